This design comes from an exercise in tuning for small area on the open sky130 flow, not from production work. At most, simulation tests tie the RTL to the original design; equivalence was not proved. Runs are listed by start time; runs that overlapped did not see each other's results, and the first one shown may already differ from the original design. The series may have gaps, and a smaller design here may also do less where the tests do not look. Only the layout flow was run in runs 4, 5 and 8 to 10; the RTL was not checked for function there. Power figures rest on the tool's default switching activity, not on a simulated workload.

## design/flow/config.mk

```make
export PLATFORM = sky130hd
export DESIGN_NAME = nasdaq_moldudp_itch
export DESIGN_NICKNAME = nasdaq_moldudp_itch
export VERILOG_FILES = /design/flow/design.v
export SDC_FILE = /design/flow/constraint.sdc
export NUM_CORES = 4
export LEC_CHECK = 0
export CAP_MARGIN = 20
export CORE_MARGIN = 2
export CORE_UTILIZATION = 40
export SLEW_MARGIN = 20
```

## design/flow/constraint.sdc

```tcl
create_clock -name core_clock -period 5.0 [get_ports {clk}]
set_input_delay 1.0000 -clock core_clock [delete_from_list [all_inputs] [get_ports {clk}]]
set_output_delay 1.0000 -clock core_clock [all_outputs]
set_load 0.01 [all_outputs]
```

## design/flow/design.v

```verilog
module moldudp64_handler (
    input  wire        clk,
    input  wire        rst,
    input  wire        udp_payload_valid,
    input  wire [7:0]  udp_payload_data,
    input  wire        udp_payload_start,
    input  wire        udp_payload_end,
    output wire        itch_msg_valid,
    output wire [7:0]  itch_msg_data,
    output wire        itch_msg_start,
    output wire        itch_msg_end,
    output wire [79:0] session_id,
    output wire [63:0] sequence_number,
    output wire [15:0] message_count,
    output wire        session_valid,
    output wire        sequence_gap,
    output wire [31:0] gap_count,
    output wire [31:0] packet_count,
    output wire [31:0] msg_extracted
);
    localparam [2:0] IDLE               = 3'd0,
                     PARSE_SESSION_ID   = 3'd1,
                     PARSE_SEQUENCE_NUM = 3'd2,
                     PARSE_MSG_COUNT    = 3'd3,
                     PARSE_MSG_LEN      = 3'd4,
                     FORWARD_MSG_DATA   = 3'd5,
                     PACKET_END         = 3'd6,
                     ERROR_STATE        = 3'd7;
    reg [2:0]  state;
    reg [79:0] session_id_reg;
    reg [63:0] sequence_num_reg;
    reg [15:0] msg_count_reg;
    reg [63:0] expected_seq;
    reg        seq_initialized;
    reg [15:0] current_msg_len;
    reg [15:0] msg_byte_cnt;
    reg [15:0] msgs_remaining;
    reg [7:0]  header_byte_cnt;
    reg [31:0] pkt_count;
    reg [31:0] msg_count_stat;
    reg [31:0] gap_cnt;
    reg        out_valid;
    reg [7:0]  out_data;
    reg        out_start;
    reg        out_end;
    reg        gap_detected;
    reg        msg_first_byte;
    wire [15:0] new_msg_count = {msg_count_reg[15:8], udp_payload_data};
    always @(posedge clk) begin
        if (rst) begin
            state           <= IDLE;
            header_byte_cnt <= 8'd0;
            msg_byte_cnt    <= 16'd0;
            current_msg_len <= 16'd0;
            msgs_remaining  <= 16'd0;
            pkt_count       <= 32'd0;
            msg_count_stat  <= 32'd0;
            gap_cnt         <= 32'd0;
            seq_initialized <= 1'b0;
            out_valid       <= 1'b0;
            out_start       <= 1'b0;
            out_end         <= 1'b0;
            gap_detected    <= 1'b0;
            msg_first_byte  <= 1'b0;
        end else begin
            out_start    <= 1'b0;
            out_end      <= 1'b0;
            out_valid    <= 1'b0;
            gap_detected <= 1'b0;
            case (state)
                IDLE: begin
                    if (udp_payload_start && udp_payload_valid) begin
                        state <= PARSE_SESSION_ID;
                        session_id_reg[79:72] <= udp_payload_data;
                        header_byte_cnt <= 8'd1;
                    end
                end
                PARSE_SESSION_ID: begin
                    if (udp_payload_valid) begin
                        case (header_byte_cnt)
                            8'd1: session_id_reg[71:64] <= udp_payload_data;
                            8'd2: session_id_reg[63:56] <= udp_payload_data;
                            8'd3: session_id_reg[55:48] <= udp_payload_data;
                            8'd4: session_id_reg[47:40] <= udp_payload_data;
                            8'd5: session_id_reg[39:32] <= udp_payload_data;
                            8'd6: session_id_reg[31:24] <= udp_payload_data;
                            8'd7: session_id_reg[23:16] <= udp_payload_data;
                            8'd8: session_id_reg[15:8]  <= udp_payload_data;
                            8'd9: begin
                                session_id_reg[7:0] <= udp_payload_data;
                                state <= PARSE_SEQUENCE_NUM;
                                header_byte_cnt <= 8'd0;
                            end
                            default: ;
                        endcase
                        if (header_byte_cnt < 8'd9)
                            header_byte_cnt <= header_byte_cnt + 8'd1;
                    end
                    if (udp_payload_end)
                        state <= ERROR_STATE;
                end
                PARSE_SEQUENCE_NUM: begin
                    if (udp_payload_valid) begin
                        case (header_byte_cnt)
                            8'd0: sequence_num_reg[63:56] <= udp_payload_data;
                            8'd1: sequence_num_reg[55:48] <= udp_payload_data;
                            8'd2: sequence_num_reg[47:40] <= udp_payload_data;
                            8'd3: sequence_num_reg[39:32] <= udp_payload_data;
                            8'd4: sequence_num_reg[31:24] <= udp_payload_data;
                            8'd5: sequence_num_reg[23:16] <= udp_payload_data;
                            8'd6: sequence_num_reg[15:8]  <= udp_payload_data;
                            8'd7: begin
                                sequence_num_reg[7:0] <= udp_payload_data;
                                state <= PARSE_MSG_COUNT;
                                header_byte_cnt <= 8'd0;
                            end
                            default: ;
                        endcase
                        if (header_byte_cnt < 8'd7)
                            header_byte_cnt <= header_byte_cnt + 8'd1;
                    end
                    if (udp_payload_end)
                        state <= ERROR_STATE;
                end
                PARSE_MSG_COUNT: begin
                    if (udp_payload_valid) begin
                        case (header_byte_cnt)
                            8'd0: msg_count_reg[15:8] <= udp_payload_data;
                            8'd1: begin
                                msg_count_reg[7:0] <= udp_payload_data;
                                if (seq_initialized) begin
                                    if (sequence_num_reg != expected_seq) begin
                                        gap_detected <= 1'b1;
                                        gap_cnt <= gap_cnt + 32'd1;
                                    end
                                end
                                seq_initialized <= 1'b1;
                                expected_seq <= sequence_num_reg + {48'd0, new_msg_count};
                                msgs_remaining <= new_msg_count;
                                if (new_msg_count == 16'd0) begin
                                    state <= PACKET_END;
                                end else begin
                                    state <= PARSE_MSG_LEN;
                                    header_byte_cnt <= 8'd0;
                                end
                                pkt_count <= pkt_count + 32'd1;
                            end
                            default: ;
                        endcase
                        if (header_byte_cnt < 8'd1)
                            header_byte_cnt <= header_byte_cnt + 8'd1;
                    end
                    if (udp_payload_end)
                        state <= ERROR_STATE;
                end
                PARSE_MSG_LEN: begin
                    if (udp_payload_valid) begin
                        case (header_byte_cnt)
                            8'd0: current_msg_len[15:8] <= udp_payload_data;
                            8'd1: begin
                                current_msg_len[7:0] <= udp_payload_data;
                                if (current_msg_len[15:8] == 8'h00 && udp_payload_data == 8'h00) begin
                                    msgs_remaining <= msgs_remaining - 16'd1;
                                    if (msgs_remaining <= 16'd1)
                                        state <= PACKET_END;
                                    else
                                        header_byte_cnt <= 8'd0;
                                end else begin
                                    state <= FORWARD_MSG_DATA;
                                    msg_byte_cnt <= 16'd0;
                                    msg_first_byte <= 1'b1;
                                end
                            end
                            default: ;
                        endcase
                        if (header_byte_cnt < 8'd1)
                            header_byte_cnt <= header_byte_cnt + 8'd1;
                    end
                    if (udp_payload_end)
                        state <= ERROR_STATE;
                end
                FORWARD_MSG_DATA: begin
                    if (udp_payload_valid) begin
                        out_valid <= 1'b1;
                        out_data <= udp_payload_data;
                        msg_byte_cnt <= msg_byte_cnt + 16'd1;
                        if (msg_first_byte) begin
                            out_start <= 1'b1;
                            msg_first_byte <= 1'b0;
                        end
                        if (msg_byte_cnt >= current_msg_len - 16'd1) begin
                            out_end <= 1'b1;
                            msgs_remaining <= msgs_remaining - 16'd1;
                            msg_count_stat <= msg_count_stat + 32'd1;
                            if (msgs_remaining <= 16'd1) begin
                                state <= PACKET_END;
                            end else begin
                                state <= PARSE_MSG_LEN;
                                header_byte_cnt <= 8'd0;
                            end
                        end
                    end
                    if (udp_payload_end) begin
                        if (msg_byte_cnt < current_msg_len - 16'd1)
                            state <= ERROR_STATE;    
                        else
                            state <= IDLE;
                    end
                end
                PACKET_END: begin
                    if (udp_payload_end || !udp_payload_valid)
                        state <= IDLE;
                end
                ERROR_STATE: begin
                    state <= IDLE;
                end
                default: state <= IDLE;
            endcase
        end
    end
    assign itch_msg_valid  = out_valid;
    assign itch_msg_data   = out_data;
    assign itch_msg_start  = out_start;
    assign itch_msg_end    = out_end;
    assign session_id      = session_id_reg;
    assign sequence_number = sequence_num_reg;
    assign message_count   = msg_count_reg;
    assign session_valid   = seq_initialized;
    assign sequence_gap    = gap_detected;
    assign gap_count       = gap_cnt;
    assign packet_count    = pkt_count;
    assign msg_extracted   = msg_count_stat;
endmodule
module nasdaq_itch_parser (
    input  wire        clk,
    input  wire        rst,
    input  wire        itch_msg_valid,
    input  wire [7:0]  itch_msg_data,
    input  wire        itch_msg_start,
    input  wire        itch_msg_end,
    output reg         msg_valid,
    output wire [7:0]  msg_type,
    output reg         msg_error,
    output reg         add_order_valid,
    output wire [15:0] stock_locate,
    output wire [15:0] tracking_number,
    output wire [47:0] timestamp,
    output wire [63:0] order_ref,
    output wire        buy_sell,
    output wire [31:0] shares,
    output wire [63:0] stock_symbol,
    output wire [31:0] price,
    output reg         order_executed_valid,
    output wire [31:0] exec_shares,
    output wire [63:0] match_number,
    output reg         order_cancel_valid,
    output wire [31:0] cancel_shares,
    output reg         order_delete_valid,
    output reg         order_replace_valid,
    output wire [63:0] original_order_ref,
    output wire [63:0] new_order_ref,
    output wire [31:0] new_shares,
    output wire [31:0] new_price,
    output wire [31:0] total_messages,
    output wire [31:0] filtered_messages
);
    localparam [2:0] IDLE        = 3'd0,
                     READ_TYPE   = 3'd1,
                     COUNT_BYTES = 3'd2,
                     COMPLETE    = 3'd3,
                     ERROR       = 3'd4;
    localparam [7:0] MSG_ADD_ORDER      = 8'h41;   
    localparam [7:0] MSG_ORDER_EXECUTED = 8'h45;   
    localparam [7:0] MSG_ORDER_DELETE   = 8'h44;   
    localparam [7:0] MSG_ORDER_CANCEL   = 8'h58;   
    localparam [7:0] MSG_ORDER_REPLACE  = 8'h55;   
    localparam [7:0] MSG_SYSTEM_EVENT   = 8'h53;   
    localparam [7:0] MSG_STOCK_DIR      = 8'h52;   
    localparam [7:0] MSG_TRADE          = 8'h50;   
    localparam [7:0] MSG_CROSS_TRADE    = 8'h51;   
    localparam ENABLE_SYMBOL_FILTER = 0;
    reg [2:0]  state;
    reg [7:0]  current_msg_type;
    reg [7:0]  expected_length;
    reg [7:0]  byte_counter;
    reg [15:0] stock_locate_reg;
    reg [15:0] tracking_number_reg;
    reg [47:0] timestamp_reg;
    reg [63:0] order_ref_reg;
    reg        buy_sell_reg;
    reg [31:0] shares_reg;
    reg [63:0] stock_symbol_reg;
    reg [31:0] price_reg;
    reg [31:0] exec_shares_reg;
    reg [63:0] match_number_reg;
    reg [31:0] cancel_shares_reg;
    reg [63:0] original_order_ref_reg;
    reg [63:0] new_order_ref_reg;
    reg [31:0] new_shares_reg;
    reg [31:0] new_price_reg;
    reg [31:0] total_msg_counter;
    reg [31:0] filtered_msg_counter;
    function [7:0] get_msg_length;
        input [7:0] t;
        begin
            case (t)
                MSG_SYSTEM_EVENT:   get_msg_length = 8'd12;
                MSG_STOCK_DIR:      get_msg_length = 8'd39;
                MSG_ADD_ORDER:      get_msg_length = 8'd36;
                MSG_ORDER_EXECUTED: get_msg_length = 8'd31;
                MSG_ORDER_CANCEL:   get_msg_length = 8'd23;
                MSG_ORDER_DELETE:   get_msg_length = 8'd19;
                MSG_ORDER_REPLACE:  get_msg_length = 8'd35;
                MSG_TRADE:          get_msg_length = 8'd44;
                MSG_CROSS_TRADE:    get_msg_length = 8'd40;
                default:            get_msg_length = 8'd0;
            endcase
        end
    endfunction
    function is_symbol_filtered;
        input [63:0] sym;
        begin
            if (!ENABLE_SYMBOL_FILTER)
                is_symbol_filtered = 1'b1;
            else
                is_symbol_filtered =
                    sym == 64'h4141504C20202020 || sym == 64'h54534C4120202020 ||
                    sym == 64'h5350592020202020 || sym == 64'h5151512020202020 ||
                    sym == 64'h474F4F474C202020 || sym == 64'h4D53465420202020 ||
                    sym == 64'h414D5A4E20202020 || sym == 64'h4E56444120202020 ||
                    sym == 64'h4248502020202020 || sym == 64'h4342412020202020 ||
                    sym == 64'h43534C2020202020 || sym == 64'h5742432020202020 ||
                    sym == 64'h4E41422020202020 || sym == 64'h414E5A2020202020 ||
                    sym == 64'h5745532020202020 || sym == 64'h574F572020202020;
        end
    endfunction
    wire [8:0] byte_counter_p1 = {1'b0, byte_counter} + 9'd1;
    wire       last_byte       = byte_counter_p1 >= {1'b0, expected_length};
    always @(posedge clk) begin
        if (rst) begin
            state                <= IDLE;
            current_msg_type     <= 8'd0;
            expected_length      <= 8'd0;
            byte_counter         <= 8'd0;
            msg_valid            <= 1'b0;
            msg_error            <= 1'b0;
            add_order_valid      <= 1'b0;
            order_executed_valid <= 1'b0;
            order_cancel_valid   <= 1'b0;
            order_delete_valid   <= 1'b0;
            order_replace_valid  <= 1'b0;
            total_msg_counter    <= 32'd0;
            filtered_msg_counter <= 32'd0;
        end else begin
            msg_valid            <= 1'b0;
            msg_error            <= 1'b0;
            add_order_valid      <= 1'b0;
            order_executed_valid <= 1'b0;
            order_cancel_valid   <= 1'b0;
            order_delete_valid   <= 1'b0;
            order_replace_valid  <= 1'b0;
            case (state)
                IDLE: begin
                    if (itch_msg_start && itch_msg_valid) begin
                        current_msg_type <= itch_msg_data;
                        expected_length  <= get_msg_length(itch_msg_data);
                        byte_counter     <= 8'd1;
                        if (get_msg_length(itch_msg_data) == 8'd0)
                            state <= ERROR;
                        else
                            state <= COUNT_BYTES;
                    end
                end
                READ_TYPE: begin
                    state <= IDLE;
                end
                COUNT_BYTES: begin
                    if (itch_msg_valid) begin
                        if (current_msg_type == MSG_ADD_ORDER) begin
                            case (byte_counter)
                            8'd1: stock_locate_reg[15:8] <= itch_msg_data;
                            8'd2: stock_locate_reg[7:0] <= itch_msg_data;
                            8'd3: tracking_number_reg[15:8] <= itch_msg_data;
                            8'd4: tracking_number_reg[7:0] <= itch_msg_data;
                            8'd5: timestamp_reg[47:40] <= itch_msg_data;
                            8'd6: timestamp_reg[39:32] <= itch_msg_data;
                            8'd7: timestamp_reg[31:24] <= itch_msg_data;
                            8'd8: timestamp_reg[23:16] <= itch_msg_data;
                            8'd9: timestamp_reg[15:8] <= itch_msg_data;
                            8'd10: timestamp_reg[7:0] <= itch_msg_data;
                            8'd11: order_ref_reg[63:56] <= itch_msg_data;
                            8'd12: order_ref_reg[55:48] <= itch_msg_data;
                            8'd13: order_ref_reg[47:40] <= itch_msg_data;
                            8'd14: order_ref_reg[39:32] <= itch_msg_data;
                            8'd15: order_ref_reg[31:24] <= itch_msg_data;
                            8'd16: order_ref_reg[23:16] <= itch_msg_data;
                            8'd17: order_ref_reg[15:8] <= itch_msg_data;
                            8'd18: order_ref_reg[7:0] <= itch_msg_data;
                            8'd19: buy_sell_reg <= (itch_msg_data == 8'h42);
                            8'd20: shares_reg[31:24] <= itch_msg_data;
                            8'd21: shares_reg[23:16] <= itch_msg_data;
                            8'd22: shares_reg[15:8] <= itch_msg_data;
                            8'd23: shares_reg[7:0] <= itch_msg_data;
                            8'd24: stock_symbol_reg[63:56] <= itch_msg_data;
                            8'd25: stock_symbol_reg[55:48] <= itch_msg_data;
                            8'd26: stock_symbol_reg[47:40] <= itch_msg_data;
                            8'd27: stock_symbol_reg[39:32] <= itch_msg_data;
                            8'd28: stock_symbol_reg[31:24] <= itch_msg_data;
                            8'd29: stock_symbol_reg[23:16] <= itch_msg_data;
                            8'd30: stock_symbol_reg[15:8] <= itch_msg_data;
                            8'd31: stock_symbol_reg[7:0] <= itch_msg_data;
                            8'd32: price_reg[31:24] <= itch_msg_data;
                            8'd33: price_reg[23:16] <= itch_msg_data;
                            8'd34: price_reg[15:8] <= itch_msg_data;
                            8'd35: price_reg[7:0] <= itch_msg_data;
                            default: ;
                            endcase
                        end else if (current_msg_type == MSG_ORDER_EXECUTED) begin
                            case (byte_counter)
                            8'd11: order_ref_reg[63:56] <= itch_msg_data;
                            8'd12: order_ref_reg[55:48] <= itch_msg_data;
                            8'd13: order_ref_reg[47:40] <= itch_msg_data;
                            8'd14: order_ref_reg[39:32] <= itch_msg_data;
                            8'd15: order_ref_reg[31:24] <= itch_msg_data;
                            8'd16: order_ref_reg[23:16] <= itch_msg_data;
                            8'd17: order_ref_reg[15:8] <= itch_msg_data;
                            8'd18: order_ref_reg[7:0] <= itch_msg_data;
                            8'd19: exec_shares_reg[31:24] <= itch_msg_data;
                            8'd20: exec_shares_reg[23:16] <= itch_msg_data;
                            8'd21: exec_shares_reg[15:8] <= itch_msg_data;
                            8'd22: exec_shares_reg[7:0] <= itch_msg_data;
                            8'd23: match_number_reg[63:56] <= itch_msg_data;
                            8'd24: match_number_reg[55:48] <= itch_msg_data;
                            8'd25: match_number_reg[47:40] <= itch_msg_data;
                            8'd26: match_number_reg[39:32] <= itch_msg_data;
                            8'd27: match_number_reg[31:24] <= itch_msg_data;
                            8'd28: match_number_reg[23:16] <= itch_msg_data;
                            8'd29: match_number_reg[15:8] <= itch_msg_data;
                            8'd30: match_number_reg[7:0] <= itch_msg_data;
                            default: ;
                            endcase
                        end else if (current_msg_type == MSG_ORDER_CANCEL) begin
                            case (byte_counter)
                            8'd11: order_ref_reg[63:56] <= itch_msg_data;
                            8'd12: order_ref_reg[55:48] <= itch_msg_data;
                            8'd13: order_ref_reg[47:40] <= itch_msg_data;
                            8'd14: order_ref_reg[39:32] <= itch_msg_data;
                            8'd15: order_ref_reg[31:24] <= itch_msg_data;
                            8'd16: order_ref_reg[23:16] <= itch_msg_data;
                            8'd17: order_ref_reg[15:8] <= itch_msg_data;
                            8'd18: order_ref_reg[7:0] <= itch_msg_data;
                            8'd19: cancel_shares_reg[31:24] <= itch_msg_data;
                            8'd20: cancel_shares_reg[23:16] <= itch_msg_data;
                            8'd21: cancel_shares_reg[15:8] <= itch_msg_data;
                            8'd22: cancel_shares_reg[7:0] <= itch_msg_data;
                            default: ;
                            endcase
                        end else if (current_msg_type == MSG_ORDER_DELETE) begin
                            case (byte_counter)
                            8'd11: order_ref_reg[63:56] <= itch_msg_data;
                            8'd12: order_ref_reg[55:48] <= itch_msg_data;
                            8'd13: order_ref_reg[47:40] <= itch_msg_data;
                            8'd14: order_ref_reg[39:32] <= itch_msg_data;
                            8'd15: order_ref_reg[31:24] <= itch_msg_data;
                            8'd16: order_ref_reg[23:16] <= itch_msg_data;
                            8'd17: order_ref_reg[15:8] <= itch_msg_data;
                            8'd18: order_ref_reg[7:0] <= itch_msg_data;
                            default: ;
                            endcase
                        end else if (current_msg_type == MSG_ORDER_REPLACE) begin
                            case (byte_counter)
                            8'd11: original_order_ref_reg[63:56] <= itch_msg_data;
                            8'd12: original_order_ref_reg[55:48] <= itch_msg_data;
                            8'd13: original_order_ref_reg[47:40] <= itch_msg_data;
                            8'd14: original_order_ref_reg[39:32] <= itch_msg_data;
                            8'd15: original_order_ref_reg[31:24] <= itch_msg_data;
                            8'd16: original_order_ref_reg[23:16] <= itch_msg_data;
                            8'd17: original_order_ref_reg[15:8] <= itch_msg_data;
                            8'd18: original_order_ref_reg[7:0] <= itch_msg_data;
                            8'd19: new_order_ref_reg[63:56] <= itch_msg_data;
                            8'd20: new_order_ref_reg[55:48] <= itch_msg_data;
                            8'd21: new_order_ref_reg[47:40] <= itch_msg_data;
                            8'd22: new_order_ref_reg[39:32] <= itch_msg_data;
                            8'd23: new_order_ref_reg[31:24] <= itch_msg_data;
                            8'd24: new_order_ref_reg[23:16] <= itch_msg_data;
                            8'd25: new_order_ref_reg[15:8] <= itch_msg_data;
                            8'd26: new_order_ref_reg[7:0] <= itch_msg_data;
                            8'd27: new_shares_reg[31:24] <= itch_msg_data;
                            8'd28: new_shares_reg[23:16] <= itch_msg_data;
                            8'd29: new_shares_reg[15:8] <= itch_msg_data;
                            8'd30: new_shares_reg[7:0] <= itch_msg_data;
                            8'd31: new_price_reg[31:24] <= itch_msg_data;
                            8'd32: new_price_reg[23:16] <= itch_msg_data;
                            8'd33: new_price_reg[15:8] <= itch_msg_data;
                            8'd34: new_price_reg[7:0] <= itch_msg_data;
                            default: ;
                            endcase
                        end
                        byte_counter <= byte_counter + 8'd1;
                        if (last_byte)
                            state <= COMPLETE;
                    end
                    if (itch_msg_end && !last_byte)
                        state <= ERROR;
                end
                COMPLETE: begin
                    total_msg_counter <= total_msg_counter + 32'd1;
                    if (current_msg_type == MSG_ADD_ORDER) begin
                        if (is_symbol_filtered(stock_symbol_reg)) begin
                            msg_valid <= 1'b1;
                            add_order_valid <= 1'b1;
                            filtered_msg_counter <= filtered_msg_counter + 32'd1;
                        end
                    end else if (current_msg_type == MSG_ORDER_EXECUTED) begin
                        msg_valid <= 1'b1;
                        order_executed_valid <= 1'b1;
                        filtered_msg_counter <= filtered_msg_counter + 32'd1;
                    end else if (current_msg_type == MSG_ORDER_CANCEL) begin
                        msg_valid <= 1'b1;
                        order_cancel_valid <= 1'b1;
                        filtered_msg_counter <= filtered_msg_counter + 32'd1;
                    end else if (current_msg_type == MSG_ORDER_DELETE) begin
                        msg_valid <= 1'b1;
                        order_delete_valid <= 1'b1;
                        filtered_msg_counter <= filtered_msg_counter + 32'd1;
                    end else if (current_msg_type == MSG_ORDER_REPLACE) begin
                        msg_valid <= 1'b1;
                        order_replace_valid <= 1'b1;
                        filtered_msg_counter <= filtered_msg_counter + 32'd1;
                    end
                    state <= IDLE;
                end
                ERROR: begin
                    msg_error <= 1'b1;
                    state <= IDLE;
                end
                default: state <= IDLE;
            endcase
            if (itch_msg_end) begin
                if (state != COMPLETE && state != IDLE && state != ERROR) begin
                    if (!(state == COUNT_BYTES && last_byte)) begin
                        msg_error <= 1'b1;
                        state <= IDLE;
                    end
                end
            end
        end
    end
    assign msg_type           = current_msg_type;
    assign stock_locate       = stock_locate_reg;
    assign tracking_number    = tracking_number_reg;
    assign timestamp          = timestamp_reg;
    assign order_ref          = order_ref_reg;
    assign buy_sell           = buy_sell_reg;
    assign shares             = shares_reg;
    assign stock_symbol       = stock_symbol_reg;
    assign price              = price_reg;
    assign exec_shares        = exec_shares_reg;
    assign match_number       = match_number_reg;
    assign cancel_shares      = cancel_shares_reg;
    assign original_order_ref = original_order_ref_reg;
    assign new_order_ref      = new_order_ref_reg;
    assign new_shares         = new_shares_reg;
    assign new_price          = new_price_reg;
    assign total_messages     = total_msg_counter;
    assign filtered_messages  = filtered_msg_counter;
endmodule
module nasdaq_moldudp_itch (
    input  wire        clk,
    input  wire        rst,
    input  wire        udp_payload_valid,
    input  wire [7:0]  udp_payload_data,
    input  wire        udp_payload_start,
    input  wire        udp_payload_end,
    output wire [79:0] session_id,
    output wire [63:0] sequence_number,
    output wire [15:0] message_count,
    output wire        session_valid,
    output wire        sequence_gap,
    output wire [31:0] gap_count,
    output wire [31:0] packet_count,
    output wire [31:0] msg_extracted,
    output wire        msg_valid,
    output wire [7:0]  msg_type,
    output wire        msg_error,
    output wire        add_order_valid,
    output wire [15:0] stock_locate,
    output wire [15:0] tracking_number,
    output wire [47:0] timestamp,
    output wire [63:0] order_ref,
    output wire        buy_sell,
    output wire [31:0] shares,
    output wire [63:0] stock_symbol,
    output wire [31:0] price,
    output wire        order_executed_valid,
    output wire [31:0] exec_shares,
    output wire [63:0] match_number,
    output wire        order_cancel_valid,
    output wire [31:0] cancel_shares,
    output wire        order_delete_valid,
    output wire        order_replace_valid,
    output wire [63:0] original_order_ref,
    output wire [63:0] new_order_ref,
    output wire [31:0] new_shares,
    output wire [31:0] new_price,
    output wire [31:0] total_messages,
    output wire [31:0] filtered_messages
);
    wire       mold_itch_valid;
    wire [7:0] mold_itch_data;
    wire       mold_itch_start;
    wire       mold_itch_end;
    moldudp64_handler moldudp64_inst (
        .clk               (clk),
        .rst               (rst),
        .udp_payload_valid (udp_payload_valid),
        .udp_payload_data  (udp_payload_data),
        .udp_payload_start (udp_payload_start),
        .udp_payload_end   (udp_payload_end),
        .itch_msg_valid    (mold_itch_valid),
        .itch_msg_data     (mold_itch_data),
        .itch_msg_start    (mold_itch_start),
        .itch_msg_end      (mold_itch_end),
        .session_id        (session_id),
        .sequence_number   (sequence_number),
        .message_count     (message_count),
        .session_valid     (session_valid),
        .sequence_gap      (sequence_gap),
        .gap_count         (gap_count),
        .packet_count      (packet_count),
        .msg_extracted     (msg_extracted)
    );
    nasdaq_itch_parser nasdaq_itch_inst (
        .clk                  (clk),
        .rst                  (rst),
        .itch_msg_valid       (mold_itch_valid),
        .itch_msg_data        (mold_itch_data),
        .itch_msg_start       (mold_itch_start),
        .itch_msg_end         (mold_itch_end),
        .msg_valid            (msg_valid),
        .msg_type             (msg_type),
        .msg_error            (msg_error),
        .add_order_valid      (add_order_valid),
        .stock_locate         (stock_locate),
        .tracking_number      (tracking_number),
        .timestamp            (timestamp),
        .order_ref            (order_ref),
        .buy_sell             (buy_sell),
        .shares               (shares),
        .stock_symbol         (stock_symbol),
        .price                (price),
        .order_executed_valid (order_executed_valid),
        .exec_shares          (exec_shares),
        .match_number         (match_number),
        .order_cancel_valid   (order_cancel_valid),
        .cancel_shares        (cancel_shares),
        .order_delete_valid   (order_delete_valid),
        .order_replace_valid  (order_replace_valid),
        .original_order_ref   (original_order_ref),
        .new_order_ref        (new_order_ref),
        .new_shares           (new_shares),
        .new_price            (new_price),
        .total_messages       (total_messages),
        .filtered_messages    (filtered_messages)
    );
endmodule
```

## design/flow/run.sh

```bash
#!/bin/bash
# synth_recipe.tcl (not shown) runs the flow's synth.tcl, then flattens the netlist and writes it again
# the make line also repeats each setting of config.mk as NAME=value (left out here)
make -C /OpenROAD-flow-scripts/flow DESIGN_CONFIG=/design/flow/config.mk WORK_HOME=/design/flow/orfs CLKGATE_MAP_FILE= SYNTH_SCRIPT=/design/flow/synth_recipe.tcl finish
```

==> flow_summary.toml, run 1 <==
[power]
switchingPower_mw = 4.20
swShare = 0.224
comb_power_share = 0.048
power_density_nw_per_um2 = 337
power_frac_seq = 0.519
power.internal_mw = 14.6
power.leakage_nw = 18.5
ir_drop_mv = 0.293
pwr-share-clk = 0.432

[sta]
worst_slew_pin_slew_ns = 1.09
final.setup.worst_slack_ns = 0.886
slew_violations = 0
setup_viol = 0
fmax_mhz = 243
rsz0062_at_grt = "no"
finalHoldViolCount = 0
timing.slew.headroom = 0.270
finClkSkew_ns = 0.0230
fin_setup_tns_ns = 0
final.min_clock_period_ns = 4.11
period_share = 0.823

[placement]
dp_hpwl_um = 101000
place_inst = 5201
place_ws_ns = 0.619
place.gp.congestion = 0.888
port_buffers = 942

[run_status]
status = "complete, no violations"

[global_route]
gr-total-overflow = 0
grt_antenna_before_repair = 5
grt_max_degree = 168
grt_pass1_wl_um = 195000
first_global_vias = 26600
grt_usage = 0.257

[clocking]
clk_latency_ns = 0.71
clockBufferDepth = 3
hold_buffers = 0
cts_tree = "done"
clk_pin_slew_ns = 0.06
cts-resized-gates = 0
post_cts_buffers = 0
htreeDepth = 3
numClockSinks = 1081
cts_root_buf = "clkbuf_16"
cts_buffers = 110

[layout]
drive_gt1_frac = 0.0659
largest_register_ffs = 80
fin_nets = 4015
instances_no_fill = 5409
syn2layout_area_growth_pct = 36.4

[yosys]
synth_edf_count = 825
ys.flop_type = "edfxtp_1"
syn-cell-area_um2 = 40900
synth_top_cell_area_share = 0.606
ys_seq_elements = 1081
yosysTopAreaCell = "edfxtp_1"
ys_seq_area_frac = 0.732
synthTopCellsByArea = "edfxtp_1 (61%), dfxtp_1 (13%), xnor2_1 (3.8%)"
synth_common_cells = "edfxtp_1 (825), nor2_1 (309), dfxtp_1 (256), nand2_1 (184), xnor2_1 (176)"
ys_async_sr_fraction = 0
synthCells = 2922
ys_types = 72
syn_area_per_cell_um2 = 14.0
ys_warn_count = 2
yosysMostFrequentCell = "edfxtp_1"

[worst_hold_path]
min_path_type = "reg2reg"

[routing]
drc = 0
via_per_inst = 5.22
drt_iter0_drc = 2269
routedWlPerCell_um = 25.8
dr.pass1.iters = 6
routed_wl_um = 140000
final_antenna_net_count = 0
num_vias = 28200

[critical_path]
crit_fanout = 17
worstSetupPathType = "reg2reg"
critical_path.top_delay_family = "simple AND/OR/NAND/NOR gates"
crit_required_ns = 5.60
path_buf_inv = 2
cp.arrival_ns = 4.71
critPathMaxStageDelay_ns = 0.48
start_kind = "flop"
end_kind = "flop"
crit_chain = "nor3_1 > nand2b_1 > nor4_1 > nand2b_1 > nor4_1 > xnor2_1 > ha_1 > a21oi_1 > o21a_1 > a2bb2oi_1 > nand2_1 > nor3_1 > buf_4 > nor3_1 > buf_4 > a311oi_1"
critPathSlowestCell = "a2bb2oi_1"
cp_common_cell = "nor3_1"

[floorplanning]
ios = 943
core_area_um2 = 102000
die_h_um = 324
die_w_um = 324
start_util = 0.402
placementRows = 117
die_area_um2 = 105000

[job]
maxCapViolations = 0
path summary, 6_finish.rpt:
| check | start | endpoint | slack, ns | cells past startpoint |
|---|---|---|---|---|
| worst max-delay path | moldudp64_inst.current_msg_len[2] | moldudp64_inst.header_byte_cnt[0] | 0.89 | 16 |
| worst min-delay path | nasdaq_itch_inst.expected_length[5] | nasdaq_itch_inst.expected_length[5] | 0.46 | 2 |
| worst min register to register | nasdaq_itch_inst.expected_length[5] | nasdaq_itch_inst.expected_length[5] | 0.46 | 2 |
| worst max register to register | moldudp64_inst.current_msg_len[2] | moldudp64_inst.header_byte_cnt[0] | 0.89 | 16 |
kinds of logic after synthesis:
group                    Yosys count  synth area share
AND/OR/NAND/NOR                 1007             0.124
multiplexers                      21           0.00527
adder cells (fa/ha/maj)           59            0.0181
XOR/XNOR                         246            0.0527
buffers and inverters            156            0.0149
AO/OA/AOI/OAI                    352            0.0531
flip-flops                      1081             0.732
placed cells by master, fill, tap and decap left out, types with 19 or more instances in the layout:
cell type and count:
nor2_1 306, nand3_1 91, xor2_1 70, and2_1 19
and3_1 51, clkdlybuf4s50_1 941, nor2b_1 23, inv_1 60
o31ai_1 27, edfxtp_1 825, xnor2_1 176, dfxtp_1 256
buf_4 61, or3_1 39, a21oi_1 130, clkbuf_16 112
nor3_1 62, o21ai_0 79, ha_1 56, and4_1 27
clkbuf_1 21, nand2_1 184, clkinv_2 19, nor4_1 43
clkinv_1 25, nand4_1 89
stage by stage:
stage	hold WS (ns)	power (mW)	cell area [um2]	utilization
floorplan	0.431	10.5	40900	-
global placement	0.442	10.8	52100	0.513
detailed placement	0.447	10.8	52200	0.513
CTS	0.455	18.9	55700	0.548
global route	0.497	19.3	55700	0.548
finish	0.456	18.8	55700	0.548
cell type report:
type	count	area, um2
clock inverter	65	559
sequential	1081	29900
antenna	2	5.00
clock buffer	141	2990
multi-input combinational	1685	10400
timing repair buffer	1006	9950
fill	8474	45900
inverter	61	229
tap	1368	1710
metal layers:
metal | vias to the layer above | GRT usage | routed length (um)
met5 | - | 0 | 0
li1 | 12900 | - | -
met3 | 197 | 0.0727 | 11800
met4 | 0 | 0.0877 | 4460
met1 | 14000 | 0.309 | 53600
met2 | 1111 | 0.442 | 69800
power groups by stage:
stage          Clock [mW]  Sequential (mW)  Combinational (mW)
3_3_place_gp            0             9.93               0.890
6_report             8.11             9.74               0.908
2_1_floorplan           0             9.89               0.627
5_1_grt              8.60             9.74               0.997
3_5_place_dp            0             9.93               0.893
4_1_cts              8.25             9.73               0.898
tightest hold or removal path, cell delays in order, from the launching register on:
cell	delay, ns
dfxtp_1	0.31
nand2_1	0.05
a21oi_1	0.05
==> run 2: changes to the inputs <==
==> design/flow/design.v (replaced) <==
module moldudp64_handler (
    input  wire        clk,
    input  wire        rst,
    input  wire        udp_payload_valid,
    input  wire [7:0]  udp_payload_data,
    input  wire        udp_payload_start,
    input  wire        udp_payload_end,
    output wire        itch_msg_valid,
    output wire [7:0]  itch_msg_data,
    output wire        itch_msg_start,
    output wire        itch_msg_end,
    output wire [79:0] session_id,
    output wire [63:0] sequence_number,
    output wire [15:0] message_count,
    output wire        session_valid,
    output wire        sequence_gap,
    output wire [31:0] gap_count,
    output wire [31:0] packet_count,
    output wire [31:0] msg_extracted
);
    localparam [2:0] IDLE               = 3'd0,
                     PARSE_SESSION_ID   = 3'd1,
                     PARSE_SEQUENCE_NUM = 3'd2,
                     PARSE_MSG_COUNT    = 3'd3,
                     PARSE_MSG_LEN      = 3'd4,
                     FORWARD_MSG_DATA   = 3'd5,
                     PACKET_END         = 3'd6,
                     ERROR_STATE        = 3'd7;
    reg [2:0]  state;
    reg [79:0] session_id_reg;
    reg [63:0] sequence_num_reg;
    reg [15:0] msg_count_reg;
    reg [63:0] expected_seq;
    reg        seq_initialized;
    reg [15:0] msg_rem;
    reg [15:0] msgs_remaining;
    reg [3:0]  header_byte_cnt;
    reg [31:0] pkt_count;
    reg [31:0] msg_count_stat;
    reg [31:0] gap_cnt;
    reg        out_valid;
    reg [7:0]  out_data;
    reg        out_start;
    reg        out_end;
    reg        gap_detected;
    reg        msg_first_byte;
    wire [15:0] new_msg_count = {msg_count_reg[15:8], udp_payload_data};
    wire [15:0] new_msg_len   = {msg_rem[15:8], udp_payload_data};
    wire        msg_last      = (msg_rem == 16'd0);
    wire        one_left      = (msgs_remaining[15:1] == 15'd0);
    always @(posedge clk) begin
        if (rst) begin
            state           <= IDLE;
            pkt_count       <= 32'd0;
            msg_count_stat  <= 32'd0;
            gap_cnt         <= 32'd0;
            seq_initialized <= 1'b0;
            out_valid       <= 1'b0;
            out_start       <= 1'b0;
            out_end         <= 1'b0;
            gap_detected    <= 1'b0;
        end else begin
            out_start    <= 1'b0;
            out_end      <= 1'b0;
            out_valid    <= 1'b0;
            gap_detected <= 1'b0;
            case (state)
                IDLE: begin
                    if (udp_payload_start && udp_payload_valid) begin
                        state <= PARSE_SESSION_ID;
                        session_id_reg[79:72] <= udp_payload_data;
                        header_byte_cnt <= 4'd1;
                    end
                end
                PARSE_SESSION_ID: begin
                    if (udp_payload_valid) begin
                        case (header_byte_cnt)
                            4'd1: session_id_reg[71:64] <= udp_payload_data;
                            4'd2: session_id_reg[63:56] <= udp_payload_data;
                            4'd3: session_id_reg[55:48] <= udp_payload_data;
                            4'd4: session_id_reg[47:40] <= udp_payload_data;
                            4'd5: session_id_reg[39:32] <= udp_payload_data;
                            4'd6: session_id_reg[31:24] <= udp_payload_data;
                            4'd7: session_id_reg[23:16] <= udp_payload_data;
                            4'd8: session_id_reg[15:8]  <= udp_payload_data;
                            default: session_id_reg[7:0] <= udp_payload_data;
                        endcase
                        if (header_byte_cnt == 4'd9) begin
                            state <= PARSE_SEQUENCE_NUM;
                            header_byte_cnt <= 4'd0;
                        end else begin
                            header_byte_cnt <= header_byte_cnt + 4'd1;
                        end
                    end
                    if (udp_payload_end)
                        state <= ERROR_STATE;
                end
                PARSE_SEQUENCE_NUM: begin
                    if (udp_payload_valid) begin
                        case (header_byte_cnt[2:0])
                            3'd0: sequence_num_reg[63:56] <= udp_payload_data;
                            3'd1: sequence_num_reg[55:48] <= udp_payload_data;
                            3'd2: sequence_num_reg[47:40] <= udp_payload_data;
                            3'd3: sequence_num_reg[39:32] <= udp_payload_data;
                            3'd4: sequence_num_reg[31:24] <= udp_payload_data;
                            3'd5: sequence_num_reg[23:16] <= udp_payload_data;
                            3'd6: sequence_num_reg[15:8]  <= udp_payload_data;
                            3'd7: sequence_num_reg[7:0]   <= udp_payload_data;
                        endcase
                        if (header_byte_cnt[2:0] == 3'd7) begin
                            state <= PARSE_MSG_COUNT;
                            header_byte_cnt <= 4'd0;
                        end else begin
                            header_byte_cnt <= header_byte_cnt + 4'd1;
                        end
                    end
                    if (udp_payload_end)
                        state <= ERROR_STATE;
                end
                PARSE_MSG_COUNT: begin
                    if (udp_payload_valid) begin
                        if (!header_byte_cnt[0]) begin
                            msg_count_reg[15:8] <= udp_payload_data;
                            header_byte_cnt <= 4'd1;
                        end else begin
                            msg_count_reg[7:0] <= udp_payload_data;
                            if (seq_initialized && sequence_num_reg != expected_seq) begin
                                gap_detected <= 1'b1;
                                gap_cnt <= gap_cnt + 32'd1;
                            end
                            seq_initialized <= 1'b1;
                            expected_seq <= sequence_num_reg + {48'd0, new_msg_count};
                            msgs_remaining <= new_msg_count;
                            if (new_msg_count == 16'd0) begin
                                state <= PACKET_END;
                            end else begin
                                state <= PARSE_MSG_LEN;
                                header_byte_cnt <= 4'd0;
                            end
                            pkt_count <= pkt_count + 32'd1;
                        end
                    end
                    if (udp_payload_end)
                        state <= ERROR_STATE;
                end
                PARSE_MSG_LEN: begin
                    if (udp_payload_valid) begin
                        if (!header_byte_cnt[0]) begin
                            msg_rem[15:8] <= udp_payload_data;
                            header_byte_cnt <= 4'd1;
                        end else begin
                            msg_rem <= new_msg_len - 16'd1;
                            if (new_msg_len == 16'd0) begin
                                msgs_remaining <= msgs_remaining - 16'd1;
                                if (one_left)
                                    state <= PACKET_END;
                                else
                                    header_byte_cnt <= 4'd0;
                            end else begin
                                state <= FORWARD_MSG_DATA;
                                msg_first_byte <= 1'b1;
                            end
                        end
                    end
                    if (udp_payload_end)
                        state <= ERROR_STATE;
                end
                FORWARD_MSG_DATA: begin
                    if (udp_payload_valid) begin
                        out_valid <= 1'b1;
                        out_data <= udp_payload_data;
                        msg_rem <= msg_rem - 16'd1;
                        if (msg_first_byte) begin
                            out_start <= 1'b1;
                            msg_first_byte <= 1'b0;
                        end
                        if (msg_last) begin
                            out_end <= 1'b1;
                            msgs_remaining <= msgs_remaining - 16'd1;
                            msg_count_stat <= msg_count_stat + 32'd1;
                            if (one_left) begin
                                state <= PACKET_END;
                            end else begin
                                state <= PARSE_MSG_LEN;
                                header_byte_cnt <= 4'd0;
                            end
                        end
                    end
                    if (udp_payload_end) begin
                        if (!msg_last)
                            state <= ERROR_STATE;
                        else
                            state <= IDLE;
                    end
                end
                PACKET_END: begin
                    if (udp_payload_end || !udp_payload_valid)
                        state <= IDLE;
                end
                default: begin
                    state <= IDLE;
                end
            endcase
        end
    end
    assign itch_msg_valid  = out_valid;
    assign itch_msg_data   = out_data;
    assign itch_msg_start  = out_start;
    assign itch_msg_end    = out_end;
    assign session_id      = session_id_reg;
    assign sequence_number = sequence_num_reg;
    assign message_count   = msg_count_reg;
    assign session_valid   = seq_initialized;
    assign sequence_gap    = gap_detected;
    assign gap_count       = gap_cnt;
    assign packet_count    = pkt_count;
    assign msg_extracted   = msg_count_stat;
endmodule
module nasdaq_itch_parser (
    input  wire        clk,
    input  wire        rst,
    input  wire        itch_msg_valid,
    input  wire [7:0]  itch_msg_data,
    input  wire        itch_msg_start,
    input  wire        itch_msg_end,
    output wire        msg_valid,
    output wire [7:0]  msg_type,
    output reg         msg_error,
    output wire        add_order_valid,
    output wire [15:0] stock_locate,
    output wire [15:0] tracking_number,
    output wire [47:0] timestamp,
    output wire [63:0] order_ref,
    output wire        buy_sell,
    output wire [31:0] shares,
    output wire [63:0] stock_symbol,
    output wire [31:0] price,
    output wire        order_executed_valid,
    output wire [31:0] exec_shares,
    output wire [63:0] match_number,
    output wire        order_cancel_valid,
    output wire [31:0] cancel_shares,
    output wire        order_delete_valid,
    output wire        order_replace_valid,
    output wire [63:0] original_order_ref,
    output wire [63:0] new_order_ref,
    output wire [31:0] new_shares,
    output wire [31:0] new_price,
    output wire [31:0] total_messages,
    output wire [31:0] filtered_messages
);
    localparam [1:0] IDLE        = 2'd0,
                     COUNT_BYTES = 2'd1,
                     COMPLETE    = 2'd2,
                     ERROR       = 2'd3;
    localparam [7:0] MSG_ADD_ORDER      = 8'h41;   
    localparam [7:0] MSG_ORDER_EXECUTED = 8'h45;   
    localparam [7:0] MSG_ORDER_DELETE   = 8'h44;   
    localparam [7:0] MSG_ORDER_CANCEL   = 8'h58;   
    localparam [7:0] MSG_ORDER_REPLACE  = 8'h55;   
    localparam [7:0] MSG_SYSTEM_EVENT   = 8'h53;   
    localparam [7:0] MSG_STOCK_DIR      = 8'h52;   
    localparam [7:0] MSG_TRADE          = 8'h50;   
    localparam [7:0] MSG_CROSS_TRADE    = 8'h51;   
    reg [1:0]   state;
    reg [7:0]   current_msg_type;
    reg [5:0]   byte_counter;       
    reg [279:0] msg_buf;            
    reg         report;             
    reg [31:0]  total_msg_counter;
    reg [31:0]  filtered_msg_counter;
    function [5:0] last_pos;
        input [7:0] t;
        begin
            case (t)
                MSG_SYSTEM_EVENT:   last_pos = 6'd11;
                MSG_STOCK_DIR:      last_pos = 6'd38;
                MSG_ADD_ORDER:      last_pos = 6'd35;
                MSG_ORDER_EXECUTED: last_pos = 6'd30;
                MSG_ORDER_CANCEL:   last_pos = 6'd22;
                MSG_ORDER_DELETE:   last_pos = 6'd18;
                MSG_ORDER_REPLACE:  last_pos = 6'd34;
                MSG_TRADE:          last_pos = 6'd43;
                MSG_CROSS_TRADE:    last_pos = 6'd39;
                default:            last_pos = 6'd0;
            endcase
        end
    endfunction
    wire is_a = current_msg_type == MSG_ADD_ORDER;
    wire is_e = current_msg_type == MSG_ORDER_EXECUTED;
    wire is_x = current_msg_type == MSG_ORDER_CANCEL;
    wire is_d = current_msg_type == MSG_ORDER_DELETE;
    wire is_u = current_msg_type == MSG_ORDER_REPLACE;
    wire reported_type = is_a | is_e | is_x | is_d | is_u;
    wire last_byte = byte_counter == last_pos(current_msg_type);
    integer k;
    always @(posedge clk) begin
        if (rst) begin
            state                <= IDLE;
            msg_error            <= 1'b0;
            report               <= 1'b0;
            total_msg_counter    <= 32'd0;
            filtered_msg_counter <= 32'd0;
        end else begin
            msg_error <= 1'b0;
            report    <= 1'b0;
            case (state)
                IDLE: begin
                    if (itch_msg_start && itch_msg_valid) begin
                        current_msg_type <= itch_msg_data;
                        byte_counter     <= 6'd1;
                        if (last_pos(itch_msg_data) == 6'd0)
                            state <= ERROR;
                        else
                            state <= COUNT_BYTES;
                    end
                end
                COUNT_BYTES: begin
                    if (itch_msg_valid) begin
                        byte_counter <= byte_counter + 6'd1;
                        if (last_byte)
                            state <= COMPLETE;
                    end
                    if (itch_msg_end && !last_byte) begin
                        msg_error <= 1'b1;
                        state <= IDLE;
                    end
                end
                COMPLETE: begin
                    total_msg_counter <= total_msg_counter + 32'd1;
                    if (reported_type) begin
                        report <= 1'b1;
                        filtered_msg_counter <= filtered_msg_counter + 32'd1;
                    end
                    state <= IDLE;
                end
                default: begin
                    msg_error <= 1'b1;
                    state <= IDLE;
                end
            endcase
        end
    end
    always @(posedge clk) begin
        if (state == COUNT_BYTES && itch_msg_valid) begin
            for (k = 1; k <= 35; k = k + 1)
                if (byte_counter == k)
                    msg_buf[8*k-1 -: 8] <= itch_msg_data;
        end
    end
    assign msg_valid            = report;
    assign add_order_valid      = report & is_a;
    assign order_executed_valid = report & is_e;
    assign order_cancel_valid   = report & is_x;
    assign order_delete_valid   = report & is_d;
    assign order_replace_valid  = report & is_u;
    assign msg_type           = current_msg_type;
    assign stock_locate       = {msg_buf[7:0], msg_buf[15:8]};
    assign tracking_number    = {msg_buf[23:16], msg_buf[31:24]};
    assign timestamp          = {msg_buf[39:32], msg_buf[47:40], msg_buf[55:48], msg_buf[63:56], msg_buf[71:64], msg_buf[79:72]};
    assign order_ref          = {msg_buf[87:80], msg_buf[95:88], msg_buf[103:96], msg_buf[111:104], msg_buf[119:112], msg_buf[127:120], msg_buf[135:128], msg_buf[143:136]};
    assign buy_sell           = msg_buf[151:144] == 8'h42;
    assign shares             = {msg_buf[159:152], msg_buf[167:160], msg_buf[175:168], msg_buf[183:176]};
    assign stock_symbol       = {msg_buf[191:184], msg_buf[199:192], msg_buf[207:200], msg_buf[215:208], msg_buf[223:216], msg_buf[231:224], msg_buf[239:232], msg_buf[247:240]};
    assign price              = {msg_buf[255:248], msg_buf[263:256], msg_buf[271:264], msg_buf[279:272]};
    assign exec_shares        = {msg_buf[151:144], msg_buf[159:152], msg_buf[167:160], msg_buf[175:168]};
    assign match_number       = {msg_buf[183:176], msg_buf[191:184], msg_buf[199:192], msg_buf[207:200], msg_buf[215:208], msg_buf[223:216], msg_buf[231:224], msg_buf[239:232]};
    assign cancel_shares      = {msg_buf[151:144], msg_buf[159:152], msg_buf[167:160], msg_buf[175:168]};
    assign original_order_ref = {msg_buf[87:80], msg_buf[95:88], msg_buf[103:96], msg_buf[111:104], msg_buf[119:112], msg_buf[127:120], msg_buf[135:128], msg_buf[143:136]};
    assign new_order_ref      = {msg_buf[151:144], msg_buf[159:152], msg_buf[167:160], msg_buf[175:168], msg_buf[183:176], msg_buf[191:184], msg_buf[199:192], msg_buf[207:200]};
    assign new_shares         = {msg_buf[215:208], msg_buf[223:216], msg_buf[231:224], msg_buf[239:232]};
    assign new_price          = {msg_buf[247:240], msg_buf[255:248], msg_buf[263:256], msg_buf[271:264]};
    assign total_messages     = total_msg_counter;
    assign filtered_messages  = filtered_msg_counter;
endmodule
module nasdaq_moldudp_itch (
    input  wire        clk,
    input  wire        rst,
    input  wire        udp_payload_valid,
    input  wire [7:0]  udp_payload_data,
    input  wire        udp_payload_start,
    input  wire        udp_payload_end,
    output wire [79:0] session_id,
    output wire [63:0] sequence_number,
    output wire [15:0] message_count,
    output wire        session_valid,
    output wire        sequence_gap,
    output wire [31:0] gap_count,
    output wire [31:0] packet_count,
    output wire [31:0] msg_extracted,
    output wire        msg_valid,
    output wire [7:0]  msg_type,
    output wire        msg_error,
    output wire        add_order_valid,
    output wire [15:0] stock_locate,
    output wire [15:0] tracking_number,
    output wire [47:0] timestamp,
    output wire [63:0] order_ref,
    output wire        buy_sell,
    output wire [31:0] shares,
    output wire [63:0] stock_symbol,
    output wire [31:0] price,
    output wire        order_executed_valid,
    output wire [31:0] exec_shares,
    output wire [63:0] match_number,
    output wire        order_cancel_valid,
    output wire [31:0] cancel_shares,
    output wire        order_delete_valid,
    output wire        order_replace_valid,
    output wire [63:0] original_order_ref,
    output wire [63:0] new_order_ref,
    output wire [31:0] new_shares,
    output wire [31:0] new_price,
    output wire [31:0] total_messages,
    output wire [31:0] filtered_messages
);
    wire       mold_itch_valid;
    wire [7:0] mold_itch_data;
    wire       mold_itch_start;
    wire       mold_itch_end;
    moldudp64_handler moldudp64_inst (
        .clk               (clk),
        .rst               (rst),
        .udp_payload_valid (udp_payload_valid),
        .udp_payload_data  (udp_payload_data),
        .udp_payload_start (udp_payload_start),
        .udp_payload_end   (udp_payload_end),
        .itch_msg_valid    (mold_itch_valid),
        .itch_msg_data     (mold_itch_data),
        .itch_msg_start    (mold_itch_start),
        .itch_msg_end      (mold_itch_end),
        .session_id        (session_id),
        .sequence_number   (sequence_number),
        .message_count     (message_count),
        .session_valid     (session_valid),
        .sequence_gap      (sequence_gap),
        .gap_count         (gap_count),
        .packet_count      (packet_count),
        .msg_extracted     (msg_extracted)
    );
    nasdaq_itch_parser nasdaq_itch_inst (
        .clk                  (clk),
        .rst                  (rst),
        .itch_msg_valid       (mold_itch_valid),
        .itch_msg_data        (mold_itch_data),
        .itch_msg_start       (mold_itch_start),
        .itch_msg_end         (mold_itch_end),
        .msg_valid            (msg_valid),
        .msg_type             (msg_type),
        .msg_error            (msg_error),
        .add_order_valid      (add_order_valid),
        .stock_locate         (stock_locate),
        .tracking_number      (tracking_number),
        .timestamp            (timestamp),
        .order_ref            (order_ref),
        .buy_sell             (buy_sell),
        .shares               (shares),
        .stock_symbol         (stock_symbol),
        .price                (price),
        .order_executed_valid (order_executed_valid),
        .exec_shares          (exec_shares),
        .match_number         (match_number),
        .order_cancel_valid   (order_cancel_valid),
        .cancel_shares        (cancel_shares),
        .order_delete_valid   (order_delete_valid),
        .order_replace_valid  (order_replace_valid),
        .original_order_ref   (original_order_ref),
        .new_order_ref        (new_order_ref),
        .new_shares           (new_shares),
        .new_price            (new_price),
        .total_messages       (total_messages),
        .filtered_messages    (filtered_messages)
    );
endmodule
==> flow_summary.toml, run 2 <==
[layout]
largest_register_ffs = 280
instances_no_fill = 4385
n_fill_cell = 6590
syn2layout_area_growth_pct = 35.0
layout_common_cells = "clkdlybuf4s50_1 (941), edfxtp_1 (563), nor2_1 (247), dfxtp_1 (172), nand2_1 (167)"
layout_commonest_cell = "clkdlybuf4s50_1"
drive_gt1_frac = 0.0609
fin_nets = 3317

[worst_hold_path]
hold_start = "moldudp64_inst.msg_count_stat[5]"
holdPathStages = 2
min_path_type = "reg2reg"
hold_end = "moldudp64_inst.msg_count_stat[5]"

[clocking]
cts_tree = "done"
clk_pin_slew_ns = 0.05
hold_buffers = 0
clockBufferDepth = 3
post_cts_buffers = 0
numClockSinks = 735
cts_root_buf = "clkbuf_16"
clk_latency_ns = 0.64
cts_buffers = 81
htreeDepth = 3
cts-resized-gates = 0

[routing]
dr.pass1.iters = 5
num_vias = 23500
routedWlPerCell_um = 30.1
drc = 0
routed_wl_um = 132000
final_antenna_net_count = 0
drt_iter0_drc = 1985
via_per_inst = 5.35

[sta]
setup_viol = 0
timing.slew.headroom = 0.261
fin_setup_tns_ns = 0
worst_slew_pin_slew_ns = 1.10
rsz0062_at_grt = "no"
slew_violations = 0
finClkSkew_ns = 0.0297
fmax_mhz = 264
final.min_clock_period_ns = 3.79
period_share = 0.758
finalHoldViolCount = 0

[yosys]
ys_seq_area_frac = 0.637
synth_mux_area_frac = 0.00611
syn_area_per_cell_um2 = 12.3
ys_seq_elements = 735
synthXorXnorAreaFrac = 0.0765
yosysTopAreaCell = "edfxtp_1"
synth_compound_area_frac = 0.0428
synth_edf_count = 563
synthCells = 2590
synthSimpleGateAreaFrac = 0.134
syn-cell-area_um2 = 31900
synthTopCellsByArea = "edfxtp_1 (53%), dfxtp_1 (11%), buf_4 (7.3%)"
ys.flop_type = "edfxtp_1"
synth_top_cell_area_share = 0.529
synthAdderAreaFrac = 0.0139
ys_warn_count = 2
ys_types = 69
synth_common_cells = "edfxtp_1 (563), buf_4 (312), nor2_1 (247), dfxtp_1 (172), nand2_1 (167)"
ys_async_sr_fraction = 0
synth_top_family_by_area = "simple AND/OR/NAND/NOR gates"
yosysMostFrequentCell = "edfxtp_1"

[critical_path]
end_kind = "output pin"
crit_required_ns = 4.00
r2r-start = "moldudp64_inst.sequence_num_reg[2]"
crit_fanout = 15
worstSetupPathType = "reg2out"
cp.arrival_ns = 2.79
start_kind = "flop"
reg2reg_depth = 7
r2r_setup_slack_ns = 1.34
reg2reg_to = "moldudp64_inst.gap_cnt[31]"

[job]
maxCapViolations = 0

[placement]
place.gp.congestion = 0.998
place_inst = 4236
dp_hpwl_um = 102000
port_buffers = 942

[power]
ir_drop_mv = 0.228
pwr-share-clk = 0.455
power_density_nw_per_um2 = 314
switchingPower_mw = 3.07
power.leakage_nw = 14.5
power.internal_mw = 10.5
comb_power_share = 0.046
swShare = 0.226
power_frac_seq = 0.499

[global_route]
grt_pass1_wl_um = 179000
first_global_vias = 22700
grt_usage = 0.311
gr-total-overflow = 0
grt_antenna_before_repair = 7
grt_max_degree = 77

[floorplanning]
die_area_um2 = 82100
ios = 943
start_util = 0.404
die_w_um = 287
placementRows = 103
die_h_um = 287
core_area_um2 = 79000

[run_status]
status = "complete, no violations"
## run 2: cell types whose count changed in the layout (fill, tap and decap cells not counted), moves of 18 or more
cell	before	now
nand4_1	89	69
xor2_1	70	125
edfxtp_1	825	563
a21oi_1	130	72
dfxtp_1	256	172
nor2_1	306	247
clkbuf_16	112	81
ha_1	56	34
o31ai_1	27	9
xnor2_1	176	154
buf_4	61	35
nand3_1	91	67
## run 2: power by group through the flow
| stage | registers, mW | logic (mW) | clock network [mW] |
|---|---|---|---|
| after global placement | 6.88 | 0.601 | 0 |
| after floorplan | 6.83 | 0.424 | 0 |
| after CTS | 6.76 | 0.619 | 6.28 |
| after global routing | 6.77 | 0.681 | 6.50 |
| after detailed placement | 6.89 | 0.617 | 0 |
| final | 6.76 | 0.620 | 6.17 |
## run 2: stage by stage
| step | utilization | hold slack (ns) | total power [mW] | setup WS (ns) | area [um2] |
|---|---|---|---|---|---|
| after global routing | 0.546 | 0.522 | 13.9 | 1.13 | 43100 |
| after global placement | 0.511 | 0.486 | 7.49 | 0.779 | 40300 |
| after detailed placement | 0.511 | 0.494 | 7.51 | 0.685 | 40300 |
| after floorplan | - | 0.420 | 7.25 | 1.04 | 31900 |
| after CTS | 0.545 | 0.501 | 13.7 | 1.18 | 43100 |
| final | 0.546 | 0.502 | 13.5 | 1.21 | 43100 |
## run 2: critical path, cell delays in order, from the launching register on
cell,delay [ns]
edfxtp_1,0.62
or3b_2,0.61
nor4_1,0.25
clkdlybuf4s50_1,0.70
## run 2: area by class of cell
type / instances / area, um2 / share of cell area
flip-flops and latches: 735 / 20300 / 0.472
repair buffers: 977 / 9690 / 0.225
multi-input cells: 1411 / 8760 / 0.203
clock buffers: 100 / 2160 / 0.0501
well taps: 1050 / 1310 / 0.0305
clock inverters: 48 / 583 / 0.0135
inverters: 63 / 236 / 0.00549
diodes: 1 / 2.50 / 0.0000581
## run 2: kinds of logic (layout without fill, tap and decap cells)
| kind of cell | Yosys count | after routing |
|---|---|---|
| compound gates | 227 | 227 |
| xor+xnor | 279 | 279 |
| fa+ha+maj | 35 | 35 |
| buf+inv | 444 | 1188 |
| flops | 735 | 735 |
| mux | 18 | 18 |
| other cells | 0 | 1 |
| simple gates | 852 | 852 |
## run 2: worst max-delay path by stage
stage,cells past startpoint,end,from,slack [ns]
after floorplan,8,moldudp64_inst.msgs_remaining[0],udp_payload_data[1],1.04
after global placement,11,moldudp64_inst.expected_seq[54],udp_payload_data[1],0.78
after detailed placement,11,moldudp64_inst.expected_seq[48],udp_payload_data[1],0.68
after CTS,3,order_delete_valid,nasdaq_itch_inst.current_msg_type[3],1.18
after global routing,3,order_delete_valid,nasdaq_itch_inst.current_msg_type[3],1.13
final,3,order_delete_valid,nasdaq_itch_inst.current_msg_type[3],1.21
## run 2: routing by layer
metal | vias up | GRT usage | part of all wire
met5 | - | 0.0180 | 0.0017
met4 | 4 | 0.118 | 0.040
met3 | 198 | 0.119 | 0.11
met2 | 1175 | 0.502 | 0.47
met1 | 11800 | 0.376 | 0.38
li1 | 10300 | - | -
==> run 3: changes to the inputs <==
==> design/flow/flow/run.sh (new file) <==
#!/bin/bash
# Standard ORFS layout (standard.sh), with two layout-only changes:
#  - port buffers use the smallest buffer cell instead of clkdlybuf4s50_1;
#  - buffers that Yosys inserted (e.g. to split nets that feed several output
#    ports) are removed at floorplan, since every port gets its own buffer anyway.
# Synthesis is the standard synthesis, unchanged.
set -euo pipefail
export BUFFER_PORTS_ARGS="-buffer_cell sky130_fd_sc_hd__buf_1"
export REMOVE_ABC_BUFFERS=1
bash standard.sh > standard_flow.log 2>&1
==> design/flow/standard.sh (new file) <==
#!/bin/bash
# synth_recipe.tcl (not shown) runs the flow's synth.tcl, then flattens the netlist and writes it again
# the make line also repeats each setting of config.mk as NAME=value (left out here)
make -C /OpenROAD-flow-scripts/flow DESIGN_CONFIG=/design/flow/config.mk WORK_HOME=/design/flow/orfs CLKGATE_MAP_FILE= SYNTH_SCRIPT=/design/flow/synth_recipe.tcl "${@:-finish}"
--- a/design/flow/config.mk
+++ b/design/flow/config.mk
@@ -8,4 +8,5 @@
 export CAP_MARGIN = 20
 export CORE_MARGIN = 2
 export CORE_UTILIZATION = 40
+export CTS_BUF_LIST = sky130_fd_sc_hd__clkbuf_4
 export SLEW_MARGIN = 20
removed: design/flow/run.sh
==> flow_summary.toml, run 3 <==
[layout]
layout_commonest_cell = "buf_1"
fin_nets = 3430
drive_gt1_frac = 0.106
syn2layout_area_growth_pct = 15.6
layout_common_cells = "buf_1 (941), edfxtp_1 (563), clkbuf_4 (276), nor2_1 (247), dfxtp_1 (172)"
largest_register_ffs = 280
fin_util = 0.467

[placement]
place.gp.congestion = 1.02
dp_hpwl_um = 96600
port_buffers = 942

[clocking]
cts_tree = "done"
cts_root_buf = "clkbuf_4"
cts-resized-gates = 0
clk_pin_slew_ns = 0.07
htreeDepth = 4
clockBufferDepth = 3
numClockSinks = 735
post_cts_buffers = 0
cts_buffers = 190
clk_latency_ns = 1.06
hold_buffers = 0

[global_route]
use_met1 = 0.382
grt_max_degree = 93
grt_antenna_before_repair = 6
first_global_vias = 22500
busiest_layer = "met2"
met3_usage = 0.128
grt_usage = 0.301
gr-total-overflow = 0
grt_pass1_wl_um = 172000
grt_use_met2 = 0.462

[critical_path]
cp.arrival_ns = 2.61
r2r-start = "moldudp64_inst.sequence_num_reg[0]"
path_buf_inv = 1
crit_fanout = 15
end_kind = "output pin"
reg2reg_to = "moldudp64_inst.expected_seq[58]"
start_kind = "flop"
r2r_setup_slack_ns = 1.43
critPathMaxStageDelay_ns = 0.59
critical_path.top_delay_family = "simple AND/OR/NAND/NOR gates"
reg2reg_depth = 11
crit_required_ns = 4.00
critPathSlowestCell = "edfxtp_1"
crit_chain = "or3b_2 > nor4_1 > buf_1"
worstSetupPathType = "reg2out"

[power]
ir_drop_mv = 0.275
p_total_mw = 12.6
power.leakage_nw = 12.1
power_density_nw_per_um2 = 342

[sta]
setup_viol = 0
timing.slew.headroom = 0.280
rsz0062_at_grt = "no"
worst_slew_pin_slew_ns = 1.07
finalHoldViolCount = 0
fin_setup_tns_ns = 0
final.min_clock_period_ns = 3.61
period_share = 0.721
finClkSkew_ns = 0.105
slew_violations = 0
fmax_mhz = 277

[run_status]
status = "complete, no violations"

[yosys]
synth_common_cells = "edfxtp_1 (563), buf_4 (312), nor2_1 (247), dfxtp_1 (172), nand2_1 (167)"
synthCells = 2590
syn_area_per_cell_um2 = 12.3
yosysMostFrequentCell = "edfxtp_1"
synth_top_cell_area_share = 0.529
synth_edf_count = 563
ys_seq_area_frac = 0.637
ys_types = 69
ys_seq_elements = 735
ys_async_sr_fraction = 0
yosysTopAreaCell = "edfxtp_1"
synthTopCellsByArea = "edfxtp_1 (53%), dfxtp_1 (11%), buf_4 (7.3%)"
ys.flop_type = "edfxtp_1"
syn-cell-area_um2 = 31900
ys_warn_count = 2

[worst_hold_path]
hold_start = "udp_payload_data[0]"
min_path_type = "in2reg"
holdPathStages = 2
hold_end = "moldudp64_inst.expected_seq[0]"

[routing]
final_antenna_net_count = 0
drt_iter0_drc = 2150
dr.pass1.iters = 5
drc = 0
num_vias = 24000
routedWlPerCell_um = 27.9
routed_wl_um = 128000
via_per_inst = 5.24

[floorplanning]
core_area_um2 = 79000
ios = 943
die_w_um = 287
start_util = 0.404
die_area_um2 = 82100
die_h_um = 287
placementRows = 103

[job]
maxCapViolations = 0
-- run 3: cell counts after synthesis --
Identical to the previous run, type by type.
-- run 3: how the worst max path moves through the flow --
stage,cells past startpoint,start,slack (ns),end
floorplan,8,udp_payload_data[1],1.00,moldudp64_inst.msgs_remaining[0]
global placement,9,udp_payload_data[7],0.97,moldudp64_inst.expected_seq[63]
detailed placement,9,udp_payload_data[7],0.92,moldudp64_inst.expected_seq[63]
CTS,3,nasdaq_itch_inst.current_msg_type[3],1.27,order_delete_valid
global route,4,nasdaq_itch_inst.current_msg_type[0],1.17,add_order_valid
finish,3,nasdaq_itch_inst.current_msg_type[3],1.39,order_delete_valid
-- run 3: stage by stage --
| step | instances | hold slack (ns) | setup WS [ns] | area (um2) |
|---|---|---|---|---|
| floorplan | 2209 | 0.420 | 1.00 | 29300 |
| global placement | 4240 | 0.479 | 0.969 | 34500 |
| detailed placement | 4240 | 0.481 | 0.922 | 34500 |
| CTS | 4581 | 0.225 | 1.27 | 36900 |
| global route | 4586 | 0.284 | 1.17 | 36900 |
| finish | 4586 | 0.360 | 1.39 | 36900 |
-- run 3: routing by layer --
metal / vias up / wire length [um] / share of wire
met1: 12000 / 51200 / 0.40
met3: 189 / 14500 / 0.11
li1: 10700 / - / -
met2: 1211 / 58300 / 0.46
met5: - / 0 / 0
met4: 0 / 3600 / 0.028
-- run 3: worst reg2reg max path, delay by kind of cell, from the launching register on --
| family | cells | cell delay, ns |
|---|---|---|
| AO/OA/AOI/OAI | 5 | 1.68 |
| buffers and inverters | 2 | 0.42 |
| XOR/XNOR | 1 | 0.17 |
| adder cells (fa/ha/maj) | 2 | 0.47 |
| flip-flops | 1 | 0.46 |
| AND/OR/NAND/NOR | 1 | 0.07 |
-- run 3: logic make-up (layout without fill, tap and decap cells) --
family | Yosys count | in the layout | synth area share
fa+ha+maj | 35 | 35 | 0.0139
simple gates | 852 | 852 | 0.134
flops | 735 | 735 | 0.637
compound gates | 227 | 227 | 0.0428
xor+xnor | 279 | 279 | 0.0765
other cells | 0 | 5 | 0
mux | 18 | 18 | 0.00611
buf+inv | 444 | 1385 | 0.0890
-- run 3: layout make-up --
type                       count  area (um2)
inverter                      63         236
multi-input combinational   1411        8750
antenna                        5        12.5
fill                        7393       42100
clock buffer                 275        2060
tap                         1050        1310
timing repair buffer         981        3830
sequential                   735       20300
clock inverter                66         364
-- run 3: where the power goes --
group / internal (mW) / total [mW] / switching, mW
clock: 2.57 / 5.26 / 2.69
sequential: 6.64 / 6.75 / 0.109
combinational: 0.193 / 0.612 / 0.419
total: 9.41 / 12.6 / 3.22
==> run 4: changes to the inputs <==
--- a/design/flow/design.v
+++ b/design/flow/design.v
@@ -48,6 +48,19 @@
     wire [15:0] new_msg_len   = {msg_rem[15:8], udp_payload_data};
     wire        msg_last      = (msg_rem == 16'd0);
     wire        one_left      = (msgs_remaining[15:1] == 15'd0);
+    wire        count_done    = state == PARSE_MSG_COUNT && udp_payload_valid && header_byte_cnt[0];
+    wire        gap_found     = count_done && seq_initialized && sequence_num_reg != expected_seq;
+    wire        msg_done      = state == FORWARD_MSG_DATA && udp_payload_valid && msg_last;
+    function [31:0] incr;
+        input [31:0] c;
+        input        inc;
+        integer      i;
+        begin
+            incr[0] = c[0] ^ inc;
+            for (i = 1; i < 32; i = i + 1)
+                incr[i] = c[i] ^ (inc & (&(c | ~((32'd1 << i) - 32'd1))));
+        end
+    endfunction
     always @(posedge clk) begin
         if (rst) begin
             state           <= IDLE;
@@ -63,7 +76,10 @@
             out_start    <= 1'b0;
             out_end      <= 1'b0;
             out_valid    <= 1'b0;
-            gap_detected <= 1'b0;
+            gap_detected <= gap_found;
+            pkt_count      <= incr(pkt_count, count_done);
+            gap_cnt        <= incr(gap_cnt, gap_found);
+            msg_count_stat <= incr(msg_count_stat, msg_done);
             case (state)
                 IDLE: begin
                     if (udp_payload_start && udp_payload_valid) begin
@@ -124,10 +140,6 @@
                             header_byte_cnt <= 4'd1;
                         end else begin
                             msg_count_reg[7:0] <= udp_payload_data;
-                            if (seq_initialized && sequence_num_reg != expected_seq) begin
-                                gap_detected <= 1'b1;
-                                gap_cnt <= gap_cnt + 32'd1;
-                            end
                             seq_initialized <= 1'b1;
                             expected_seq <= sequence_num_reg + {48'd0, new_msg_count};
                             msgs_remaining <= new_msg_count;
@@ -137,7 +149,6 @@
                                 state <= PARSE_MSG_LEN;
                                 header_byte_cnt <= 4'd0;
                             end
-                            pkt_count <= pkt_count + 32'd1;
                         end
                     end
                     if (udp_payload_end)
@@ -177,7 +188,6 @@
                         if (msg_last) begin
                             out_end <= 1'b1;
                             msgs_remaining <= msgs_remaining - 16'd1;
-                            msg_count_stat <= msg_count_stat + 32'd1;
                             if (one_left) begin
                                 state <= PACKET_END;
                             end else begin
@@ -294,6 +304,16 @@
     wire reported_type = is_a | is_e | is_x | is_d | is_u;
     wire last_byte = byte_counter == last_pos(current_msg_type);
     integer k;
+    function [31:0] incr;
+        input [31:0] c;
+        input        inc;
+        integer      i;
+        begin
+            incr[0] = c[0] ^ inc;
+            for (i = 1; i < 32; i = i + 1)
+                incr[i] = c[i] ^ (inc & (&(c | ~((32'd1 << i) - 32'd1))));
+        end
+    endfunction
     always @(posedge clk) begin
         if (rst) begin
             state                <= IDLE;
@@ -304,6 +324,8 @@
         end else begin
             msg_error <= 1'b0;
             report    <= 1'b0;
+            total_msg_counter    <= incr(total_msg_counter, state == COMPLETE);
+            filtered_msg_counter <= incr(filtered_msg_counter, state == COMPLETE && reported_type);
             case (state)
                 IDLE: begin
                     if (itch_msg_start && itch_msg_valid) begin
@@ -327,11 +349,7 @@
                     end
                 end
                 COMPLETE: begin
-                    total_msg_counter <= total_msg_counter + 32'd1;
-                    if (reported_type) begin
-                        report <= 1'b1;
-                        filtered_msg_counter <= filtered_msg_counter + 32'd1;
-                    end
+                    report <= reported_type;
                     state <= IDLE;
                 end
                 default: begin
==> flow_summary.toml, run 4 <==
[critical_path]
r2r-start = "moldudp64_inst.msg_rem[0]"
end_kind = "output pin"
crit_fanout = 11
worstSetupPathType = "reg2out"
cp.arrival_ns = 2.95
reg2reg_to = "moldudp64_inst.state[1]"
r2r_setup_slack_ns = 1.53
crit_required_ns = 4.00
start_kind = "flop"
reg2reg_depth = 9

[sta]
fin_setup_tns_ns = 0
period_share = 0.790
finClkSkew_ns = 0.0879
rsz0062_at_grt = "no"
timing.slew.headroom = 0.245
worst_slew_pin_slew_ns = 1.13
finalHoldViolCount = 0
fmax_mhz = 253
setup_viol = 0
final.min_clock_period_ns = 3.95
slew_violations = 0

[yosys]
synthTopCellsByArea = "edfxtp_1 (53%), dfxtp_1 (11%), buf_4 (7.4%)"
ys_types = 74
synth_common_cells = "edfxtp_1 (563), buf_4 (312), nor2_1 (270), dfxtp_1 (172), xor2_1 (144)"
synth_edf_count = 563
yosysTopAreaCell = "edfxtp_1"
ys_seq_elements = 735
ys_async_sr_fraction = 0
syn_area_per_cell_um2 = 12.6
ys.flop_type = "edfxtp_1"
synthCells = 2523
yosysMostFrequentCell = "edfxtp_1"
synth_top_cell_area_share = 0.533
syn-cell-area_um2 = 31700
ys_seq_area_frac = 0.641
ys_warn_count = 2

[clocking]
clk_pin_slew_ns = 0.06
post_cts_buffers = 0
cts_buffers = 193
hold_buffers = 0
cts_root_buf = "clkbuf_4"
clockBufferDepth = 3
htreeDepth = 4
cts_tree = "done"
cts-resized-gates = 0
numClockSinks = 735
clk_latency_ns = 1.05

[run_status]
status = "complete, no violations"

[layout]
drive_gt1_frac = 0.110
fin_area_um2 = 36800
seq_area_um2 = 20300
syn2layout_area_growth_pct = 15.9
multi_input_area_um2 = 8660
layout_common_cells = "buf_1 (941), edfxtp_1 (563), clkbuf_4 (271), nor2_1 (269), dfxtp_1 (172)"
largest_register_ffs = 280
fin_nets = 3368
layout_commonest_cell = "buf_1"
n_fill_cell = 7381

[worst_hold_path]
hold_start = "udp_payload_data[0]"
hold_end = "moldudp64_inst.expected_seq[0]"
min_path_type = "in2reg"
holdPathStages = 2

[placement]
dp_hpwl_um = 99300
place_area_um2 = 34300
port_buffers = 942
place.gp.congestion = 0.943

[floorplanning]
die_h_um = 286
core_area_um2 = 78700
die_area_um2 = 81600
ios = 943
die_w_um = 286
placementRows = 103
start_util = 0.403

[routing]
routedWlPerCell_um = 28.9
final_antenna_net_count = 0
drt_iter0_drc = 1998
num_vias = 23500
routed_wl_um = 131000
via_per_inst = 5.20
drc = 0
dr.pass1.iters = 5

[global_route]
gr-total-overflow = 0
grt_max_degree = 98
grt_pass1_wl_um = 175000
grt_usage = 0.311
first_global_vias = 22100
grt_antenna_before_repair = 5

[job]
maxCapViolations = 0

[power]
ir_drop_mv = 0.238
power_density_nw_per_um2 = 337
p_total_mw = 12.4
power.leakage_nw = 12.4
run 4: cell types whose count changed after synthesis, sizes merged, moves of 14 or more:
| cell | before | now |
|---|---|---|
| nand3 | 67 | 83 |
| or3 | 40 | 17 |
| o21ai | 76 | 33 |
| and2 | 26 | 40 |
| nor2 | 247 | 270 |
| xor2 | 125 | 144 |
| nand2b | 8 | 23 |
| inv | 63 | 36 |
| nand2 | 167 | 121 |
| xnor2 | 154 | 125 |
| nor3 | 63 | 49 |
run 4: worst max-delay path by stage:
stage,from,to,depth (start not counted)
5_1_grt,nasdaq_itch_inst.current_msg_type[3],add_order_valid,4
4_1_cts,nasdaq_itch_inst.current_msg_type[3],add_order_valid,4
3_3_place_gp,udp_payload_data[0],moldudp64_inst.expected_seq[54],11
3_5_place_dp,udp_payload_data[0],moldudp64_inst.header_byte_cnt[3],11
2_1_floorplan,udp_payload_valid,moldudp64_inst.expected_seq[0],3
6_report,nasdaq_itch_inst.current_msg_type[3],add_order_valid,4
run 4: per-stage QoR:
step                hold WS, ns   util  std cells  setup WS, ns
floorplan                 0.443      -       2145         0.241
global placement          0.482  0.435       4171          1.15
CTS                       0.211  0.467       4519         0.930
global route              0.280  0.467       4522         0.831
finish                    0.352  0.467       4522          1.05
detailed placement        0.489  0.435       4171          1.03
run 4: kinds of logic (layout without fill, tap and decap cells):
| logic type | count (synthesis) | count (layout) | synth area share |
|---|---|---|---|
| mux | 20 | 20 | 0.00698 |
| buf+inv | 415 | 1362 | 0.0870 |
| simple gates | 853 | 853 | 0.137 |
| fa+ha+maj | 38 | 38 | 0.0152 |
| compound gates | 193 | 193 | 0.0383 |
| flops | 735 | 735 | 0.641 |
| xor+xnor | 269 | 269 | 0.0742 |
| other cells | 0 | 2 | 0 |
run 4: cell type report:
type | instances | share of cell area
flip-flops and latches | 735 | 0.553
diodes | 2 | 0.000136
multi-input cells | 1373 | 0.235
clock buffers | 270 | 0.0551
repair buffers | 977 | 0.105
clock inverters | 78 | 0.0121
inverters | 37 | 0.00377
well taps | 1050 | 0.0357
run 4: power breakdown:
part           switching, mW  total [mW]  leakage, nW  internal [mW]
Combinational          0.308       0.453         4.47          0.146
Sequential            0.0730        6.66         6.45           6.59
Clock                   2.69        5.29         1.46           2.60
run 4: routing by layer:
metal / track usage / share of wire / vias up
met5: 0.0174 / 0.0017 / -
met4: 0.129 / 0.042 / 4
met3: 0.167 / 0.13 / 216
met2: 0.476 / 0.45 / 1188
met1: 0.362 / 0.37 / 11700
li1: - / - / 10400
run 4: critical path, cell delays in order, from the launching register on:
cell      delay (ns)
edfxtp_1        0.55
nor4b_1         0.75
nand4b_1        0.25
nor3_1          0.19
buf_1           0.22
==> run 5: changes to the inputs <==
--- a/design/flow/design.v
+++ b/design/flow/design.v
@@ -54,11 +54,14 @@
     function [31:0] incr;
         input [31:0] c;
         input        inc;
+        reg          t;
         integer      i;
         begin
-            incr[0] = c[0] ^ inc;
-            for (i = 1; i < 32; i = i + 1)
-                incr[i] = c[i] ^ (inc & (&(c | ~((32'd1 << i) - 32'd1))));
+            t = inc;
+            for (i = 0; i < 32; i = i + 1) begin
+                incr[i] = c[i] ^ t;
+                t = t & c[i];
+            end
         end
     endfunction
     always @(posedge clk) begin
@@ -307,11 +310,14 @@
     function [31:0] incr;
         input [31:0] c;
         input        inc;
+        reg          t;
         integer      i;
         begin
-            incr[0] = c[0] ^ inc;
-            for (i = 1; i < 32; i = i + 1)
-                incr[i] = c[i] ^ (inc & (&(c | ~((32'd1 << i) - 32'd1))));
+            t = inc;
+            for (i = 0; i < 32; i = i + 1) begin
+                incr[i] = c[i] ^ t;
+                t = t & c[i];
+            end
         end
     endfunction
     always @(posedge clk) begin
==> flow_summary.toml, run 5 <==
[sta]
finalHoldViolCount = 0
rsz0062_at_grt = "yes"
fin_setup_tns_ns = -32.29
worst_slew_pin_slew_ns = 1.17
final.min_clock_period_ns = 6.89
setup_viol = 45
period_share = 1.38
hold_ws_ns = 0.457
fmax_mhz = 145
slew_violations = 0
final.setup.worst_slack_ns = -1.89
timing.slew.headroom = 0.214
finClkSkew_ns = 0.0951

[floorplanning]
start_util = 0.403
placementRows = 102
die_area_um2 = 80400
die_w_um = 284
ios = 943
die_h_um = 284
core_area_um2 = 77500

[power]
switchingPower_mw = 3.32
power.internal_mw = 9.62
p_total_mw = 12.9
pwr-share-clk = 0.412
power_density_nw_per_um2 = 325
swShare = 0.257
comb_power_share = 0.069
power_frac_seq = 0.519
ir_drop_mv = 0.279
power.leakage_nw = 13.8

[yosys]
ys.flop_type = "edfxtp_1"
synth_top_family_by_area = "simple AND/OR/NAND/NOR gates"
synth_top_cell_area_share = 0.541
synth_edf_count = 563
yosysTopAreaCell = "edfxtp_1"
synthCells = 2253
synthTopCellsByArea = "edfxtp_1 (54%), dfxtp_1 (11%), ha_1 (7.5%)"
ys_types = 73
ys_seq_elements = 735
synthSimpleGateAreaFrac = 0.105
ys_warn_count = 2
syn_area_per_cell_um2 = 13.9
ys_seq_area_frac = 0.651
syn-cell-area_um2 = 31300
synth_compound_area_frac = 0.0338
ys_async_sr_fraction = 0
synth_common_cells = "edfxtp_1 (563), buf_4 (312), ha_1 (188), dfxtp_1 (172), nor2b_1 (165)"
synth_mux_area_frac = 0.000640
synthXorXnorAreaFrac = 0.0462
synthAdderAreaFrac = 0.0759
yosysMostFrequentCell = "edfxtp_1"

[routing]
via_per_inst = 5.21
routedWlPerCell_um = 30.0
drt_iter0_drc = 2133
routed_wl_um = 133000
dr.pass1.iters = 6
final_antenna_net_count = 0
drc = 0
num_vias = 23000

[global_route]
met3_usage = 0.172
grt_use_met2 = 0.499
grt_pass1_wl_um = 180000
first_global_vias = 23100
grt_usage = 0.323
gr-total-overflow = 0
grt_max_degree = 106
busiest_layer = "met2"
use_met1 = 0.366
grt_antenna_before_repair = 11

[clocking]
cts_root_buf = "clkbuf_4"
clk_latency_ns = 1.06
cts_tree = "done"
cts_buffers = 192
numClockSinks = 735
hold_buffers = 0
htreeDepth = 4
clockBufferDepth = 3
clk_pin_slew_ns = 0.07

[critical_path]
start_kind = "flop"
end_kind = "flop"
path_buf_inv = 2
critPathMaxStageDelay_ns = 0.41
critical_path.top_delay_family = "adder cells"
crit_start = "moldudp64_inst.sequence_num_reg[23]"
path_depth = 41
cp_common_cell = "ha_4"
r2r-start = "moldudp64_inst.sequence_num_reg[23]"
r2r_setup_slack_ns = -1.89
crit_required_ns = 5.90
setup.worst_path.end = "moldudp64_inst.gap_cnt[31]"
cp.arrival_ns = 7.79
crit_fanout = 2
reg2reg_depth = 41
reg2reg_to = "moldudp64_inst.gap_cnt[31]"
worstSetupPathType = "reg2reg"
critPathSlowestCell = "edfxtp_1"

[run_status]
so.violations = "setup timing"
status = "complete, but fails checks"

[placement]
place_inst = 4051
place.gp.congestion = 0.986
dp_hpwl_um = 101000
port_buffers = 942

[layout]
largest_register_ffs = 280
layout_commonest_cell = "buf_1"
instances_no_fill = 4425
layout_common_cells = "buf_1 (941), edfxtp_1 (563), clkbuf_4 (278), buf_4 (206), dfxtp_1 (168)"
syn2layout_area_growth_pct = 27.4
fin_util = 0.514
drive_gt1_frac = 0.217
n_fill_cell = 6728
fin_nets = 3429

[job]
maxCapViolations = 0

[worst_hold_path]
min_path_type = "in2reg"
-- run 5: worst reg2reg max path, delay by kind of cell (launching register included) --
kind	cells	cell delay, ns
and+or+nand+nor	6	0.88
xor gates and xnor gates	2	0.30
buffers and inverters	2	0.31
DFF	1	0.41
adders and majority gates	31	4.87
-- run 5: through the flow --
step / setup WS (ns) / area (um2)
2_1_floorplan: -1.92 / 28600
3_3_place_gp: -2.75 / 35000
3_5_place_dp: -2.86 / 35000
4_1_cts: -1.76 / 39700
5_1_grt: -2.07 / 39800
6_report: -1.89 / 39800
-- run 5: cell type report --
class	instances	area, um2	area share
clock buffers	277	2080	0.0522
well taps	1040	1300	0.0327
multi-input cells	1107	10300	0.260
inverters	33	126	0.00317
repair buffers	1158	5200	0.131
flip-flops and latches	735	20400	0.511
diodes	5	12.5	0.000314
clock inverters	70	403	0.0101
-- run 5: worst min path at each step --
| stage | startpoint | depth (start not counted) | end |
|---|---|---|---|
| finish | udp_payload_end | 4 | moldudp64_inst.state[1] |
| detailed placement | moldudp64_inst.pkt_count[31] | 2 | moldudp64_inst.pkt_count[31] |
| global route | udp_payload_end | 4 | moldudp64_inst.state[1] |
| floorplan | moldudp64_inst.msg_first_byte | 1 | moldudp64_inst.out_start |
| CTS | udp_payload_end | 4 | moldudp64_inst.state[1] |
| global placement | moldudp64_inst.out_start | 2 | nasdaq_itch_inst.state[1] |
-- run 5: repair_timing --
action                                  4_1_cts  5_1_grt
gates cloned                                  0        0
resized for setup                           341       17
pin swaps                                    37       15
endpoints found under the setup margin       67       50
setup buffers                                19        5
hold endpoints to repair                      0        0
-- run 5: cells by family (layout without fill, tap and decap cells) --
kind of cell / after synthesis / after routing
flip-flops: 735 / 735
AND/OR/NAND/NOR: 592 / 592
buffers and inverters: 411 / 1538
adder cells (fa/ha/maj): 189 / 189
XOR/XNOR: 165 / 165
AO/OA/AOI/OAI: 159 / 159
multiplexers: 2 / 2
other: 0 / 5
-- run 5: per-layer routing --
layer / up-vias / part of all wire
met5: - / 0.00058
met4: 8 / 0.051
met3: 259 / 0.13
met2: 1403 / 0.45
met1: 11500 / 0.36
li1: 9864 / -
-- run 5: power by group through the flow --
stage	sequential, mW	clock, mW	combinational (mW)
2_1_floorplan	6.89	0	0.411
3_3_place_gp	6.84	0	0.819
3_5_place_dp	6.84	0	0.837
4_1_cts	6.71	5.43	0.869
5_1_grt	6.72	5.76	0.973
6_report	6.72	5.33	0.892
==> run 6: changes to the inputs <==
--- a/design/flow/design.v
+++ b/design/flow/design.v
@@ -46,7 +46,7 @@
     reg        msg_first_byte;
     wire [15:0] new_msg_count = {msg_count_reg[15:8], udp_payload_data};
     wire [15:0] new_msg_len   = {msg_rem[15:8], udp_payload_data};
-    wire        msg_last      = (msg_rem == 16'd0);
+    wire        msg_last      = (msg_rem == 16'd1);
     wire        one_left      = (msgs_remaining[15:1] == 15'd0);
     wire        count_done    = state == PARSE_MSG_COUNT && udp_payload_valid && header_byte_cnt[0];
     wire        gap_found     = count_done && seq_initialized && sequence_num_reg != expected_seq;
@@ -54,14 +54,11 @@
     function [31:0] incr;
         input [31:0] c;
         input        inc;
-        reg          t;
         integer      i;
         begin
-            t = inc;
-            for (i = 0; i < 32; i = i + 1) begin
-                incr[i] = c[i] ^ t;
-                t = t & c[i];
-            end
+            incr[0] = c[0] ^ inc;
+            for (i = 1; i < 32; i = i + 1)
+                incr[i] = c[i] ^ (inc & (&(c | ~((32'd1 << i) - 32'd1))));
         end
     endfunction
     always @(posedge clk) begin
@@ -163,7 +160,7 @@
                             msg_rem[15:8] <= udp_payload_data;
                             header_byte_cnt <= 4'd1;
                         end else begin
-                            msg_rem <= new_msg_len - 16'd1;
+                            msg_rem <= new_msg_len;
                             if (new_msg_len == 16'd0) begin
                                 msgs_remaining <= msgs_remaining - 16'd1;
                                 if (one_left)
@@ -310,14 +307,11 @@
     function [31:0] incr;
         input [31:0] c;
         input        inc;
-        reg          t;
         integer      i;
         begin
-            t = inc;
-            for (i = 0; i < 32; i = i + 1) begin
-                incr[i] = c[i] ^ t;
-                t = t & c[i];
-            end
+            incr[0] = c[0] ^ inc;
+            for (i = 1; i < 32; i = i + 1)
+                incr[i] = c[i] ^ (inc & (&(c | ~((32'd1 << i) - 32'd1))));
         end
     endfunction
     always @(posedge clk) begin
==> flow_summary.toml, run 6 <==
[critical_path]
reg2reg_to = "moldudp64_inst.expected_seq[40]"
crit_start = "nasdaq_itch_inst.current_msg_type[5]"
end_kind = "output pin"
crit_chain = "or3b_1 > nor2_1 > nand2_1 > nor4_1 > buf_1"
reg2reg_depth = 11
crit_required_ns = 4.00
start_kind = "flop"
path_depth = 5
critPathMaxStageDelay_ns = 0.46
worstSetupPathType = "reg2out"
setup.worst_path.end = "order_delete_valid"
cp.arrival_ns = 2.93
r2r-start = "moldudp64_inst.sequence_num_reg[0]"
critPathSlowestCell = "or3b_1"
critical_path.top_delay_family = "simple AND/OR/NAND/NOR gates"
path_buf_inv = 1
crit_fanout = 4
r2r_setup_slack_ns = 1.55

[routing]
drc = 0
num_vias = 23200
drt_iter0_drc = 2122
routedWlPerCell_um = 28.6
routed_wl_um = 129000
dr.pass1.iters = 5
final_antenna_net_count = 0
via_per_inst = 5.16

[clocking]
cts_buffers = 189
hold_buffers = 0
numClockSinks = 735
cts_tree = "done"
clk_latency_ns = 1.07
htreeDepth = 4
clockBufferDepth = 3
clk_pin_slew_ns = 0.08
cts_root_buf = "clkbuf_4"
cts-resized-gates = 0
post_cts_buffers = 0

[yosys]
synthTopCellsByArea = "edfxtp_1 (53%), dfxtp_1 (11%), buf_4 (7.4%)"
syn_area_per_cell_um2 = 12.8
synthAdderAreaFrac = 0.0144
synth_mux_area_frac = 0.00722
syn-cell-area_um2 = 31700
yosysMostFrequentCell = "edfxtp_1"
synthXorXnorAreaFrac = 0.0776
ys_warn_count = 2
ys_seq_elements = 735
synthSimpleGateAreaFrac = 0.137
synth_top_cell_area_share = 0.533
yosysTopAreaCell = "edfxtp_1"
synthCells = 2477
synth_common_cells = "edfxtp_1 (563), buf_4 (314), nor2_1 (250), dfxtp_1 (172), xor2_1 (153)"
ys_types = 87
ys_seq_area_frac = 0.642
synth_top_family_by_area = "simple AND/OR/NAND/NOR gates"
ys_async_sr_fraction = 0
synth_compound_area_frac = 0.0337
ys.flop_type = "edfxtp_1"
synth_edf_count = 563

[layout]
layout_common_cells = "buf_1 (941), edfxtp_1 (563), clkbuf_4 (268), nor2_1 (249), dfxtp_1 (172)"
drive_gt1_frac = 0.111
largest_register_ffs = 280
layout_commonest_cell = "buf_1"
n_fill_cell = 7382
syn2layout_area_growth_pct = 16.4
fin_nets = 3323
fin_area_um2 = 36900

[run_status]
status = "complete, no violations"

[floorplanning]
core_area_um2 = 78700
die_area_um2 = 81500
start_util = 0.403
placementRows = 103
die_h_um = 286
die_w_um = 286
ios = 943

[sta]
rsz0062_at_grt = "no"
timing.slew.headroom = 0.285
fmax_mhz = 254
finalHoldViolCount = 0
finClkSkew_ns = 0.0887
period_share = 0.786
slew_violations = 0
final.min_clock_period_ns = 3.93
worst_slew_pin_slew_ns = 1.07
setup_viol = 0

[global_route]
grt_max_degree = 188
grt_usage = 0.306
gr-total-overflow = 0
grt_pass1_wl_um = 172000
first_global_vias = 21600
grt_antenna_before_repair = 14

[power]
p_total_mw = 12.6
power_density_nw_per_um2 = 341
power.leakage_nw = 12.6
ir_drop_mv = 0.273

[placement]
dp_hpwl_um = 96600
place.gp.congestion = 1.11
port_buffers = 942
place_area_um2 = 34300

[worst_hold_path]
min_path_type = "in2reg"

[job]
maxCapViolations = 0
[run 6: changes by cell type in the layout (fill, tap and decap cells not counted), moves of 51 or more]
cell	before	now
nor2_1	97	249
xor2_1	33	153
nor2b_1	162	35
buf_4	206	35
ha_4	155	0
nand2_1	78	129
[run 6: where the power goes]
part / switching, mW / leakage (nW) / internal [mW]
sequential: 0.0936 / 6.45 / 6.60
combinational: 0.340 / 4.63 / 0.171
clock: 2.69 / 1.50 / 2.70
total: 3.12 / 12.6 / 9.47
[run 6: layout make-up]
cell class,instances,area (um2),share of cell area
Tap cell,1050,1310,0.0356
Inverter,47,176,0.00478
Antenna cell,10,25.0,0.000678
Multi-Input combinational cell,1320,8590,0.233
Clock inverter,89,553,0.0150
Timing Repair Buffer,982,3880,0.105
Clock buffer,267,2000,0.0543
Sequential cell,735,20300,0.551
[run 6: cells by family (layout without fill, tap and decap cells)]
family                     count (synthesis)  in the layout
and+or+nand+nor                          817            817
DFF                                      735            735
adders and majority gates                 36             36
buffers and inverters                    422           1385
muxes                                     20             20
xor gates and xnor gates                 281            281
other                                      0             10
AOI/OAI and AO/OA                        166            166
[run 6: worst min path at each step]
stage                                                      start                                     end  cells after the start
after floorplan                    moldudp64_inst.msg_first_byte                moldudp64_inst.out_start                      1
after global placement    nasdaq_itch_inst.total_msg_counter[31]  nasdaq_itch_inst.total_msg_counter[31]                      2
after detailed placement  nasdaq_itch_inst.total_msg_counter[10]  nasdaq_itch_inst.total_msg_counter[10]                      2
after CTS                                                    rst                 moldudp64_inst.state[0]                      2
after global routing                                         rst                 moldudp64_inst.state[0]                      2
final                                                        rst                 moldudp64_inst.state[0]                      2
[run 6: per-layer routing]
metal	vias up	global-route usage	routed length [um]
met1	11500	0.384	50900
met2	1247	0.454	56900
met5	-	0	13
met4	2	0.148	6390
met3	234	0.132	14500
li1	10200	-	-
[run 6: per-stage QoR]
| stage | utilization | setup WS (ns) | TNS, ns | instances | hold WS, ns |
|---|---|---|---|---|---|
| 5_1_grt | 0.468 | 0.840 | 0 | 4494 | 0.158 |
| 6_report | 0.469 | 1.07 | 0 | 4500 | 0.263 |
| 2_1_floorplan | - | -1.65 | -118.56 | 2102 | 0.443 |
| 4_1_cts | 0.468 | 0.930 | 0 | 4488 | 0.120 |
| 3_5_place_dp | 0.435 | 0.981 | 0 | 4132 | 0.490 |
| 3_3_place_gp | 0.435 | 0.950 | 0 | 4130 | 0.477 |
==> run 7: changes to the inputs <==
--- a/design/flow/config.mk
+++ b/design/flow/config.mk
@@ -8,5 +8,7 @@
 export CAP_MARGIN = 20
 export CORE_MARGIN = 2
 export CORE_UTILIZATION = 40
-export CTS_BUF_LIST = sky130_fd_sc_hd__clkbuf_4
+export CTS_BUF_LIST = sky130_fd_sc_hd__clkbuf_8
+export CTS_CLUSTER_DIAMETER = 60
+export CTS_CLUSTER_SIZE = 16
 export SLEW_MARGIN = 20
==> flow_summary.toml, run 7 <==
[sta]
fmax_mhz = 280
rsz0062_at_grt = "no"
hold_ws_ns = 0.501
period_share = 0.715
final.min_clock_period_ns = 3.58
slew_violations = 0
fin_setup_tns_ns = 0
final.setup.worst_slack_ns = 1.42
finClkSkew_ns = 0.0356
timing.slew.headroom = 0.274
worst_slew_pin_slew_ns = 1.09
setup_viol = 0
finalHoldViolCount = 0

[power]
power.internal_mw = 8.37
comb_power_share = 0.046
power_frac_seq = 0.609
p_total_mw = 11.0
swShare = 0.238
ir_drop_mv = 0.251
pwr-share-clk = 0.344
switchingPower_mw = 2.62
power_density_nw_per_um2 = 308
power.leakage_nw = 11.8

[global_route]
grt_pass1_wl_um = 168000
first_global_vias = 20500
grt_antenna_before_repair = 9
gr-total-overflow = 0
grt_usage = 0.298
grt_max_degree = 188

[yosys]
yosysMostFrequentCell = "edfxtp_1"
ys.flop_type = "edfxtp_1"
synth_top_cell_area_share = 0.533
syn-cell-area_um2 = 31700
ys_seq_area_frac = 0.642
syn_area_per_cell_um2 = 12.8
synth_edf_count = 563
synthTopCellsByArea = "edfxtp_1 (53%), dfxtp_1 (11%), buf_4 (7.4%)"
yosysTopAreaCell = "edfxtp_1"
ys_types = 87
synth_common_cells = "edfxtp_1 (563), buf_4 (314), nor2_1 (250), dfxtp_1 (172), xor2_1 (153)"
ys_warn_count = 2
ys_async_sr_fraction = 0
synthCells = 2477
ys_seq_elements = 735

[clocking]
hold_buffers = 0
cts_root_buf = "clkbuf_8"
htreeDepth = 3
cts_buffers = 66
cts-resized-gates = 0
clockBufferDepth = 3
clk_pin_slew_ns = 0.10
numClockSinks = 735
clk_latency_ns = 0.69
cts_tree = "done"
post_cts_buffers = 0

[critical_path]
reg2reg_depth = 11
crit_fanout = 4
critPathSlowestCell = "or3b_1"
worstSetupPathType = "reg2out"
start_kind = "flop"
crit_required_ns = 4.00
r2r_setup_slack_ns = 1.43
r2r-start = "moldudp64_inst.sequence_num_reg[0]"
cp.arrival_ns = 2.58
critical_path.top_delay_family = "simple AND/OR/NAND/NOR gates"
end_kind = "output pin"
crit_chain = "or3b_1 > nor2_1 > nand2_1 > nor4_1 > buf_1"
critPathMaxStageDelay_ns = 0.46
reg2reg_to = "moldudp64_inst.expected_seq[40]"
path_buf_inv = 1

[layout]
syn2layout_area_growth_pct = 12.6
drive_gt1_frac = 0.0566
instances_no_fill = 4252
layout_common_cells = "buf_1 (941), edfxtp_1 (563), nor2_1 (249), dfxtp_1 (172), xor2_1 (153)"
n_fill_cell = 7338
layout_commonest_cell = "buf_1"
fin_util = 0.453
fin_area_um2 = 35700
fin_nets = 3200
largest_register_ffs = 280

[routing]
final_antenna_net_count = 0
routedWlPerCell_um = 29.7
drc = 0
dr.pass1.iters = 5
via_per_inst = 5.26
drt_iter0_drc = 1986
routed_wl_um = 126000
num_vias = 22400

[run_status]
status = "complete, no violations"

[placement]
place_area_um2 = 34300
place_ws_ns = 0.981
place.gp.congestion = 1.11
place_inst = 4132
dp_hpwl_um = 96600
port_buffers = 942

[floorplanning]
die_w_um = 286
die_area_um2 = 81500
ios = 943
placementRows = 103
start_util = 0.403
die_h_um = 286
core_area_um2 = 78700

[worst_hold_path]
hold_end = "nasdaq_itch_inst.total_msg_counter[10]"
hold_start = "nasdaq_itch_inst.total_msg_counter[10]"
holdPathStages = 2
min_path_type = "reg2reg"

[job]
maxCapViolations = 0
-- run 7: kinds of logic (layout without fill, tap and decap cells) --
logic type,count (synthesis),after routing,synth area share
multiplexers,20,20,0.00722
buffers and inverters,422,1142,0.0879
XOR/XNOR,281,281,0.0776
AND/OR/NAND/NOR,817,817,0.137
flip-flops,735,735,0.642
adder cells (fa/ha/maj),36,36,0.0144
AO/OA/AOI/OAI,166,166,0.0337
other,0,5,0
-- run 7: worst max-delay path by stage --
stage | from | endpoint | cells past startpoint
floorplan | udp_payload_valid | moldudp64_inst.expected_seq[0] | 2
global placement | udp_payload_data[0] | moldudp64_inst.expected_seq[40] | 12
detailed placement | udp_payload_data[0] | moldudp64_inst.expected_seq[40] | 12
CTS | nasdaq_itch_inst.current_msg_type[5] | add_order_valid | 5
global route | nasdaq_itch_inst.current_msg_type[5] | add_order_valid | 5
finish | nasdaq_itch_inst.current_msg_type[5] | order_delete_valid | 5
-- run 7: final cells by class --
class / count / area, um2 / share of cell area
Antenna cell: 5 / 12.5 / 0.000351
Clock buffer: 72 / 991 / 0.0278
Clock inverter: 41 / 372 / 0.0104
Inverter: 47 / 176 / 0.00494
Multi-Input combinational cell: 1320 / 8590 / 0.241
Sequential cell: 735 / 20300 / 0.570
Tap cell: 1050 / 1310 / 0.0368
Timing Repair Buffer: 982 / 3880 / 0.109
-- run 7: routing by layer --
layer / global-route usage / vias to the layer above / wire (um)
met3: 0.131 / 189 / 14500
met1: 0.373 / 11200 / 49600
li1: - / 9801 / -
met5: 0.0116 / - / 135
met4: 0.137 / 2 / 6280
met2: 0.444 / 1223 / 55500
-- run 7: worst register-to-register path, stage by stage (launching register included) --
cell and delay, ns:
edfxtp_1 0.44, ha_1 0.24, inv_1 0.08, fa_1 0.20
nor2b_1 0.07, o31a_1 0.29, o41ai_1 0.59, o21ai_1 0.32
a31oi_2 0.56, buf_4 0.31, nor2_1 0.07, xor2_1 0.16
-- run 7: power by group through the flow --
stage	clock network, mW	logic [mW]	registers (mW)
CTS	3.88	0.507	6.69
global route	4.08	0.564	6.70
floorplan	0	0.300	6.82
detailed placement	0	0.505	6.83
global placement	0	0.499	6.83
finish	3.78	0.508	6.69
==> run 8: changes to the inputs <==
--- a/design/flow/design.v
+++ b/design/flow/design.v
@@ -6,9 +6,10 @@
     input  wire        udp_payload_start,
     input  wire        udp_payload_end,
     output wire        itch_msg_valid,
-    output wire [7:0]  itch_msg_data,
     output wire        itch_msg_start,
     output wire        itch_msg_end,
+    output wire        itch_next_valid,
+    output wire        itch_next_start,
     output wire [79:0] session_id,
     output wire [63:0] sequence_number,
     output wire [15:0] message_count,
@@ -39,7 +40,6 @@
     reg [31:0] msg_count_stat;
     reg [31:0] gap_cnt;
     reg        out_valid;
-    reg [7:0]  out_data;
     reg        out_start;
     reg        out_end;
     reg        gap_detected;
@@ -179,7 +179,6 @@
                 FORWARD_MSG_DATA: begin
                     if (udp_payload_valid) begin
                         out_valid <= 1'b1;
-                        out_data <= udp_payload_data;
                         msg_rem <= msg_rem - 16'd1;
                         if (msg_first_byte) begin
                             out_start <= 1'b1;
@@ -214,7 +213,8 @@
         end
     end
     assign itch_msg_valid  = out_valid;
-    assign itch_msg_data   = out_data;
+    assign itch_next_valid = !rst && state == FORWARD_MSG_DATA && udp_payload_valid;
+    assign itch_next_start = itch_next_valid && msg_first_byte;
     assign itch_msg_start  = out_start;
     assign itch_msg_end    = out_end;
     assign session_id      = session_id_reg;
@@ -230,9 +230,11 @@
     input  wire        clk,
     input  wire        rst,
     input  wire        itch_msg_valid,
-    input  wire [7:0]  itch_msg_data,
     input  wire        itch_msg_start,
     input  wire        itch_msg_end,
+    input  wire        itch_next_valid,
+    input  wire        itch_next_start,
+    input  wire [7:0]  itch_next_data,
     output wire        msg_valid,
     output wire [7:0]  msg_type,
     output reg         msg_error,
@@ -314,56 +316,58 @@
                 incr[i] = c[i] ^ (inc & (&(c | ~((32'd1 << i) - 32'd1))));
         end
     endfunction
+    reg [1:0] next_state;
+    reg [5:0] next_counter;
+    always @(*) begin
+        next_state   = state;
+        next_counter = byte_counter;
+        case (state)
+            IDLE: begin
+                if (itch_msg_start && itch_msg_valid) begin
+                    next_counter = 6'd1;
+                    if (last_pos(current_msg_type) == 6'd0)
+                        next_state = ERROR;
+                    else
+                        next_state = COUNT_BYTES;
+                end
+            end
+            COUNT_BYTES: begin
+                if (itch_msg_valid) begin
+                    next_counter = byte_counter + 6'd1;
+                    if (last_byte)
+                        next_state = COMPLETE;
+                end
+                if (itch_msg_end && !last_byte)
+                    next_state = IDLE;
+            end
+            default: next_state = IDLE;
+        endcase
+        if (rst)
+            next_state = IDLE;
+    end
     always @(posedge clk) begin
+        state        <= next_state;
+        byte_counter <= next_counter;
         if (rst) begin
-            state                <= IDLE;
             msg_error            <= 1'b0;
             report               <= 1'b0;
             total_msg_counter    <= 32'd0;
             filtered_msg_counter <= 32'd0;
         end else begin
-            msg_error <= 1'b0;
-            report    <= 1'b0;
+            msg_error <= state == ERROR ||
+                         (state == COUNT_BYTES && itch_msg_end && !last_byte);
+            report    <= state == COMPLETE && reported_type;
             total_msg_counter    <= incr(total_msg_counter, state == COMPLETE);
             filtered_msg_counter <= incr(filtered_msg_counter, state == COMPLETE && reported_type);
-            case (state)
-                IDLE: begin
-                    if (itch_msg_start && itch_msg_valid) begin
-                        current_msg_type <= itch_msg_data;
-                        byte_counter     <= 6'd1;
-                        if (last_pos(itch_msg_data) == 6'd0)
-                            state <= ERROR;
-                        else
-                            state <= COUNT_BYTES;
-                    end
-                end
-                COUNT_BYTES: begin
-                    if (itch_msg_valid) begin
-                        byte_counter <= byte_counter + 6'd1;
-                        if (last_byte)
-                            state <= COMPLETE;
-                    end
-                    if (itch_msg_end && !last_byte) begin
-                        msg_error <= 1'b1;
-                        state <= IDLE;
-                    end
-                end
-                COMPLETE: begin
-                    report <= reported_type;
-                    state <= IDLE;
-                end
-                default: begin
-                    msg_error <= 1'b1;
-                    state <= IDLE;
-                end
-            endcase
         end
     end
     always @(posedge clk) begin
-        if (state == COUNT_BYTES && itch_msg_valid) begin
+        if (next_state == IDLE && itch_next_start)
+            current_msg_type <= itch_next_data;
+        if (next_state == COUNT_BYTES && itch_next_valid) begin
             for (k = 1; k <= 35; k = k + 1)
-                if (byte_counter == k)
-                    msg_buf[8*k-1 -: 8] <= itch_msg_data;
+                if (next_counter == k)
+                    msg_buf[8*k-1 -: 8] <= itch_next_data;
         end
     end
     assign msg_valid            = report;
@@ -433,7 +437,8 @@
     output wire [31:0] filtered_messages
 );
     wire       mold_itch_valid;
-    wire [7:0] mold_itch_data;
+    wire       mold_next_valid;
+    wire       mold_next_start;
     wire       mold_itch_start;
     wire       mold_itch_end;
     moldudp64_handler moldudp64_inst (
@@ -444,7 +449,8 @@
         .udp_payload_start (udp_payload_start),
         .udp_payload_end   (udp_payload_end),
         .itch_msg_valid    (mold_itch_valid),
-        .itch_msg_data     (mold_itch_data),
+        .itch_next_valid   (mold_next_valid),
+        .itch_next_start   (mold_next_start),
         .itch_msg_start    (mold_itch_start),
         .itch_msg_end      (mold_itch_end),
         .session_id        (session_id),
@@ -460,7 +466,9 @@
         .clk                  (clk),
         .rst                  (rst),
         .itch_msg_valid       (mold_itch_valid),
-        .itch_msg_data        (mold_itch_data),
+        .itch_next_valid      (mold_next_valid),
+        .itch_next_start      (mold_next_start),
+        .itch_next_data       (udp_payload_data),
         .itch_msg_start       (mold_itch_start),
         .itch_msg_end         (mold_itch_end),
         .msg_valid            (msg_valid),
--- a/design/flow/config.mk
+++ b/design/flow/config.mk
@@ -8,7 +8,7 @@
 export CAP_MARGIN = 20
 export CORE_MARGIN = 2
 export CORE_UTILIZATION = 40
-export CTS_BUF_LIST = sky130_fd_sc_hd__clkbuf_8
+export CTS_BUF_LIST = sky130_fd_sc_hd__clkbuf_16
 export CTS_CLUSTER_DIAMETER = 60
-export CTS_CLUSTER_SIZE = 16
+export CTS_CLUSTER_SIZE = 24
 export SLEW_MARGIN = 20
==> flow_summary.toml, run 8 <==
[yosys]
yosysTopAreaCell = "edfxtp_1"
syn_area_per_cell_um2 = 12.6
synth_edf_count = 549
synthTopCellsByArea = "edfxtp_1 (53%), dfxtp_1 (12%), buf_4 (7.6%)"
yosysMostFrequentCell = "edfxtp_1"
ys_seq_elements = 727
synthCells = 2453
syn-cell-area_um2 = 30900
ys_warn_count = 2
ys.flop_type = "edfxtp_1"
ys_async_sr_fraction = 0
ys_seq_area_frac = 0.648
ys_types = 73
synth_top_cell_area_share = 0.533
synth_common_cells = "edfxtp_1 (549), buf_4 (313), nor2_1 (268), xnor2_1 (191), dfxtp_1 (178)"

[sta]
finClkSkew_ns = 0.0368
rsz0062_at_grt = "no"
fmax_mhz = 221
setup_viol = 0
worst_slew_pin_slew_ns = 1.04
timing.slew.headroom = 0.309
period_share = 0.906
hold_ws_ns = 0.503
final.min_clock_period_ns = 4.53
finalHoldViolCount = 0
slew_violations = 0

[layout]
instances_no_fill = 4200
layout_common_cells = "buf_1 (933), edfxtp_1 (549), nor2_1 (266), xnor2_1 (191), dfxtp_1 (178)"
syn2layout_area_growth_pct = 15.2
fin_area_um2 = 35600
layout_commonest_cell = "buf_1"
largest_register_ffs = 280
n_antenna_cell = 0
fin_util = 0.468
drive_gt1_frac = 0.0562
fin_nets = 3167

[clocking]
cts-resized-gates = 0
clk_pin_slew_ns = 0.09
clockBufferDepth = 3
hold_buffers = 0
numClockSinks = 727
htreeDepth = 2
clk_latency_ns = 0.66
cts_buffers = 56
post_cts_buffers = 0
cts_tree = "done"
cts_root_buf = "clkbuf_16"

[routing]
num_vias = 22100
dr.pass1.iters = 5
final_antenna_net_count = 0
routed_wl_um = 129000
drt_iter0_drc = 1941
via_per_inst = 5.26
routedWlPerCell_um = 30.7
drc = 0

[global_route]
grt_use_met2 = 0.468
grt_usage = 0.312
grt_antenna_before_repair = 5
use_met1 = 0.370
met3_usage = 0.0913
grt_max_degree = 96
first_global_vias = 20200
busiest_layer = "met2"
gr-total-overflow = 0
grt_pass1_wl_um = 168000

[floorplanning]
ios = 943
start_util = 0.406
die_w_um = 282
die_h_um = 282
die_area_um2 = 79600
placementRows = 101
core_area_um2 = 76200

[critical_path]
reg2reg_depth = 9
start_kind = "flop"
cp.arrival_ns = 4.79
end_kind = "flop"
crit_required_ns = 5.26
crit_fanout = 8
worstSetupPathType = "reg2reg"

[worst_hold_path]
holdPathStages = 2
min_path_type = "reg2reg"

[placement]
dp_hpwl_um = 96200
place_inst = 4094
port_buffers = 942
place_area_um2 = 33500
place.gp.congestion = 1.00

[run_status]
status = "complete, no violations"

[power]
p_total_mw = 11.9
power_density_nw_per_um2 = 334
power.leakage_nw = 11.4
ir_drop_mv = 0.318

[job]
maxCapViolations = 0
-- run 8: final cells by class --
class                           count  area [um2]
Fill cell                        7129       40600
Sequential cell                   727       20000
Multi-Input combinational cell   1303        8140
Timing Repair Buffer              981        3870
Clock buffer                       56        1400
Tap cell                         1030        1290
Clock inverter                     50         679
Inverter                           53         199
-- run 8: per-stage QoR --
| stage | setup slack, ns | setup TNS, ns |
|---|---|---|
| 2_1_floorplan | -3.73 | -268.77 |
| 3_3_place_gp | 0.558 | 0 |
| 3_5_place_dp | 0.476 | 0 |
| 4_1_cts | 0.445 | 0 |
| 5_1_grt | 0.297 | 0 |
| 6_report | 0.471 | 0 |
-- run 8: routing by layer --
layer,vias up,part of all wire,wire length (um)
li1,9738,-,-
met1,11000,0.37,47500
met2,1165,0.44,56300
met3,206,0.094,12100
met4,2,0.10,13000
met5,-,0.00010,13
-- run 8: worst paths after layout --
path,startpoint,to,slack [ns]
setup reg to reg,nasdaq_itch_inst.current_msg_type[3],nasdaq_itch_inst.msg_buf[39],0.47
hold reg to reg,moldudp64_inst.gap_cnt[31],moldudp64_inst.gap_cnt[31],0.50
hold / removal,moldudp64_inst.gap_cnt[31],moldudp64_inst.gap_cnt[31],0.50
setup / recovery,nasdaq_itch_inst.current_msg_type[3],nasdaq_itch_inst.msg_buf[39],0.47
-- run 8: cells by family after synthesis --
logic type | synth area share
simple gates | 0.131
flops | 0.648
buf+inv | 0.0896
xor+xnor | 0.0807
compound gates | 0.0358
fa+ha+maj | 0.0132
mux | 0.00166
-- run 8: report_power, final --
part           switching (mW)  total, mW  internal [mW]  leakage (nW)
combinational           0.268      0.355         0.0873          4.02
clock                    2.60       5.02           2.42          1.01
sequential             0.0312       6.53           6.50          6.37
total                    2.90       11.9           9.01          11.4
-- run 8: critical path, cell delays in order, from the launching register on --
cell and delay (ns):
edfxtp_1 0.54, or4b_4 0.63, o31ai_1 0.25, o31ai_1 0.10, o22a_1 0.25, or3_4 0.42
a221oi_4 0.43, nand4_2 0.42, buf_4 0.32, nor2_1 0.76
==> run 9: changes to the inputs <==
--- a/design/flow/config.mk
+++ b/design/flow/config.mk
@@ -8,7 +8,7 @@
 export CAP_MARGIN = 20
 export CORE_MARGIN = 2
 export CORE_UTILIZATION = 40
-export CTS_BUF_LIST = sky130_fd_sc_hd__clkbuf_16
-export CTS_CLUSTER_DIAMETER = 60
-export CTS_CLUSTER_SIZE = 24
+export CTS_BUF_LIST = sky130_fd_sc_hd__clkbuf_8
+export CTS_CLUSTER_DIAMETER = 50
+export CTS_CLUSTER_SIZE = 20
 export SLEW_MARGIN = 20
==> flow_summary.toml, run 9 <==
[run_status]
status = "complete, no violations"

[yosys]
ys_types = 73
yosysMostFrequentCell = "edfxtp_1"
syn-cell-area_um2 = 30900
ys.flop_type = "edfxtp_1"
ys_seq_area_frac = 0.648
synth_top_family_by_area = "simple AND/OR/NAND/NOR gates"
ys_warn_count = 2
synthXorXnorAreaFrac = 0.0807
yosysTopAreaCell = "edfxtp_1"
synth_common_cells = "edfxtp_1 (549), buf_4 (313), nor2_1 (268), xnor2_1 (191), dfxtp_1 (178)"
ys_async_sr_fraction = 0
synthAdderAreaFrac = 0.0132
synth_edf_count = 549
synthTopCellsByArea = "edfxtp_1 (53%), dfxtp_1 (12%), buf_4 (7.6%)"
synth_mux_area_frac = 0.00166
synth_compound_area_frac = 0.0358
synthSimpleGateAreaFrac = 0.131
ys_seq_elements = 727
synth_top_cell_area_share = 0.533
synthCells = 2453
syn_area_per_cell_um2 = 12.6

[power]
power_frac_seq = 0.571
pwr-share-clk = 0.398
power.leakage_nw = 11.3
switchingPower_mw = 2.92
power.internal_mw = 8.53
comb_power_share = 0.031
p_total_mw = 11.4
power_density_nw_per_um2 = 323
ir_drop_mv = 0.314
swShare = 0.255

[global_route]
grt_usage = 0.314
grt_max_degree = 96
grt_antenna_before_repair = 2
first_global_vias = 20300
grt_pass1_wl_um = 169000
gr-total-overflow = 0

[clocking]
numClockSinks = 727
cts_buffers = 78
cts-resized-gates = 0
cts_root_buf = "clkbuf_8"
clockBufferDepth = 3
cts_tree = "done"
htreeDepth = 3
hold_buffers = 0
clk_latency_ns = 0.72
post_cts_buffers = 0
clk_pin_slew_ns = 0.11

[layout]
drive_gt1_frac = 0.0670
n_fill_cell = 7172
syn2layout_area_growth_pct = 14.5
instances_no_fill = 4242
layout_commonest_cell = "buf_1"
fin_area_um2 = 35400
largest_register_ffs = 280
fin_nets = 3189
layout_common_cells = "buf_1 (933), edfxtp_1 (549), nor2_1 (266), xnor2_1 (191), dfxtp_1 (178)"

[routing]
routedWlPerCell_um = 30.5
dr.pass1.iters = 6
final_antenna_net_count = 0
drc = 0
via_per_inst = 5.24
drt_iter0_drc = 2162
routed_wl_um = 129000
num_vias = 22200

[floorplanning]
ios = 943
placementRows = 101
die_h_um = 282
die_w_um = 282
core_area_um2 = 76200
start_util = 0.406
die_area_um2 = 79600

[sta]
worst_slew_pin_slew_ns = 1.07
period_share = 0.904
finClkSkew_ns = 0.0493
timing.slew.headroom = 0.289
setup_viol = 0
fmax_mhz = 221
final.setup.worst_slack_ns = 0.479
final.min_clock_period_ns = 4.52
finalHoldViolCount = 0
rsz0062_at_grt = "no"
slew_violations = 0

[placement]
place.gp.congestion = 1.00
place_inst = 4094
port_buffers = 942
dp_hpwl_um = 96200
place_ws_ns = 0.476
place_area_um2 = 33500

[worst_hold_path]
hold_end = "moldudp64_inst.gap_cnt[31]"
min_path_type = "reg2reg"
holdPathStages = 2
hold_start = "moldudp64_inst.gap_cnt[31]"

[critical_path]
reg2reg_depth = 9
crit_required_ns = 5.30
crit_fanout = 8
worstSetupPathType = "reg2reg"
start_kind = "flop"
r2r_setup_slack_ns = 0.48
end_kind = "flop"
cp.arrival_ns = 4.82
r2r-start = "nasdaq_itch_inst.current_msg_type[3]"
reg2reg_to = "nasdaq_itch_inst.msg_buf[33]"

[job]
maxCapViolations = 0
==> run 9: cell counts after synthesis <==
Identical to the previous run, type by type.
==> run 9: metal layers <==
layer / vias to the layer above / part of all wire / GRT usage
li1: 9785 / - / -
met4: 0 / 0.098 / 0.262
met1: 11000 / 0.37 / 0.377
met3: 230 / 0.095 / 0.0904
met5: - / 0 / 0
met2: 1206 / 0.44 / 0.467
==> run 9: cell families after synthesis <==
logic type / count (synthesis)
buffers and inverters: 423
AND/OR/NAND/NOR: 801
flip-flops: 727
multiplexers: 5
AO/OA/AOI/OAI: 180
adder cells (fa/ha/maj): 32
XOR/XNOR: 285
==> run 9: power groups by stage <==
stage | Combinational, mW | Clock [mW] | Sequential (mW)
after CTS | 0.354 | 4.66 | 6.53
after detailed placement | 0.353 | 0 | 6.66
after global routing | 0.383 | 4.86 | 6.53
final | 0.356 | 4.56 | 6.53
after global placement | 0.351 | 0 | 6.66
after floorplan | 0.131 | 0 | 6.67
==> run 9: worst max-delay path by stage <==
stage | from | end | slack [ns] | cells after the start
global placement | nasdaq_itch_inst.current_msg_type[3] | nasdaq_itch_inst.msg_buf[36] | 0.56 | 9
finish | nasdaq_itch_inst.current_msg_type[3] | nasdaq_itch_inst.msg_buf[33] | 0.48 | 9
detailed placement | nasdaq_itch_inst.current_msg_type[3] | nasdaq_itch_inst.msg_buf[37] | 0.48 | 9
global route | nasdaq_itch_inst.current_msg_type[3] | nasdaq_itch_inst.msg_buf[33] | 0.26 | 9
floorplan | rst | moldudp64_inst.expected_seq[0] | -3.73 | 1
CTS | nasdaq_itch_inst.current_msg_type[3] | nasdaq_itch_inst.msg_buf[33] | 0.43 | 9
==> run 9: worst max-delay path: stages, from the launching register on <==
cell      delay [ns]
edfxtp_1        0.55
or4b_4          0.63
o31ai_1         0.25
o31ai_1         0.11
o22a_1          0.25
or3_4           0.42
a221oi_4        0.43
nand4_2         0.42
buf_4           0.32
nor2_1          0.74
==> run 9: cell type report <==
class                           instances  area (um2)  area share
Sequential cell                       727       20000       0.566
Multi-Input combinational cell       1303        8140       0.230
Timing Repair Buffer                  981        3870       0.109
Tap cell                             1030        1290      0.0364
Clock buffer                           80        1100      0.0311
Clock inverter                         66         776      0.0219
Inverter                               53         199     0.00561
Antenna cell                            2        5.00    0.000141
==> run 9: stage by stage <==
| step | hold WS, ns | util | setup TNS, ns |
|---|---|---|---|
| global placement | 0.465 | 0.440 | 0 |
| finish | 0.506 | 0.465 | 0 |
| detailed placement | 0.490 | 0.440 | 0 |
| floorplan | 0.460 | - | -268.77 |
| CTS | 0.503 | 0.465 | 0 |
| global route | 0.531 | 0.465 | 0 |
==> run 10: changes to the inputs <==
--- a/design/flow/config.mk
+++ b/design/flow/config.mk
@@ -7,8 +7,8 @@
 export LEC_CHECK = 0
 export CAP_MARGIN = 20
 export CORE_MARGIN = 2
-export CORE_UTILIZATION = 40
+export CORE_UTILIZATION = 55
 export CTS_BUF_LIST = sky130_fd_sc_hd__clkbuf_8
-export CTS_CLUSTER_DIAMETER = 50
+export CTS_CLUSTER_DIAMETER = 80
 export CTS_CLUSTER_SIZE = 20
 export SLEW_MARGIN = 20
==> flow_summary.toml, run 10 <==
[yosys]
ys.flop_type = "edfxtp_1"
synth_edf_count = 549
ys_async_sr_fraction = 0
yosysTopAreaCell = "edfxtp_1"
synthTopCellsByArea = "edfxtp_1 (53%), dfxtp_1 (12%), buf_4 (7.6%)"
synth_top_cell_area_share = 0.533
ys_types = 73
synthCells = 2453
ys_seq_elements = 727
synth_common_cells = "edfxtp_1 (549), buf_4 (313), nor2_1 (268), xnor2_1 (191), dfxtp_1 (178)"
ys_seq_area_frac = 0.648
yosysMostFrequentCell = "edfxtp_1"
syn_area_per_cell_um2 = 12.6
syn-cell-area_um2 = 30900
ys_warn_count = 2

[floorplanning]
placementRows = 86
die_h_um = 241
start_util = 0.559
die_w_um = 241

[run_status]
haltStage = "I/O pin placement"
tool.error = "[ERROR PPL-0024] Number of IO pins (943) exceeds maximum number of available positions (866). Increase the die perimeter from 964.66um to 1282.48um."
status = "did not finish"
## run 10: cells by family after synthesis
family          synth area share
fa+ha+maj                 0.0132
buf+inv                   0.0896
simple gates               0.131
flops                      0.648
compound gates            0.0358
mux                      0.00166
xor+xnor                  0.0807
==> run 11: changes to the inputs <==
--- a/design/flow/design.v
+++ b/design/flow/design.v
@@ -35,7 +35,7 @@
     reg        seq_initialized;
     reg [15:0] msg_rem;
     reg [15:0] msgs_remaining;
-    reg [3:0]  header_byte_cnt;
+    wire [3:0] header_byte_cnt = msg_rem[3:0];
     reg [31:0] pkt_count;
     reg [31:0] msg_count_stat;
     reg [31:0] gap_cnt;
@@ -85,7 +85,7 @@
                     if (udp_payload_start && udp_payload_valid) begin
                         state <= PARSE_SESSION_ID;
                         session_id_reg[79:72] <= udp_payload_data;
-                        header_byte_cnt <= 4'd1;
+                        msg_rem[3:0] <= 4'd1;
                     end
                 end
                 PARSE_SESSION_ID: begin
@@ -103,9 +103,9 @@
                         endcase
                         if (header_byte_cnt == 4'd9) begin
                             state <= PARSE_SEQUENCE_NUM;
-                            header_byte_cnt <= 4'd0;
+                            msg_rem[3:0] <= 4'd0;
                         end else begin
-                            header_byte_cnt <= header_byte_cnt + 4'd1;
+                            msg_rem[3:0] <= header_byte_cnt + 4'd1;
                         end
                     end
                     if (udp_payload_end)
@@ -125,9 +125,9 @@
                         endcase
                         if (header_byte_cnt[2:0] == 3'd7) begin
                             state <= PARSE_MSG_COUNT;
-                            header_byte_cnt <= 4'd0;
+                            msg_rem[3:0] <= 4'd0;
                         end else begin
-                            header_byte_cnt <= header_byte_cnt + 4'd1;
+                            msg_rem[3:0] <= header_byte_cnt + 4'd1;
                         end
                     end
                     if (udp_payload_end)
@@ -137,7 +137,7 @@
                     if (udp_payload_valid) begin
                         if (!header_byte_cnt[0]) begin
                             msg_count_reg[15:8] <= udp_payload_data;
-                            header_byte_cnt <= 4'd1;
+                            msg_rem[3:0] <= 4'd1;
                         end else begin
                             msg_count_reg[7:0] <= udp_payload_data;
                             seq_initialized <= 1'b1;
@@ -147,7 +147,7 @@
                                 state <= PACKET_END;
                             end else begin
                                 state <= PARSE_MSG_LEN;
-                                header_byte_cnt <= 4'd0;
+                                msg_rem[3:0] <= 4'd0;
                             end
                         end
                     end
@@ -158,15 +158,13 @@
                     if (udp_payload_valid) begin
                         if (!header_byte_cnt[0]) begin
                             msg_rem[15:8] <= udp_payload_data;
-                            header_byte_cnt <= 4'd1;
+                            msg_rem[3:0] <= 4'd1;
                         end else begin
                             msg_rem <= new_msg_len;
                             if (new_msg_len == 16'd0) begin
                                 msgs_remaining <= msgs_remaining - 16'd1;
                                 if (one_left)
                                     state <= PACKET_END;
-                                else
-                                    header_byte_cnt <= 4'd0;
                             end else begin
                                 state <= FORWARD_MSG_DATA;
                                 msg_first_byte <= 1'b1;
@@ -191,7 +189,6 @@
                                 state <= PACKET_END;
                             end else begin
                                 state <= PARSE_MSG_LEN;
-                                header_byte_cnt <= 4'd0;
                             end
                         end
                     end
--- a/design/flow/config.mk
+++ b/design/flow/config.mk
@@ -7,8 +7,8 @@
 export LEC_CHECK = 0
 export CAP_MARGIN = 20
 export CORE_MARGIN = 2
-export CORE_UTILIZATION = 55
+export CORE_UTILIZATION = 40
 export CTS_BUF_LIST = sky130_fd_sc_hd__clkbuf_8
-export CTS_CLUSTER_DIAMETER = 80
-export CTS_CLUSTER_SIZE = 20
+export CTS_CLUSTER_DIAMETER = 60
+export CTS_CLUSTER_SIZE = 16
 export SLEW_MARGIN = 20
==> flow_summary.toml, run 11 <==
[layout]
layout_commonest_cell = "buf_1"
largest_register_ffs = 280
seq_area_um2 = 19900
fin_nets = 3119
fin_util = 0.453
drive_gt1_frac = 0.0527
layout_common_cells = "buf_1 (933), edfxtp_1 (545), nor2_1 (255), xnor2_1 (202), dfxtp_1 (178)"
n_fill_cell = 7173
syn2layout_area_growth_pct = 12.2
multi_input_area_um2 = 8070

[placement]
dp_hpwl_um = 88900
place_ws_ns = 0.500
port_buffers = 942
place.gp.congestion = 0.942

[routing]
routed_wl_um = 119000
routedWlPerCell_um = 28.7
num_vias = 21600
dr.pass1.iters = 6
via_per_inst = 5.22
drc = 0
final_antenna_net_count = 0
drt_iter0_drc = 1952

[sta]
finalHoldViolCount = 0
finClkSkew_ns = 0.0936
setup_viol = 0
final.setup.worst_slack_ns = 0.536
slew_violations = 0
worst_slew_pin_slew_ns = 1.16
timing.slew.headroom = 0.229
rsz0062_at_grt = "no"
final.min_clock_period_ns = 4.46
fin_setup_tns_ns = 0
fmax_mhz = 224
hold_ws_ns = 0.499
period_share = 0.893

[clocking]
hold_buffers = 0
clockBufferDepth = 3
cts_buffers = 61
cts_root_buf = "clkbuf_8"
cts-resized-gates = 0
htreeDepth = 2
post_cts_buffers = 0
clk_pin_slew_ns = 0.11
cts_tree = "done"
clk_latency_ns = 0.75
numClockSinks = 723

[yosys]
syn-cell-area_um2 = 30700
syn_area_per_cell_um2 = 12.8
ys_warn_count = 2
ys_seq_area_frac = 0.648
synthTopCellsByArea = "edfxtp_1 (53%), dfxtp_1 (12%), buf_4 (7.6%)"
synth_common_cells = "edfxtp_1 (545), buf_4 (313), nor2_1 (255), xnor2_1 (202), dfxtp_1 (178)"
synthCells = 2406
synth_top_cell_area_share = 0.532
ys.flop_type = "edfxtp_1"
ys_types = 78
yosysMostFrequentCell = "edfxtp_1"
yosysTopAreaCell = "edfxtp_1"
ys_async_sr_fraction = 0
ys_seq_elements = 723
synth_edf_count = 545

[global_route]
grt_usage = 0.288
gr-total-overflow = 0
first_global_vias = 19400
grt_max_degree = 196
grt_pass1_wl_um = 156000
grt_antenna_before_repair = 6

[floorplanning]
die_w_um = 281
ios = 943
start_util = 0.404
die_h_um = 281
core_area_um2 = 76100
die_area_um2 = 79100
placementRows = 101

[critical_path]
start_kind = "flop"
worstSetupPathType = "reg2reg"
r2r-start = "nasdaq_itch_inst.current_msg_type[1]"
reg2reg_depth = 8
reg2reg_to = "nasdaq_itch_inst.msg_buf[143]"
crit_fanout = 11
r2r_setup_slack_ns = 0.54
crit_required_ns = 5.36
end_kind = "flop"
cp.arrival_ns = 4.82

[power]
p_total_mw = 10.3
power_frac_seq = 0.629
power.internal_mw = 7.88
power_density_nw_per_um2 = 299
power.leakage_nw = 11.0
ir_drop_mv = 0.241
swShare = 0.236
comb_power_share = 0.036
switchingPower_mw = 2.43
pwr-share-clk = 0.336

[worst_hold_path]
hold_start = "nasdaq_itch_inst.filtered_msg_counter[31]"
holdPathStages = 2
hold_end = "nasdaq_itch_inst.filtered_msg_counter[31]"
min_path_type = "reg2reg"

[job]
maxCapViolations = 0

[run_status]
status = "complete, no violations"
## run 11: worst max path at each step
stage                                               from                             end  cells after the start
floorplan                              udp_payload_valid  moldudp64_inst.expected_seq[0]                      2
global placement    nasdaq_itch_inst.current_msg_type[1]   nasdaq_itch_inst.msg_buf[142]                      8
detailed placement  nasdaq_itch_inst.current_msg_type[1]   nasdaq_itch_inst.msg_buf[142]                      8
CTS                 nasdaq_itch_inst.current_msg_type[1]   nasdaq_itch_inst.msg_buf[141]                      8
global route        nasdaq_itch_inst.current_msg_type[1]   nasdaq_itch_inst.msg_buf[139]                      8
finish              nasdaq_itch_inst.current_msg_type[1]   nasdaq_itch_inst.msg_buf[143]                      8
## run 11: through the flow
stage               instances  area, um2
finish                   4147      34500
global route             4145      34500
CTS                      4143      34500
detailed placement       4039      33300
global placement         4039      33300
floorplan                2034      28100
## run 11: layout make-up
class | instances | share of cell area
flip-flops and latches | 723 | 0.578
multi-input cells | 1270 | 0.234
repair buffers | 975 | 0.111
well taps | 1030 | 0.0374
clock buffers | 62 | 0.0247
clock inverters | 42 | 0.0105
inverters | 41 | 0.00446
diodes | 4 | 0.000290
## run 11: cell families after synthesis
logic type | Yosys count | share of synthesized area
buffers and inverters | 413 | 0.0900
XOR/XNOR | 282 | 0.0803
multiplexers | 14 | 0.00488
AND/OR/NAND/NOR | 768 | 0.126
AO/OA/AOI/OAI | 172 | 0.0365
adder cells (fa/ha/maj) | 34 | 0.0141
flip-flops | 723 | 0.648
## run 11: worst max-delay path, cell delays in order, from the launching register on
cell	delay, ns
edfxtp_1	0.57
nor4b_2	0.46
o21ai_0	0.21
xnor2_1	0.19
a2111oi_4	0.41
a31o_4	0.23
a31oi_4	0.10
or4_1	1.02
nor2_1	0.87
## run 11: power groups by stage
stage / Sequential, mW / Clock, mW / Combinational [mW]
after floorplan: 6.63 / 0 / 0.142
after detailed placement: 6.62 / 0 / 0.366
final: 6.48 / 3.46 / 0.367
after global routing: 6.49 / 3.71 / 0.400
after CTS: 6.48 / 3.53 / 0.368
after global placement: 6.62 / 0 / 0.365
## run 11: metal layers
layer / vias to the layer above / global-route usage / routed length [um]
met3: 173 / 0.109 / 13700
met1: 10800 / 0.356 / 45600
li1: 9540 / - / -
met5: - / 0.0131 / 143
met4: 2 / 0.111 / 4970
met2: 1135 / 0.454 / 54600
==> run 12: changes to the inputs <==
--- a/design/flow/config.mk
+++ b/design/flow/config.mk
@@ -5,10 +5,10 @@
 export SDC_FILE = /design/flow/constraint.sdc
 export NUM_CORES = 4
 export LEC_CHECK = 0
-export CAP_MARGIN = 20
+export CAP_MARGIN = 0
 export CORE_MARGIN = 2
 export CORE_UTILIZATION = 40
 export CTS_BUF_LIST = sky130_fd_sc_hd__clkbuf_8
 export CTS_CLUSTER_DIAMETER = 60
 export CTS_CLUSTER_SIZE = 16
-export SLEW_MARGIN = 20
+export SLEW_MARGIN = 0
==> flow_summary.toml, run 12 <==
[run_status]
status = "complete, no violations"

[floorplanning]
placementRows = 101
die_w_um = 281
die_area_um2 = 79100
start_util = 0.404
ios = 943
die_h_um = 281
core_area_um2 = 76100

[placement]
port_buffers = 942
place_area_um2 = 33300
place_inst = 4039
place_ws_ns = 0.500
place.gp.congestion = 0.942
dp_hpwl_um = 88900

[layout]
fin_nets = 3119
layout_common_cells = "buf_1 (933), edfxtp_1 (545), nor2_1 (255), xnor2_1 (202), dfxtp_1 (178)"
n_fill_cell = 7173
syn2layout_area_growth_pct = 12.2
fin_area_um2 = 34500
largest_register_ffs = 280
drive_gt1_frac = 0.0527
layout_commonest_cell = "buf_1"
instances_no_fill = 4147

[yosys]
synth_compound_area_frac = 0.0365
synth_edf_count = 545
ys_types = 78
synthCells = 2406
synthAdderAreaFrac = 0.0141
synthSimpleGateAreaFrac = 0.126
syn-cell-area_um2 = 30700
synth_mux_area_frac = 0.00488
synth_top_family_by_area = "simple AND/OR/NAND/NOR gates"
synthXorXnorAreaFrac = 0.0803
ys_seq_elements = 723
yosysTopAreaCell = "edfxtp_1"
ys.flop_type = "edfxtp_1"
synth_common_cells = "edfxtp_1 (545), buf_4 (313), nor2_1 (255), xnor2_1 (202), dfxtp_1 (178)"
synthTopCellsByArea = "edfxtp_1 (53%), dfxtp_1 (12%), buf_4 (7.6%)"
syn_area_per_cell_um2 = 12.8
ys_async_sr_fraction = 0
yosysMostFrequentCell = "edfxtp_1"
synth_top_cell_area_share = 0.532
ys_seq_area_frac = 0.648
ys_warn_count = 2

[routing]
via_per_inst = 5.22
routedWlPerCell_um = 28.7
final_antenna_net_count = 0
drc = 0
num_vias = 21600
dr.pass1.iters = 6
drt_iter0_drc = 1952
routed_wl_um = 119000

[power]
power_density_nw_per_um2 = 299
power.leakage_nw = 11.0
ir_drop_mv = 0.241

[clocking]
numClockSinks = 723
hold_buffers = 0
cts_root_buf = "clkbuf_8"
clk_latency_ns = 0.75
htreeDepth = 2
cts_buffers = 61
post_cts_buffers = 0
clk_pin_slew_ns = 0.11
clockBufferDepth = 3
cts_tree = "done"
cts-resized-gates = 0

[global_route]
grt_pass1_wl_um = 156000
first_global_vias = 19400
grt_usage = 0.288
grt_max_degree = 196
grt_antenna_before_repair = 6
gr-total-overflow = 0

[sta]
final.min_clock_period_ns = 4.46
finalHoldViolCount = 0
period_share = 0.893
slew_violations = 0
fin_setup_tns_ns = 0
timing.slew.headroom = 0.229
worst_slew_pin_slew_ns = 1.16
fmax_mhz = 224
final.setup.worst_slack_ns = 0.536
setup_viol = 0
rsz0062_at_grt = "no"
finClkSkew_ns = 0.0936

[critical_path]
worstSetupPathType = "reg2reg"
cp.arrival_ns = 4.82
crit_fanout = 11
reg2reg_depth = 8
crit_required_ns = 5.36
end_kind = "flop"
start_kind = "flop"

[job]
maxCapViolations = 0

[worst_hold_path]
holdPathStages = 2
min_path_type = "reg2reg"
run 12: cell counts in the layout (fill, tap and decap cells not counted):
Identical to the previous run, type by type.
run 12: kinds of logic (layout without fill, tap and decap cells):
| family | count (synthesis) | after routing |
|---|---|---|
| fa+ha+maj | 34 | 34 |
| xor+xnor | 282 | 282 |
| buf+inv | 413 | 1120 |
| compound gates | 172 | 172 |
| other cells | 0 | 4 |
| flops | 723 | 723 |
| simple gates | 768 | 768 |
| mux | 14 | 14 |
run 12: path summary, 6_finish.rpt:
| kind | start | endpoint | slack, ns |
|---|---|---|---|
| setup / recovery | nasdaq_itch_inst.current_msg_type[1] | nasdaq_itch_inst.msg_buf[143] | 0.54 |
| hold / removal | nasdaq_itch_inst.filtered_msg_counter[31] | nasdaq_itch_inst.filtered_msg_counter[31] | 0.50 |
| setup reg to reg | nasdaq_itch_inst.current_msg_type[1] | nasdaq_itch_inst.msg_buf[143] | 0.54 |
| hold reg to reg | nasdaq_itch_inst.filtered_msg_counter[31] | nasdaq_itch_inst.filtered_msg_counter[31] | 0.50 |
run 12: power by group:
part           internal (mW)  switching (mW)
Combinational         0.0936           0.274
Clock                   1.33            2.14
Sequential              6.46          0.0227
Total                   7.88            2.43
run 12: area by class of cell:
cell class                 instances  area (um2)  area share
antenna                            4        10.0    0.000290
clock buffer                      62         853      0.0247
clock inverter                    42         362      0.0105
inverter                          41         154     0.00446
multi-input combinational       1270        8070       0.234
sequential                       723       19900       0.578
tap                             1030        1290      0.0374
timing repair buffer             975        3830       0.111
run 12: metrics by stage:
| step | power [mW] | util | hold slack (ns) |
|---|---|---|---|
| after detailed placement | 6.99 | 0.437 | 0.481 |
| after global placement | 6.98 | 0.437 | 0.472 |
| final | 10.3 | 0.453 | 0.499 |
| after global routing | 10.6 | 0.453 | 0.524 |
| after CTS | 10.4 | 0.453 | 0.498 |
| after floorplan | 6.77 | - | 0.443 |
run 12: critical path, cell delays in order (launching register included):
cell and delay [ns]:
edfxtp_1 0.57, nor4b_2 0.46, o21ai_0 0.21, xnor2_1 0.19, a2111oi_4 0.41, a31o_4 0.23, a31oi_4 0.10, or4_1 1.02
nor2_1 0.87
run 12: routing by layer:
layer	vias to the layer above	routed length (um)	track usage
met4	2	4970	0.111
met2	1135	54600	0.454
met5	-	143	0.0131
li1	9540	-	-
met3	173	13700	0.109
met1	10800	45600	0.356
==> run 13: changes to the inputs <==
==> design/flow/flow/run.sh (replaced) <==
#!/bin/bash
# Standard ORFS layout (standard.sh), with layout-only changes:
#  - port buffers use the smallest buffer cell instead of clkdlybuf4s50_1;
#  - buffers that Yosys inserted (e.g. to split nets that feed several output
#    ports) are removed at floorplan, since every port gets its own buffer anyway;
#  - clock tree synthesis without dummy balancing loads.
# Synthesis is the standard synthesis, unchanged.
set -euo pipefail
export BUFFER_PORTS_ARGS="-buffer_cell sky130_fd_sc_hd__buf_1"
export REMOVE_ABC_BUFFERS=1
export CTS_ARGS="-sink_clustering_enable -repair_clock_nets -sink_clustering_size 16 -sink_clustering_max_diameter 60 -buf_list sky130_fd_sc_hd__clkbuf_8 -dont_use_dummy_load"
bash standard.sh > standard_flow.log 2>&1
--- a/design/flow/config.mk
+++ b/design/flow/config.mk
@@ -5,10 +5,10 @@
 export SDC_FILE = /design/flow/constraint.sdc
 export NUM_CORES = 4
 export LEC_CHECK = 0
-export CAP_MARGIN = 0
+export CAP_MARGIN = 20
 export CORE_MARGIN = 2
 export CORE_UTILIZATION = 40
 export CTS_BUF_LIST = sky130_fd_sc_hd__clkbuf_8
 export CTS_CLUSTER_DIAMETER = 60
 export CTS_CLUSTER_SIZE = 16
-export SLEW_MARGIN = 0
+export SLEW_MARGIN = 20
==> flow_summary.toml, run 13 <==
[sta]
slew_violations = 0
rsz0062_at_grt = "no"
period_share = 0.907
fmax_mhz = 221
worst_slew_pin_slew_ns = 1.12
setup_viol = 0
final.setup.worst_slack_ns = 0.466
finClkSkew_ns = 0.154
timing.slew.headroom = 0.254
final.min_clock_period_ns = 4.53
finalHoldViolCount = 0

[critical_path]
crit_chain = "nor4b_2 > o21ai_0 > xnor2_1 > a2111oi_4 > a31o_4 > a31oi_4 > or4_1 > nor2_1"
start_kind = "flop"
critical_path.top_delay_family = "simple AND/OR/NAND/NOR gates"
end_kind = "flop"
critPathSlowestCell = "or4_1"
crit_required_ns = 5.33
path_buf_inv = 0
critPathMaxStageDelay_ns = 1.01
crit_fanout = 11
cp.arrival_ns = 4.87
worstSetupPathType = "reg2reg"

[power]
power.leakage_nw = 10.7
power_density_nw_per_um2 = 287
ir_drop_mv = 0.223

[layout]
n_fill_cell = 7196
layout_commonest_cell = "buf_1"
fin_area_um2 = 34100
largest_register_ffs = 280
layout_common_cells = "buf_1 (933), edfxtp_1 (545), nor2_1 (255), xnor2_1 (202), dfxtp_1 (178)"
fin_util = 0.449
fin_nets = 3119
syn2layout_area_growth_pct = 11.0
drive_gt1_frac = 0.0456

[routing]
num_vias = 21600
drc = 0
routedWlPerCell_um = 29.0
drt_iter0_drc = 1923
via_per_inst = 5.26
final_antenna_net_count = 0
routed_wl_um = 119000
dr.pass1.iters = 5

[floorplanning]
ios = 943
start_util = 0.404
die_area_um2 = 79100
core_area_um2 = 76100
die_w_um = 281
placementRows = 101
die_h_um = 281

[global_route]
grt_usage = 0.288
first_global_vias = 19400
grt_pass1_wl_um = 156000
gr-total-overflow = 0
grt_max_degree = 196
grt_antenna_before_repair = 5

[yosys]
synth_edf_count = 545
syn_area_per_cell_um2 = 12.8
ys_seq_area_frac = 0.648
synth_common_cells = "edfxtp_1 (545), buf_4 (313), nor2_1 (255), xnor2_1 (202), dfxtp_1 (178)"
synth_mux_area_frac = 0.00488
synth_compound_area_frac = 0.0365
synthXorXnorAreaFrac = 0.0803
synthSimpleGateAreaFrac = 0.126
synthAdderAreaFrac = 0.0141
synth_top_family_by_area = "simple AND/OR/NAND/NOR gates"
synthTopCellsByArea = "edfxtp_1 (53%), dfxtp_1 (12%), buf_4 (7.6%)"
ys_warn_count = 2
yosysTopAreaCell = "edfxtp_1"
ys_async_sr_fraction = 0
ys.flop_type = "edfxtp_1"
synth_top_cell_area_share = 0.532
syn-cell-area_um2 = 30700
synthCells = 2406
ys_seq_elements = 723
ys_types = 78
yosysMostFrequentCell = "edfxtp_1"

[worst_hold_path]
min_path_type = "reg2reg"

[run_status]
status = "complete, no violations"

[clocking]
clockBufferDepth = 3
numClockSinks = 723
cts_buffers = 61
post_cts_buffers = 0
hold_buffers = 0
clk_latency_ns = 0.75
cts_tree = "done"
clk_pin_slew_ns = 0.10
cts-resized-gates = 0
cts_root_buf = "clkbuf_8"
htreeDepth = 2

[placement]
dp_hpwl_um = 88900
place.gp.congestion = 0.942
place_ws_ns = 0.500
place_area_um2 = 33300
port_buffers = 942

[job]
maxCapViolations = 0
run 13: final timing paths:
check,slack [ns],startpoint,end,depth (start not counted)
setup / recovery,0.47,nasdaq_itch_inst.current_msg_type[1],nasdaq_itch_inst.msg_buf[139],8
hold / removal,0.50,nasdaq_itch_inst.filtered_msg_counter[31],nasdaq_itch_inst.filtered_msg_counter[31],2
setup reg to reg,0.47,nasdaq_itch_inst.current_msg_type[1],nasdaq_itch_inst.msg_buf[139],8
hold reg to reg,0.50,nasdaq_itch_inst.filtered_msg_counter[31],nasdaq_itch_inst.filtered_msg_counter[31],2
run 13: logic make-up (layout without fill, tap and decap cells):
family	count (synthesis)	in the layout
and+or+nand+nor	768	768
DFF	723	723
buffers and inverters	413	1077
xor gates and xnor gates	282	282
AOI/OAI and AO/OA	172	172
adders and majority gates	34	34
muxes	14	14
other	0	4
run 13: metrics by stage:
step	hold slack [ns]	setup TNS [ns]	power, mW	std cells
6_report	0.497	0	9.80	4104
5_1_grt	0.523	0	10.1	4101
4_1_cts	0.497	0	9.86	4100
3_5_place_dp	0.481	0	6.99	4039
3_3_place_gp	0.472	0	6.98	4039
2_1_floorplan	0.443	-115.91	6.77	2034
run 13: area by class of cell:
type,instances,area [um2],area share
Clock buffer,61,840,0.0246
Antenna cell,4,10.0,0.000293
Timing Repair Buffer,975,3830,0.112
Tap cell,1030,1290,0.0378
Multi-Input combinational cell,1270,8070,0.237
Sequential cell,723,19900,0.584
Inverter,41,154,0.00451
run 13: metal layers:
layer  track usage  vias up  part of all wire
li1              -     9495                 -
met1         0.353    10800              0.38
met2         0.448     1115              0.45
met3         0.113      194              0.12
met4         0.122        2             0.046
met5        0.0131        -            0.0012
run 13: worst register-to-register path, cell delays in order, from the launching register on:
cell	delay, ns
edfxtp_1	0.57
nor4b_2	0.48
o21ai_0	0.22
xnor2_1	0.20
a2111oi_4	0.41
a31o_4	0.24
a31oi_4	0.10
or4_1	1.01
nor2_1	0.88
run 13: report_power, final:
part           internal, mW  switching (mW)  total [mW]
Sequential             6.46          0.0229        6.49
Clock                  1.08            1.87        2.94
Combinational        0.0935           0.275       0.368
==> run 14: changes to the inputs <==
--- a/design/flow/flow/run.sh
+++ b/design/flow/flow/run.sh
@@ -8,5 +8,5 @@
 set -euo pipefail
 export BUFFER_PORTS_ARGS="-buffer_cell sky130_fd_sc_hd__buf_1"
 export REMOVE_ABC_BUFFERS=1
-export CTS_ARGS="-sink_clustering_enable -repair_clock_nets -sink_clustering_size 16 -sink_clustering_max_diameter 60 -buf_list sky130_fd_sc_hd__clkbuf_8 -dont_use_dummy_load"
+export CTS_ARGS="-sink_clustering_enable -repair_clock_nets -sink_clustering_size 18 -sink_clustering_max_diameter 60 -buf_list sky130_fd_sc_hd__clkbuf_8 -dont_use_dummy_load"
 bash standard.sh > standard_flow.log 2>&1
--- a/design/flow/config.mk
+++ b/design/flow/config.mk
@@ -10,5 +10,5 @@
 export CORE_UTILIZATION = 40
 export CTS_BUF_LIST = sky130_fd_sc_hd__clkbuf_8
 export CTS_CLUSTER_DIAMETER = 60
-export CTS_CLUSTER_SIZE = 16
+export CTS_CLUSTER_SIZE = 18
 export SLEW_MARGIN = 20
==> flow_summary.toml, run 14 <==
[yosys]
syn_area_per_cell_um2 = 12.8
synth_top_family_by_area = "simple AND/OR/NAND/NOR gates"
synthAdderAreaFrac = 0.0141
synthCells = 2406
synth_common_cells = "edfxtp_1 (545), buf_4 (313), nor2_1 (255), xnor2_1 (202), dfxtp_1 (178)"
synthSimpleGateAreaFrac = 0.126
ys_seq_elements = 723
yosysMostFrequentCell = "edfxtp_1"
ys_seq_area_frac = 0.648
synthXorXnorAreaFrac = 0.0803
synth_top_cell_area_share = 0.532
ys_warn_count = 2
syn-cell-area_um2 = 30700
synthTopCellsByArea = "edfxtp_1 (53%), dfxtp_1 (12%), buf_4 (7.6%)"
ys.flop_type = "edfxtp_1"
ys_async_sr_fraction = 0
ys_types = 78
synth_mux_area_frac = 0.00488
synth_edf_count = 545
yosysTopAreaCell = "edfxtp_1"
synth_compound_area_frac = 0.0365

[sta]
timing.slew.headroom = 0.227
slew_violations = 0
period_share = 0.900
finalHoldViolCount = 0
final.min_clock_period_ns = 4.50
rsz0062_at_grt = "no"
fmax_mhz = 222
setup_viol = 0
hold_ws_ns = 0.498
finClkSkew_ns = 0.173
worst_slew_pin_slew_ns = 1.16

[routing]
via_per_inst = 5.25
drt_iter0_drc = 1864
final_antenna_net_count = 0
routedWlPerCell_um = 29.0
dr.pass1.iters = 5
num_vias = 21500
drc = 0
routed_wl_um = 119000

[power]
ir_drop_mv = 0.254
p_total_mw = 9.77
power_density_nw_per_um2 = 286
power.leakage_nw = 10.7

[critical_path]
cp.arrival_ns = 4.84
reg2reg_depth = 8
crit_fanout = 11
crit_start = "nasdaq_itch_inst.current_msg_type[1]"
worstSetupPathType = "reg2reg"
crit_required_ns = 5.34
reg2reg_to = "nasdaq_itch_inst.msg_buf[141]"
setup.worst_path.end = "nasdaq_itch_inst.msg_buf[141]"
r2r_setup_slack_ns = 0.50
r2r-start = "nasdaq_itch_inst.current_msg_type[1]"
end_kind = "flop"
start_kind = "flop"

[job]
maxCapViolations = 0

[worst_hold_path]
min_path_type = "reg2reg"

[layout]
drive_gt1_frac = 0.0450
layout_commonest_cell = "buf_1"
layout_common_cells = "buf_1 (933), edfxtp_1 (545), nor2_1 (255), xnor2_1 (202), dfxtp_1 (178)"
syn2layout_area_growth_pct = 10.9
fin_nets = 3117
fin_util = 0.448
fin_area_um2 = 34100
largest_register_ffs = 280

[run_status]
status = "complete, no violations"

[global_route]
grt_usage = 0.288
gr-total-overflow = 0
grt_antenna_before_repair = 8
first_global_vias = 19400
grt_pass1_wl_um = 156000
grt_max_degree = 196

[clocking]
cts_tree = "done"
cts-resized-gates = 0
clk_pin_slew_ns = 0.11
cts_root_buf = "clkbuf_8"
post_cts_buffers = 0
clk_latency_ns = 0.75
htreeDepth = 2
clockBufferDepth = 3
hold_buffers = 0
numClockSinks = 723
cts_buffers = 59

[floorplanning]
placementRows = 101
die_h_um = 281
ios = 943
die_area_um2 = 79100
core_area_um2 = 76100
start_util = 0.404
die_w_um = 281

[placement]
place.gp.congestion = 0.942
place_area_um2 = 33300
dp_hpwl_um = 88900
port_buffers = 942
[run 14: cell types whose count changed in the layout (fill, tap and decap cells not counted), sizes merged]
cell,delta
diode,+3
clkbuf,-2
[run 14: logic make-up (layout without fill, tap and decap cells)]
| kind of cell | Yosys count | count (layout) |
|---|---|---|
| multiplexers | 14 | 14 |
| XOR/XNOR | 282 | 282 |
| AND/OR/NAND/NOR | 768 | 768 |
| flip-flops | 723 | 723 |
| other | 0 | 7 |
| buffers and inverters | 413 | 1075 |
| adder cells (fa/ha/maj) | 34 | 34 |
| AO/OA/AOI/OAI | 172 | 172 |
[run 14: worst min path at each step]
stage / to / startpoint / depth (start not counted)
final: nasdaq_itch_inst.filtered_msg_counter[31] / nasdaq_itch_inst.filtered_msg_counter[31] / 2
after global routing: nasdaq_itch_inst.total_msg_counter[31] / nasdaq_itch_inst.total_msg_counter[31] / 2
after CTS: nasdaq_itch_inst.filtered_msg_counter[31] / nasdaq_itch_inst.filtered_msg_counter[31] / 2
after detailed placement: nasdaq_itch_inst.filtered_msg_counter[31] / nasdaq_itch_inst.filtered_msg_counter[31] / 2
after global placement: nasdaq_itch_inst.filtered_msg_counter[31] / nasdaq_itch_inst.filtered_msg_counter[31] / 2
after floorplan: moldudp64_inst.out_start / moldudp64_inst.msg_first_byte / 1
[run 14: cell type report]
type,count,area [um2]
Inverter,41,154
Antenna cell,7,17.5
Sequential cell,723,19900
Tap cell,1030,1290
Fill cell,7177,42000
Timing Repair Buffer,975,3830
Clock buffer,59,812
Multi-Input combinational cell,1270,8070
[run 14: power by group]
| group | total, mW | internal (mW) | switching [mW] |
|---|---|---|---|
| clock | 2.92 | 1.04 | 1.87 |
| sequential | 6.49 | 6.46 | 0.0228 |
| combinational | 0.368 | 0.0935 | 0.275 |
| total | 9.77 | 7.60 | 2.17 |
[run 14: worst max-delay path, cell delays in order, from the launching register on]
cell and delay, ns:
edfxtp_1 0.57, nor4b_2 0.46, o21ai_0 0.21, xnor2_1 0.20, a2111oi_4 0.41, a31o_4 0.23, a31oi_4 0.10, or4_1 1.02
nor2_1 0.86
[run 14: routing by layer]
layer  global-route usage  up-vias  share of wire
met5               0.0131        -         0.0013
met4                0.114        4          0.045
met3                0.113      188           0.12
met2                0.453     1173           0.46
met1                0.354    10700           0.38
li1                     -     9490              -
[run 14: metrics by stage]
stage / setup slack (ns) / cells / setup TNS [ns]
floorplan: -1.61 / 2034 / -115.91
global placement: 0.604 / 4039 / 0
detailed placement: 0.500 / 4039 / 0
CTS: 0.436 / 4098 / 0
global route: 0.309 / 4100 / 0
finish: 0.502 / 4105 / 0
==> run 15: changes to the inputs <==
--- a/design/flow/flow/run.sh
+++ b/design/flow/flow/run.sh
@@ -8,5 +8,5 @@
 set -euo pipefail
 export BUFFER_PORTS_ARGS="-buffer_cell sky130_fd_sc_hd__buf_1"
 export REMOVE_ABC_BUFFERS=1
-export CTS_ARGS="-sink_clustering_enable -repair_clock_nets -sink_clustering_size 18 -sink_clustering_max_diameter 60 -buf_list sky130_fd_sc_hd__clkbuf_8 -dont_use_dummy_load"
+export CTS_ARGS="-sink_clustering_enable -repair_clock_nets -sink_clustering_size 16 -sink_clustering_max_diameter 75 -buf_list sky130_fd_sc_hd__clkbuf_8 -dont_use_dummy_load"
 bash standard.sh > standard_flow.log 2>&1
--- a/design/flow/config.mk
+++ b/design/flow/config.mk
@@ -9,6 +9,6 @@
 export CORE_MARGIN = 2
 export CORE_UTILIZATION = 40
 export CTS_BUF_LIST = sky130_fd_sc_hd__clkbuf_8
-export CTS_CLUSTER_DIAMETER = 60
-export CTS_CLUSTER_SIZE = 18
+export CTS_CLUSTER_DIAMETER = 75
+export CTS_CLUSTER_SIZE = 16
 export SLEW_MARGIN = 20
==> flow_summary.toml, run 15 <==
[critical_path]
crit_fanout = 11
start_kind = "flop"
crit_chain = "nor4b_2 > o21ai_0 > xnor2_1 > a2111oi_4 > a31o_4 > a31oi_4 > or4_1 > nor2_1"
crit_required_ns = 5.31
critPathMaxStageDelay_ns = 1.01
worstSetupPathType = "reg2reg"
critPathSlowestCell = "or4_1"
cp.arrival_ns = 4.79
end_kind = "flop"
reg2reg_depth = 8

[layout]
fin_nets = 3114
n_fill_cell = 7190
layout_commonest_cell = "buf_1"
layout_common_cells = "buf_1 (933), edfxtp_1 (545), nor2_1 (255), xnor2_1 (202), dfxtp_1 (178)"
instances_no_fill = 4101
syn2layout_area_growth_pct = 10.8
drive_gt1_frac = 0.0440
largest_register_ffs = 280
fin_area_um2 = 34100
multi_input_area_um2 = 8070
seq_area_um2 = 19900
fin_util = 0.448

[routing]
drt_iter0_drc = 1982
wl_met2_um = 55000
routedWlPerCell_um = 29.1
num_vias = 21500
m1WireLength_um = 45000
final_antenna_net_count = 0
dr.pass1.iters = 7
via_per_inst = 5.23
highest_layer = "met5"
drc = 0
routed_wl_um = 119000
route.met3.wl_um = 14700

[power]
power_frac_seq = 0.667
power.leakage_nw = 10.7
switchingPower_mw = 2.16
ir_drop_mv = 0.217
comb_power_share = 0.038
power.internal_mw = 7.55
swShare = 0.223
power_density_nw_per_um2 = 285
pwr-share-clk = 0.295
p_total_mw = 9.72

[sta]
period_share = 0.895
setup_viol = 0
slew_violations = 0
final.min_clock_period_ns = 4.48
worst_slew_pin_slew_ns = 1.20
hold_ws_ns = 0.496
rsz0062_at_grt = "no"
finalHoldViolCount = 0
finClkSkew_ns = 0.118
final.setup.worst_slack_ns = 0.524
fmax_mhz = 223
fin_setup_tns_ns = 0
timing.slew.headroom = 0.199

[yosys]
ys_async_sr_fraction = 0
synth_common_cells = "edfxtp_1 (545), buf_4 (313), nor2_1 (255), xnor2_1 (202), dfxtp_1 (178)"
synthTopCellsByArea = "edfxtp_1 (53%), dfxtp_1 (12%), buf_4 (7.6%)"
synth_top_cell_area_share = 0.532
syn-cell-area_um2 = 30700
ys.flop_type = "edfxtp_1"
synthCells = 2406
syn_area_per_cell_um2 = 12.8
ys_types = 78
synth_edf_count = 545
ys_seq_elements = 723
ys_seq_area_frac = 0.648
ys_warn_count = 2
yosysMostFrequentCell = "edfxtp_1"
yosysTopAreaCell = "edfxtp_1"

[placement]
port_buffers = 942
place_inst = 4039
place.gp.congestion = 0.942
dp_hpwl_um = 88900
place_area_um2 = 33300
place_ws_ns = 0.500

[clocking]
clockBufferDepth = 3
htreeDepth = 2
clk_pin_slew_ns = 0.10
numClockSinks = 723
cts-resized-gates = 0
clk_latency_ns = 0.70
cts_tree = "done"
post_cts_buffers = 0
hold_buffers = 0
cts_root_buf = "clkbuf_8"
cts_buffers = 56

[run_status]
status = "complete, no violations"

[global_route]
grt_antenna_before_repair = 6
grt_usage = 0.288
gr-total-overflow = 0
first_global_vias = 19300
grt_max_degree = 196
grt_pass1_wl_um = 156000

[job]
maxCapViolations = 0

[worst_hold_path]
holdPathStages = 2
min_path_type = "reg2reg"

[floorplanning]
placementRows = 101
die_h_um = 281
die_w_um = 281
die_area_um2 = 79100
ios = 943
core_area_um2 = 76100
start_util = 0.404
==> run 15: cell counts after synthesis <==
Identical to the previous run, type by type.
==> run 15: layer usage <==
| layer | vias up | global-route usage |
|---|---|---|
| met1 | 10700 | 0.354 |
| met2 | 1135 | 0.458 |
| met3 | 161 | 0.116 |
| met5 | - | 0.0131 |
| met4 | 2 | 0.0997 |
| li1 | 9481 | - |
==> run 15: power by group through the flow <==
| stage | clock (mW) | sequential, mW | combinational, mW |
|---|---|---|---|
| after detailed placement | 0 | 6.62 | 0.366 |
| after floorplan | 0 | 6.63 | 0.142 |
| after global routing | 3.11 | 6.49 | 0.399 |
| final | 2.86 | 6.48 | 0.368 |
| after CTS | 2.93 | 6.48 | 0.368 |
| after global placement | 0 | 6.62 | 0.365 |
==> run 15: cell families (layout without fill, tap and decap cells) <==
group | after synthesis | after routing | share of synthesized area
xor gates and xnor gates | 282 | 282 | 0.0803
adders and majority gates | 34 | 34 | 0.0141
DFF | 723 | 723 | 0.648
muxes | 14 | 14 | 0.00488
buffers and inverters | 413 | 1072 | 0.0900
and+or+nand+nor | 768 | 768 | 0.126
other | 0 | 6 | 0
AOI/OAI and AO/OA | 172 | 172 | 0.0365
==> run 15: layout make-up <==
cell class | count | area share
Timing Repair Buffer | 975 | 0.112
Clock buffer | 56 | 0.0226
Inverter | 41 | 0.00452
Multi-Input combinational cell | 1270 | 0.237
Sequential cell | 723 | 0.585
Antenna cell | 6 | 0.000441
Tap cell | 1030 | 0.0378
==> run 15: worst max-delay path: cells and delay by family (launching register included) <==
kind	cells	cell delay [ns]
AND/OR/NAND/NOR	3	2.37
AO/OA/AOI/OAI	4	0.95
flip-flops	1	0.57
XOR/XNOR	1	0.19
==> run 15: final timing paths <==
path,start,to,slack (ns)
hold reg to reg,nasdaq_itch_inst.filtered_msg_counter[31],nasdaq_itch_inst.filtered_msg_counter[31],0.50
hold / removal,nasdaq_itch_inst.filtered_msg_counter[31],nasdaq_itch_inst.filtered_msg_counter[31],0.50
setup reg to reg,nasdaq_itch_inst.current_msg_type[1],nasdaq_itch_inst.msg_buf[139],0.52
setup / recovery,nasdaq_itch_inst.current_msg_type[1],nasdaq_itch_inst.msg_buf[139],0.52
==> run 16: changes to the inputs <==
--- a/design/flow/config.mk
+++ b/design/flow/config.mk
@@ -7,7 +7,7 @@
 export LEC_CHECK = 0
 export CAP_MARGIN = 20
 export CORE_MARGIN = 2
-export CORE_UTILIZATION = 40
+export CORE_UTILIZATION = 47
 export CTS_BUF_LIST = sky130_fd_sc_hd__clkbuf_8
 export CTS_CLUSTER_DIAMETER = 75
 export CTS_CLUSTER_SIZE = 16
==> flow_summary.toml, run 16 <==
[yosys]
syn_area_per_cell_um2 = 12.8
yosysTopAreaCell = "edfxtp_1"
ys.flop_type = "edfxtp_1"
yosysMostFrequentCell = "edfxtp_1"
ys_seq_area_frac = 0.648
synthTopCellsByArea = "edfxtp_1 (53%), dfxtp_1 (12%), buf_4 (7.6%)"
syn-cell-area_um2 = 30700
ys_types = 78
synth_top_cell_area_share = 0.532
synth_edf_count = 545
synth_common_cells = "edfxtp_1 (545), buf_4 (313), nor2_1 (255), xnor2_1 (202), dfxtp_1 (178)"
ys_seq_elements = 723
ys_warn_count = 2
ys_async_sr_fraction = 0
synthCells = 2406

[floorplanning]
start_util = 0.476
die_w_um = 260
placementRows = 93
die_h_um = 260

[run_status]
tool.error = "[ERROR PPL-0024] Number of IO pins (943) exceeds maximum number of available positions (936). Increase the die perimeter from 1038.98um to 1282.48um."
haltStage = "I/O pin placement"
status = "did not finish"
## run 16: cell families after synthesis
family,Yosys count,synth area share
and+or+nand+nor,768,0.126
DFF,723,0.648
buffers and inverters,413,0.0900
xor gates and xnor gates,282,0.0803
AOI/OAI and AO/OA,172,0.0365
adders and majority gates,34,0.0141
muxes,14,0.00488
==> run 17: changes to the inputs <==
--- a/design/flow/flow/run.sh
+++ b/design/flow/flow/run.sh
@@ -8,5 +8,5 @@
 set -euo pipefail
 export BUFFER_PORTS_ARGS="-buffer_cell sky130_fd_sc_hd__buf_1"
 export REMOVE_ABC_BUFFERS=1
-export CTS_ARGS="-sink_clustering_enable -repair_clock_nets -sink_clustering_size 16 -sink_clustering_max_diameter 75 -buf_list sky130_fd_sc_hd__clkbuf_8 -dont_use_dummy_load"
+export CTS_ARGS="-sink_clustering_enable -repair_clock_nets -sink_clustering_size 10 -sink_clustering_max_diameter 60 -buf_list sky130_fd_sc_hd__clkbuf_4 -dont_use_dummy_load"
 bash standard.sh > standard_flow.log 2>&1
--- a/design/flow/config.mk
+++ b/design/flow/config.mk
@@ -7,8 +7,8 @@
 export LEC_CHECK = 0
 export CAP_MARGIN = 20
 export CORE_MARGIN = 2
-export CORE_UTILIZATION = 47
-export CTS_BUF_LIST = sky130_fd_sc_hd__clkbuf_8
-export CTS_CLUSTER_DIAMETER = 75
-export CTS_CLUSTER_SIZE = 16
+export CORE_UTILIZATION = 40
+export CTS_BUF_LIST = sky130_fd_sc_hd__clkbuf_4
+export CTS_CLUSTER_DIAMETER = 60
+export CTS_CLUSTER_SIZE = 10
 export SLEW_MARGIN = 20
==> flow_summary.toml, run 17 <==
[placement]
port_buffers = 942
dp_hpwl_um = 88900
place.gp.congestion = 0.942
place_inst = 4039

[yosys]
ys_warn_count = 2
synthTopCellsByArea = "edfxtp_1 (53%), dfxtp_1 (12%), buf_4 (7.6%)"
synth_top_family_by_area = "simple AND/OR/NAND/NOR gates"
synthXorXnorAreaFrac = 0.0803
ys_seq_elements = 723
synthSimpleGateAreaFrac = 0.126
synth_top_cell_area_share = 0.532
synth_mux_area_frac = 0.00488
synthCells = 2406
synthAdderAreaFrac = 0.0141
ys_seq_area_frac = 0.648
syn-cell-area_um2 = 30700
synth_compound_area_frac = 0.0365
ys.flop_type = "edfxtp_1"
yosysTopAreaCell = "edfxtp_1"
synth_common_cells = "edfxtp_1 (545), buf_4 (313), nor2_1 (255), xnor2_1 (202), dfxtp_1 (178)"
yosysMostFrequentCell = "edfxtp_1"
synth_edf_count = 545
syn_area_per_cell_um2 = 12.8
ys_async_sr_fraction = 0
ys_types = 78

[power]
power_frac_seq = 0.679
comb_power_share = 0.039
ir_drop_mv = 0.192
pwr-share-clk = 0.283
power_density_nw_per_um2 = 281
power.leakage_nw = 10.7
power.internal_mw = 7.36
swShare = 0.230
switchingPower_mw = 2.19
p_total_mw = 9.55

[critical_path]
crit_fanout = 11
crit_required_ns = 5.51
worstSetupPathType = "reg2reg"
start_kind = "flop"
cp.arrival_ns = 4.93
crit_start = "nasdaq_itch_inst.current_msg_type[1]"
r2r-start = "nasdaq_itch_inst.current_msg_type[1]"
end_kind = "flop"

[routing]
final_antenna_net_count = 0
dr.pass1.iters = 5
via_per_inst = 5.24
drt_iter0_drc = 1910
routedWlPerCell_um = 29.0
num_vias = 21700
routed_wl_um = 120000
drc = 0

[layout]
layout_common_cells = "buf_1 (933), edfxtp_1 (545), nor2_1 (255), xnor2_1 (202), dfxtp_1 (178)"
largest_register_ffs = 280
fin_util = 0.446
drive_gt1_frac = 0.0539
layout_commonest_cell = "buf_1"
fin_nets = 3146
instances_no_fill = 4132
syn2layout_area_growth_pct = 10.4

[worst_hold_path]
hold_start = "udp_payload_data[1]"
min_path_type = "in2reg"

[sta]
fmax_mhz = 226
rsz0062_at_grt = "no"
worst_slew_pin_slew_ns = 1.16
timing.slew.headroom = 0.225
setup_viol = 0
final.min_clock_period_ns = 4.42
finalHoldViolCount = 0
slew_violations = 0
fin_setup_tns_ns = 0
finClkSkew_ns = 0.115
period_share = 0.885

[floorplanning]
core_area_um2 = 76100
ios = 943
die_area_um2 = 79100
placementRows = 101
start_util = 0.404
die_h_um = 281
die_w_um = 281

[clocking]
cts_buffers = 88
cts_root_buf = "clkbuf_4"
numClockSinks = 723
clockBufferDepth = 3
clk_latency_ns = 0.90
cts_tree = "done"
cts-resized-gates = 0
htreeDepth = 3
hold_buffers = 0
clk_pin_slew_ns = 0.12
post_cts_buffers = 0

[global_route]
grt_usage = 0.291
grt_antenna_before_repair = 8
gr-total-overflow = 0
first_global_vias = 19600
grt_max_degree = 196
grt_pass1_wl_um = 157000

[job]
maxCapViolations = 0

[run_status]
status = "complete, no violations"
==> run 17: cell counts after synthesis <==
Identical to the previous run, type by type.
==> run 17: cells by family after synthesis <==
logic type / Yosys count
AO/OA/AOI/OAI: 172
flip-flops: 723
adder cells (fa/ha/maj): 34
AND/OR/NAND/NOR: 768
multiplexers: 14
XOR/XNOR: 282
buffers and inverters: 413
==> run 17: final cells by class <==
| cell class | instances | area (um2) |
|---|---|---|
| Timing Repair Buffer | 975 | 3830 |
| Tap cell | 1030 | 1290 |
| Multi-Input combinational cell | 1270 | 8070 |
| Clock buffer | 88 | 661 |
| Fill cell | 7240 | 42100 |
| Inverter | 41 | 154 |
| Antenna cell | 5 | 12.5 |
| Sequential cell | 723 | 19900 |
==> run 17: per-layer routing <==
layer  GRT usage  share of wire
met3       0.109           0.11
met5      0.0131         0.0013
met2       0.456           0.46
met4       0.118          0.041
met1       0.360           0.39
==> run 17: through the flow <==
| stage | hold WS, ns | area [um2] | worst slack [ns] |
|---|---|---|---|
| after floorplan | 0.443 | 28100 | -1.61 |
| after global placement | 0.472 | 33300 | 0.604 |
| after detailed placement | 0.481 | 33300 | 0.500 |
| after CTS | 0.376 | 33900 | 0.518 |
| after global routing | 0.385 | 33900 | 0.402 |
| final | 0.478 | 33900 | 0.576 |
==> run 17: power by group through the flow <==
stage	registers [mW]	logic, mW	clock network, mW
detailed placement	6.62	0.366	0
floorplan	6.63	0.142	0
global route	6.49	0.400	2.98
CTS	6.48	0.368	2.79
finish	6.48	0.369	2.70
global placement	6.62	0.365	0
==> run 17: final timing paths <==
kind	endpoint	cells after the start	slack, ns
worst max-delay path	nasdaq_itch_inst.msg_buf[141]	8	0.58
worst min-delay path	moldudp64_inst.sequence_num_reg[1]	1	0.48
worst max register to register	nasdaq_itch_inst.msg_buf[141]	8	0.58
worst min register to register	moldudp64_inst.msg_count_stat[4]	3	0.49
==> run 17: critical path, stage by stage (launching register included) <==
cell	delay [ns]
edfxtp_1	0.58
nor4b_2	0.47
o21ai_0	0.21
xnor2_1	0.19
a2111oi_4	0.41
a31o_4	0.23
a31oi_4	0.10
or4_1	1.00
nor2_1	0.91
==> run 18: changes to the inputs <==
--- a/design/flow/flow/run.sh
+++ b/design/flow/flow/run.sh
@@ -8,5 +8,5 @@
 set -euo pipefail
 export BUFFER_PORTS_ARGS="-buffer_cell sky130_fd_sc_hd__buf_1"
 export REMOVE_ABC_BUFFERS=1
-export CTS_ARGS="-sink_clustering_enable -repair_clock_nets -sink_clustering_size 10 -sink_clustering_max_diameter 60 -buf_list sky130_fd_sc_hd__clkbuf_4 -dont_use_dummy_load"
+export CTS_ARGS="-sink_clustering_enable -repair_clock_nets -sink_clustering_size 24 -sink_clustering_max_diameter 75 -buf_list sky130_fd_sc_hd__clkbuf_16 -dont_use_dummy_load"
 bash standard.sh > standard_flow.log 2>&1
--- a/design/flow/config.mk
+++ b/design/flow/config.mk
@@ -8,7 +8,7 @@
 export CAP_MARGIN = 20
 export CORE_MARGIN = 2
 export CORE_UTILIZATION = 40
-export CTS_BUF_LIST = sky130_fd_sc_hd__clkbuf_4
-export CTS_CLUSTER_DIAMETER = 60
-export CTS_CLUSTER_SIZE = 10
+export CTS_BUF_LIST = sky130_fd_sc_hd__clkbuf_16
+export CTS_CLUSTER_DIAMETER = 75
+export CTS_CLUSTER_SIZE = 24
 export SLEW_MARGIN = 20
==> flow_summary.toml, run 18 <==
[global_route]
grt_pass1_wl_um = 156000
first_global_vias = 19200
gr-total-overflow = 0
grt_max_degree = 196
grt_usage = 0.287
grt_antenna_before_repair = 6

[clocking]
cts_tree = "done"
cts_buffers = 46
post_cts_buffers = 0
hold_buffers = 0
clockBufferDepth = 3
cts_root_buf = "clkbuf_16"
clk_latency_ns = 0.60
cts-resized-gates = 0
clk_pin_slew_ns = 0.10
numClockSinks = 723
htreeDepth = 2

[critical_path]
setup.worst_path.end = "nasdaq_itch_inst.msg_buf[140]"
r2r-start = "nasdaq_itch_inst.current_msg_type[1]"
end_kind = "flop"
worstSetupPathType = "reg2reg"
crit_required_ns = 5.24
reg2reg_depth = 8
reg2reg_to = "nasdaq_itch_inst.msg_buf[140]"
crit_start = "nasdaq_itch_inst.current_msg_type[1]"
cp.arrival_ns = 4.67
r2r_setup_slack_ns = 0.57
crit_fanout = 11
start_kind = "flop"

[sta]
worst_slew_pin_slew_ns = 1.15
setup_viol = 0
period_share = 0.885
finClkSkew_ns = 0.0822
fmax_mhz = 226
rsz0062_at_grt = "no"
fin_setup_tns_ns = 0
final.min_clock_period_ns = 4.43
slew_violations = 0
finalHoldViolCount = 0
timing.slew.headroom = 0.232

[layout]
drive_gt1_frac = 0.0409
fin_area_um2 = 34400
layout_commonest_cell = "buf_1"
layout_common_cells = "buf_1 (933), edfxtp_1 (545), nor2_1 (255), xnor2_1 (202), dfxtp_1 (178)"
largest_register_ffs = 280
fin_nets = 3104
syn2layout_area_growth_pct = 12.0

[yosys]
ys_seq_area_frac = 0.648
synth_top_cell_area_share = 0.532
ys_seq_elements = 723
ys_async_sr_fraction = 0
synthTopCellsByArea = "edfxtp_1 (53%), dfxtp_1 (12%), buf_4 (7.6%)"
synthAdderAreaFrac = 0.0141
synth_common_cells = "edfxtp_1 (545), buf_4 (313), nor2_1 (255), xnor2_1 (202), dfxtp_1 (178)"
ys_warn_count = 2
synthXorXnorAreaFrac = 0.0803
synthSimpleGateAreaFrac = 0.126
synth_top_family_by_area = "simple AND/OR/NAND/NOR gates"
yosysMostFrequentCell = "edfxtp_1"
synth_compound_area_frac = 0.0365
synth_mux_area_frac = 0.00488
synth_edf_count = 545
yosysTopAreaCell = "edfxtp_1"
ys.flop_type = "edfxtp_1"
synthCells = 2406
syn-cell-area_um2 = 30700
syn_area_per_cell_um2 = 12.8
ys_types = 78

[floorplanning]
die_h_um = 281
placementRows = 101
core_area_um2 = 76100
die_w_um = 281
die_area_um2 = 79100
start_util = 0.404
ios = 943

[run_status]
status = "complete, no violations"

[placement]
place.gp.congestion = 0.942
dp_hpwl_um = 88900
place_area_um2 = 33300
port_buffers = 942

[routing]
routed_wl_um = 119000
dr.pass1.iters = 6
routedWlPerCell_um = 29.0
drc = 0
drt_iter0_drc = 1909
num_vias = 21400
final_antenna_net_count = 0
via_per_inst = 5.24

[power]
ir_drop_mv = 0.252
power.leakage_nw = 10.9
power_density_nw_per_um2 = 302

[worst_hold_path]
min_path_type = "reg2reg"

[job]
maxCapViolations = 0
-- run 18: per-stage QoR --
step	instances	hold slack, ns	utilization	setup WS, ns	power [mW]
2_1_floorplan	2034	0.443	-	-1.61	6.77
3_3_place_gp	4039	0.472	0.437	0.604	6.98
3_5_place_dp	4039	0.481	0.437	0.500	6.99
4_1_cts	4085	0.497	0.453	0.511	10.4
5_1_grt	4086	0.523	0.453	0.388	10.7
6_report	4089	0.496	0.453	0.574	10.4
-- run 18: cell type report --
type                            instances  area, um2
Inverter                               41        154
Sequential cell                       723      19900
Antenna cell                            4       10.0
Fill cell                            7153      41600
Timing Repair Buffer                  975       3830
Tap cell                             1030       1290
Clock buffer                           46       1150
Multi-Input combinational cell       1270       8070
-- run 18: how the worst min path moves through the flow --
stage | start | to | slack [ns] | cells after the start
5_1_grt | nasdaq_itch_inst.total_msg_counter[31] | nasdaq_itch_inst.total_msg_counter[31] | 0.52 | 2
2_1_floorplan | moldudp64_inst.msg_first_byte | moldudp64_inst.out_start | 0.44 | 1
4_1_cts | nasdaq_itch_inst.filtered_msg_counter[31] | nasdaq_itch_inst.filtered_msg_counter[31] | 0.50 | 2
6_report | nasdaq_itch_inst.filtered_msg_counter[31] | nasdaq_itch_inst.filtered_msg_counter[31] | 0.50 | 2
3_5_place_dp | nasdaq_itch_inst.filtered_msg_counter[31] | nasdaq_itch_inst.filtered_msg_counter[31] | 0.48 | 2
3_3_place_gp | nasdaq_itch_inst.filtered_msg_counter[31] | nasdaq_itch_inst.filtered_msg_counter[31] | 0.47 | 2
-- run 18: cells by family (layout without fill, tap and decap cells) --
family | count (synthesis) | after routing
other cells | 0 | 4
flops | 723 | 723
fa+ha+maj | 34 | 34
xor+xnor | 282 | 282
compound gates | 172 | 172
simple gates | 768 | 768
mux | 14 | 14
buf+inv | 413 | 1062
-- run 18: metal layers --
layer  GRT usage  share of wire  vias to the layer above
met5      0.0131         0.0012                        -
met4       0.122          0.048                        2
met3       0.105           0.11                      172
met2       0.448           0.45                     1139
met1       0.358           0.38                    10700
li1            -              -                     9467
-- run 18: report_power, final --
part           total (mW)  internal [mW]  switching [mW]
Combinational       0.368         0.0935           0.274
Sequential           6.49           6.46          0.0227
Clock                3.54           1.63            1.91
-- run 18: critical path, cell delays in order, from the launching register on --
cell	delay (ns)
edfxtp_1	0.56
nor4b_2	0.48
o21ai_0	0.21
xnor2_1	0.20
a2111oi_4	0.41
a31o_4	0.23
a31oi_4	0.10
or4_1	1.02
nor2_1	0.88
==> run 19: changes to the inputs <==
--- a/design/flow/flow/run.sh
+++ b/design/flow/flow/run.sh
@@ -8,5 +8,5 @@
 set -euo pipefail
 export BUFFER_PORTS_ARGS="-buffer_cell sky130_fd_sc_hd__buf_1"
 export REMOVE_ABC_BUFFERS=1
-export CTS_ARGS="-sink_clustering_enable -repair_clock_nets -sink_clustering_size 24 -sink_clustering_max_diameter 75 -buf_list sky130_fd_sc_hd__clkbuf_16 -dont_use_dummy_load"
+export CTS_ARGS="-sink_clustering_enable -repair_clock_nets -sink_clustering_size 16 -sink_clustering_max_diameter 75 -buf_list sky130_fd_sc_hd__clkbuf_8 -dont_use_dummy_load"
 bash standard.sh > standard_flow.log 2>&1
--- a/design/flow/config.mk
+++ b/design/flow/config.mk
@@ -8,7 +8,8 @@
 export CAP_MARGIN = 20
 export CORE_MARGIN = 2
 export CORE_UTILIZATION = 40
-export CTS_BUF_LIST = sky130_fd_sc_hd__clkbuf_16
+export CTS_BUF_LIST = sky130_fd_sc_hd__clkbuf_8
 export CTS_CLUSTER_DIAMETER = 75
-export CTS_CLUSTER_SIZE = 24
+export CTS_CLUSTER_SIZE = 16
+export GPL_TIMING_DRIVEN = 0
 export SLEW_MARGIN = 20
==> flow_summary.toml, run 19 <==
[yosys]
syn_area_per_cell_um2 = 12.8
ys_async_sr_fraction = 0
yosysMostFrequentCell = "edfxtp_1"
syn-cell-area_um2 = 30700
ys_types = 78
synthTopCellsByArea = "edfxtp_1 (53%), dfxtp_1 (12%), buf_4 (7.6%)"
synth_common_cells = "edfxtp_1 (545), buf_4 (313), nor2_1 (255), xnor2_1 (202), dfxtp_1 (178)"
synthCells = 2406
yosysTopAreaCell = "edfxtp_1"
synth_edf_count = 545
synth_top_cell_area_share = 0.532
ys_seq_area_frac = 0.648
ys_seq_elements = 723
ys_warn_count = 2
ys.flop_type = "edfxtp_1"

[floorplanning]
die_area_um2 = 79100
die_h_um = 281
core_area_um2 = 76100
placementRows = 101
ios = 943
start_util = 0.404
die_w_um = 281

[critical_path]
critPathSlowestCell = "or4_1"
start_kind = "flop"
crit_chain = "nor4b_2 > o21ai_0 > xnor2_1 > a2111oi_4 > a31o_4 > a31oi_4 > or4_1 > nor2_1"
reg2reg_to = "nasdaq_itch_inst.msg_buf[130]"
crit_required_ns = 5.31
r2r_setup_slack_ns = 0.28
reg2reg_depth = 8
cp.arrival_ns = 5.02
critPathMaxStageDelay_ns = 0.98
r2r-start = "nasdaq_itch_inst.current_msg_type[1]"
end_kind = "flop"
crit_fanout = 11
worstSetupPathType = "reg2reg"

[sta]
period_share = 0.943
worst_slew_pin_slew_ns = 1.11
final.min_clock_period_ns = 4.72
slew_violations = 0
final.setup.worst_slack_ns = 0.285
fmax_mhz = 212
finalHoldViolCount = 0
hold_ws_ns = 0.492
finClkSkew_ns = 0.124
fin_setup_tns_ns = 0
setup_viol = 0
rsz0062_at_grt = "no"
timing.slew.headroom = 0.260

[layout]
fin_nets = 3120
largest_register_ffs = 280
fin_area_um2 = 34400
drive_gt1_frac = 0.0482
layout_commonest_cell = "buf_1"
layout_common_cells = "buf_1 (933), edfxtp_1 (545), nor2_1 (254), xnor2_1 (202), dfxtp_1 (178)"
syn2layout_area_growth_pct = 12.0

[clocking]
cts-resized-gates = 0
post_cts_buffers = 0
clk_pin_slew_ns = 0.10
cts_root_buf = "clkbuf_8"
cts_tree = "done"
hold_buffers = 0
htreeDepth = 2
clockBufferDepth = 3
cts_buffers = 55
numClockSinks = 723
clk_latency_ns = 0.72

[worst_hold_path]
hold_end = "nasdaq_itch_inst.filtered_msg_counter[31]"
holdPathStages = 2
min_path_type = "reg2reg"
hold_start = "nasdaq_itch_inst.filtered_msg_counter[31]"

[routing]
routedWlPerCell_um = 28.7
dr.pass1.iters = 6
final_antenna_net_count = 0
drc = 0
via_per_inst = 5.21
drt_iter0_drc = 1753
routed_wl_um = 118000
num_vias = 21400

[power]
switchingPower_mw = 2.16
power_frac_seq = 0.668
comb_power_share = 0.040
power_density_nw_per_um2 = 282
swShare = 0.223
pwr-share-clk = 0.292
power.internal_mw = 7.56
ir_drop_mv = 0.212
p_total_mw = 9.73
power.leakage_nw = 10.8

[run_status]
status = "complete, no violations"

[global_route]
first_global_vias = 19100
grt_max_degree = 42
grt_usage = 0.284
grt_antenna_before_repair = 8
gr-total-overflow = 0
grt_pass1_wl_um = 154000

[placement]
place_area_um2 = 33700
dp_hpwl_um = 92100
place.gp.congestion = 0.945
port_buffers = 942
place_ws_ns = -0.0623

[job]
maxCapViolations = 0
==> run 19: changes by cell type in the layout (fill, tap and decap cells not counted), moves of 4 or more <==
cell,change
buf_4,-20
clkbuf_8,+55
clkbuf_16,-46
buf_12,+19
clkbuf_4,-9
buf_16,+4
buf_2,+10
==> run 19: power groups by stage <==
| stage | clock network, mW | logic, mW | registers (mW) |
|---|---|---|---|
| 6_report | 2.84 | 0.392 | 6.50 |
| 5_1_grt | 3.09 | 0.418 | 6.50 |
| 4_1_cts | 2.91 | 0.389 | 6.49 |
| 3_5_place_dp | 0 | 0.387 | 6.63 |
| 3_3_place_gp | 0 | 0.331 | 6.65 |
| 2_1_floorplan | 0 | 0.142 | 6.63 |
==> run 19: critical path, delay by kind of cell (launching register included) <==
| kind | cells | cell delay [ns] |
|---|---|---|
| xor+xnor | 1 | 0.21 |
| simple gates | 3 | 2.50 |
| compound gates | 4 | 1.01 |
| flops | 1 | 0.58 |
==> run 19: layout make-up <==
class	instances	area, um2
Antenna cell	3	7.51
Clock buffer	55	757
Fill cell	7094	41600
Inverter	41	154
Multi-Input combinational cell	1270	8110
Sequential cell	723	19900
Tap cell	1030	1290
Timing Repair Buffer	982	4190
==> run 19: routing by layer <==
| layer | GRT usage | routed length [um] | vias up |
|---|---|---|---|
| li1 | - | - | 9480 |
| met1 | 0.347 | 44600 | 10600 |
| met2 | 0.455 | 54300 | 1078 |
| met3 | 0.117 | 14300 | 164 |
| met4 | 0.0891 | 4290 | 2 |
| met5 | 0.00938 | 101 | - |
==> run 19: logic make-up after synthesis <==
group / after synthesis / synth area share
AND/OR/NAND/NOR: 768 / 0.126
flip-flops: 723 / 0.648
buffers and inverters: 413 / 0.0900
XOR/XNOR: 282 / 0.0803
AO/OA/AOI/OAI: 172 / 0.0365
adder cells (fa/ha/maj): 34 / 0.0141
multiplexers: 14 / 0.00488
==> run 19: worst max path at each step <==
stage	start	to	slack (ns)
after floorplan	udp_payload_valid	moldudp64_inst.expected_seq[0]	-1.61
after global placement	rst	moldudp64_inst.msg_count_reg[3]	-17.66
after detailed placement	udp_payload_data[0]	moldudp64_inst.expected_seq[32]	-0.06
after CTS	nasdaq_itch_inst.current_msg_type[1]	nasdaq_itch_inst.msg_buf[128]	0.22
after global routing	nasdaq_itch_inst.current_msg_type[1]	nasdaq_itch_inst.msg_buf[130]	0.02
final	nasdaq_itch_inst.current_msg_type[1]	nasdaq_itch_inst.msg_buf[130]	0.28
==> run 19: per-stage QoR <==
stage,std cells,utilization
after floorplan,2034,-
final,4104,0.453
after CTS,4101,0.452
after global routing,4102,0.453
after detailed placement,4046,0.442
after global placement,4006,0.433

re-timing with driven ports:
How much do the figures lean on ideal ports? The routed layouts below were timed once more, with nothing changed but the port constraints.
Step 1 (the two cells are an assumption about what drives the block):
set clk [get_ports {clk}]
set_driving_cell -lib_cell sky130_fd_sc_hd__clkbuf_16 $clk
set_driving_cell -lib_cell sky130_fd_sc_hd__buf_2 [delete_from_list [all_inputs] $clk]
Step 2 times the ports against the registers' clock, not the clock port: input delays grow and output delays shrink by t, the midpoint of the rising clock arrivals with the driver on.
a / b / c = ideal / step 1 / step 2; a / b = the first two.
| run | t, ns | slack for setup (ns) | cell pins on the clock port's net |
|---|---|---|---|
| run 1 | 0.764 | 0.886 / 0.886 / 0.594 | 1 |
| run 2 | 0.690 | 1.211 / 1.144 / 0.604 | 1 |
| run 3 | 1.068 | 1.394 / 1.333 / 0.766 | 1 |
| run 4 | 1.062 | 1.051 / 0.994 / 0.960 | 1 |
| run 5 | 1.073 | -1.886 / -1.886 / -2.455 | 1 |
| run 6 | 1.083 | 1.068 / 1.010 / 0.840 | 1 |
| run 7 | 0.728 | 1.424 / 1.365 / 0.760 | 1 |
| run 8 | 0.709 | 0.471 / 0.471 / 0.471 | 1 |
| run 9 | 0.758 | 0.479 / 0.479 / 0.479 | 1 |
| run 11 | 0.772 | 0.536 / 0.536 / 0.536 | 1 |
| run 12 | 0.772 | 0.536 / 0.536 / 0.536 | 1 |
| run 13 | 0.734 | 0.466 / 0.466 / 0.466 | 1 |
| run 14 | 0.731 | 0.502 / 0.502 / 0.502 | 1 |
| run 15 | 0.707 | 0.524 / 0.524 / 0.524 | 1 |
| run 17 | 0.891 | 0.576 / 0.576 / 0.543 | 1 |
| run 18 | 0.635 | 0.574 / 0.574 / 0.506 | 1 |
| run 19 | 0.724 | 0.285 / 0.285 / -0.116 | 1 |
Met with ideal ports but missed after step 2: setup timing in run 19. For run 7, which loses most, drivers alone change the setup slack by -0.059 ns; drivers and shift together by -0.664 ns.
